Background: an optimization exercise with open tools, aiming at a short achievable clock period and few clock cycles. Do not read the settings as production practice.
Where RTL was checked, it was by simulation tests only, not by an equivalence proof against the original.
Runs are listed by start time; runs that overlapped did not see each other's results, and the first one shown may already differ from the original design.
The series may have gaps, and a smaller design here may also do less where the tests do not look.
Only the layout flow was run in runs 1 to 3; the RTL was not checked for function there.
Power is estimated from default activity; no workload was simulated.

`flow/config.mk`:
```
export PLATFORM = sky130hd
export DESIGN_NAME = processor
export DESIGN_NICKNAME = processor
export VERILOG_FILES = /design/flow/design.v
export SDC_FILE = /design/flow/constraint.sdc
export NUM_CORES = 4
export LEC_CHECK = 0
export CAP_MARGIN = 20
export CORE_MARGIN = 2
export CORE_UTILIZATION = 40
export SLEW_MARGIN = 20
```
`flow/constraint.sdc`:
```
create_clock -name core_clock -period 8.0 [get_ports {CLK}]
set_input_delay 1.6000 -clock core_clock [delete_from_list [all_inputs] [get_ports {CLK}]]
set_output_delay 1.6000 -clock core_clock [all_outputs]
set_load 0.01 [all_outputs]
```
`flow/design.v`:
```
`timescale 1ns / 1ps
module adder(
	a,b,
	o
	);
	input [31:0] a;
	input [31:0] b;
	output [31:0] o;
	assign o=a+b;
endmodule
`timescale 1ns / 1ps
module ALU(
	a,b,
	aluop,
	o,z);
	input [31:0] a,b;
	input [2:0]aluop;
	output [31:0] o;
	output z;
	reg [31:0] o;
	wire [31:0] diff;
	assign diff = a-b;
	assign z = ~|o;
	always@(*)begin
		case(aluop)
			3'd0:o<=a+b;
			3'd1:o<=a-b;
			3'd2:o<=a&b;
			3'd3:o<=a|b;
			3'd4:o<=a^b;
			3'd5:o<=~(a|b);
			3'd6:begin
				o<={31'd0,diff[31]};
			end
			3'd7:o<={b,16'h0};
			default:o<=0;
		endcase
	end
endmodule
`timescale 1ns / 1ps
module functoaluop(
	func,opcode,
	aluop
	);
	input [5:0] func;
	input [5:0] opcode;
	output [2:0] aluop;
	reg [2:0] aluop;
	always@(func or opcode)begin
		case (opcode)
			6'b000000:begin
				case(func)
					6'b100000:aluop<=3'd0;
					6'b100010:aluop<=3'd1;
					6'b100100:aluop<=3'd2;
					6'b100101:aluop<=3'd3;
					6'b100110:aluop<=3'd4;
					6'b100111:aluop<=3'd5;
					6'b101010:aluop<=3'd6;
					default:aluop<=3'd0;
				endcase
			end
			6'b001000:aluop<=3'd0;
			6'b001100:aluop<=3'd2;
			6'b001111:aluop<=3'd7;
			6'b001101:aluop<=3'd3;
			6'b001010:aluop<=3'd6;
			6'b000100:aluop<=3'd1;
			6'b010101:aluop<=3'd1;
			default:aluop<=3'd0;
		endcase
	end
endmodule
`timescale 1ns / 1ps
module InstDecode(
	inst,
	CommandString
	);
	input [31:0] inst;
	output [9:0]CommandString;
	reg[1:0] PCSource;
	reg WriteEnable;
	reg ALUSrcB;
	reg WriteAddr;
	reg MemWrite;
	reg WriteData;
	wire [2:0] ALUControl;
	assign CommandString={PCSource,WriteEnable,
		ALUSrcB,WriteAddr,
		MemWrite,WriteData,
		ALUControl};
	functoaluop falop(
		.func(inst[5:0]),
		.opcode(inst[31:26]),
		.aluop(ALUControl)
		);
	always@(*)begin
		case(inst[31:26])
			6'd0:begin 
				PCSource<=2'd0;
				WriteEnable<=1'b1;
				if(inst[5:0]==5'd0)WriteEnable<=1'b0;
				ALUSrcB<=1'b0;
				WriteAddr<=1'b1;
				MemWrite<=1'b0;
				WriteData<=1'b0;
			end
			6'b001000:begin 
				PCSource <=2'd0;
				WriteEnable<=1'b1;
				ALUSrcB<=1'b1;
				WriteAddr<=1'b0;
				MemWrite<=1'b0;
				WriteData<=1'b0;
			end
			6'b001100:begin 
				PCSource <=2'd0;
				WriteEnable<=1'b1;
				ALUSrcB<=1'b1;
				WriteAddr<=1'b0;
				MemWrite<=1'b0;
				WriteData<=1'b0;
			end
			6'b001111:begin 
				PCSource <=2'd0;
				WriteEnable<=1'b1;
				ALUSrcB<=1'b1;
				WriteAddr<=1'b0;
				MemWrite<=1'b0;
				WriteData<=1'b0;
			end
			6'b001101:begin 
				PCSource <=2'd0;
				WriteEnable<=1'b1;
				ALUSrcB<=1'b1;
				WriteAddr<=1'b0;
				MemWrite<=1'b0;
				WriteData<=1'b0;
			end
			6'b001010:begin 
				PCSource <=2'd0;
				WriteEnable<=1'b1;
				ALUSrcB<=1'b1;
				WriteAddr<=1'b0;
				MemWrite<=1'b0;
				WriteData<=1'b0;
			end
			6'b000100:begin 
				PCSource<=2'd1;
				WriteEnable<=1'b0;
				ALUSrcB<=1'b0;
				WriteAddr<=1'b0;
				MemWrite<=1'b0;
				WriteData<=1'b0;
			end
			6'b010101:begin 
				PCSource<=2'd3;
				WriteEnable<=1'b0;
				ALUSrcB<=1'b0;
				WriteAddr<=1'b0;
				MemWrite<=1'b0;
				WriteData<=1'b0;
			end
			6'b100011:begin 
				PCSource<=2'd0;
				WriteEnable<=1'b1;
				ALUSrcB<=1'b1;
				WriteAddr<=1'b0;
				MemWrite<=1'b0;
				WriteData<=1'b1;
			end
			6'b101011:begin 
				PCSource<=2'd0;
				WriteEnable<=1'b0;
				ALUSrcB<=1'b1;
				WriteAddr<=1'b0;
				MemWrite<=1'b1;
				WriteData<=1'b0;
			end
			6'b000010:begin 
				PCSource<=2'd2;
				WriteEnable<=1'b0;
				ALUSrcB<=1'b0;
				WriteAddr<=1'b0;
				MemWrite<=1'b0;
				WriteData<=1'b0;
			end
			default:begin
				PCSource<=2'd0;
				WriteEnable<=1'b0;
				ALUSrcB<=1'b0;
				WriteAddr<=1'b0;
				MemWrite<=1'b0;
				WriteData<=1'b0;
			end
		endcase
	end
endmodule
`timescale 1ns / 1ps
module mux(
	in0,in1,in2,in3,
	select,
	muxout
	);
	input [31:0] in1;
	input [31:0] in2;
	input [31:0] in3;
	input [31:0] in0;
	input [1:0] select;
	output [31:0] muxout;
	assign muxout = (select == 2'd0 )? in0 : (select == 2'd1)? in1 : (select == 2'd2)? in2 : in3;
endmodule
`timescale 1ns / 1ps
module register(
	clk,nrst,
	in,latch,
	out);
	input clk;
	input nrst;
	input [31:0] in;
	input latch;
	output [31:0] out;
	reg [31:0] out;
	always@(posedge clk or negedge nrst)begin
		if(!nrst)out<= 32'd0;
		else if (!latch)out<=out;
		else out<=in;
	end
endmodule
`timescale 1ns / 1ps
module regfile(
	clk,nrst,
	RegWrite,
	rreg1, rreg2,
	wra, wrd,
	rd1, rd2
	);
	input clk;
	input nrst;
	input RegWrite;
	input [4:0] rreg1;
	input [4:0] rreg2;
	input [4:0] wra;
	input [31:0] wrd;
	output [31:0] rd1;
	output [31:0] rd2;
	reg [31:0] rd1;
	reg [31:0] rd2;
	reg [31:0] r [31:0];
	integer i;
	always@(*)begin
		rd1<=r[rreg1];
		rd2<=r[rreg2];
	end
	always@(posedge clk or negedge nrst)begin
		if(!nrst)
			for (i=0;i<32;i=i+1)begin
				r[i] <=32'd0;			
			end
		else begin
			if(RegWrite&&(|wra))r[wra]<=wrd;
		end
	end
endmodule
`timescale 1ns / 1ps
module processor(
	CLK,NRST,INST,DATA_IN,
	INST_ADDR,DATA_ADDR,DATA_OUT,DATA_WRITE
	);
	input CLK;
	input NRST;
	input [31:0] INST;
	input [31:0] DATA_IN;
	output [31:0] INST_ADDR;
	output [31:0] DATA_ADDR;
	output [31:0] DATA_OUT;
	output DATA_WRITE;
	wire [31:0] BranchComputationResult;
	wire [31:0] PCIncrementResult;
	wire [31:0] CurrentPC;
	wire [31:0] PCMuxResult;
	wire [9:0] CommandString;
	wire [31:0] PCIncrementResult_FU;
	wire [31:0] INST_FU;
	wire [31:0] CommandString_FU;
	wire [31:0] ID_PCIncrementResult;
	wire [31:0] ID_INST;
	wire [31:0] ID_COMMAND;
	wire [4:0] ReadReg1;
	wire [4:0] ReadReg2;
	wire [31:0] ReadData1;
	wire [31:0] ReadData2;
	wire [4:0] ReadDest;
	wire [15:0] Immediate;
	wire [31:0] SEImmediate;
	wire [31:0] SLImmediate;
	wire [31:0] ALUBMuxOut;
	wire [31:0] DestinationMuxOut;
	wire [31:0] ReadData1_FU;
	wire [31:0] ReadData2_FU;
	wire IDEXE_1;
	wire [31:0] PCMUX3;
	wire [31:0] FU_IDEXE_COMMAND;
	wire [31:0] EXE_RS;
	wire [31:0] EXE_RT;
	wire [31:0] EXE_INST;
	wire [31:0]EXE_PCIncrementResult;
	wire [31:0]ALUSrcA;
	wire [31:0]ALUSrcB;
	wire [31:0]EXE_SLImmediate;
	wire [31:0] StoreOperand;
	wire [31:0]DestAddress;
	wire [31:0]ALUResult;
	wire ZERO;
	wire [31:0]EXE_COMMAND;
	wire [31:0] ALUSrcA_FU;
	wire [31:0] StoreOperand_FU;
	wire [31:0] ALUSrcB_FU;
	wire IDEXE_2;
	wire [31:0] MEM_INST;
	wire [31:0] AddressOrData;
	wire[31:0] MemWriteData;
	wire [31:0] MemReadData;
	wire [31:0] RFWriteData;
	wire [31:0] RFWriteAddress;
	wire [31:0]MEM_COMMAND;
	wire [31:0] StoreOperandInput_FU;
	wire [2:0] ALUControl;
	assign INST_ADDR = CurrentPC;
	assign DATA_ADDR = AddressOrData;
	assign DATA_OUT = MemWriteData;
	assign MemReadData = DATA_IN;
	wire [1:0] PCSource;
	assign ReadReg1 = ID_INST[25:21];
	assign ReadReg2 = ID_INST[20:16];
	assign ReadDest = ID_INST[15:11];
	assign Immediate = ID_INST[15:0];
	assign SEImmediate = {{16{Immediate[15]}},Immediate};
	assign SLImmediate = {SEImmediate[29:0],2'b0};
	assign WriteEnable= MEM_COMMAND[7];
	assign ALUSrcBControl = ID_COMMAND[6];
	assign WriteAddr = ID_COMMAND[5];
	assign ALUControl = EXE_COMMAND[2:0];
	assign DATA_WRITE = MEM_COMMAND[4];
	assign WriteData = MEM_COMMAND[3];
	assign WriteCommit = MEM_COMMAND[7];
	assign PCSource = (EXE_COMMAND[9:8]==2'd1&&ZERO)? {2'b01}: (EXE_COMMAND[9:8]==2'd3&&(~ZERO))? {2'b01}: (ID_COMMAND[9:8]==2'd2)? 2'd2:2'd0;
	assign ALUSrcA_FU = (|EXE_RS)? (RFWriteAddress==EXE_RS&&WriteCommit)? RFWriteData: ALUSrcA : 32'b0;
	assign ALUSrcB_FU = ((RFWriteAddress==EXE_RT)&&(~EXE_COMMAND[6])&&(|EXE_RT)&&WriteCommit)? RFWriteData : ALUSrcB;
	assign ReadData1_FU = (|ReadReg1)? (RFWriteAddress=={27'b0,ReadReg1}&&WriteCommit)? RFWriteData: ReadData1 :32'b0;
	assign ReadData2_FU = (RFWriteAddress=={27'b0,ReadReg2}&&(~ID_COMMAND[6])&&(|ReadReg2)&&WriteCommit)? RFWriteData : ReadData2;
	assign StoreOperandInput_FU = (RFWriteAddress=={27'b0,ReadReg2}&&(|ReadReg2)&&WriteCommit)? RFWriteData : ReadData2_FU;
	assign StoreOperand_FU = (RFWriteAddress==EXE_RT&&(|EXE_RT)&&WriteCommit) ? RFWriteData : StoreOperand;
	assign IFID_INST_LATCH = ID_COMMAND[9:8]!=2'd2;
	assign StallForB = (PCSource==2'd1);
	assign FU_WriteEnable_IFID = (StallForB)? CommandString : 0;
	assign FU_WriteEnable_IDEXE = (StallForB)? ID_COMMAND : 0;
	assign PCMUX3 = {ID_PCIncrementResult[31:28],ID_INST[25:0],2'b0};
	assign PCIncrementResult_FU = (IFID_INST_LATCH)? PCIncrementResult:0;
	assign INST_FU = (IFID_INST_LATCH)? INST:0;
	assign CommandString_FU = (IFID_INST_LATCH&&(PCSource!=2'd1))? {21'b0,CommandString}:0;
	assign FU_IDEXE_COMMAND = (PCSource==2'd1)? 0:ID_COMMAND;
	mux PCSourceMux(
		.in0(PCIncrementResult),
		.in1(BranchComputationResult),
		.in2(PCMUX3),
		.in3(32'b0),
		.select(PCSource),
		.muxout(PCMuxResult)
		);
	register PCREG(
		.clk(CLK),
		.nrst(NRST),
		.in(PCMuxResult),
		.latch(1'b1),
		.out(CurrentPC)
		);
	adder PCIncrementAdder(
		.a(32'd4),
		.b(CurrentPC),
		.o(PCIncrementResult)
		);
	InstDecode IDEC(
		.inst(INST),
		.CommandString(CommandString)
		);
	register IFID_PC(
		.clk(CLK),
		.nrst(NRST),
		.in(PCIncrementResult_FU),
		.latch(1'b1),
		.out(ID_PCIncrementResult)
		);
	register IFID_INST(
		.clk(CLK),
		.nrst(NRST),
		.in(INST_FU),
		.latch(1'b1),
		.out(ID_INST)
		);
	register IFID_COMMAND(
		.clk(CLK),
		.nrst(NRST),
		.in(CommandString_FU),
		.latch(1'b1),
		.out(ID_COMMAND)
		);
	regfile rfile(
		.clk(CLK),
		.nrst(NRST),
		.RegWrite(WriteEnable),
		.rreg1(ReadReg1),
		.rreg2(ReadReg2),
		.wra(RFWriteAddress[4:0]),
		.wrd(RFWriteData),
		.rd1(ReadData1),
		.rd2(ReadData2)
		);
	mux ALUSRCBMUX(
		.in0(ReadData2_FU),
		.in1(SEImmediate),
		.in2(32'd0),
		.in3(32'd0),
		.select({1'b0,ALUSrcBControl}),
		.muxout(ALUBMuxOut)
		);
	mux DestAddrMux(
		.in0({27'b0,ReadReg2}),
		.in1({27'b0,ReadDest}),
		.in2(32'b0),
		.in3(32'b0),
		.select({1'b0,WriteAddr}),
		.muxout(DestinationMuxOut)
		);
	register IDEXE_INST(
		.clk(CLK),
		.nrst(NRST),
		.in(ID_INST),
		.latch(1'b1),
		.out(EXE_INST)
		);
	register IFID_RSP(
		.clk(CLK),
		.nrst(NRST),
		.in({27'b0,ReadReg1}),
		.latch(1'b1),
		.out(EXE_RS)
		);
	register IFID_RTP(
		.clk(CLK),
		.nrst(NRST),
		.in({27'b0,ReadReg2}),
		.latch(1'b1),
		.out(EXE_RT)
		);
	register IDEXE_PC(
		.clk(CLK),
		.nrst(NRST),
		.in(ID_PCIncrementResult),
		.latch(1'b1),
		.out(EXE_PCIncrementResult)
		);
	register SLIMreg(
		.clk(CLK),
		.nrst(NRST),
		.in(SLImmediate),
		.latch(1'b1),
		.out(EXE_SLImmediate)
		);
	register RD1(
		.clk(CLK),
		.nrst(NRST),
		.in(ReadData1_FU),
		.latch(1'b1),
		.out(ALUSrcA)
		);
	register RD2(
		.clk(CLK),
		.nrst(NRST),
		.in(ALUBMuxOut),
		.latch(1'b1),
		.out(ALUSrcB)
		);
	register DEST(
		.clk(CLK),
		.nrst(NRST),
		.in(DestinationMuxOut),
		.latch(1'b1),
		.out(DestAddress)
		);
	register EXE_COMMAND_REG(
		.clk(CLK),
		.nrst(NRST),
		.in(FU_IDEXE_COMMAND),
		.latch(1'b1),
		.out(EXE_COMMAND)
		);
	register SOR(
		.clk(CLK),
		.nrst(NRST),
		.in(StoreOperandInput_FU),
		.latch(1'b1),
		.out(StoreOperand)
		);
	adder bca(
		.a(EXE_PCIncrementResult),
		.b(EXE_SLImmediate),
		.o(BranchComputationResult)
		);
	ALU ULA(
		.a(ALUSrcA_FU),
		.b(ALUSrcB_FU),
		.aluop(ALUControl),
		.o(ALUResult),
		.z(ZERO)
		);
	register ALUOUTMEM(
		.clk(CLK),
		.nrst(NRST),
		.in(ALUResult),
		.latch(1'b1),
		.out(AddressOrData)
		);
	register EXEMEM_INST(
		.clk(CLK),
		.nrst(NRST),
		.in(EXE_INST),
		.latch(1'b1),
		.out(MEM_INST)
		);
	register WDR(
		.clk(CLK),
		.nrst(NRST),
		.in(StoreOperand_FU),
		.latch(1'b1),
		.out(MemWriteData)
		);
	register MCP(
		.clk(CLK),
		.nrst(NRST),
		.in(EXE_COMMAND),
		.latch(1'b1),
		.out(MEM_COMMAND)
		);
	register DR(
		.clk(CLK),
		.nrst(NRST),
		.in(DestAddress),
		.latch(1'b1),
		.out(RFWriteAddress)
		);
	mux wbmux(
		.in0(AddressOrData),
		.in1(MemReadData),
		.in2(32'b0),
		.in3(32'b0),
		.select({1'b0,WriteData}),
		.muxout(RFWriteData)
		);		
endmodule
```
`flow/run.sh`:
```
#!/bin/bash
# synth_recipe.tcl (not shown) runs the flow's synth.tcl, then flattens the netlist and writes it again
# the make line also repeats each setting of config.mk as NAME=value (left out here)
make -C /OpenROAD-flow-scripts/flow DESIGN_CONFIG=/design/flow/config.mk WORK_HOME=/design/flow/orfs CLKGATE_MAP_FILE= SYNTH_SCRIPT=/design/flow/synth_recipe.tcl finish
```
==> reports/metrics.csv, run 1 <==
metric,value,unit
fp-row-count,149,
ctsHoldBuffers,0,
r2r_slack,0.63,ns
ff2ff_path_depth,23,
vias_per_cell,6.89,
r2r-end,PCREG.out[13]$_DFF_PN0_,
grt.total_usage,38.0,%
synth_cells,7094,
pin_count,163,
reg2reg_from,DR.out[2]$_DFF_PN0_,
place.detailed.hpwl,192000,um
numPortBuffers,162,
root_buffer,clkbuf_16,
ys_seq_elements,1364,
pre_cts_ws,-0.166,ns
cts_made_buffers,153,
grt_setup_unrepaired,no,
fill_cells,15400,
drive_above_1_share,10.0,%
final_antenna_net_count,0,
peakVddDrop,0.000191,V
cp.arrival,8.10,ns
synthToLayoutAreaGrowth,15.6,%
cpPeakStageDelay,0.55,ns
outcome,finished clean,
core_area,0.165,sq mm
min_path_type,reg -> reg,
ys.flop_type,dfrtp_1,
nets,7217,
drc,0,
cts_max_path_buffers,3,
fmax,0.135,GHz
hp-start,IFID_PC.out[27]$_DFF_PN0_,
ys_types,92,
cts_setup_buffers,0,
worstPathMaxFanout,21,
ys_seq_area_share,51.2,%
clk_latency,0.84,ns
period_minus_slack,7.39,ns
post-route-period-util,92.4,%
skew,0.0519,ns
maxSlewHeadroom,9.33,%
total_power,22.8,mW
drt_iter0_drc,12900,
p_seq_share,39.9,%
start_util,40.3,%
synth_edf_count,0,
min_path_cells,0,
grt-ovfl-total,0,
tightestPinTransition,1.35,ns
totalNegativeSetupSlack,0,ns
p_int,14.6,mW
wl_per_cell,35.2,um
area.sequential,0.0341,sq mm
cts-htree-levels,4,
first_pass_iters,11,
setup_ws,0.612,ns
gp_congestion,0.978,
p_leak,31.6,nW
grt_pass1_vias,59400,
cts_tree,yes,
die_area,0.170,sq mm
die_w,412,um
hold_end,IDEXE_PC.out[27]$_DFF_PN0_,
cts.repair.resized,0,
worstSetupStartpointType,input port,
switchingPower,8.25,mW
clock_power_share,32.1,%
finalHoldViolations,0,
cap_violations,0,
antenna_found_initial,18,
path_class,in -> reg,
multi_input_area,0.0308,sq mm
grt_pass1_wl,458000,um
cp.required,8.72,ns
critPathCaptureType,flip-flop,
synthArstFlopShare,100,%
wl,330000,um
avgSynthCellArea,9.40,sq um
power.density,296,mW/mm^2
grt_max_degree,172,
vias,64500,
slowest_stage,or4_1,
power_frac_comb,28.0,%
cts_sinks,1364,
slew_violations,0,
yosysWarnings,15,
clk_pin_slew,0.06,ns
setup_viol,0,
die_h,412,um
sw_frac_of_total,36.2,%
netlist_area,0.0667,sq mm
## final cells by class
cell class | instances | area share [%]
sequential | 1364 | 44.3
clock inverter | 55 | 0.845
multi-input combinational | 4970 | 39.9
tap | 2189 | 3.55
inverter | 111 | 0.540
clock buffer | 219 | 5.79
antenna | 24 | 0.0779
timing repair buffer | 429 | 5.00
## power groups by stage
stage          logic, mW  clock network, mW  registers [mW]
5_1_grt             6.83               7.62            9.21
2_1_floorplan       3.66                  0            8.84
3_3_place_gp        6.07                  0            9.16
3_5_place_dp        6.12                  0            9.18
6_report            6.38               7.33            9.11
4_1_cts             6.15               7.33            9.07
## state kept, by name, summed over array words and instances (netlist names)
register,cells
MCP.out,3
rfile.r,1024
SOR.out,32
IFID_RTP.out,5
SLIMreg.out,16
EXE_COMMAND_REG.out,9
PCREG.out,32
IDEXE_PC.out,32
IFID_INST.out,26
IFID_RSP.out,5
IFID_COMMAND.out,10
DR.out,5
ALUOUTMEM.out,32
DEST.out,5
RD2.out,32
WDR.out,32
RD1.out,32
IFID_PC.out,32
## how the worst max path moves through the flow
| stage | start | end | slack (ns) | cells after the start |
|---|---|---|---|---|
| after floorplan | MCP.out[3]$_DFF_PN0_ | PCREG.out[0]$_DFFE_PN0N_ | 1.42 | 26 |
| after global placement | DATA_IN[0] | PCREG.out[23]$_DFF_PN0_ | -0.24 | 26 |
| after detailed placement | DATA_IN[0] | PCREG.out[13]$_DFF_PN0_ | -0.17 | 26 |
| after CTS | DATA_IN[0] | PCREG.out[13]$_DFF_PN0_ | 0.67 | 26 |
| after global routing | DR.out[2]$_DFF_PN0_ | PCREG.out[13]$_DFF_PN0_ | 0.23 | 23 |
| final | DATA_IN[0] | PCREG.out[13]$_DFF_PN0_ | 0.61 | 26 |
## worst max-delay path, delay by kind of cell
family / cells / cell delay [ns]
adder cells (fa/ha/maj): 2 / 0.62
AO/OA/AOI/OAI: 5 / 0.72
multiplexers: 3 / 0.79
AND/OR/NAND/NOR: 10 / 3.02
buffers and inverters: 6 / 1.33
## synthesized netlist by cell type, types with 31 or more instances
master / n / area share, %
o21ai_0: 651 / 4.9
nor2_1: 826 / 4.6
xor2_1: 52 / 0.68
nand2_1: 679 / 3.8
dfrtp_1: 1364 / 51
xnor2_1: 46 / 0.60
a22o_1: 330 / 4.3
clkbuf_1: 602 / 3.4
ha_1: 119 / 2.2
nor3_1: 63 / 0.47
and2_1: 46 / 0.43
a221oi_1: 372 / 4.9
a22oi_1: 274 / 3.1
nand3_1: 150 / 1.1
mux2i_1: 70 / 1.1
inv_1: 110 / 0.62
buf_1: 31 / 0.17
nand2b_1: 34 / 0.32
nand4_1: 109 / 1.0
a21oi_1: 693 / 5.2
a222oi_1: 34 / 0.51
## metrics by stage
stage | hold slack, ns | cells | cell area, sq um | utilization, %
after floorplan | 0.331 | 7094 | 66700 | -
after CTS | 0.337 | 9329 | 76900 | 46.5
after global placement | 0.331 | 9050 | 71700 | 43.4
final | 0.345 | 9361 | 77100 | 46.6
after global routing | 0.351 | 9342 | 77100 | 46.6
after detailed placement | 0.335 | 9055 | 71800 | 43.4
## metal layers
layer	global-route usage [%]	share of wire (%)
met5	2.29	0.19
met2	52.8	40
met1	47.9	36
met4	24.5	8.3
met3	16.1	15
## layout by cell type, fill, tap and decap left out, types with 34 or more instances in the layout
cell and n:
dfrtp_1 1361, nor2_1 754, a21oi_1 693, nand2_1 671, o21ai_0 646, a221oi_1 371
a22o_1 330, a22oi_1 274, buf_4 247, clkdlybuf4s50_1 161, clkbuf_16 157, nand3_1 148
ha_1 119, inv_1 110, nand4_1 109, nor2_4 73, nor3_1 59, xor2_1 52
xnor2_1 46, and2_1 45, mux2i_1 39, a222oi_1 34
## kinds of logic after synthesis
kind of cell / Yosys count / share of synthesized area, %
AO/OA/AOI/OAI: 2591 / 25.8
AND/OR/NAND/NOR: 2056 / 13.4
flip-flops: 1364 / 51.2
buffers and inverters: 760 / 4.36
adder cells (fa/ha/maj): 122 / 2.32
multiplexers: 103 / 1.61
XOR/XNOR: 98 / 1.29
==> run 2: changes to the inputs <==
==> flow/design.v (replaced) <==
`timescale 1ns / 1ps
module adder(
	a,b,
	o
	);
	input [31:0] a;
	input [31:0] b;
	output [31:0] o;
	assign o=a+b;
endmodule
`timescale 1ns / 1ps
module ALU(
	a,b,
	aluop,
	o,z);
	input [31:0] a,b;
	input [2:0]aluop;
	output [31:0] o;
	output z;
	reg [31:0] o;
	wire [31:0] diff;
	assign diff = a-b;
	assign z = ~|o;
	always@(*)begin
		case(aluop)
			3'd0:o<=a+b;
			3'd1:o<=a-b;
			3'd2:o<=a&b;
			3'd3:o<=a|b;
			3'd4:o<=a^b;
			3'd5:o<=~(a|b);
			3'd6:begin
				o<={31'd0,diff[31]};
			end
			3'd7:o<={b,16'h0};
			default:o<=0;
		endcase
	end
endmodule
`timescale 1ns / 1ps
module functoaluop(
	func,opcode,
	aluop
	);
	input [5:0] func;
	input [5:0] opcode;
	output [2:0] aluop;
	reg [2:0] aluop;
	always@(func or opcode)begin
		case (opcode)
			6'b000000:begin
				case(func)
					6'b100000:aluop<=3'd0;
					6'b100010:aluop<=3'd1;
					6'b100100:aluop<=3'd2;
					6'b100101:aluop<=3'd3;
					6'b100110:aluop<=3'd4;
					6'b100111:aluop<=3'd5;
					6'b101010:aluop<=3'd6;
					default:aluop<=3'd0;
				endcase
			end
			6'b001000:aluop<=3'd0;
			6'b001100:aluop<=3'd2;
			6'b001111:aluop<=3'd7;
			6'b001101:aluop<=3'd3;
			6'b001010:aluop<=3'd6;
			6'b000100:aluop<=3'd1;
			6'b010101:aluop<=3'd1;
			default:aluop<=3'd0;
		endcase
	end
endmodule
`timescale 1ns / 1ps
module InstDecode(
	inst,
	CommandString
	);
	input [31:0] inst;
	output [9:0]CommandString;
	reg[1:0] PCSource;
	reg WriteEnable;
	reg ALUSrcB;
	reg WriteAddr;
	reg MemWrite;
	reg WriteData;
	wire [2:0] ALUControl;
	assign CommandString={PCSource,WriteEnable,
		ALUSrcB,WriteAddr,
		MemWrite,WriteData,
		ALUControl};
	functoaluop falop(
		.func(inst[5:0]),
		.opcode(inst[31:26]),
		.aluop(ALUControl)
		);
	always@(*)begin
		case(inst[31:26])
			6'd0:begin 
				PCSource<=2'd0;
				WriteEnable<=1'b1;
				if(inst[5:0]==5'd0)WriteEnable<=1'b0;
				ALUSrcB<=1'b0;
				WriteAddr<=1'b1;
				MemWrite<=1'b0;
				WriteData<=1'b0;
			end
			6'b001000:begin 
				PCSource <=2'd0;
				WriteEnable<=1'b1;
				ALUSrcB<=1'b1;
				WriteAddr<=1'b0;
				MemWrite<=1'b0;
				WriteData<=1'b0;
			end
			6'b001100:begin 
				PCSource <=2'd0;
				WriteEnable<=1'b1;
				ALUSrcB<=1'b1;
				WriteAddr<=1'b0;
				MemWrite<=1'b0;
				WriteData<=1'b0;
			end
			6'b001111:begin 
				PCSource <=2'd0;
				WriteEnable<=1'b1;
				ALUSrcB<=1'b1;
				WriteAddr<=1'b0;
				MemWrite<=1'b0;
				WriteData<=1'b0;
			end
			6'b001101:begin 
				PCSource <=2'd0;
				WriteEnable<=1'b1;
				ALUSrcB<=1'b1;
				WriteAddr<=1'b0;
				MemWrite<=1'b0;
				WriteData<=1'b0;
			end
			6'b001010:begin 
				PCSource <=2'd0;
				WriteEnable<=1'b1;
				ALUSrcB<=1'b1;
				WriteAddr<=1'b0;
				MemWrite<=1'b0;
				WriteData<=1'b0;
			end
			6'b000100:begin 
				PCSource<=2'd1;
				WriteEnable<=1'b0;
				ALUSrcB<=1'b0;
				WriteAddr<=1'b0;
				MemWrite<=1'b0;
				WriteData<=1'b0;
			end
			6'b010101:begin 
				PCSource<=2'd3;
				WriteEnable<=1'b0;
				ALUSrcB<=1'b0;
				WriteAddr<=1'b0;
				MemWrite<=1'b0;
				WriteData<=1'b0;
			end
			6'b100011:begin 
				PCSource<=2'd0;
				WriteEnable<=1'b1;
				ALUSrcB<=1'b1;
				WriteAddr<=1'b0;
				MemWrite<=1'b0;
				WriteData<=1'b1;
			end
			6'b101011:begin 
				PCSource<=2'd0;
				WriteEnable<=1'b0;
				ALUSrcB<=1'b1;
				WriteAddr<=1'b0;
				MemWrite<=1'b1;
				WriteData<=1'b0;
			end
			6'b000010:begin 
				PCSource<=2'd2;
				WriteEnable<=1'b0;
				ALUSrcB<=1'b0;
				WriteAddr<=1'b0;
				MemWrite<=1'b0;
				WriteData<=1'b0;
			end
			default:begin
				PCSource<=2'd0;
				WriteEnable<=1'b0;
				ALUSrcB<=1'b0;
				WriteAddr<=1'b0;
				MemWrite<=1'b0;
				WriteData<=1'b0;
			end
		endcase
	end
endmodule
`timescale 1ns / 1ps
module mux(
	in0,in1,in2,in3,
	select,
	muxout
	);
	input [31:0] in1;
	input [31:0] in2;
	input [31:0] in3;
	input [31:0] in0;
	input [1:0] select;
	output [31:0] muxout;
	assign muxout = (select == 2'd0 )? in0 : (select == 2'd1)? in1 : (select == 2'd2)? in2 : in3;
endmodule
`timescale 1ns / 1ps
module register(
	clk,nrst,
	in,latch,
	out);
	input clk;
	input nrst;
	input [31:0] in;
	input latch;
	output [31:0] out;
	reg [31:0] out;
	always@(posedge clk or negedge nrst)begin
		if(!nrst)out<= 32'd0;
		else if (!latch)out<=out;
		else out<=in;
	end
endmodule
`timescale 1ns / 1ps
module regfile(
	clk,nrst,
	RegWrite,
	rreg1, rreg2,
	wra, wrd,
	rd1, rd2
	);
	input clk;
	input nrst;
	input RegWrite;
	input [4:0] rreg1;
	input [4:0] rreg2;
	input [4:0] wra;
	input [31:0] wrd;
	output [31:0] rd1;
	output [31:0] rd2;
	reg [31:0] rd1;
	reg [31:0] rd2;
	reg [31:0] r [31:0];
	integer i;
	always@(*)begin
		rd1<=r[rreg1];
		rd2<=r[rreg2];
	end
	always@(posedge clk or negedge nrst)begin
		if(!nrst)
			for (i=0;i<32;i=i+1)begin
				r[i] <=32'd0;			
			end
		else begin
			if(RegWrite&&(|wra))r[wra]<=wrd;
		end
	end
endmodule
`timescale 1ns / 1ps
module processor(
	CLK,NRST,INST,DATA_IN,
	INST_ADDR,DATA_ADDR,DATA_OUT,DATA_WRITE
	);
	input CLK;
	input NRST;
	input [31:0] INST;
	input [31:0] DATA_IN;
	output [31:0] INST_ADDR;
	output [31:0] DATA_ADDR;
	output [31:0] DATA_OUT;
	output DATA_WRITE;
	reg [31:0] pc;          
	reg [31:0] pc_n;        
	reg        d_valid;
	reg [31:0] d_inst;
	reg [31:0] d_pc4;
	reg        d_pt;        
	reg        d_br;        
	reg [31:0] e_a, e_b, e_s;    
	reg [4:0]  e_rd;        
	reg        e_load, e_store, e_br, e_inv;
	reg [5:0]  e_op;        
	reg        e_slt;
	reg [31:0] e_alt;
	reg [31:0] m_res;       
	reg [31:0] m_addr;      
	reg [31:0] m_sdata;
	reg [4:0]  m_rd;
	reg        m_load;
	reg        m_store;
	reg [31:0] rf [1:31];
	wire [31:0] fpc = ~pc_n;
	assign INST_ADDR = pc;
	wire [31:0] pc4;
	wire [31:2] inc_c;      
	assign inc_c[2] = 1'b1;
	genvar gk;
	generate
		for (gk = 3; gk < 32; gk = gk + 1) begin : g_inc
			assign inc_c[gk] = &fpc[gk-1:2];
		end
	endgenerate
	assign pc4 = {fpc[31:2] ^ inc_c[31:2], fpc[1:0]};
	wire [5:0] f_op = INST[31:26];
	wire f_j   = (f_op == 6'b000010);
	wire f_beq = (f_op == 6'b000100);
	wire f_bne = (f_op == 6'b010101);
	wire f_same = (INST[25:21] == INST[20:16]);
	wire f_brany = f_beq | f_bne;
	wire f_dyn = INST[15] | f_bne;
	wire f_pt = f_brany & (f_same ? f_beq : f_dyn);
	wire [29:0] f_tgt_w;
	ks_add #(30) u_ftgt(.a(fpc[31:2]), .b({{14{INST[15]}}, INST[15:0]}), .cin(1'b1), .s(f_tgt_w));
	wire [31:0] f_tgt = {f_tgt_w, 2'b00};
	wire [31:0] f_jt = {pc4[31:28], INST[25:0], 2'b00};
	wire [5:0] d_opc = d_inst[31:26];
	wire [5:0] d_fn  = d_inst[5:0];
	wire [4:0] d_rs  = d_inst[25:21];
	wire [4:0] d_rt  = d_inst[20:16];
	wire [4:0] d_rdf = d_inst[15:11];
	wire [31:0] d_se = {{16{d_inst[15]}}, d_inst[15:0]};
	wire d_rtype = (d_opc == 6'b000000);
	wire d_nop   = d_rtype & (d_fn == 6'b000000);
	wire d_addi  = (d_opc == 6'b001000);
	wire d_andi  = (d_opc == 6'b001100);
	wire d_ori   = (d_opc == 6'b001101);
	wire d_slti  = (d_opc == 6'b001010);
	wire d_lui   = (d_opc == 6'b001111);
	wire d_bne   = (d_opc == 6'b010101);
	wire d_lw    = (d_opc == 6'b100011);
	wire d_sw    = (d_opc == 6'b101011);
	wire d_alur  = d_rtype & ~d_nop;
	wire d_imm   = d_addi | d_andi | d_ori | d_slti | d_lui | d_lw | d_sw;
	wire d_use_rs = d_alur | d_addi | d_andi | d_ori | d_slti | d_lw | d_sw | d_br;
	wire d_use_rt = d_alur | d_sw | d_br;
	wire [4:0] d_dst = d_alur ? d_rdf :
	                   (d_addi | d_andi | d_ori | d_slti | d_lui | d_lw) ? d_rt : 5'd0;
	wire r_sub = d_alur & (d_fn == 6'b100010);
	wire r_and = d_alur & (d_fn == 6'b100100);
	wire r_or  = d_alur & (d_fn == 6'b100101);
	wire r_xor = d_alur & (d_fn == 6'b100110);
	wire r_nor = d_alur & (d_fn == 6'b100111);
	wire r_slt = d_alur & (d_fn == 6'b101010);
	wire [5:0] d_aluop;
	assign d_aluop[1] = r_sub;
	assign d_aluop[2] = r_and | d_andi;
	assign d_aluop[3] = r_or | d_ori | d_lui;
	assign d_aluop[4] = r_xor;
	assign d_aluop[5] = r_nor;
	assign d_aluop[0] = ~(r_sub | r_and | d_andi | r_or | d_ori | d_lui | r_xor | r_nor | r_slt | d_slti);
	wire d_slt = r_slt | d_slti;
	wire [31:0] wb_data = m_load ? DATA_IN : m_res;
	wire [31:0] rf_rs = (d_rs == 5'd0) ? 32'd0 : rf[d_rs];
	wire [31:0] rf_rt = (d_rt == 5'd0) ? 32'd0 : rf[d_rt];
	wire [31:0] d_rsv = (m_rd != 5'd0 && m_rd == d_rs) ? wb_data : rf_rs;
	wire [31:0] d_rtv = (m_rd != 5'd0 && m_rd == d_rt) ? wb_data : rf_rt;
	wire e_wr = (e_rd != 5'd0);
	wire fwd_a = e_wr & (e_rd == d_rs) & d_use_rs;
	wire fwd_b = e_wr & (e_rd == d_rt) & ~d_imm;
	wire fwd_s = e_wr & (e_rd == d_rt);
	wire stall = d_valid & e_load & e_wr &
	             ((d_use_rs & (d_rs == e_rd)) | (d_use_rt & (d_rt == e_rd)));
	wire [29:0] d_tgt_w;
	ks_add #(30) u_dtgt(.a(d_pc4[31:2]), .b(d_se[29:0]), .cin(1'b0), .s(d_tgt_w));
	wire [31:0] d_tgt = {d_tgt_w, 2'b00};
	wire [31:0] sum, diff;
	ks_add #(32) u_sum(.a(e_a), .b(e_b), .cin(1'b0), .s(sum));
	ks_add #(32) u_diff(.a(e_a), .b(~e_b), .cin(1'b1), .s(diff));
	wire [31:0] alu = ({32{e_op[0]}} & sum)
	                | ({32{e_op[1]}} & diff)
	                | ({32{e_op[2]}} & (e_a & e_b))
	                | ({32{e_op[3]}} & (e_a | e_b))
	                | ({32{e_op[4]}} & (e_a ^ e_b))
	                | ({32{e_op[5]}} & ~(e_a | e_b))
	                | {31'd0, e_slt & diff[31]};
	wire eq = (e_a == e_b);
	wire mispred = e_br & (eq ^ e_inv);
	assign DATA_ADDR = m_addr;
	assign DATA_OUT = m_sdata;
	assign DATA_WRITE = m_store;
	wire e_bubble = mispred | stall | ~d_valid;
	wire s_hold = ~mispred & stall;
	wire s_jmp  = ~mispred & ~stall & f_j;
	wire s_tgt  = ~mispred & ~stall & ~f_j & f_pt;
	wire s_seq  = ~mispred & ~stall & ~f_j & ~f_pt;
	wire [31:0] npc = ({32{mispred}} & e_alt)
	                | ({32{s_hold}} & fpc)
	                | ({32{s_jmp}} & f_jt)
	                | ({32{s_tgt}} & f_tgt)
	                | ({32{s_seq}} & pc4);
	always @(posedge CLK or negedge NRST) begin
		if (!NRST) begin
			pc <= 32'd0;
			pc_n <= 32'hffffffff;
			d_valid <= 1'b0; d_inst <= 32'd0; d_pc4 <= 32'd0; d_pt <= 1'b0; d_br <= 1'b0;
			e_a <= 32'd0; e_b <= 32'd0; e_s <= 32'd0;
			e_rd <= 5'd0; e_load <= 1'b0; e_store <= 1'b0; e_br <= 1'b0; e_inv <= 1'b0;
			e_op <= 6'd0; e_slt <= 1'b0; e_alt <= 32'd0;
			m_res <= 32'd0; m_addr <= 32'd0; m_sdata <= 32'd0; m_rd <= 5'd0; m_load <= 1'b0; m_store <= 1'b0;
		end else begin
			pc <= npc;
			pc_n <= ~npc;
			if (mispred) d_valid <= 1'b0;
			else if (!stall) d_valid <= 1'b1;
			if (!stall) begin
				d_inst <= INST;
				d_pc4 <= pc4;
				d_pt <= f_pt;
				d_br <= f_brany & ~f_same;
			end
			e_a <= fwd_a ? alu : (d_use_rs ? d_rsv : 32'd0);
			e_b <= d_imm ? (d_lui ? {d_inst[15:0], 16'd0} : d_se) : (fwd_b ? alu : d_rtv);
			e_s <= fwd_s ? alu : d_rtv;
			e_op <= d_aluop;
			e_slt <= d_slt;
			e_inv <= d_bne ^ d_pt;
			e_alt <= d_pt ? d_pc4 : d_tgt;
			if (e_bubble) begin
				e_rd <= 5'd0; e_load <= 1'b0; e_store <= 1'b0; e_br <= 1'b0;
			end else begin
				e_rd <= d_dst; e_load <= d_lw; e_store <= d_sw; e_br <= d_br;
			end
			m_res <= alu;
			m_addr <= alu;
			m_sdata <= e_s;
			m_rd <= e_rd;
			m_load <= e_load;
			m_store <= e_store;
		end
	end
	integer i;
	always @(posedge CLK or negedge NRST) begin
		if (!NRST) begin
			for (i = 1; i < 32; i = i + 1) rf[i] <= 32'd0;
		end else if (m_rd != 5'd0) begin
			rf[m_rd] <= wb_data;
		end
	end
endmodule
module ks_add #(parameter W = 32) (
	input  [W-1:0] a,
	input  [W-1:0] b,
	input          cin,
	output [W-1:0] s
	);
	localparam L = $clog2(W);
	wire [W-1:0] g [0:L];
	wire [W-1:0] p [0:L];
	wire [W-1:0] hp = a ^ b;
	assign g[0] = (a & b) | {{(W-1){1'b0}}, hp[0] & cin};
	assign p[0] = hp;
	genvar lv, k;
	generate
		for (lv = 1; lv <= L; lv = lv + 1) begin : g_lv
			for (k = 0; k < W; k = k + 1) begin : g_bit
				if (k >= (1 << (lv-1))) begin : g_op
					assign g[lv][k] = g[lv-1][k] | (p[lv-1][k] & g[lv-1][k-(1<<(lv-1))]);
					assign p[lv][k] = p[lv-1][k] & p[lv-1][k-(1<<(lv-1))];
				end else begin : g_pass
					assign g[lv][k] = g[lv-1][k];
					assign p[lv][k] = p[lv-1][k];
				end
			end
		end
	endgenerate
	assign s = hp ^ {g[L][W-2:0], cin};
endmodule
--- a/flow/config.mk
+++ b/flow/config.mk
@@ -8,4 +8,6 @@
 export CAP_MARGIN = 20
 export CORE_MARGIN = 2
 export CORE_UTILIZATION = 40
+export SETUP_SLACK_MARGIN = 5
 export SLEW_MARGIN = 20
+export TNS_END_PERCENT = 100
==> run 2 against run 1 <==
Against the previous run: register-to-register slack better by 3.8 ns; final area up 16%; fmax up 110%; die area up 3.5%; still clean; routed wire length up 15%.
==> reports/metrics.csv, run 2 <==
metric,value,unit
layout_commonest_cell,dfrtp_1,
worstPathMaxFanout,52,
power.density,266,mW/mm^2
core_area,0.172,sq mm
die_area,0.176,sq mm
grt-ovfl-total,0,
yosysTopAreaCellShare,47.3,%
vias,73100,
pin_count,163,
die_w,420,um
reg2reg_from,m_rd[0]$_DFF_PN0_,
gp_congestion,0.978,
period_minus_slack,3.58,ns
grt_setup_unrepaired,yes,
ys.flop_type,dfrtp_1,
fp-row-count,152,
synth_area_leaders,"dfrtp_1 (47%), a21oi_1 (7.2%), a22oi_1 (6.2%)",
synth_cells,7694,
yosysMostFrequentCell,dfrtp_1,
fill_cells,15500,
hold_end,m_sdata[15]$_DFF_PN0_,
ys_types,87,
finalHoldViolations,0,
first_pass_iters,11,
cts_made_buffers,150,
grt_pass1_vias,66900,
r2r_slack,4.42,ns
ff2ff_path_depth,4,
ys_seq_area_share,48.5,%
p_leak,36.1,nW
critPathCaptureType,flip-flop,
tightestPinTransition,1.30,ns
place.detailed.hpwl,205000,um
synth_edf_count,0,
yosys.area.top_type,dfrtp_1,
worstSetupStartpointType,flip-flop,
largest_register_ffs,992,
drive_above_1_share,23.4,%
maxSlewHeadroom,13.3,%
hp-start,e_s[15]$_DFF_PN0_,
cp.arrival,4.25,ns
regMostFlops,rf,
min_path_cells,0,
grt_pass1_wl,507000,um
cts-htree-levels,4,
totalNegativeSetupSlack,0,ns
cp.required,8.67,ns
wl,378000,um
avgSynthCellArea,8.98,sq um
cap_violations,0,
yosysWarnings,4,
synthToLayoutAreaGrowth,29.2,%
cts_sinks,1338,
grt.total_usage,40.6,%
skew,0.0592,ns
clk_latency,0.87,ns
drt_iter0_drc,14500,
vias_per_cell,6.92,
clk_pin_slew,0.06,ns
antenna_found_initial,25,
drc,0,
setup_viol,0,
slew_violations,0,
cts_max_path_buffers,3,
path_class,reg -> reg,
fmax,0.279,GHz
die_h,420,um
peakVddDrop,0.000183,V
root_buffer,clkbuf_16,
ys_seq_elements,1338,
post-route-period-util,44.8,%
cts_tree,yes,
synthArstFlopShare,100,%
final_antenna_net_count,0,
nets,8328,
r2r-end,rf[21][27]$_DFFE_PN0P_,
ctsHoldBuffers,0,
outcome,finished clean,
min_path_type,reg -> reg,
start_util,40.3,%
final_cell_mix,"dfrtp_1 (1274), a21oi_1 (917), nor2_1 (807)",
synth_commonest_cells,"dfrtp_1 (1306), a21oi_1 (999), nor2_1 (894)",
total_power,23.7,mW
netlist_area,0.0691,sq mm
wl_per_cell,35.8,um
numPortBuffers,162,
grt_max_degree,174,
## run 2: cell count changes in the layout (fill, tap and decap cells not counted), moves of 155 or more
cell	before	now
a22o_1	330	137
a22oi_1	274	563
buf_4	247	480
a221oi_1	371	128
a21oi_1	693	917
o21ai_0	646	491
## run 2: final cells by class
class | instances | area (sq um) | area share, %
Sequential cell | 1338 | 33600 | 37.6
Tap cell | 2310 | 2890 | 3.24
Timing Repair Buffer | 900 | 9210 | 10.3
Clock inverter | 65 | 903 | 1.01
Antenna cell | 23 | 57.6 | 0.0645
Clock buffer | 209 | 4380 | 4.91
Inverter | 221 | 865 | 0.969
Multi-Input combinational cell | 5489 | 37400 | 41.9
## run 2: logic make-up after synthesis
| kind of cell | share of synthesized area (%) |
|---|---|
| adders and majority gates | 2.98 |
| DFF | 48.5 |
| buffers and inverters | 4.83 |
| muxes | 1.20 |
| and+or+nand+nor | 14.6 |
| AOI/OAI and AO/OA | 26.7 |
| xor gates and xnor gates | 1.17 |
## run 2: stage by stage
stage	cell area, sq um	cells	util, %	setup WS, ns	hold WS, ns
3_5_place_dp	74100	9701	43.2	2.87	0.336
6_report	89200	10600	52.0	4.42	0.348
2_1_floorplan	69500	7694	-	4.24	0.331
4_1_cts	83800	10200	48.8	4.58	0.350
5_1_grt	89200	10500	52.0	4.47	0.354
3_3_place_gp	74000	9697	43.1	2.97	0.336
## run 2: where the power goes
group	switching (mW)	internal (mW)	total, mW
Clock	3.17	4.38	7.55
Sequential	1.03	7.91	8.94
Combinational	4.48	2.73	7.21
Total	8.68	15.0	23.7
## run 2: metal layers
layer / routed length (um) / vias up / track usage, %
li1: - / 28900 / -
met1: 134000 / 35200 / 50.9
met2: 147000 / 6689 / 55.3
met3: 59800 / 2196 / 18.4
met4: 36100 / 42 / 27.2
met5: 992 / - / 1.42
## run 2: how the worst max path moves through the flow
stage,to,startpoint,slack [ns],cells after the start
2_1_floorplan,pc[24]$_DFF_PN0_,INST[0],4.24,13
3_3_place_gp,pc_n[28]$_DFF_PN1_,e_a[3]$_DFF_PN0_,2.97,11
3_5_place_dp,pc_n[28]$_DFF_PN1_,e_a[3]$_DFF_PN0_,2.87,11
4_1_cts,pc_n[28]$_DFF_PN1_,e_b[29]$_DFF_PN0_,4.58,14
5_1_grt,pc[10]$_DFF_PN0_,e_b[28]$_DFF_PN0_,4.47,13
6_report,rf[21][27]$_DFFE_PN0P_,m_rd[0]$_DFF_PN0_,4.42,4
## run 2: worst max-delay path, cell delays in order (launching register included)
cell and delay [ns]:
dfrtp_1 0.90, nand2b_1 0.64, nor2_4 0.70, buf_4 0.87
a21oi_1 0.18
## run 2: repair_timing
action                                  4_1_cts  5_1_grt
setup buffers                               250      264
endpoints found under the setup margin      486      396
gates resized for setup                    1030      554
cloned                                       16       24
pin swaps                                   172      277
==> run 3: changes to the inputs <==
--- a/flow/design.v
+++ b/flow/design.v
@@ -278,35 +278,44 @@
 	reg [31:0] pc;          
 	reg [31:0] pc_n;        
 	reg        d_valid;
-	reg [31:0] d_inst;
-	reg [31:0] d_pc4;
 	reg        d_pt;        
 	reg        d_br;        
-	reg [31:0] e_a, e_b, e_s;    
+	reg        d_fix;       
+	reg        d_j;         
+	reg        d_use_rs;    
+	reg        d_use_rt;
+	reg        stall;       
+	reg [31:0] d_inst;
+	reg [31:0] d_pc4;       
+	reg [31:0] d_tgt;
+	reg [31:1] d_rs_oh;     
+	reg [31:1] d_rt_oh;
 	reg [4:0]  e_rd;        
-	reg        e_load, e_store, e_br, e_inv;
+	reg        e_load, e_store, e_br, e_inv, e_late, e_fs;
 	reg [5:0]  e_op;        
 	reg        e_slt;
+	reg [31:0] e_a, e_b;    
+	reg [31:0] e_an, e_bn;  
+	reg [31:0] e_s;         
+	reg        e_eq;        
 	reg [31:0] e_alt;
-	reg [31:0] m_res;       
-	reg [31:0] m_addr;      
-	reg [31:0] m_sdata;
 	reg [4:0]  m_rd;
+	reg [31:1] m_we;        
+	reg        m_mis;       
 	reg        m_load;
 	reg        m_store;
+	reg [31:0] m_res;       
+	reg [31:0] m_addr;      
+	reg [31:0] m_sdata;
+	reg [31:0] m_alt;
+	reg [4:0]  w_rd;        
+	reg [31:1] w_we;
+	reg [31:0] w_data;
 	reg [31:0] rf [1:31];
 	wire [31:0] fpc = ~pc_n;
 	assign INST_ADDR = pc;
-	wire [31:0] pc4;
-	wire [31:2] inc_c;      
-	assign inc_c[2] = 1'b1;
-	genvar gk;
-	generate
-		for (gk = 3; gk < 32; gk = gk + 1) begin : g_inc
-			assign inc_c[gk] = &fpc[gk-1:2];
-		end
-	endgenerate
-	assign pc4 = {fpc[31:2] ^ inc_c[31:2], fpc[1:0]};
+	wire [9:0] f_seq = fpc[11:2] + 10'd1;
+	wire f_seq_x = &fpc[11:2];
 	wire [5:0] f_op = INST[31:26];
 	wire f_j   = (f_op == 6'b000010);
 	wire f_beq = (f_op == 6'b000100);
@@ -314,11 +323,31 @@
 	wire f_same = (INST[25:21] == INST[20:16]);
 	wire f_brany = f_beq | f_bne;
 	wire f_dyn = INST[15] | f_bne;
-	wire f_pt = f_brany & (f_same ? f_beq : f_dyn);
-	wire [29:0] f_tgt_w;
-	ks_add #(30) u_ftgt(.a(fpc[31:2]), .b({{14{INST[15]}}, INST[15:0]}), .cin(1'b1), .s(f_tgt_w));
-	wire [31:0] f_tgt = {f_tgt_w, 2'b00};
-	wire [31:0] f_jt = {pc4[31:28], INST[25:0], 2'b00};
+	wire f_short = (INST[15:9] == {7{INST[9]}});
+	wire f_pt = f_brany & f_short & (f_same ? f_beq : f_dyn);
+	wire [9:0] f_tlo;
+	wire f_tc;
+	assign {f_tc, f_tlo} = {1'b0, fpc[11:2]} + {1'b0, INST[9:0]} + 11'd1;
+	wire f_tgt_x = f_tc ^ INST[9];
+	wire f_j_x = &fpc[27:2];
+	wire [29:0] f_pc4_w, f_tgtf_w;
+	assign f_pc4_w = fpc[31:2] + 30'd1;
+	assign f_tgtf_w = fpc[31:2] + {{14{INST[15]}}, INST[15:0]} + 30'd1;
+	wire f_rtype = (f_op == 6'b000000);
+	wire f_alur  = f_rtype & (INST[5:0] != 6'b000000);
+	wire f_immrs = (f_op == 6'b001000) | (f_op == 6'b001100) | (f_op == 6'b001101) |
+	               (f_op == 6'b001010) | (f_op == 6'b100011) | (f_op == 6'b101011);
+	wire f_brres = f_brany & (~f_same | ~f_short);    
+	wire f_use_rs = f_alur | f_immrs | f_brres;
+	wire f_use_rt = f_alur | (f_op == 6'b101011) | f_brres;
+	wire [31:1] f_rs_oh, f_rt_oh;
+	genvar gr;
+	generate
+		for (gr = 1; gr < 32; gr = gr + 1) begin : g_oh
+			assign f_rs_oh[gr] = (INST[25:21] == gr);
+			assign f_rt_oh[gr] = (INST[20:16] == gr);
+		end
+	endgenerate
 	wire [5:0] d_opc = d_inst[31:26];
 	wire [5:0] d_fn  = d_inst[5:0];
 	wire [4:0] d_rs  = d_inst[25:21];
@@ -337,8 +366,6 @@
 	wire d_sw    = (d_opc == 6'b101011);
 	wire d_alur  = d_rtype & ~d_nop;
 	wire d_imm   = d_addi | d_andi | d_ori | d_slti | d_lui | d_lw | d_sw;
-	wire d_use_rs = d_alur | d_addi | d_andi | d_ori | d_slti | d_lw | d_sw | d_br;
-	wire d_use_rt = d_alur | d_sw | d_br;
 	wire [4:0] d_dst = d_alur ? d_rdf :
 	                   (d_addi | d_andi | d_ori | d_slti | d_lui | d_lw) ? d_rt : 5'd0;
 	wire r_sub = d_alur & (d_fn == 6'b100010);
@@ -356,22 +383,50 @@
 	assign d_aluop[0] = ~(r_sub | r_and | d_andi | r_or | d_ori | d_lui | r_xor | r_nor | r_slt | d_slti);
 	wire d_slt = r_slt | d_slti;
 	wire [31:0] wb_data = m_load ? DATA_IN : m_res;
-	wire [31:0] rf_rs = (d_rs == 5'd0) ? 32'd0 : rf[d_rs];
-	wire [31:0] rf_rt = (d_rt == 5'd0) ? 32'd0 : rf[d_rt];
-	wire [31:0] d_rsv = (m_rd != 5'd0 && m_rd == d_rs) ? wb_data : rf_rs;
-	wire [31:0] d_rtv = (m_rd != 5'd0 && m_rd == d_rt) ? wb_data : rf_rt;
+	reg [31:0] rf_rs, rf_rt;
+	integer ri;
+	always @(*) begin
+		rf_rs = 32'd0;
+		rf_rt = 32'd0;
+		for (ri = 1; ri < 32; ri = ri + 1) begin
+			rf_rs = rf_rs | ({32{d_rs_oh[ri]}} & rf[ri]);
+			rf_rt = rf_rt | ({32{d_rt_oh[ri]}} & rf[ri]);
+		end
+	end
+	wire d_bm_rs = (m_rd != 5'd0) & (m_rd == d_rs);
+	wire d_bm_rt = (m_rd != 5'd0) & (m_rd == d_rt);
+	wire d_bw_rs = (w_rd != 5'd0) & (w_rd == d_rs);
+	wire d_bw_rt = (w_rd != 5'd0) & (w_rd == d_rt);
+	wire [31:0] d_rsv = d_bm_rs ? (m_load ? DATA_IN : m_res) : d_bw_rs ? w_data : rf_rs;
+	wire [31:0] d_rtv = d_bm_rt ? (m_load ? DATA_IN : m_res) : d_bw_rt ? w_data : rf_rt;
+	wire d_eq = (d_rsv == d_rtv);
 	wire e_wr = (e_rd != 5'd0);
 	wire fwd_a = e_wr & (e_rd == d_rs) & d_use_rs;
 	wire fwd_b = e_wr & (e_rd == d_rt) & ~d_imm;
 	wire fwd_s = e_wr & (e_rd == d_rt);
-	wire stall = d_valid & e_load & e_wr &
-	             ((d_use_rs & (d_rs == e_rd)) | (d_use_rt & (d_rt == e_rd)));
-	wire [29:0] d_tgt_w;
-	ks_add #(30) u_dtgt(.a(d_pc4[31:2]), .b(d_se[29:0]), .cin(1'b0), .s(d_tgt_w));
-	wire [31:0] d_tgt = {d_tgt_w, 2'b00};
-	wire [31:0] sum, diff;
-	ks_add #(32) u_sum(.a(e_a), .b(e_b), .cin(1'b0), .s(sum));
-	ks_add #(32) u_diff(.a(e_a), .b(~e_b), .cin(1'b1), .s(diff));
+	wire [31:0] z_t = e_an ^ e_bn;
+	wire [31:0] z_c = {~(e_an[30:0] & e_bn[30:0]), 1'b0};
+	wire z_sum = ~|(z_t ^ z_c);
+	wire br_fa = (e_rd == d_rs);
+	wire br_fwd = e_wr & (br_fa | (e_rd == d_rt));
+	wire br_r0 = br_fa ? (d_rt == 5'd0) : (d_rs == 5'd0);
+	wire br_z = e_op[0] & br_r0;
+	wire z_ab = (e_an == e_bn);
+	wire z_and = ~|(~e_an & ~e_bn);
+	wire z_or = &(e_an & e_bn);
+	wire z_nor = ~|(e_an & e_bn);
+	wire z_val = (e_op[0] & z_sum) | (e_op[1] & z_ab) | (e_op[2] & z_and) |
+	             (e_op[3] & z_or) | (e_op[4] & z_ab) | (e_op[5] & z_nor);
+	wire d_zres = d_valid & d_br & br_fwd & br_r0 & ~e_load & ~e_slt;
+	wire d_mis = d_zres & ~stall & ~mispred & (z_val ^ d_bne ^ d_pt);
+	wire [31:0] d_alt = d_pt ? d_pc4 : d_tgt;
+	wire stall_next = ~mispred & ~d_redir & ~stall & d_valid & d_lw & (d_rt != 5'd0) &
+	                  ((f_use_rs & (INST[25:21] == d_rt)) | (f_use_rt & (INST[20:16] == d_rt)));
+	wire [31:0] d_next = d_j ? {d_pc4[31:28], d_inst[25:0], 2'b00} : d_pt ? d_tgt : d_pc4;
+	wire [31:0] sum, diff_n;
+	assign sum = e_a + e_b;
+	assign diff_n = e_an + ~e_bn;
+	wire [31:0] diff = ~diff_n;
 	wire [31:0] alu = ({32{e_op[0]}} & sum)
 	                | ({32{e_op[1]}} & diff)
 	                | ({32{e_op[2]}} & (e_a & e_b))
@@ -380,66 +435,137 @@
 	                | ({32{e_op[5]}} & ~(e_a | e_b))
 	                | {31'd0, e_slt & diff[31]};
 	wire eq = (e_a == e_b);
-	wire mispred = e_br & (eq ^ e_inv);
+	wire mis_e = e_br & ~e_late & (e_eq ^ e_inv) & ~m_mis;
+	wire mis_late = e_br & e_late & (eq ^ e_inv) & ~m_mis;
+	wire mispred = mis_e | m_mis;
+	wire [31:0] redirect = m_mis ? m_alt : e_alt;
 	assign DATA_ADDR = m_addr;
 	assign DATA_OUT = m_sdata;
 	assign DATA_WRITE = m_store;
+	wire d_redir = d_valid & (d_fix | d_mis) & ~stall;
 	wire e_bubble = mispred | stall | ~d_valid;
+	wire s_dred = ~mispred & d_redir;
 	wire s_hold = ~mispred & stall;
-	wire s_jmp  = ~mispred & ~stall & f_j;
-	wire s_tgt  = ~mispred & ~stall & ~f_j & f_pt;
-	wire s_seq  = ~mispred & ~stall & ~f_j & ~f_pt;
-	wire [31:0] npc = ({32{mispred}} & e_alt)
-	                | ({32{s_hold}} & fpc)
-	                | ({32{s_jmp}} & f_jt)
-	                | ({32{s_tgt}} & f_tgt)
-	                | ({32{s_seq}} & pc4);
+	wire s_f    = ~mispred & ~stall & ~d_redir;
+	wire s_jmp  = s_f & f_j;
+	wire s_tgt  = s_f & ~f_j & f_pt;
+	wire s_seq  = s_f & ~f_j & ~f_pt;
+	wire [31:0] npc_far = ({32{mispred}} & redirect)
+	                    | ({32{s_dred & ~d_mis}} & d_next)
+	                    | ({32{s_dred & d_mis}} & d_alt)
+	                    | ({32{s_hold}} & fpc);
+	wire [11:2] npc_lo = npc_far[11:2]
+	                   | ({10{s_jmp}} & INST[9:0])
+	                   | ({10{s_tgt}} & f_tlo)
+	                   | ({10{s_seq}} & f_seq);
+	wire [31:12] npc_hi = npc_far[31:12]
+	                    | ({20{s_jmp}} & {fpc[31:28], INST[25:10]})
+	                    | ({20{s_tgt | s_seq}} & fpc[31:12]);
+	wire [31:0] npc = {npc_hi, npc_lo, 2'b00};
+	wire f_fix = (s_jmp & f_j_x) | (s_tgt & f_tgt_x) | (s_seq & f_seq_x);
 	always @(posedge CLK or negedge NRST) begin
 		if (!NRST) begin
 			pc <= 32'd0;
 			pc_n <= 32'hffffffff;
-			d_valid <= 1'b0; d_inst <= 32'd0; d_pc4 <= 32'd0; d_pt <= 1'b0; d_br <= 1'b0;
-			e_a <= 32'd0; e_b <= 32'd0; e_s <= 32'd0;
+			d_valid <= 1'b0; d_pt <= 1'b0; d_br <= 1'b0; d_fix <= 1'b0; d_j <= 1'b0;
+			d_use_rs <= 1'b0; d_use_rt <= 1'b0; stall <= 1'b0;
 			e_rd <= 5'd0; e_load <= 1'b0; e_store <= 1'b0; e_br <= 1'b0; e_inv <= 1'b0;
-			e_op <= 6'd0; e_slt <= 1'b0; e_alt <= 32'd0;
-			m_res <= 32'd0; m_addr <= 32'd0; m_sdata <= 32'd0; m_rd <= 5'd0; m_load <= 1'b0; m_store <= 1'b0;
+			e_late <= 1'b0; e_fs <= 1'b0; e_op <= 6'd0; e_slt <= 1'b0;
+			m_rd <= 5'd0; m_we <= 31'd0; m_mis <= 1'b0; m_load <= 1'b0; m_store <= 1'b0;
+			w_rd <= 5'd0; w_we <= 31'd0;
 		end else begin
+			w_rd <= m_rd;
+			w_we <= m_we;
 			pc <= npc;
 			pc_n <= ~npc;
-			if (mispred) d_valid <= 1'b0;
+			stall <= stall_next;
+			if (mispred | d_redir) d_valid <= 1'b0;
 			else if (!stall) d_valid <= 1'b1;
 			if (!stall) begin
-				d_inst <= INST;
-				d_pc4 <= pc4;
 				d_pt <= f_pt;
-				d_br <= f_brany & ~f_same;
+				d_br <= f_brres;
+				d_use_rs <= f_use_rs;
+				d_use_rt <= f_use_rt;
+				d_fix <= f_fix;
+				d_j <= f_j;
 			end
-			e_a <= fwd_a ? alu : (d_use_rs ? d_rsv : 32'd0);
-			e_b <= d_imm ? (d_lui ? {d_inst[15:0], 16'd0} : d_se) : (fwd_b ? alu : d_rtv);
-			e_s <= fwd_s ? alu : d_rtv;
+			e_fs <= fwd_s;
+			e_late <= br_fwd & ~br_z;
 			e_op <= d_aluop;
 			e_slt <= d_slt;
 			e_inv <= d_bne ^ d_pt;
-			e_alt <= d_pt ? d_pc4 : d_tgt;
 			if (e_bubble) begin
 				e_rd <= 5'd0; e_load <= 1'b0; e_store <= 1'b0; e_br <= 1'b0;
 			end else begin
-				e_rd <= d_dst; e_load <= d_lw; e_store <= d_sw; e_br <= d_br;
+				e_rd <= d_dst; e_load <= d_lw; e_store <= d_sw; e_br <= d_br & ~d_zres;
+			end
+			if (m_mis) begin
+				m_rd <= 5'd0; m_we <= 31'd0; m_load <= 1'b0; m_store <= 1'b0; m_mis <= 1'b0;
+			end else begin
+				m_rd <= e_rd;
+				m_we <= e_we;
+				m_load <= e_load;
+				m_store <= e_store;
+				m_mis <= mis_late;
 			end
-			m_res <= alu;
-			m_addr <= alu;
-			m_sdata <= e_s;
-			m_rd <= e_rd;
-			m_load <= e_load;
-			m_store <= e_store;
 		end
 	end
+	wire [31:0] and_ab = e_a & e_b;
+	wire [31:0] or_ab  = e_a | e_b;
+	wire [31:0] xor_ab = e_a ^ e_b;
+	wire [31:0] a_d = d_use_rs ? d_rsv : 32'd0;
+	wire [31:0] b_d = d_imm ? (d_lui ? {d_inst[15:0], 16'd0} : d_se) : d_rtv;
+	wire fb = fwd_b & ~d_imm;
+	wire [31:0] a_next = ({32{fwd_a & e_op[0]}} & sum)
+	                   | ({32{fwd_a & e_op[1]}} & diff)
+	                   | ({32{fwd_a & e_op[2]}} & and_ab)
+	                   | ({32{fwd_a & e_op[3]}} & or_ab)
+	                   | ({32{fwd_a & e_op[4]}} & xor_ab)
+	                   | ({32{fwd_a & e_op[5]}} & ~or_ab)
+	                   | {31'd0, fwd_a & e_slt & diff[31]}
+	                   | ({32{~fwd_a}} & a_d);
+	wire [31:0] b_next = ({32{fb & e_op[0]}} & sum)
+	                   | ({32{fb & e_op[1]}} & diff)
+	                   | ({32{fb & e_op[2]}} & and_ab)
+	                   | ({32{fb & e_op[3]}} & or_ab)
+	                   | ({32{fb & e_op[4]}} & xor_ab)
+	                   | ({32{fb & e_op[5]}} & ~or_ab)
+	                   | {31'd0, fb & e_slt & diff[31]}
+	                   | ({32{~fb}} & b_d);
+	always @(posedge CLK) begin
+		if (!stall) begin
+			d_inst <= INST;
+			d_pc4 <= {f_pc4_w, 2'b00};
+			d_tgt <= {f_tgtf_w, 2'b00};
+			d_rs_oh <= f_rs_oh;
+			d_rt_oh <= f_rt_oh;
+		end
+		e_a <= a_next;
+		e_b <= b_next;
+		e_an <= ~a_next;
+		e_bn <= ~b_next;
+		e_s <= d_rtv;
+		e_eq <= br_fwd ? z_sum : d_eq;
+		e_alt <= d_alt;
+		m_res <= alu;
+		m_addr <= alu;
+		m_sdata <= e_fs ? m_res : e_s;
+		m_alt <= e_alt;
+		w_data <= wb_data;
+	end
+	wire [31:1] e_we;
+	genvar gw;
+	generate
+		for (gw = 1; gw < 32; gw = gw + 1) begin : g_we
+			assign e_we[gw] = (e_rd == gw);
+		end
+	endgenerate
 	integer i;
 	always @(posedge CLK or negedge NRST) begin
 		if (!NRST) begin
 			for (i = 1; i < 32; i = i + 1) rf[i] <= 32'd0;
-		end else if (m_rd != 5'd0) begin
-			rf[m_rd] <= wb_data;
+		end else begin
+			for (i = 1; i < 32; i = i + 1) if (w_we[i]) rf[i] <= w_data;
 		end
 	end
 endmodule
@@ -447,7 +573,8 @@
 	input  [W-1:0] a,
 	input  [W-1:0] b,
 	input          cin,
-	output [W-1:0] s
+	output [W-1:0] s,
+	output         co
 	);
 	localparam L = $clog2(W);
 	wire [W-1:0] g [0:L];
@@ -470,4 +597,5 @@
 		end
 	endgenerate
 	assign s = hp ^ {g[L][W-2:0], cin};
+	assign co = g[L][W-1];
 endmodule
==> run 3 against run 2 <==
Against the previous run: still clean on timing, DRC and antenna; sequential share of layout area rose by 4.1 points; final cell count fell by 4.9%; final area rose by 7.4%; critical endpoint is now e_eq$_DFF_P_; global-route usage fell by 6.4 points; power fell by 6.2%; fmax fell by 4.6%; flip-flop and latch count rose by 285; largest power group unchanged; synthesized cell count fell by 8.3%; area after synthesis rose by 15%; routed wire length fell by 4.6%; first-iteration DRC count fell by 11%; combinational power fell by 48%.
==> reports/metrics.csv, run 3 <==
metric,value,unit
antenna_found_initial,22,
slew_violations,0,
critPathCaptureType,flip-flop,
total_power,22.2,mW
synthToLayoutAreaGrowth,20.3,%
path_class,reg -> reg,
cts_max_path_buffers,3,
yosys.area.top_type,dfrtp_1,
start_util,40.3,%
die_h,450,um
clk_pin_slew,0.06,ns
power.density,232,mW/mm^2
cp.arrival,4.50,ns
root_buffer,clkbuf_16,
post-route-period-util,46.9,%
synth_area_leaders,"dfrtp_1 (35%), mux2_2 (15%), dfxtp_1 (8.0%)",
period_minus_slack,3.75,ns
peakVddDrop,0.000246,V
grt-ovfl-total,0,
numPortBuffers,160,
largest_register_ffs,992,
core_area,0.198,sq mm
cts-htree-levels,4,
regMostFlops,rf,
p_leak,42.9,nW
ys_seq_elements,1623,
gp_congestion,0.958,
synth_cells,7059,
layout_commonest_cell,dfrtp_1,
grt_setup_unrepaired,yes,
worstSetupStartpointType,flip-flop,
ctsHoldBuffers,0,
synth_edf_count,154,
fp-row-count,163,
cts_sinks,1623,
clk_latency,0.85,ns
ys_types,91,
grt_pass1_vias,65700,
grt_max_degree,147,
totalNegativeSetupSlack,0,ns
skew,0.0455,ns
drt_iter0_drc,12900,
place.detailed.hpwl,198000,um
ys.flop_type,dfrtp_1,
min_path_type,reg -> reg,
drc,0,
grt_pass1_wl,498000,um
yosysMostFrequentCell,dfrtp_1,
finalHoldViolations,0,
vias,68400,
vias_per_cell,6.82,
die_area,0.203,sq mm
wl,360000,um
setup_viol,0,
final_antenna_net_count,0,
first_pass_iters,11,
die_w,450,um
outcome,finished clean,
worstPathMaxFanout,27,
cap_violations,0,
wl_per_cell,35.9,um
yosysWarnings,2,
synth_commonest_cells,"dfrtp_1 (1122), mux2_2 (1070), a22oi_1 (482)",
avgSynthCellArea,11.3,sq um
ys_seq_area_share,50.0,%
drive_above_1_share,35.1,%
cp.required,8.75,ns
synthArstFlopShare,71.0,%
cts_tree,yes,
grt.total_usage,34.2,%
final_cell_mix,"dfrtp_1 (1084), mux2_2 (1068), a22oi_1 (482)",
fmax,0.266,GHz
netlist_area,0.0797,sq mm
tightestPinTransition,1.25,ns
yosysTopAreaCellShare,35.2,%
maxSlewHeadroom,16.7,%
nets,7493,
cts_made_buffers,171,
pin_count,163,
-- run 3: cell types whose count changed after synthesis, sizes merged, moves of 92 or more --
cell	delta
a21oi	-791
a221oi	+102
a22oi	-92
buf	+103
clkbuf	-168
dfrtp	-184
dfxtp	+317
edfxtp	+154
inv	+119
mux2	+1037
nand2	-495
nor2	-499
o21ai	-472
-- run 3: logic make-up after synthesis --
| logic type | count (synthesis) | synth area share (%) |
|---|---|---|
| muxes | 1156 | 16.2 |
| AOI/OAI and AO/OA | 1645 | 15.7 |
| and+or+nand+nor | 1302 | 8.22 |
| DFF | 1623 | 50.0 |
| xor gates and xnor gates | 209 | 2.30 |
| adders and majority gates | 192 | 3.04 |
| other | 1 | 0.00471 |
| buffers and inverters | 931 | 4.50 |
-- run 3: repair_timing --
action	in CTS	in global routing
setup endpoints to repair	367	240
pin swaps	165	177
resized for setup	1005	274
cloned	13	0
buffers inserted	166	73
-- run 3: worst paths after layout --
| kind | from | endpoint | slack (ns) | depth (start not counted) |
|---|---|---|---|---|
| worst max-delay path | d_rs_oh[30]$_DFFE_PN_ | e_eq$_DFF_P_ | 4.25 | 11 |
| worst min-delay path | m_we[27]$_DFF_PN0_ | w_we[27]$_DFF_PN0_ | 0.33 | 0 |
| worst max register to register | d_rs_oh[30]$_DFFE_PN_ | e_eq$_DFF_P_ | 4.25 | 11 |
| worst min register to register | m_we[27]$_DFF_PN0_ | w_we[27]$_DFF_PN0_ | 0.33 | 0 |
| max in group asynchronous | NRST | rf[13][1]$_DFFE_PN0P_ | 5.30 | 3 |
| min in group asynchronous | NRST | rf[6][20]$_DFFE_PN0P_ | 0.76 | 1 |
-- run 3: cell type report --
class                      count  area (sq um)
antenna                       11          27.5
clock buffer                 247          5130
clock inverter                75           957
fill                       17500        102000
inverter                     340          1300
multi-input combinational   4508         39800
sequential                  1623         40000
tap                         2640          3300
timing repair buffer         591          5370
-- run 3: worst max-delay path, cell delays in order (launching register included) --
cell	delay [ns]
edfxtp_1	0.64
buf_6	0.40
a222oi_1	0.48
nand3_1	0.12
nor2_1	0.15
nand3b_1	0.37
a31oi_4	0.40
xnor2_4	0.21
nand4_1	0.31
nor4_2	0.36
nand4_1	0.14
o21ai_1	0.10
-- run 3: stage by stage --
stage / area [sq um] / std cells / utilization (%) / hold WS [ns] / worst slack [ns]
global route: 95800 / 10000 / 48.5 / 0.349 / 4.22
finish: 95800 / 10000 / 48.5 / 0.333 / 4.25
CTS: 94200 / 9951 / 47.7 / 0.337 / 4.38
detailed placement: 84200 / 9450 / 42.6 / 0.335 / 2.81
floorplan: 80100 / 7060 / - / 0.331 / 4.00
global placement: 84200 / 9450 / 42.6 / 0.331 / 2.83
-- run 3: where the power goes --
part           internal, mW  switching [mW]
clock network          5.03            3.65
logic                  1.61            2.11
registers              9.17           0.657
-- run 3: metal layers --
layer	GRT usage [%]	part of all wire [%]	vias to the layer above
li1	-	-	26700
met1	44.9	38	34300
met2	46.3	40	5854
met3	14.4	15	1491
met4	20.3	7.3	22
met5	0.473	0.055	-
==> run 4: changes to the inputs <==
==> flow/design.v (replaced) <==
`timescale 1ns / 1ps
module adder(
	a,b,
	o
	);
	input [31:0] a;
	input [31:0] b;
	output [31:0] o;
	assign o=a+b;
endmodule
`timescale 1ns / 1ps
module ALU(
	a,b,
	aluop,
	o,z);
	input [31:0] a,b;
	input [2:0]aluop;
	output [31:0] o;
	output z;
	reg [31:0] o;
	wire [31:0] diff;
	assign diff = a-b;
	assign z = ~|o;
	always@(*)begin
		case(aluop)
			3'd0:o<=a+b;
			3'd1:o<=a-b;
			3'd2:o<=a&b;
			3'd3:o<=a|b;
			3'd4:o<=a^b;
			3'd5:o<=~(a|b);
			3'd6:begin
				o<={31'd0,diff[31]};
			end
			3'd7:o<={b,16'h0};
			default:o<=0;
		endcase
	end
endmodule
`timescale 1ns / 1ps
module functoaluop(
	func,opcode,
	aluop
	);
	input [5:0] func;
	input [5:0] opcode;
	output [2:0] aluop;
	reg [2:0] aluop;
	always@(func or opcode)begin
		case (opcode)
			6'b000000:begin
				case(func)
					6'b100000:aluop<=3'd0;
					6'b100010:aluop<=3'd1;
					6'b100100:aluop<=3'd2;
					6'b100101:aluop<=3'd3;
					6'b100110:aluop<=3'd4;
					6'b100111:aluop<=3'd5;
					6'b101010:aluop<=3'd6;
					default:aluop<=3'd0;
				endcase
			end
			6'b001000:aluop<=3'd0;
			6'b001100:aluop<=3'd2;
			6'b001111:aluop<=3'd7;
			6'b001101:aluop<=3'd3;
			6'b001010:aluop<=3'd6;
			6'b000100:aluop<=3'd1;
			6'b010101:aluop<=3'd1;
			default:aluop<=3'd0;
		endcase
	end
endmodule
`timescale 1ns / 1ps
module InstDecode(
	inst,
	CommandString
	);
	input [31:0] inst;
	output [9:0]CommandString;
	reg[1:0] PCSource;
	reg WriteEnable;
	reg ALUSrcB;
	reg WriteAddr;
	reg MemWrite;
	reg WriteData;
	wire [2:0] ALUControl;
	assign CommandString={PCSource,WriteEnable,
		ALUSrcB,WriteAddr,
		MemWrite,WriteData,
		ALUControl};
	functoaluop falop(
		.func(inst[5:0]),
		.opcode(inst[31:26]),
		.aluop(ALUControl)
		);
	always@(*)begin
		case(inst[31:26])
			6'd0:begin 
				PCSource<=2'd0;
				WriteEnable<=1'b1;
				if(inst[5:0]==5'd0)WriteEnable<=1'b0;
				ALUSrcB<=1'b0;
				WriteAddr<=1'b1;
				MemWrite<=1'b0;
				WriteData<=1'b0;
			end
			6'b001000:begin 
				PCSource <=2'd0;
				WriteEnable<=1'b1;
				ALUSrcB<=1'b1;
				WriteAddr<=1'b0;
				MemWrite<=1'b0;
				WriteData<=1'b0;
			end
			6'b001100:begin 
				PCSource <=2'd0;
				WriteEnable<=1'b1;
				ALUSrcB<=1'b1;
				WriteAddr<=1'b0;
				MemWrite<=1'b0;
				WriteData<=1'b0;
			end
			6'b001111:begin 
				PCSource <=2'd0;
				WriteEnable<=1'b1;
				ALUSrcB<=1'b1;
				WriteAddr<=1'b0;
				MemWrite<=1'b0;
				WriteData<=1'b0;
			end
			6'b001101:begin 
				PCSource <=2'd0;
				WriteEnable<=1'b1;
				ALUSrcB<=1'b1;
				WriteAddr<=1'b0;
				MemWrite<=1'b0;
				WriteData<=1'b0;
			end
			6'b001010:begin 
				PCSource <=2'd0;
				WriteEnable<=1'b1;
				ALUSrcB<=1'b1;
				WriteAddr<=1'b0;
				MemWrite<=1'b0;
				WriteData<=1'b0;
			end
			6'b000100:begin 
				PCSource<=2'd1;
				WriteEnable<=1'b0;
				ALUSrcB<=1'b0;
				WriteAddr<=1'b0;
				MemWrite<=1'b0;
				WriteData<=1'b0;
			end
			6'b010101:begin 
				PCSource<=2'd3;
				WriteEnable<=1'b0;
				ALUSrcB<=1'b0;
				WriteAddr<=1'b0;
				MemWrite<=1'b0;
				WriteData<=1'b0;
			end
			6'b100011:begin 
				PCSource<=2'd0;
				WriteEnable<=1'b1;
				ALUSrcB<=1'b1;
				WriteAddr<=1'b0;
				MemWrite<=1'b0;
				WriteData<=1'b1;
			end
			6'b101011:begin 
				PCSource<=2'd0;
				WriteEnable<=1'b0;
				ALUSrcB<=1'b1;
				WriteAddr<=1'b0;
				MemWrite<=1'b1;
				WriteData<=1'b0;
			end
			6'b000010:begin 
				PCSource<=2'd2;
				WriteEnable<=1'b0;
				ALUSrcB<=1'b0;
				WriteAddr<=1'b0;
				MemWrite<=1'b0;
				WriteData<=1'b0;
			end
			default:begin
				PCSource<=2'd0;
				WriteEnable<=1'b0;
				ALUSrcB<=1'b0;
				WriteAddr<=1'b0;
				MemWrite<=1'b0;
				WriteData<=1'b0;
			end
		endcase
	end
endmodule
`timescale 1ns / 1ps
module mux(
	in0,in1,in2,in3,
	select,
	muxout
	);
	input [31:0] in1;
	input [31:0] in2;
	input [31:0] in3;
	input [31:0] in0;
	input [1:0] select;
	output [31:0] muxout;
	assign muxout = (select == 2'd0 )? in0 : (select == 2'd1)? in1 : (select == 2'd2)? in2 : in3;
endmodule
`timescale 1ns / 1ps
module register(
	clk,nrst,
	in,latch,
	out);
	input clk;
	input nrst;
	input [31:0] in;
	input latch;
	output [31:0] out;
	reg [31:0] out;
	always@(posedge clk or negedge nrst)begin
		if(!nrst)out<= 32'd0;
		else if (!latch)out<=out;
		else out<=in;
	end
endmodule
`timescale 1ns / 1ps
module regfile(
	clk,nrst,
	RegWrite,
	rreg1, rreg2,
	wra, wrd,
	rd1, rd2
	);
	input clk;
	input nrst;
	input RegWrite;
	input [4:0] rreg1;
	input [4:0] rreg2;
	input [4:0] wra;
	input [31:0] wrd;
	output [31:0] rd1;
	output [31:0] rd2;
	reg [31:0] rd1;
	reg [31:0] rd2;
	reg [31:0] r [31:0];
	integer i;
	always@(*)begin
		rd1<=r[rreg1];
		rd2<=r[rreg2];
	end
	always@(posedge clk or negedge nrst)begin
		if(!nrst)
			for (i=0;i<32;i=i+1)begin
				r[i] <=32'd0;			
			end
		else begin
			if(RegWrite&&(|wra))r[wra]<=wrd;
		end
	end
endmodule
`timescale 1ns / 1ps
module processor(
	CLK,NRST,INST,DATA_IN,
	INST_ADDR,DATA_ADDR,DATA_OUT,DATA_WRITE
	);
	input CLK;
	input NRST;
	input [31:0] INST;
	input [31:0] DATA_IN;
	output [31:0] INST_ADDR;
	output [31:0] DATA_ADDR;
	output [31:0] DATA_OUT;
	output DATA_WRITE;
	reg [31:0] pc;          
	reg [31:0] pc_n;        
	reg        d_valid;
	reg [31:0] d_inst;
	reg [31:0] d_pc4;
	reg        d_pt;        
	reg        d_br;        
	reg [31:0] e_a, e_b, e_s;    
	reg [4:0]  e_rd;        
	reg        e_load, e_store, e_br, e_inv;
	reg [5:0]  e_op;        
	reg        e_slt;
	reg [31:0] e_alt;
	reg [31:0] m_res;       
	reg [31:0] m_addr;      
	reg [31:0] m_sdata;
	reg [4:0]  m_rd;
	reg        m_load;
	reg        m_store;
	reg [31:0] rf [1:31];
	wire [31:0] fpc = ~pc_n;
	assign INST_ADDR = pc;
	wire [31:0] pc4;
	wire [31:2] inc_c;      
	assign inc_c[2] = 1'b1;
	genvar gk;
	generate
		for (gk = 3; gk < 32; gk = gk + 1) begin : g_inc
			assign inc_c[gk] = &fpc[gk-1:2];
		end
	endgenerate
	assign pc4 = {fpc[31:2] ^ inc_c[31:2], fpc[1:0]};
	wire [5:0] f_op = INST[31:26];
	wire f_j   = (f_op == 6'b000010);
	wire f_beq = (f_op == 6'b000100);
	wire f_bne = (f_op == 6'b010101);
	wire f_same = (INST[25:21] == INST[20:16]);
	wire f_brany = f_beq | f_bne;
	wire f_dyn = INST[15] | f_bne;
	wire f_pt = f_brany & (f_same ? f_beq : f_dyn);
	wire [29:0] f_tgt_w;
	ks_add #(30) u_ftgt(.a(fpc[31:2]), .b({{14{INST[15]}}, INST[15:0]}), .cin(1'b1), .s(f_tgt_w));
	wire [31:0] f_tgt = {f_tgt_w, 2'b00};
	wire [31:0] f_jt = {pc4[31:28], INST[25:0], 2'b00};
	wire [5:0] d_opc = d_inst[31:26];
	wire [5:0] d_fn  = d_inst[5:0];
	wire [4:0] d_rs  = d_inst[25:21];
	wire [4:0] d_rt  = d_inst[20:16];
	wire [4:0] d_rdf = d_inst[15:11];
	wire [31:0] d_se = {{16{d_inst[15]}}, d_inst[15:0]};
	wire d_rtype = (d_opc == 6'b000000);
	wire d_nop   = d_rtype & (d_fn == 6'b000000);
	wire d_addi  = (d_opc == 6'b001000);
	wire d_andi  = (d_opc == 6'b001100);
	wire d_ori   = (d_opc == 6'b001101);
	wire d_slti  = (d_opc == 6'b001010);
	wire d_lui   = (d_opc == 6'b001111);
	wire d_bne   = (d_opc == 6'b010101);
	wire d_lw    = (d_opc == 6'b100011);
	wire d_sw    = (d_opc == 6'b101011);
	wire d_alur  = d_rtype & ~d_nop;
	wire d_imm   = d_addi | d_andi | d_ori | d_slti | d_lui | d_lw | d_sw;
	wire d_use_rs = d_alur | d_addi | d_andi | d_ori | d_slti | d_lw | d_sw | d_br;
	wire d_use_rt = d_alur | d_sw | d_br;
	wire [4:0] d_dst = d_alur ? d_rdf :
	                   (d_addi | d_andi | d_ori | d_slti | d_lui | d_lw) ? d_rt : 5'd0;
	wire r_sub = d_alur & (d_fn == 6'b100010);
	wire r_and = d_alur & (d_fn == 6'b100100);
	wire r_or  = d_alur & (d_fn == 6'b100101);
	wire r_xor = d_alur & (d_fn == 6'b100110);
	wire r_nor = d_alur & (d_fn == 6'b100111);
	wire r_slt = d_alur & (d_fn == 6'b101010);
	wire [5:0] d_aluop;
	assign d_aluop[1] = r_sub;
	assign d_aluop[2] = r_and | d_andi;
	assign d_aluop[3] = r_or | d_ori | d_lui;
	assign d_aluop[4] = r_xor;
	assign d_aluop[5] = r_nor;
	assign d_aluop[0] = ~(r_sub | r_and | d_andi | r_or | d_ori | d_lui | r_xor | r_nor | r_slt | d_slti);
	wire d_slt = r_slt | d_slti;
	wire [31:0] wb_data = m_load ? DATA_IN : m_res;
	wire [31:0] rf_rs = (d_rs == 5'd0) ? 32'd0 : rf[d_rs];
	wire [31:0] rf_rt = (d_rt == 5'd0) ? 32'd0 : rf[d_rt];
	wire [31:0] d_rsv = (m_rd != 5'd0 && m_rd == d_rs) ? wb_data : rf_rs;
	wire [31:0] d_rtv = (m_rd != 5'd0 && m_rd == d_rt) ? wb_data : rf_rt;
	wire e_wr = (e_rd != 5'd0);
	wire fwd_a = e_wr & (e_rd == d_rs) & d_use_rs;
	wire fwd_b = e_wr & (e_rd == d_rt) & ~d_imm;
	wire fwd_s = e_wr & (e_rd == d_rt);
	wire stall = d_valid & e_load & e_wr &
	             ((d_use_rs & (d_rs == e_rd)) | (d_use_rt & (d_rt == e_rd)));
	wire [29:0] d_tgt_w;
	ks_add #(30) u_dtgt(.a(d_pc4[31:2]), .b(d_se[29:0]), .cin(1'b0), .s(d_tgt_w));
	wire [31:0] d_tgt = {d_tgt_w, 2'b00};
	wire [31:0] sum, diff;
	ks_add #(32) u_sum(.a(e_a), .b(e_b), .cin(1'b0), .s(sum));
	ks_add #(32) u_diff(.a(e_a), .b(~e_b), .cin(1'b1), .s(diff));
	wire [31:0] alu = ({32{e_op[0]}} & sum)
	                | ({32{e_op[1]}} & diff)
	                | ({32{e_op[2]}} & (e_a & e_b))
	                | ({32{e_op[3]}} & (e_a | e_b))
	                | ({32{e_op[4]}} & (e_a ^ e_b))
	                | ({32{e_op[5]}} & ~(e_a | e_b))
	                | {31'd0, e_slt & diff[31]};
	wire eq = (e_a == e_b);
	wire mispred = e_br & (eq ^ e_inv);
	assign DATA_ADDR = m_addr;
	assign DATA_OUT = m_sdata;
	assign DATA_WRITE = m_store;
	wire e_bubble = mispred | stall | ~d_valid;
	wire s_hold = ~mispred & stall;
	wire s_jmp  = ~mispred & ~stall & f_j;
	wire s_tgt  = ~mispred & ~stall & ~f_j & f_pt;
	wire s_seq  = ~mispred & ~stall & ~f_j & ~f_pt;
	wire [31:0] npc = ({32{mispred}} & e_alt)
	                | ({32{s_hold}} & fpc)
	                | ({32{s_jmp}} & f_jt)
	                | ({32{s_tgt}} & f_tgt)
	                | ({32{s_seq}} & pc4);
	always @(posedge CLK or negedge NRST) begin
		if (!NRST) begin
			pc <= 32'd0;
			pc_n <= 32'hffffffff;
			d_valid <= 1'b0; d_inst <= 32'd0; d_pc4 <= 32'd0; d_pt <= 1'b0; d_br <= 1'b0;
			e_a <= 32'd0; e_b <= 32'd0; e_s <= 32'd0;
			e_rd <= 5'd0; e_load <= 1'b0; e_store <= 1'b0; e_br <= 1'b0; e_inv <= 1'b0;
			e_op <= 6'd0; e_slt <= 1'b0; e_alt <= 32'd0;
			m_res <= 32'd0; m_addr <= 32'd0; m_sdata <= 32'd0; m_rd <= 5'd0; m_load <= 1'b0; m_store <= 1'b0;
		end else begin
			pc <= npc;
			pc_n <= ~npc;
			if (mispred) d_valid <= 1'b0;
			else if (!stall) d_valid <= 1'b1;
			if (!stall) begin
				d_inst <= INST;
				d_pc4 <= pc4;
				d_pt <= f_pt;
				d_br <= f_brany & ~f_same;
			end
			e_a <= fwd_a ? alu : (d_use_rs ? d_rsv : 32'd0);
			e_b <= d_imm ? (d_lui ? {d_inst[15:0], 16'd0} : d_se) : (fwd_b ? alu : d_rtv);
			e_s <= fwd_s ? alu : d_rtv;
			e_op <= d_aluop;
			e_slt <= d_slt;
			e_inv <= d_bne ^ d_pt;
			e_alt <= d_pt ? d_pc4 : d_tgt;
			if (e_bubble) begin
				e_rd <= 5'd0; e_load <= 1'b0; e_store <= 1'b0; e_br <= 1'b0;
			end else begin
				e_rd <= d_dst; e_load <= d_lw; e_store <= d_sw; e_br <= d_br;
			end
			m_res <= alu;
			m_addr <= alu;
			m_sdata <= e_s;
			m_rd <= e_rd;
			m_load <= e_load;
			m_store <= e_store;
		end
	end
	integer i;
	always @(posedge CLK or negedge NRST) begin
		if (!NRST) begin
			for (i = 1; i < 32; i = i + 1) rf[i] <= 32'd0;
		end else if (m_rd != 5'd0) begin
			rf[m_rd] <= wb_data;
		end
	end
endmodule
module ks_add #(parameter W = 32) (
	input  [W-1:0] a,
	input  [W-1:0] b,
	input          cin,
	output [W-1:0] s
	);
	localparam L = (W <= 2) ? 1 : (W <= 4) ? 2 : (W <= 8) ? 3 : (W <= 16) ? 4 : (W <= 32) ? 5 : 6;
	wire [W-1:0] g [0:L];
	wire [W-1:0] p [0:L];
	wire [W-1:0] hp = a ^ b;
	assign g[0] = (a & b) | {{(W-1){1'b0}}, hp[0] & cin};
	assign p[0] = hp;
	genvar lv, k;
	generate
		for (lv = 1; lv <= L; lv = lv + 1) begin : g_lv
			for (k = 0; k < W; k = k + 1) begin : g_bit
				if (k >= (1 << (lv-1))) begin : g_op
					assign g[lv][k] = g[lv-1][k] | (p[lv-1][k] & g[lv-1][k-(1<<(lv-1))]);
					assign p[lv][k] = p[lv-1][k] & p[lv-1][k-(1<<(lv-1))];
				end else begin : g_pass
					assign g[lv][k] = g[lv-1][k];
					assign p[lv][k] = p[lv-1][k];
				end
			end
		end
	endgenerate
	assign s = hp ^ {g[L][W-2:0], cin};
endmodule
==> run 4 against run 3 <==
Against the previous run: highest routed layer unchanged; area after synthesis shrank 13%; utilization rose by 3.5 points; register-to-register slack better by 0.17 ns; critical path depth decreased by 7; clock-buffer cell count is 38 lower; critical path type unchanged; combinational power up 94%; critical endpoint is now rf[21][27]$_DFFE_PN0P_; largest cell class is now multi-input combinational cells.
==> reports/metrics.csv, run 4 <==
metric,value,unit
synth_cells,7694,
grt-ovfl-total,0,
start_util,40.3,%
layout_commonest_cell,dfrtp_1,
p_leak,36.1,nW
netlist_area,0.0691,sq mm
cts-htree-levels,4,
die_h,420,um
core_area,0.172,sq mm
root_buffer,clkbuf_16,
total_power,23.7,mW
synthArstFlopShare,100,%
fin_area,0.0892,sq mm
fmax,0.279,GHz
die_w,420,um
vias,73100,
slew_violations,0,
synth_edf_count,0,
worstSetupStartpointType,flip-flop,
grt_setup_unrepaired,yes,
post-route-period-util,44.8,%
cts_max_path_buffers,3,
numPortBuffers,162,
ys_seq_elements,1338,
period_minus_slack,3.58,ns
synth_area_leaders,"dfrtp_1 (47%), a21oi_1 (7.2%), a22oi_1 (6.2%)",
fp-row-count,152,
yosys.area.top_type,dfrtp_1,
cap_violations,0,
cts_sinks,1338,
wl_per_cell,35.8,um
cp_cell_sequence,nand2b_1 -> nor2_4 -> buf_4 -> a21oi_1,
antenna_found_initial,25,
first_pass_iters,11,
drive_above_1_share,23.4,%
vias_per_cell,6.92,
ys_seq_area_share,48.5,%
maxSlewHeadroom,13.3,%
final_antenna_net_count,0,
regMostFlops,rf,
place.detailed.hpwl,205000,um
power.density,266,mW/mm^2
synth_commonest_cells,"dfrtp_1 (1306), a21oi_1 (999), nor2_1 (894)",
grt.total_usage,40.6,%
cp.arrival,4.25,ns
path_class,reg -> reg,
totalNegativeSetupSlack,0,ns
yosysMostFrequentCell,dfrtp_1,
pin_count,163,
dp_cells,9701,
grt_pass1_wl,507000,um
slowest_stage,dfrtp_1,
min_path_type,reg -> reg,
largest_register_ffs,992,
grt_max_degree,174,
grt_pass1_vias,66900,
cp.required,8.67,ns
clk_latency,0.87,ns
drc,0,
final_cell_mix,"dfrtp_1 (1274), a21oi_1 (917), nor2_1 (807)",
synthToLayoutAreaGrowth,29.2,%
critPathCaptureType,flip-flop,
clk_pin_slew,0.06,ns
hold_end,m_sdata[15]$_DFF_PN0_,
die_area,0.176,sq mm
dpl_cell_area,0.0741,sq mm
reg2reg_from,m_rd[0]$_DFF_PN0_,
outcome,finished clean,
peakVddDrop,0.000183,V
nets,8328,
wl,378000,um
cts_tree,yes,
cpPeakStageDelay,0.90,ns
r2r_slack,4.42,ns
min_path_cells,0,
final_core_util,52.0,%
avgSynthCellArea,8.98,sq um
worstPathMaxFanout,52,
skew,0.0592,ns
ys.flop_type,dfrtp_1,
yosysWarnings,4,
stdcell_count,10600,
cts_made_buffers,150,
hp-start,e_s[15]$_DFF_PN0_,
finalHoldViolations,0,
drt_iter0_drc,14500,
gp_congestion,0.978,
setup_viol,0,
tightestPinTransition,1.30,ns
r2r-end,rf[21][27]$_DFFE_PN0P_,
yosysTopAreaCellShare,47.3,%
ctsHoldBuffers,0,
ys_types,87,
ff2ff_path_depth,4,
## run 4: power breakdown
| group | switching [mW] | internal (mW) | leakage [nW] |
|---|---|---|---|
| Combinational | 4.48 | 2.73 | 20.0 |
| Clock | 3.17 | 4.38 | 2.61 |
| Sequential | 1.03 | 7.91 | 13.4 |
| Total | 8.68 | 15.0 | 36.1 |
## run 4: repair_timing
| action | in CTS | in global routing |
|---|---|---|
| cloned | 16 | 24 |
| endpoints found under the setup margin | 486 | 396 |
| pin swaps | 172 | 277 |
| setup buffers | 250 | 264 |
| gates resized for setup | 1030 | 554 |
## run 4: worst max-delay path by stage
| stage | end | start | slack [ns] | cells past startpoint |
|---|---|---|---|---|
| final | rf[21][27]$_DFFE_PN0P_ | m_rd[0]$_DFF_PN0_ | 4.42 | 4 |
| after detailed placement | pc_n[28]$_DFF_PN1_ | e_a[3]$_DFF_PN0_ | 2.87 | 11 |
| after global placement | pc_n[28]$_DFF_PN1_ | e_a[3]$_DFF_PN0_ | 2.97 | 11 |
| after CTS | pc_n[28]$_DFF_PN1_ | e_b[29]$_DFF_PN0_ | 4.58 | 14 |
| after floorplan | pc[24]$_DFF_PN0_ | INST[0] | 4.24 | 13 |
| after global routing | pc[10]$_DFF_PN0_ | e_b[28]$_DFF_PN0_ | 4.47 | 13 |
## run 4: worst max-delay path, delay by kind of cell (launching register included)
family	cells	cell delay [ns]
buffers and inverters	1	0.87
AO/OA/AOI/OAI	1	0.18
AND/OR/NAND/NOR	2	1.34
flip-flops	1	0.90
## run 4: per-layer routing
layer,GRT usage (%),wire length (um)
met1,50.9,134000
met3,18.4,59800
met2,55.3,147000
met5,1.42,992
met4,27.2,36100
## run 4: kinds of logic after synthesis
family | share of synthesized area [%]
adder cells (fa/ha/maj) | 2.98
multiplexers | 1.20
buffers and inverters | 4.83
AO/OA/AOI/OAI | 26.7
AND/OR/NAND/NOR | 14.6
XOR/XNOR | 1.17
flip-flops | 48.5
## run 4: metrics by stage
| stage | hold slack, ns | worst slack, ns |
|---|---|---|
| floorplan | 0.331 | 4.24 |
| global placement | 0.336 | 2.97 |
| detailed placement | 0.336 | 2.87 |
| CTS | 0.350 | 4.58 |
| global route | 0.354 | 4.47 |
| finish | 0.348 | 4.42 |
## run 4: final cells by class
type,count,area [sq um]
Fill cell,15500,82300
Multi-Input combinational cell,5489,37400
Sequential cell,1338,33600
Timing Repair Buffer,900,9210
Clock buffer,209,4380
Tap cell,2310,2890
Clock inverter,65,903
Inverter,221,865
Antenna cell,23,57.6
Testbench counts for the RTL of run 4, summed over its fixed seeds: cycles 37,842.
==> run 5: changes to the inputs <==
--- a/flow/design.v
+++ b/flow/design.v
@@ -281,8 +281,15 @@
 	reg [31:0] d_inst;
 	reg [31:0] d_pc4;
 	reg        d_pt;        
+	reg        d_fix;       
+	reg        d_j;
+	reg        e_fix;
+	reg [31:0] e_next;
+	reg        e_pt;
 	reg        d_br;        
-	reg [31:0] e_a, e_b, e_s;    
+	reg [31:0] e_a, e_b;    
+	reg [31:0] e_s;         
+	reg        e_fs;
 	reg [4:0]  e_rd;        
 	reg        e_load, e_store, e_br, e_inv;
 	reg [5:0]  e_op;        
@@ -292,33 +299,40 @@
 	reg [31:0] m_addr;      
 	reg [31:0] m_sdata;
 	reg [4:0]  m_rd;
+	reg [31:1] m_we;        
 	reg        m_load;
 	reg        m_store;
 	reg [31:0] rf [1:31];
 	wire [31:0] fpc = ~pc_n;
 	assign INST_ADDR = pc;
-	wire [31:0] pc4;
-	wire [31:2] inc_c;      
-	assign inc_c[2] = 1'b1;
-	genvar gk;
-	generate
-		for (gk = 3; gk < 32; gk = gk + 1) begin : g_inc
-			assign inc_c[gk] = &fpc[gk-1:2];
-		end
-	endgenerate
-	assign pc4 = {fpc[31:2] ^ inc_c[31:2], fpc[1:0]};
+	wire [29:0] pc4_w = fpc[31:2] + 30'd1;
+	wire [31:0] pc4 = {pc4_w, 2'b00};
+	wire [9:0] f_seq = fpc[11:2] + 10'd1;
+	wire f_seq_x = &fpc[11:2];
+	wire f_j_x = &fpc[27:2];
 	wire [5:0] f_op = INST[31:26];
 	wire f_j   = (f_op == 6'b000010);
 	wire f_beq = (f_op == 6'b000100);
 	wire f_bne = (f_op == 6'b010101);
 	wire f_same = (INST[25:21] == INST[20:16]);
 	wire f_brany = f_beq | f_bne;
-	wire f_dyn = INST[15] | f_bne;
-	wire f_pt = f_brany & (f_same ? f_beq : f_dyn);
-	wire [29:0] f_tgt_w;
-	ks_add #(30) u_ftgt(.a(fpc[31:2]), .b({{14{INST[15]}}, INST[15:0]}), .cin(1'b1), .s(f_tgt_w));
-	wire [31:0] f_tgt = {f_tgt_w, 2'b00};
-	wire [31:0] f_jt = {pc4[31:28], INST[25:0], 2'b00};
+	reg [1:0] bht [0:63];
+	reg       bhv [0:63];
+	reg bp_ok, bp_v, bp_t;
+	wire [5:0] f_idx = fpc[7:2];
+	wire [5:0] f_idx_n = fpc[7:2] + 6'd1;
+	wire [1:0] bn_c = bht[f_idx_n];
+	wire f_dyn = (bp_ok & bp_v) ? bp_t : (INST[15] | f_bne);
+	reg [5:0] d_idx, e_idx, m_idx;
+	reg m_upd, m_tk, e_zr, e_ztk;
+	wire f_short = (INST[15:9] == {7{INST[9]}});
+	wire f_pt = f_brany & f_short & (f_same ? f_beq : f_dyn);
+	wire [9:0] f_tlo;
+	wire f_tc;
+	assign {f_tc, f_tlo} = {1'b0, fpc[11:2]} + {1'b0, INST[9:0]} + 11'd1;
+	wire f_tgt_x = f_tc ^ INST[9];
+	wire [31:0] f_tgt = {fpc[31:12], f_tlo, 2'b00};
+	wire [31:0] f_jt = {fpc[31:28], INST[25:0], 2'b00};
 	wire [5:0] d_opc = d_inst[31:26];
 	wire [5:0] d_fn  = d_inst[5:0];
 	wire [4:0] d_rs  = d_inst[25:21];
@@ -366,12 +380,32 @@
 	wire fwd_s = e_wr & (e_rd == d_rt);
 	wire stall = d_valid & e_load & e_wr &
 	             ((d_use_rs & (d_rs == e_rd)) | (d_use_rt & (d_rt == e_rd)));
-	wire [29:0] d_tgt_w;
-	ks_add #(30) u_dtgt(.a(d_pc4[31:2]), .b(d_se[29:0]), .cin(1'b0), .s(d_tgt_w));
+	wire [29:0] d_tgt_w = d_pc4[31:2] + d_se[29:0];
 	wire [31:0] d_tgt = {d_tgt_w, 2'b00};
 	wire [31:0] sum, diff;
 	ks_add #(32) u_sum(.a(e_a), .b(e_b), .cin(1'b0), .s(sum));
 	ks_add #(32) u_diff(.a(e_a), .b(~e_b), .cin(1'b1), .s(diff));
+	wire [31:0] and_ab = e_a & e_b;
+	wire [31:0] or_ab  = e_a | e_b;
+	wire [31:0] xor_ab = e_a ^ e_b;
+	wire [31:0] a_d = d_use_rs ? d_rsv : 32'd0;
+	wire [31:0] b_d = d_imm ? (d_lui ? {d_inst[15:0], 16'd0} : d_se) : d_rtv;
+	wire [31:0] a_next = ({32{fwd_a & e_op[0]}} & sum)
+	                   | ({32{fwd_a & e_op[1]}} & diff)
+	                   | ({32{fwd_a & e_op[2]}} & and_ab)
+	                   | ({32{fwd_a & e_op[3]}} & or_ab)
+	                   | ({32{fwd_a & e_op[4]}} & xor_ab)
+	                   | ({32{fwd_a & e_op[5]}} & ~or_ab)
+	                   | {31'd0, fwd_a & e_slt & diff[31]}
+	                   | ({32{~fwd_a}} & a_d);
+	wire [31:0] b_next = ({32{fwd_b & e_op[0]}} & sum)
+	                   | ({32{fwd_b & e_op[1]}} & diff)
+	                   | ({32{fwd_b & e_op[2]}} & and_ab)
+	                   | ({32{fwd_b & e_op[3]}} & or_ab)
+	                   | ({32{fwd_b & e_op[4]}} & xor_ab)
+	                   | ({32{fwd_b & e_op[5]}} & ~or_ab)
+	                   | {31'd0, fwd_b & e_slt & diff[31]}
+	                   | ({32{~fwd_b}} & b_d);
 	wire [31:0] alu = ({32{e_op[0]}} & sum)
 	                | ({32{e_op[1]}} & diff)
 	                | ({32{e_op[2]}} & (e_a & e_b))
@@ -380,66 +414,128 @@
 	                | ({32{e_op[5]}} & ~(e_a | e_b))
 	                | {31'd0, e_slt & diff[31]};
 	wire eq = (e_a == e_b);
-	wire mispred = e_br & (eq ^ e_inv);
+	wire mis_e = e_br & (eq ^ e_inv);
+	wire mispred = mis_e | e_fix;
+	wire [31:0] redirect = mis_e ? e_alt : e_next;
+	wire br_fa = (e_rd == d_rs);
+	wire br_fwd = e_wr & (br_fa | (e_rd == d_rt));
+	wire br_r0 = br_fa ? (d_rt == 5'd0) : (d_rs == 5'd0);
+	wire [31:0] z_t = e_a ^ e_b;
+	wire [31:0] z_o = e_a | e_b;
+	wire z_sum = ~|(z_t ^ {z_o[30:0], 1'b0});
+	wire z_val = (e_op[0] & z_sum) | ((e_op[1] | e_op[4]) & eq) | (e_op[2] & ~|(e_a & e_b)) |
+	             (e_op[3] & ~|z_o) | (e_op[5] & (&z_o));
+	wire d_zres = d_valid & d_br & d_pt & br_fwd & br_r0 & ~e_load & ~e_slt;
+	wire d_ztk = z_val ^ d_bne;                  
+	wire d_mis = d_zres & ~stall & ~mispred & ~d_ztk;
+	wire any_mis = mispred | d_mis;
+	wire [31:0] redirect_all = mispred ? redirect : d_pc4;
 	assign DATA_ADDR = m_addr;
 	assign DATA_OUT = m_sdata;
 	assign DATA_WRITE = m_store;
 	wire e_bubble = mispred | stall | ~d_valid;
-	wire s_hold = ~mispred & stall;
-	wire s_jmp  = ~mispred & ~stall & f_j;
-	wire s_tgt  = ~mispred & ~stall & ~f_j & f_pt;
-	wire s_seq  = ~mispred & ~stall & ~f_j & ~f_pt;
-	wire [31:0] npc = ({32{mispred}} & e_alt)
-	                | ({32{s_hold}} & fpc)
-	                | ({32{s_jmp}} & f_jt)
-	                | ({32{s_tgt}} & f_tgt)
-	                | ({32{s_seq}} & pc4);
+	wire s_hold = stall;
+	wire s_jmp  = ~stall & f_j;
+	wire s_tgt  = ~stall & ~f_j & f_pt;
+	wire s_seq  = ~stall & ~f_j & ~f_pt;
+	wire [31:0] npc_f = ({32{s_hold}} & fpc)
+	                  | ({32{s_jmp}} & f_jt)
+	                  | ({32{s_tgt}} & f_tgt)
+	                  | ({32{s_seq}} & {fpc[31:12], f_seq, 2'b00});
+	wire [31:0] npc = any_mis ? redirect_all : npc_f;
+	wire f_fix = (s_jmp & f_j_x) | (s_tgt & f_tgt_x) | (s_seq & f_seq_x);
 	always @(posedge CLK or negedge NRST) begin
 		if (!NRST) begin
 			pc <= 32'd0;
 			pc_n <= 32'hffffffff;
-			d_valid <= 1'b0; d_inst <= 32'd0; d_pc4 <= 32'd0; d_pt <= 1'b0; d_br <= 1'b0;
-			e_a <= 32'd0; e_b <= 32'd0; e_s <= 32'd0;
+			d_valid <= 1'b0; d_pt <= 1'b0; d_br <= 1'b0; d_fix <= 1'b0; d_j <= 1'b0; e_fix <= 1'b0;
+			e_fs <= 1'b0; m_we <= 31'd0;
 			e_rd <= 5'd0; e_load <= 1'b0; e_store <= 1'b0; e_br <= 1'b0; e_inv <= 1'b0;
-			e_op <= 6'd0; e_slt <= 1'b0; e_alt <= 32'd0;
-			m_res <= 32'd0; m_addr <= 32'd0; m_sdata <= 32'd0; m_rd <= 5'd0; m_load <= 1'b0; m_store <= 1'b0;
+			e_op <= 6'd0; e_slt <= 1'b0;
+			m_rd <= 5'd0; m_load <= 1'b0; m_store <= 1'b0;
 		end else begin
 			pc <= npc;
 			pc_n <= ~npc;
-			if (mispred) d_valid <= 1'b0;
+			if (any_mis) d_valid <= 1'b0;
 			else if (!stall) d_valid <= 1'b1;
 			if (!stall) begin
-				d_inst <= INST;
-				d_pc4 <= pc4;
 				d_pt <= f_pt;
-				d_br <= f_brany & ~f_same;
+				d_br <= f_brany & (~f_same | ~f_short);
+				d_fix <= f_fix;
+				d_j <= f_j;
 			end
-			e_a <= fwd_a ? alu : (d_use_rs ? d_rsv : 32'd0);
-			e_b <= d_imm ? (d_lui ? {d_inst[15:0], 16'd0} : d_se) : (fwd_b ? alu : d_rtv);
-			e_s <= fwd_s ? alu : d_rtv;
+			e_fs <= fwd_s;
 			e_op <= d_aluop;
 			e_slt <= d_slt;
 			e_inv <= d_bne ^ d_pt;
-			e_alt <= d_pt ? d_pc4 : d_tgt;
 			if (e_bubble) begin
-				e_rd <= 5'd0; e_load <= 1'b0; e_store <= 1'b0; e_br <= 1'b0;
+				e_rd <= 5'd0; e_load <= 1'b0; e_store <= 1'b0; e_br <= 1'b0; e_fix <= 1'b0;
 			end else begin
-				e_rd <= d_dst; e_load <= d_lw; e_store <= d_sw; e_br <= d_br;
+				e_rd <= d_dst; e_load <= d_lw; e_store <= d_sw; e_br <= d_br & ~d_zres; e_fix <= d_fix & ~d_mis;
 			end
-			m_res <= alu;
-			m_addr <= alu;
-			m_sdata <= e_s;
+			m_we <= e_we;
 			m_rd <= e_rd;
 			m_load <= e_load;
 			m_store <= e_store;
 		end
 	end
+	always @(posedge CLK) begin
+		if (!stall) begin
+			d_inst <= INST;
+			d_pc4 <= pc4;
+			d_idx <= f_idx;
+		end
+		e_a <= a_next;
+		e_b <= b_next;
+		e_s <= d_rtv;
+		e_alt <= d_pt ? d_pc4 : d_tgt;
+		e_next <= d_j ? {d_pc4[31:28], d_inst[25:0], 2'b00} : d_pt ? d_tgt : d_pc4;
+		e_idx <= d_idx;
+		m_res <= alu;
+		m_addr <= alu;
+		m_sdata <= e_fs ? m_res : e_s;
+		m_idx <= e_idx;
+	end
+	integer j;
+	always @(posedge CLK or negedge NRST) begin
+		if (!NRST) begin
+			for (j = 0; j < 64; j = j + 1) begin bht[j] <= 2'd0; bhv[j] <= 1'b0; end
+			bp_ok <= 1'b0; bp_v <= 1'b0; bp_t <= 1'b0;
+			m_upd <= 1'b0; m_tk <= 1'b0; e_pt <= 1'b0; e_zr <= 1'b0; e_ztk <= 1'b0;
+		end else begin
+			if (!stall) begin
+				bp_ok <= s_seq & ~any_mis;
+				bp_v <= bhv[f_idx_n];
+				bp_t <= bn_c[1];
+			end
+			e_pt <= d_pt;
+			m_upd <= e_br | e_zr;
+			m_tk <= e_zr ? e_ztk : (eq ^ e_inv ^ e_pt);
+			e_zr <= d_zres & ~e_bubble;
+			e_ztk <= d_ztk;
+			for (j = 0; j < 64; j = j + 1) begin
+				if (m_upd && m_idx == j) begin
+					bhv[j] <= 1'b1;
+					if (!bhv[j]) bht[j] <= m_tk ? 2'd2 : 2'd1;
+					else if (m_tk && bht[j] != 2'd3) bht[j] <= bht[j] + 2'd1;
+					else if (!m_tk && bht[j] != 2'd0) bht[j] <= bht[j] - 2'd1;
+				end
+			end
+		end
+	end
+	wire [31:1] e_we;
+	genvar gw;
+	generate
+		for (gw = 1; gw < 32; gw = gw + 1) begin : g_we
+			assign e_we[gw] = (e_rd == gw);
+		end
+	endgenerate
 	integer i;
 	always @(posedge CLK or negedge NRST) begin
 		if (!NRST) begin
 			for (i = 1; i < 32; i = i + 1) rf[i] <= 32'd0;
-		end else if (m_rd != 5'd0) begin
-			rf[m_rd] <= wb_data;
+		end else begin
+			for (i = 1; i < 32; i = i + 1) if (m_we[i]) rf[i] <= wb_data;
 		end
 	end
 endmodule
==> run 5 against run 4 <==
Against the previous run: sequential power rose by about 30%; final area increased by 17%; power increased by 23%; combinational power is 25% higher; synthesized cell count up 20%; sequential share of layout area grew 0.72 points; die area rose by 18%.
==> reports/metrics.csv, run 5 <==
metric,value,unit
outcome,finished clean,
fin_area,0.104,sq mm
yosysWarnings,37,
tightestPinTransition,1.31,ns
vias_per_cell,6.82,
total_power,29.2,mW
synth_cells,9249,
ys_types,94,
pin_count,163,
numPortBuffers,162,
synthToLayoutAreaGrowth,27.4,%
period_minus_slack,3.45,ns
r2r_slack,4.55,ns
drt_iter0_drc,16500,
cp.arrival,4.23,ns
die_w,456,um
ys_seq_elements,1617,
grt_pass1_vias,78800,
crit_path_frequent_cell,buf_6,
stdcell_count,12500,
antenna_found_initial,26,
hold_end,m_idx[3]$_DFF_P_,
fmax,0.289,GHz
yosysTopAreaCellShare,39.3,%
cp_cell_sequence,buf_6 -> buf_6 -> nand2b_4 -> buf_12 -> buf_4 -> nor2_4 -> buf_12 -> buf_6 -> a222oi_1 -> and3_1 -> nand4_1 -> nor4_4 -> o22ai_2 -> nor2_2 -> nor3_2,
vias,85500,
netlist_area,0.0818,sq mm
critPathCaptureType,flip-flop,
cts_max_path_buffers,3,
core_area,0.204,sq mm
regMostFlops,rf,
drc,0,
grt_setup_unrepaired,yes,
wl_per_cell,33.3,um
place.detailed.hpwl,237000,um
synthArstFlopShare,81.4,%
synth_area_leaders,"dfrtp_1 (39%), a21oi_1 (8.3%), a22oi_1 (8.0%)",
wl,418000,um
final_core_util,51.1,%
avgSynthCellArea,8.85,sq um
final_antenna_net_count,0,
min_path_type,reg -> reg,
worstPathMaxFanout,5,
cts-htree-levels,4,
grt_pass1_wl,574000,um
ys_seq_area_share,48.5,%
finalHoldViolations,0,
post-route-period-util,43.2,%
setup_viol,0,
gp_congestion,0.980,
die_area,0.208,sq mm
hp-start,e_idx[3]$_DFF_P_,
root_buffer,clkbuf_16,
skew,0.0508,ns
ys.flop_type,dfrtp_1,
grt_max_degree,171,
cts_made_buffers,175,
maxSlewHeadroom,12.4,%
synth_edf_count,68,
peakVddDrop,0.000278,V
grt-ovfl-total,0,
synth_commonest_cells,"nor2_1 (1556), a21oi_1 (1364), dfrtp_1 (1285)",
dpl_cell_area,0.0869,sq mm
p_leak,39.9,nW
largest_register_ffs,992,
clk_latency,0.88,ns
ff2ff_path_depth,15,
final_cell_mix,"nor2_1 (1457), a21oi_1 (1318), dfrtp_1 (1249)",
top_regs,"rf (992), bht (128), bhv (64)",
slowest_stage,nor4_4,
grt.total_usage,37.9,%
totalNegativeSetupSlack,0,ns
path_class,reg -> reg,
start_util,40.1,%
cts_sinks,1617,
fp-row-count,166,
layout_commonest_cell,nor2_1,
power.density,281,mW/mm^2
slew_violations,0,
yosysMostFrequentCell,nor2_1,
clk_pin_slew,0.06,ns
first_pass_iters,22,
cts_tree,yes,
reg2reg_from,d_inst[22]$_DFFE_PP_,
r2r-end,e_a[24]$_DFF_P_,
nets,9878,
worstSetupStartpointType,flip-flop,
die_h,456,um
yosys.area.top_type,dfrtp_1,
cap_violations,0,
cpPeakStageDelay,0.79,ns
dp_cells,11600,
drive_above_1_share,22.7,%
cp.required,8.78,ns
min_path_cells,0,
[run 5: logic make-up (layout without fill, tap and decap cells)]
family          after synthesis  count (layout)  synth area share (%)
other cells                   0              30                     0
mux                         159             159                  2.03
fa+ha+maj                   143             143                  2.22
flops                      1617            1617                  48.5
simple gates               3060            3063                  16.5
buf+inv                     942            1502                  4.42
xor+xnor                    156             156                  1.67
compound gates             3172            3172                  24.6
[run 5: report_power, final]
group	leakage, nW	switching (mW)	internal [mW]	total [mW]
Combinational	20.9	5.47	3.57	9.04
Sequential	16.1	1.67	9.90	11.6
Clock	2.92	3.66	4.96	8.62
[run 5: metrics by stage]
| stage | hold WS (ns) | worst slack, ns |
|---|---|---|
| 5_1_grt | 0.336 | 4.52 |
| 4_1_cts | 0.328 | 4.65 |
| 3_3_place_gp | 0.315 | 3.40 |
| 6_report | 0.327 | 4.55 |
| 2_1_floorplan | 0.310 | 4.42 |
| 3_5_place_dp | 0.313 | 3.37 |
[run 5: worst max-delay path, delay by kind of cell (launching register included)]
family                 cells  cell delay (ns)
AOI/OAI and AO/OA          2             0.44
buffers and inverters      6             0.82
DFF                        1             0.50
and+or+nand+nor            7             1.57
[run 5: timing repair]
item | 4_1_cts | 5_1_grt
buffers inserted | 281 | 278
setup endpoints to repair | 411 | 276
gates cloned | 19 | 17
pin swaps | 208 | 313
resized for setup | 1269 | 577
hold buffers | 0 | 0
endpoints found under the hold margin | 0 | 0
[run 5: worst max-delay path by stage]
stage	cells past startpoint	slack, ns	endpoint	startpoint
finish	15	4.55	e_a[24]$_DFF_P_	d_inst[22]$_DFFE_PP_
CTS	15	4.65	pc[4]$_DFF_PN0_	e_b[12]$_DFF_P_
global placement	12	3.40	pc[2]$_DFF_PN0_	INST[9]
floorplan	14	4.42	d_fix$_DFFE_PN0P_	INST[0]
detailed placement	7	3.37	pc[13]$_DFF_PN0_	INST[26]
global route	17	4.52	e_b[24]$_DFF_P_	d_inst[17]$_DFFE_PP_
[run 5: per-layer routing]
layer	wire (um)	share of wire, %	track usage [%]
met1	147000	35	47.4
met2	168000	40	53.2
met3	63500	15	14.6
met4	39400	9.4	26.6
met5	416	0.10	1.70
[run 5: final cells by class]
class	instances	area [sq um]
Clock buffer	245	5010
Sequential cell	1617	40000
Timing Repair Buffer	978	10200
Antenna cell	30	75.1
Clock inverter	75	942
Timing Repair inverter	1	5.00
Multi-Input combinational cell	6693	43800
Tap cell	2688	3360
Fill cell	18200	99800
Inverter	203	836
Testbench counts for the RTL of run 5, summed over its fixed seeds: cycles 37,134.
==> run 6: changes to the inputs <==
--- a/flow/design.v
+++ b/flow/design.v
@@ -281,6 +281,8 @@
 	reg [31:0] d_inst;
 	reg [31:0] d_pc4;
 	reg        d_pt;        
+	reg        d_use_rs;    
+	reg        d_use_rt;
 	reg        d_fix;       
 	reg        d_j;
 	reg        e_fix;
@@ -327,6 +329,12 @@
 	reg m_upd, m_tk, e_zr, e_ztk;
 	wire f_short = (INST[15:9] == {7{INST[9]}});
 	wire f_pt = f_brany & f_short & (f_same ? f_beq : f_dyn);
+	wire f_alur  = (f_op == 6'b000000) & (INST[5:0] != 6'b000000);
+	wire f_immrs = (f_op == 6'b001000) | (f_op == 6'b001100) | (f_op == 6'b001101) |
+	               (f_op == 6'b001010) | (f_op == 6'b100011) | (f_op == 6'b101011);
+	wire f_brres = f_brany & (~f_same | ~f_short);    
+	wire f_use_rs = f_alur | f_immrs | f_brres;
+	wire f_use_rt = f_alur | (f_op == 6'b101011) | f_brres;
 	wire [9:0] f_tlo;
 	wire f_tc;
 	assign {f_tc, f_tlo} = {1'b0, fpc[11:2]} + {1'b0, INST[9:0]} + 11'd1;
@@ -351,8 +359,6 @@
 	wire d_sw    = (d_opc == 6'b101011);
 	wire d_alur  = d_rtype & ~d_nop;
 	wire d_imm   = d_addi | d_andi | d_ori | d_slti | d_lui | d_lw | d_sw;
-	wire d_use_rs = d_alur | d_addi | d_andi | d_ori | d_slti | d_lw | d_sw | d_br;
-	wire d_use_rt = d_alur | d_sw | d_br;
 	wire [4:0] d_dst = d_alur ? d_rdf :
 	                   (d_addi | d_andi | d_ori | d_slti | d_lui | d_lw) ? d_rt : 5'd0;
 	wire r_sub = d_alur & (d_fn == 6'b100010);
@@ -383,8 +389,8 @@
 	wire [29:0] d_tgt_w = d_pc4[31:2] + d_se[29:0];
 	wire [31:0] d_tgt = {d_tgt_w, 2'b00};
 	wire [31:0] sum, diff;
-	ks_add #(32) u_sum(.a(e_a), .b(e_b), .cin(1'b0), .s(sum));
-	ks_add #(32) u_diff(.a(e_a), .b(~e_b), .cin(1'b1), .s(diff));
+	assign sum = e_a + e_b;
+	assign diff = e_a - e_b;
 	wire [31:0] and_ab = e_a & e_b;
 	wire [31:0] or_ab  = e_a | e_b;
 	wire [31:0] xor_ab = e_a ^ e_b;
@@ -448,7 +454,7 @@
 		if (!NRST) begin
 			pc <= 32'd0;
 			pc_n <= 32'hffffffff;
-			d_valid <= 1'b0; d_pt <= 1'b0; d_br <= 1'b0; d_fix <= 1'b0; d_j <= 1'b0; e_fix <= 1'b0;
+			d_valid <= 1'b0; d_use_rs <= 1'b0; d_use_rt <= 1'b0; d_pt <= 1'b0; d_br <= 1'b0; d_fix <= 1'b0; d_j <= 1'b0; e_fix <= 1'b0;
 			e_fs <= 1'b0; m_we <= 31'd0;
 			e_rd <= 5'd0; e_load <= 1'b0; e_store <= 1'b0; e_br <= 1'b0; e_inv <= 1'b0;
 			e_op <= 6'd0; e_slt <= 1'b0;
@@ -460,7 +466,9 @@
 			else if (!stall) d_valid <= 1'b1;
 			if (!stall) begin
 				d_pt <= f_pt;
-				d_br <= f_brany & (~f_same | ~f_short);
+				d_br <= f_brres;
+				d_use_rs <= f_use_rs;
+				d_use_rt <= f_use_rt;
 				d_fix <= f_fix;
 				d_j <= f_j;
 			end
@@ -539,31 +547,3 @@
 		end
 	end
 endmodule
-module ks_add #(parameter W = 32) (
-	input  [W-1:0] a,
-	input  [W-1:0] b,
-	input          cin,
-	output [W-1:0] s
-	);
-	localparam L = (W <= 2) ? 1 : (W <= 4) ? 2 : (W <= 8) ? 3 : (W <= 16) ? 4 : (W <= 32) ? 5 : 6;
-	wire [W-1:0] g [0:L];
-	wire [W-1:0] p [0:L];
-	wire [W-1:0] hp = a ^ b;
-	assign g[0] = (a & b) | {{(W-1){1'b0}}, hp[0] & cin};
-	assign p[0] = hp;
-	genvar lv, k;
-	generate
-		for (lv = 1; lv <= L; lv = lv + 1) begin : g_lv
-			for (k = 0; k < W; k = k + 1) begin : g_bit
-				if (k >= (1 << (lv-1))) begin : g_op
-					assign g[lv][k] = g[lv-1][k] | (p[lv-1][k] & g[lv-1][k-(1<<(lv-1))]);
-					assign p[lv][k] = p[lv-1][k] & p[lv-1][k-(1<<(lv-1))];
-				end else begin : g_pass
-					assign g[lv][k] = g[lv-1][k];
-					assign p[lv][k] = p[lv-1][k];
-				end
-			end
-		end
-	endgenerate
-	assign s = hp ^ {g[L][W-2:0], cin};
-endmodule
==> run 6 against run 5 <==
Against the previous run: still clean; fmax fell by 2.1%; global-route usage rose by 1.0 points; clock power fell by 0.8%; final cell count rose by 0.58%; largest power group unchanged.
==> reports/metrics.csv, run 6 <==
metric,value,unit
outcome,finished clean,
synth_edf_count,68,
cts_made_buffers,175,
hold_end,m_idx[4]$_DFF_P_,
yosysMostFrequentCell,nor2_1,
worstSetupStartpointType,flip-flop,
grt.total_usage,38.9,%
slew_violations,0,
drt_iter0_drc,17000,
p_int,17.5,mW
synth_area_leaders,"dfrtp_1 (39%), a21oi_1 (9.2%), a22oi_1 (7.7%)",
min_path_type,reg -> reg,
setup_viol,0,
die_h,458,um
clk_latency,0.86,ns
place.detailed.hpwl,247000,um
gp_congestion,1.01,
ys_types,102,
ys_seq_elements,1619,
netlist_area,0.0825,sq mm
nets,9970,
totalNegativeSetupSlack,0,ns
grt_pass1_wl,590000,um
top_regs,"rf (992), bht (128), bhv (64)",
r2r-end,pc[21]$_DFF_PN0_,
vias_per_cell,6.89,
fmax,0.283,GHz
synth_commonest_cells,"nor2_1 (1604), a21oi_1 (1525), dfrtp_1 (1287)",
tightestPinTransition,1.29,ns
ff2ff_path_depth,13,
cp.required,8.73,ns
post-route-period-util,44.1,%
ys.flop_type,dfrtp_1,
grt_pass1_vias,79900,
hp-start,e_idx[4]$_DFF_P_,
grt_max_degree,189,
sw_frac_of_total,36.6,%
total_power,27.6,mW
period_minus_slack,3.53,ns
antenna_found_initial,34,
worstPathMaxFanout,33,
drive_above_1_share,21.2,%
p_seq_share,40.1,%
ys_seq_area_share,48.1,%
core_area,0.205,sq mm
ctsHoldBuffers,0,
avgSynthCellArea,8.79,sq um
final_antenna_net_count,0,
final_cell_mix,"nor2_1 (1514), a21oi_1 (1448), dfrtp_1 (1250)",
p_leak,39.9,nW
cts-htree-levels,4,
r2r_slack,4.47,ns
root_buffer,clkbuf_16,
cp.arrival,4.26,ns
largest_register_ffs,992,
clk_pin_slew,0.07,ns
die_area,0.210,sq mm
critPathCaptureType,flip-flop,
cap_violations,0,
maxSlewHeadroom,14.2,%
worst_hold_slack,0.327,ns
reg2reg_from,e_op[5]$_DFF_PN0_,
skew,0.0546,ns
cts_tree,yes,
synth_cells,9392,
drc,0,
regMostFlops,rf,
synthToLayoutAreaGrowth,25.9,%
switchingPower,10.1,mW
synthArstFlopShare,81.5,%
power_frac_comb,29.0,%
min_path_cells,0,
path_class,reg -> reg,
yosys.area.top_type,dfrtp_1,
grt-ovfl-total,0,
grt_setup_unrepaired,yes,
wl,429000,um
die_w,458,um
layout_commonest_cell,nor2_1,
wl_per_cell,34.1,um
fp-row-count,166,
yosysWarnings,36,
fill_cells,18400,
pin_count,163,
first_pass_iters,15,
yosysTopAreaCellShare,39.0,%
vias,86800,
start_util,40.3,%
finalHoldViolations,0,
clock_power_share,30.9,%
cts_max_path_buffers,3,
cts_sinks,1619,
power.density,266,mW/mm^2
peakVddDrop,0.000248,V
numPortBuffers,162,
run 6: worst max-delay path: stages, from the launching register on:
cell and delay [ns]:
dfrtp_1 0.37, buf_12 0.26, nor4b_4 0.31, nand4_1 0.27
nor4_4 0.39, nand4_1 0.20, nand4_1 0.41, xor2_4 0.13
buf_12 0.17, o21ai_4 0.19, buf_4 0.15, buf_6 0.14
a211oi_1 0.06, a211o_1 0.31
run 6: layout make-up:
class                   instances  area, sq um  area share (%)
repair buffers                920         9660            9.29
clock buffers                 254         5160            4.96
flip-flops and latches       1619        40000            38.5
repair inverters                2         25.0          0.0241
multi-input cells            6827        44100            42.4
well taps                    2688         3360            3.24
clock inverters                69          781           0.751
inverters                     208          832           0.801
diodes                         16         40.0          0.0385
run 6: power groups by stage:
stage          clock network (mW)  logic, mW  registers, mW
2_1_floorplan                   0       3.93           10.6
3_5_place_dp                    0       6.28           11.1
4_1_cts                      8.54       7.24           11.0
3_3_place_gp                    0       6.15           11.1
5_1_grt                      8.89       8.40           11.2
6_report                     8.55       8.01           11.1
run 6: routing by layer:
metal	share of wire [%]	global-route usage, %
met2	40	53.5
met4	9.5	27.4
met3	16	17.1
met5	0.16	1.33
met1	35	48.1
run 6: how the worst max path moves through the flow:
stage / end / startpoint / cells after the start
global route: pc[2]$_DFF_PN0_ / e_a[31]$_DFF_P_ / 15
CTS: e_a[26]$_DFF_P_ / e_a[0]$_DFF_P_ / 14
detailed placement: pc[6]$_DFF_PN0_ / e_a[24]$_DFF_P_ / 12
floorplan: d_fix$_DFFE_PN0N_ / INST[0] / 14
global placement: pc[9]$_DFF_PN0_ / e_a[16]$_DFF_P_ / 12
finish: pc[21]$_DFF_PN0_ / e_op[5]$_DFF_PN0_ / 13
run 6: through the flow:
step | instance area [sq um] | std cells | worst slack, ns | utilization (%)
after global routing | 104000 | 12600 | 4.50 | 50.7
after detailed placement | 87900 | 11700 | 2.78 | 42.9
after CTS | 99800 | 12400 | 4.66 | 48.7
after global placement | 87800 | 11700 | 2.91 | 42.9
final | 104000 | 12600 | 4.47 | 50.8
after floorplan | 82800 | 9392 | 4.15 | -
run 6: timing repair:
| action | CTS | global route |
|---|---|---|
| setup endpoints to repair | 378 | 223 |
| pin swaps | 192 | 227 |
| buffers inserted | 310 | 191 |
| gates resized for setup | 1195 | 469 |
| endpoints found under the hold margin | 0 | 0 |
| gates cloned | 15 | 13 |
run 6: cells by family (layout without fill, tap and decap cells):
family / Yosys count / count (layout) / share of synthesized area (%)
AOI/OAI and AO/OA: 3227 / 3227 / 24.5
and+or+nand+nor: 3123 / 3127 / 16.8
DFF: 1619 / 1619 / 48.1
buffers and inverters: 954 / 1453 / 4.42
muxes: 183 / 187 / 2.33
adders and majority gates: 151 / 151 / 2.33
xor gates and xnor gates: 135 / 135 / 1.44
other: 0 / 16 / 0
Testbench counts for the RTL of run 6, summed over its fixed seeds: cycles 37,134.
==> run 7: changes to the inputs <==
--- a/flow/design.v
+++ b/flow/design.v
@@ -283,6 +283,7 @@
 	reg        d_pt;        
 	reg        d_use_rs;    
 	reg        d_use_rt;
+	reg        e_mrs, e_mrt;
 	reg        d_fix;       
 	reg        d_j;
 	reg        e_fix;
@@ -381,9 +382,9 @@
 	wire [31:0] d_rsv = (m_rd != 5'd0 && m_rd == d_rs) ? wb_data : rf_rs;
 	wire [31:0] d_rtv = (m_rd != 5'd0 && m_rd == d_rt) ? wb_data : rf_rt;
 	wire e_wr = (e_rd != 5'd0);
-	wire fwd_a = e_wr & (e_rd == d_rs) & d_use_rs;
-	wire fwd_b = e_wr & (e_rd == d_rt) & ~d_imm;
-	wire fwd_s = e_wr & (e_rd == d_rt);
+	wire fwd_a = e_mrs & d_use_rs;
+	wire fwd_b = e_mrt & ~d_imm;
+	wire fwd_s = e_mrt;
 	wire stall = d_valid & e_load & e_wr &
 	             ((d_use_rs & (d_rs == e_rd)) | (d_use_rt & (d_rt == e_rd)));
 	wire [29:0] d_tgt_w = d_pc4[31:2] + d_se[29:0];
@@ -423,15 +424,14 @@
 	wire mis_e = e_br & (eq ^ e_inv);
 	wire mispred = mis_e | e_fix;
 	wire [31:0] redirect = mis_e ? e_alt : e_next;
-	wire br_fa = (e_rd == d_rs);
-	wire br_fwd = e_wr & (br_fa | (e_rd == d_rt));
+	wire br_fa = e_mrs;
+	wire br_fwd = e_mrs | e_mrt;
 	wire br_r0 = br_fa ? (d_rt == 5'd0) : (d_rs == 5'd0);
 	wire [31:0] z_t = e_a ^ e_b;
 	wire [31:0] z_o = e_a | e_b;
 	wire z_sum = ~|(z_t ^ {z_o[30:0], 1'b0});
-	wire z_val = (e_op[0] & z_sum) | ((e_op[1] | e_op[4]) & eq) | (e_op[2] & ~|(e_a & e_b)) |
-	             (e_op[3] & ~|z_o) | (e_op[5] & (&z_o));
-	wire d_zres = d_valid & d_br & d_pt & br_fwd & br_r0 & ~e_load & ~e_slt;
+	wire z_val = z_sum;
+	wire d_zres = d_valid & d_br & d_pt & br_fwd & br_r0 & ~e_load & e_op[0];
 	wire d_ztk = z_val ^ d_bne;                  
 	wire d_mis = d_zres & ~stall & ~mispred & ~d_ztk;
 	wire any_mis = mispred | d_mis;
@@ -454,13 +454,15 @@
 		if (!NRST) begin
 			pc <= 32'd0;
 			pc_n <= 32'hffffffff;
-			d_valid <= 1'b0; d_use_rs <= 1'b0; d_use_rt <= 1'b0; d_pt <= 1'b0; d_br <= 1'b0; d_fix <= 1'b0; d_j <= 1'b0; e_fix <= 1'b0;
+			d_valid <= 1'b0; d_use_rs <= 1'b0; d_use_rt <= 1'b0; e_mrs <= 1'b0; e_mrt <= 1'b0; d_pt <= 1'b0; d_br <= 1'b0; d_fix <= 1'b0; d_j <= 1'b0; e_fix <= 1'b0;
 			e_fs <= 1'b0; m_we <= 31'd0;
 			e_rd <= 5'd0; e_load <= 1'b0; e_store <= 1'b0; e_br <= 1'b0; e_inv <= 1'b0;
 			e_op <= 6'd0; e_slt <= 1'b0;
 			m_rd <= 5'd0; m_load <= 1'b0; m_store <= 1'b0;
 		end else begin
 			pc <= npc;
+			e_mrs <= ~e_bubble & (d_dst != 5'd0) & (d_dst == INST[25:21]);
+			e_mrt <= ~e_bubble & (d_dst != 5'd0) & (d_dst == INST[20:16]);
 			pc_n <= ~npc;
 			if (any_mis) d_valid <= 1'b0;
 			else if (!stall) d_valid <= 1'b1;
==> run 7 against run 6 <==
Against the previous run: critical path type unchanged; via count shrank 0.44%; setup slack gained 0.079 ns; synthesized cell count shrank 1.0%.
==> reports/metrics.csv, run 7 <==
metric,value,unit
synthArstFlopShare,81.5,%
drive_above_1_share,21.3,%
ys_seq_elements,1621,
post-route-period-util,43.1,%
r2r-end,bp_t$_DFFE_PN0N_,
ys_types,93,
area.sequential,0.0400,sq mm
fmax,0.290,GHz
wl_per_cell,33.8,um
drt_iter0_drc,17100,
tightestPinTransition,1.19,ns
synth_cells,9298,
worstSetupStartpointType,flip-flop,
top_regs,"rf (992), bht (128), bhv (64)",
core_area,0.204,sq mm
finalHoldViolations,0,
drc,0,
vias,86400,
grt.total_usage,38.3,%
cts_sinks,1621,
root_buffer,clkbuf_16,
yosys.area.top_type,dfrtp_1,
vias_per_cell,6.89,
grt-ovfl-total,0,
skew,0.0631,ns
ff2ff_path_depth,14,
grt_pass1_wl,580000,um
pin_count,163,
largest_register_ffs,992,
reg2reg_from,pc_n[2]$_DFF_PN1_,
die_area,0.209,sq mm
final_cell_mix,"nor2_1 (1511), a21oi_1 (1408), dfrtp_1 (1252)",
min_path_cells,0,
cap_violations,0,
p_leak,39.9,nW
layout_commonest_cell,nor2_1,
place.detailed.hpwl,235000,um
ys_seq_area_share,48.5,%
first_pass_iters,11,
final_antenna_net_count,0,
grt_setup_unrepaired,yes,
power.density,258,mW/mm^2
maxSlewHeadroom,18.8,%
numPortBuffers,162,
clk_pin_slew,0.06,ns
path_class,reg -> reg,
antenna_found_initial,35,
avgSynthCellArea,8.82,sq um
cts_made_buffers,173,
total_power,26.7,mW
fp-row-count,166,
cts-htree-levels,4,
regMostFlops,rf,
peakVddDrop,0.000259,V
fill_cells,18300,
min_path_type,reg -> reg,
slew_violations,0,
yosysTopAreaCellShare,39.3,%
grt_pass1_vias,79200,
cts_max_path_buffers,3,
setup_viol,0,
cp.required,8.73,ns
synth_area_leaders,"dfrtp_1 (39%), a21oi_1 (9.0%), a22oi_1 (7.8%)",
clk_latency,0.89,ns
totalNegativeSetupSlack,0,ns
wl,424000,um
ys.flop_type,dfrtp_1,
period_minus_slack,3.45,ns
die_w,457,um
start_util,40.2,%
netlist_area,0.0820,sq mm
die_h,457,um
hp-start,e_idx[2]$_DFF_P_,
cts_tree,yes,
r2r_slack,4.55,ns
yosysMostFrequentCell,nor2_1,
synth_commonest_cells,"nor2_1 (1603), a21oi_1 (1480), dfrtp_1 (1289)",
synthToLayoutAreaGrowth,26.3,%
cp.arrival,4.18,ns
multi_input_area,0.0434,sq mm
ctsHoldBuffers,0,
hold_end,m_idx[2]$_DFF_P_,
gp_congestion,0.972,
outcome,finished clean,
yosysWarnings,36,
nets,9918,
grt_max_degree,170,
worstPathMaxFanout,11,
synth_edf_count,68,
critPathCaptureType,flip-flop,
-- run 7: changes by cell type after synthesis, moves of 17 or more --
cell,change
a21oi_1,-45
nand2_1,+30
nor3_1,-30
inv_1,+27
nand3_1,-23
nand3b_1,+22
clkbuf_1,-18
mux2_2,-18
nor4_1,-17
-- run 7: cell families after synthesis --
| kind of cell | count (synthesis) | synth area share [%] |
|---|---|---|
| AOI/OAI and AO/OA | 3176 | 24.5 |
| xor gates and xnor gates | 152 | 1.62 |
| adders and majority gates | 151 | 2.34 |
| buffers and inverters | 977 | 4.53 |
| DFF | 1621 | 48.5 |
| muxes | 154 | 1.96 |
| and+or+nand+nor | 3067 | 16.5 |
-- run 7: how the worst max path moves through the flow --
stage	startpoint	end	slack, ns	cells after the start
after floorplan	INST[9]	pc[5]$_DFF_PN0_	4.53	10
after global placement	e_a[12]$_DFF_P_	pc_n[28]$_DFF_PN1_	2.73	13
after detailed placement	e_a[21]$_DFF_P_	pc_n[31]$_DFF_PN1_	2.64	14
after CTS	e_a[0]$_DFF_P_	e_a[30]$_DFF_P_	4.51	12
after global routing	e_a[0]$_DFF_P_	m_addr[30]$_DFF_P_	4.51	12
final	pc_n[2]$_DFF_PN1_	bp_t$_DFFE_PN0N_	4.55	14
-- run 7: where the power goes --
part           switching, mW  internal [mW]
clock                   3.72           4.71
combinational           4.71           2.93
sequential              1.15           9.44
total                   9.57           17.1
-- run 7: worst max-delay path: stages, from the launching register on --
cell	delay (ns)
dfstp_2	0.60
buf_6	0.12
buf_6	0.11
inv_8	0.04
buf_4	0.14
ha_1	0.24
nand2_1	0.16
o22ai_1	0.14
buf_4	0.22
a22o_1	0.31
a222oi_1	0.35
nand4_1	0.20
a211oi_2	0.34
nand4_1	0.18
o221a_1	0.16
-- run 7: cell type report --
| cell class | instances | share of cell area, % |
|---|---|---|
| Inverter | 241 | 0.943 |
| Sequential cell | 1621 | 38.7 |
| Timing Repair Buffer | 954 | 9.57 |
| Antenna cell | 20 | 0.0484 |
| Timing Repair inverter | 1 | 0.0109 |
| Tap cell | 2688 | 3.25 |
| Clock inverter | 58 | 0.764 |
| Clock buffer | 258 | 4.83 |
| Multi-Input combinational cell | 6709 | 41.9 |
-- run 7: layer usage --
layer | up-vias | GRT usage [%] | routed length (um)
met2 | 7873 | 51.9 | 166000
met1 | 41800 | 48.0 | 148000
met4 | 48 | 25.4 | 39100
li1 | 34300 | - | -
met3 | 2477 | 18.2 | 69800
met5 | - | 0.643 | 793
-- run 7: stage by stage --
stage	worst slack (ns)	area, sq um	hold slack, ns	cells	util [%]
2_1_floorplan	4.53	82200	0.310	9298	-
3_3_place_gp	2.73	87100	0.313	11600	42.7
3_5_place_dp	2.64	87200	0.312	11600	42.7
4_1_cts	4.51	99500	0.319	12300	48.7
5_1_grt	4.51	103000	0.331	12500	50.7
6_report	4.55	104000	0.319	12600	50.7
-- run 7: timing repair --
action	CTS	global route
cloned	18	19
setup endpoints to repair	378	236
gates resized for setup	1207	440
pin swaps	248	229
setup buffers	379	154
Testbench counts for the RTL of run 7, summed over its fixed seeds: cycles 37,135.
==> run 8: changes to the inputs <==
--- a/flow/design.v
+++ b/flow/design.v
@@ -281,6 +281,8 @@
 	reg [31:0] d_inst;
 	reg [31:0] d_pc4;
 	reg        d_pt;        
+	reg [31:1] d_rs_oh;     
+	reg [31:1] d_rt_oh;
 	reg        d_use_rs;    
 	reg        d_use_rt;
 	reg        e_mrs, e_mrt;
@@ -313,6 +315,14 @@
 	wire [9:0] f_seq = fpc[11:2] + 10'd1;
 	wire f_seq_x = &fpc[11:2];
 	wire f_j_x = &fpc[27:2];
+	wire [31:1] f_rs_oh, f_rt_oh;
+	genvar gr;
+	generate
+		for (gr = 1; gr < 32; gr = gr + 1) begin : g_oh
+			assign f_rs_oh[gr] = (INST[25:21] == gr);
+			assign f_rt_oh[gr] = (INST[20:16] == gr);
+		end
+	endgenerate
 	wire [5:0] f_op = INST[31:26];
 	wire f_j   = (f_op == 6'b000010);
 	wire f_beq = (f_op == 6'b000100);
@@ -377,8 +387,16 @@
 	assign d_aluop[0] = ~(r_sub | r_and | d_andi | r_or | d_ori | d_lui | r_xor | r_nor | r_slt | d_slti);
 	wire d_slt = r_slt | d_slti;
 	wire [31:0] wb_data = m_load ? DATA_IN : m_res;
-	wire [31:0] rf_rs = (d_rs == 5'd0) ? 32'd0 : rf[d_rs];
-	wire [31:0] rf_rt = (d_rt == 5'd0) ? 32'd0 : rf[d_rt];
+	reg [31:0] rf_rs, rf_rt;
+	integer ri;
+	always @(*) begin
+		rf_rs = 32'd0;
+		rf_rt = 32'd0;
+		for (ri = 1; ri < 32; ri = ri + 1) begin
+			rf_rs = rf_rs | ({32{d_rs_oh[ri]}} & rf[ri]);
+			rf_rt = rf_rt | ({32{d_rt_oh[ri]}} & rf[ri]);
+		end
+	end
 	wire [31:0] d_rsv = (m_rd != 5'd0 && m_rd == d_rs) ? wb_data : rf_rs;
 	wire [31:0] d_rtv = (m_rd != 5'd0 && m_rd == d_rt) ? wb_data : rf_rt;
 	wire e_wr = (e_rd != 5'd0);
@@ -492,6 +510,8 @@
 	always @(posedge CLK) begin
 		if (!stall) begin
 			d_inst <= INST;
+			d_rs_oh <= f_rs_oh;
+			d_rt_oh <= f_rt_oh;
 			d_pc4 <= pc4;
 			d_idx <= f_idx;
 		end
==> run 8 against run 7 <==
Against the previous run: still clean; sequential power is 6% higher; fmax up 2.3%; clock skew up 0.015 ns; worst hold slack better by 0.0043 ns; critical endpoint is now pc_n[2]$_DFF_PN1_; largest power group unchanged.
==> reports/metrics.csv, run 8 <==
metric,value,unit
outcome,finished clean,
pin_count,163,
top_regs,"rf (992), bht (128), bhv (64)",
critPathCaptureType,flip-flop,
clk_latency,0.87,ns
first_pass_iters,13,
vias_per_cell,6.92,
post-route-period-util,42.2,%
tightestPinTransition,1.36,ns
avgSynthCellArea,9.29,sq um
cts_sinks,1683,
finalHoldViolations,0,
slew_violations,0,
cts_made_buffers,182,
peakVddDrop,0.000269,V
cts_tree,yes,
path_class,reg -> reg,
ys.flop_type,dfrtp_1,
clk_pin_slew,0.06,ns
min_path_type,reg -> reg,
worstPathMaxFanout,5,
use_met1,46.8,%
grt_max_degree,170,
root_buffer,clkbuf_16,
die_w,461,um
dpl_cell_area,0.0888,sq mm
drc,0,
fmax,0.297,GHz
power.density,288,mW/mm^2
regMostFlops,rf,
worst_hold_slack,0.323,ns
drt_iter0_drc,15500,
grt_pass1_vias,77800,
netlist_area,0.0835,sq mm
largest_register_ffs,992,
grt-ovfl-total,0,
grt.total_usage,37.3,%
r2r_slack,4.63,ns
fp-row-count,167,
grt_busiest_layer,met2,
yosysWarnings,4,
worstSetupStartpointType,flip-flop,
maxSlewHeadroom,9.50,%
vias,83800,
cts_max_path_buffers,3,
totalNegativeSetupSlack,0,ns
antenna_found_initial,21,
yosysTopAreaCellShare,38.6,%
p_leak,38.4,nW
final_antenna_net_count,0,
synthArstFlopShare,78.5,%
core_area,0.207,sq mm
cp.required,8.78,ns
place.detailed.hpwl,242000,um
setup_viol,0,
layout_commonest_cell,a21oi_1,
start_util,40.3,%
final_cell_mix,"a21oi_1 (1432), nor2_1 (1366), dfrtp_1 (1254)",
synth_area_leaders,"dfrtp_1 (39%), a21oi_1 (8.9%), nor2_1 (6.2%)",
yosysMostFrequentCell,a21oi_1,
gp_congestion,0.994,
grt_pass1_wl,572000,um
cts-htree-levels,4,
die_area,0.213,sq mm
synth_cells,8996,
wl,411000,um
synth_commonest_cells,"a21oi_1 (1482), nor2_1 (1380), dfrtp_1 (1289)",
synth_edf_count,130,
wl_per_cell,34.0,um
ys_types,101,
met2_usage,52.4,%
nets,9354,
fin_area,0.101,sq mm
grtUsageMet3,14.9,%
ys_seq_elements,1683,
drive_above_1_share,18.9,%
cap_violations,0,
cp.arrival,4.15,ns
grt_setup_unrepaired,yes,
numPortBuffers,162,
die_h,461,um
period_minus_slack,3.37,ns
synthToLayoutAreaGrowth,20.7,%
skew,0.0781,ns
yosys.area.top_type,dfrtp_1,
ys_seq_area_share,49.9,%
[run 8: changes by cell type in the layout (fill, tap and decap cells not counted), moves of 81 or more]
| cell | previous run | this run |
|---|---|---|
| a22oi_1 | 836 | 330 |
| buf_12 | 115 | 34 |
| nor3_1 | 80 | 163 |
| buf_4 | 518 | 410 |
| nor2_1 | 1511 | 1366 |
| a221oi_1 | 29 | 320 |
| a22o_1 | 23 | 302 |
| nand2_1 | 603 | 393 |
| nand2b_1 | 169 | 39 |
[run 8: what timing repair did]
item,in CTS,in global routing
hold buffers,0,0
endpoints found under the setup margin,329,211
resized for setup,1002,292
gates cloned,20,2
setup buffers,191,85
pin swaps,120,114
[run 8: path summary, 6_finish.rpt]
| check | from | end | cells after the start |
|---|---|---|---|
| hold / removal | e_idx[0]$_DFF_P_ | m_idx[0]$_DFF_P_ | 0 |
| min in group asynchronous | NRST | rf[25][22]$_DFFE_PN0P_ | 1 |
| setup reg to reg | e_a[0]$_DFF_P_ | pc_n[2]$_DFF_PN1_ | 12 |
| setup / recovery | e_a[0]$_DFF_P_ | pc_n[2]$_DFF_PN1_ | 12 |
| max in group asynchronous | NRST | rf[31][9]$_DFFE_PN0P_ | 3 |
| hold reg to reg | e_idx[0]$_DFF_P_ | m_idx[0]$_DFF_P_ | 0 |
[run 8: worst max-delay path, cell delays in order, from the launching register on]
cell	delay, ns
dfxtp_2	0.36
inv_2	0.07
ha_4	0.28
a21oi_1	0.15
o221ai_2	0.14
a2111oi_4	0.42
nand4_1	0.40
xnor2_2	0.28
or3_4	0.50
buf_12	0.17
nand2_8	0.12
buf_12	0.12
mux2_4	0.29
[run 8: stage by stage]
| step | power, mW | setup WS (ns) | utilization (%) | std cells |
|---|---|---|---|---|
| 2_1_floorplan | 15.3 | 4.38 | - | 8996 |
| 3_5_place_dp | 18.2 | 3.28 | 42.8 | 11400 |
| 4_1_cts | 28.1 | 4.72 | 47.6 | 12000 |
| 5_1_grt | 29.9 | 4.63 | 48.6 | 12100 |
| 3_3_place_gp | 18.0 | 3.36 | 42.8 | 11400 |
| 6_report | 29.0 | 4.63 | 48.6 | 12100 |
[run 8: kinds of logic after synthesis]
family                     Yosys count  synth area share, %
buffers and inverters              965                 4.44
xor gates and xnor gates           130                 1.36
muxes                              258                 3.26
adders and majority gates          143                 2.18
AOI/OAI and AO/OA                 3196                 24.9
and+or+nand+nor                   2621                 14.0
DFF                               1683                 49.9
[run 8: layout make-up]
type,count,area (sq um)
Tap cell,2788,3490
Sequential cell,1683,41900
Multi-Input combinational cell,6357,42000
Clock inverter,77,853
Inverter,231,925
Clock buffer,260,5340
Antenna cell,21,52.6
Fill cell,18900,106000
Timing Repair Buffer,682,6070
Timing Repair inverter,8,128
[run 8: power breakdown]
part / switching (mW) / total (mW) / internal, mW / leakage, nW
combinational: 5.43 / 8.89 / 3.46 / 18.6
sequential: 1.28 / 11.2 / 9.96 / 16.7
clock: 3.85 / 8.88 / 5.03 / 3.05
total: 10.6 / 29.0 / 18.4 / 38.4
[run 8: layer usage]
metal / share of wire, % / vias to the layer above / wire length, um
met5: 0.043 / - / 175
met1: 35 / 40700 / 146000
li1: - / 33400 / -
met4: 8.8 / 12 / 36300
met2: 40 / 7429 / 166000
met3: 15 / 2174 / 62600
Testbench counts for the RTL of run 8, summed over its fixed seeds: cycles 37,135.

-- re-timing with driven ports --
How much do the figures lean on ideal ports? The routed layouts below were timed once more, with nothing changed but the port constraints.
Step 1: set_driving_cell puts a clkbuf_16 on CLK and a buf_2 on each other input, an assumption about the parent block.
Step 2 moves the port delays by t, midway between the first and last clock arrival at a register: inputs arrive t later, outputs are due t later. That takes back most of the time a late clock gives input paths.
Three values: no drivers, after step 1, after step 2; two values: the first two.
run | t (ns) | setup slack, ns | hold WS [ns] | worst slew at a driven data input, ns
run 1 | 0.899 | 0.612 / 0.633 / -0.225 | 0.345 / 0.345 / 0.345 | 0.08
run 2 | 0.921 | 4.420 / 4.420 / 3.739 | 0.348 / 0.348 / 0.348 | 0.09
run 3 | 0.904 | 4.246 / 4.246 / 3.700 | 0.333 / 0.333 / 0.333 | 0.12
run 4 | 0.921 | 4.420 / 4.420 / 3.739 | 0.348 / 0.348 / 0.348 | 0.09
run 5 | 0.964 | 4.545 / 4.545 / 3.820 | 0.327 / 0.327 / 0.327 | 0.09
run 6 | 0.940 | 4.471 / 4.471 / 3.832 | 0.327 / 0.327 / 0.327 | 0.09
run 7 | 0.958 | 4.550 / 4.550 / 3.908 | 0.319 / 0.319 / 0.319 | 0.15
run 8 | 0.916 | 4.628 / 4.628 / 3.870 | 0.323 / 0.323 / 0.323 | 0.10
Met with ideal ports but missed after step 2: setup timing in run 1. The setup slack of run 1, which loses most, moves by +0.021 ns with the drivers and by -0.837 ns with both steps.
